Context: an optimization exercise on an open-source flow, tuned for small area. The choices shown serve that exercise and are no tape-out recipe. Where RTL was checked, it was by simulation tests only, not by an equivalence proof against the original. The runs stand in the order in which they began. Some may have run side by side, so a run need not build on the results above it, and the first need not be the original design. The series may have gaps, and a smaller design here may also do less where the tests do not look. Only the layout flow was run in runs 2, 3, 7, 10, 14, 15, 17 and 21; the RTL was not checked for function there. In runs 9 to 16 and 18 to 21 the design's own scripts or RTL, not TritonCTS, make the clock network. The clock input has no modelled driver; a real chip could not lean on it and would need a root buffer or a full tree.

==> design/flow/design.v <==
`default_nettype none
module top (
  input  logic hz100, reset,
  input  logic [19:0] pb,
  output logic [6:0] ss7, ss6, ss5, ss4, ss3, ss2, ss1, ss0
);
  logic [4:0] keycode;
  logic strobe;
  logic strobe_rise;
  scankey sk1 (.clk(hz100), .rst(reset), .in(pb[19:0]), .strobe(strobe), .rise(strobe_rise), .out(keycode));
  logic [31:0] data;
  digits d1 (.in(keycode), .out(data), .clk(hz100), .en(strobe_rise), .reset(reset));
  ssdec s0(.in(data[3:0]),   .out(ss0[6:0]), .enable(1'b1));
  ssdec s1(.in(data[7:4]),   .out(ss1[6:0]), .enable(|data[31:4]));
  ssdec s2(.in(data[11:8]),  .out(ss2[6:0]), .enable(|data[31:8]));
  ssdec s3(.in(data[15:12]), .out(ss3[6:0]), .enable(|data[31:12]));
  ssdec s4(.in(data[19:16]), .out(ss4[6:0]), .enable(|data[31:16]));
  ssdec s5(.in(data[23:20]), .out(ss5[6:0]), .enable(|data[31:20]));
  ssdec s6(.in(data[27:24]), .out(ss6[6:0]), .enable(|data[31:24]));
  ssdec s7(.in(data[31:28]), .out(ss7[6:0]), .enable(|data[31:28]));
endmodule
module digits(input logic [4:0]in, output logic [31:0]out, input logic clk, input logic en, input logic reset);
  logic show;
  logic [31:0] current;
  logic [31:0] save;
  logic [3:0] op;
  logic [31:0] result;
  logic [7:0]full;
 math m(.op(op), .a(save), .b(current), .r(result)); 
always_ff @(posedge clk, posedge reset) begin
if (reset) begin
  current<= 32'b0;
  save <= 0;
  op <= 0;
  show<= 1'b0;
  full <= 0;
 end
 else if (en) begin
  if(in[4]==1'b0)begin
  if(show==1 && full != 8'b11111111) begin
  current <= {28'b0, in[3:0]};
  show<=1'b0;
  if (in != 0) begin 
  full <= 8'b00000001;
  end 
  end
  else if (full != 8'b11111111) begin
  if (full[0] == 1 || in != 0)
    full <= full<<1 | 8'b00000001;
  current<= current<<4;
  current[3:0]<=in[3:0];
  end
  end
else if(in==5'b10000) begin
save<=result;
show<=1;
full <= 0;
end
else if(in==5'b10001) begin  
  if(full[7:0] != 8'b0) begin
   current <=current>>4;
    full <= full>>1;
  end
end
  else if(in==5'b10010) begin
    op<= 0;
     if(show==0)
      save<= current;
    else
        current<=32'b0;
        show<=1;
        full <= 0;
    end
  else if(in==5'b10011) begin
     op<= 1;
     if(show==0)
      save<= current;
    else
        current<=32'b0;
        show<=1;
        full <= 0; 
    end
  end
  end
  always_comb begin
    if (show==0)
     out = current;
    else
     out = save;
  end
endmodule
module math(input logic [3:0] op,
                      input logic [31:0] a,b,
                      output logic [31:0] r);
            always_comb
              case (op)
                0: r = a + b;
                1: r = a - b;
                default: r = 0;
              endcase
    endmodule
module ssdec(input logic [3:0] in,
            input logic enable,
            output logic [6:0]out);
    logic [6:0] seg7[15:0];
    assign seg7[4'hf] = (enable==1)? 7'b1110001:7'b0000000;
    assign seg7[4'he] = (enable==1)? 7'b1111001:7'b0000000;
    assign seg7[4'hd] = (enable==1)?7'b1011110:7'b0000000;
    assign seg7[4'hc] = (enable==1)?7'b0111001:7'b0000000;
    assign seg7[4'hb] = (enable==1)?7'b1111100:7'b0000000;
    assign seg7[4'ha] = (enable==1)?7'b1110111:7'b0000000;
    assign seg7[4'h9] = (enable==1)?7'b1100111:7'b0000000;
    assign seg7[4'h8] = (enable==1)?7'b1111111:7'b0000000;
    assign seg7[4'h7] = (enable==1)?7'b0000111:7'b0000000;
    assign seg7[4'h6] = (enable==1)?7'b1111101:7'b0000000;
    assign seg7[4'h5] = (enable==1)?7'b1101101:7'b0000000;
    assign seg7[4'h4] = (enable==1)?7'b1100110:7'b0000000;
    assign seg7[4'h3] = (enable==1)?7'b1001111:7'b0000000;
    assign seg7[4'h2] = (enable==1)?7'b1011011:7'b0000000;
    assign seg7[4'h1] = (enable==1)?7'b0000110:7'b0000000;
    assign seg7[4'h0] =(enable==1)?7'b0111111:7'b0000000;
    assign out = seg7[in];
endmodule
module scankey(input logic clk, input logic [19:0]in, input logic rst, output logic strobe, output logic rise, output logic[4:0]out);
logic [1:0]delay;
assign strobe = delay[1];
assign rise = delay[0] & ~delay[1];
always_ff@(posedge clk, posedge rst) begin
if(rst)
  delay<=2'b00;
else begin
  delay[0]<=|in;
  delay[1]<= delay[0];
end
end
always_comb begin
out[0]=in[19]|in[17]|in[15]|in[13]|in[11]|in[9]|in[7]|in[5]|in[3]|in[1];
out[1]=in[19]|in[18]|in[15]|in[14]|in[11]|in[10]|in[7]|in[6]|in[3]|in[2];
out[2]=in[15]|in[14]|in[13]|in[12]|in[7]|in[6]|in[5]|in[4];
out[3]=in[15]|in[14]|in[13]|in[12]|in[11]|in[10]|in[9]|in[8];
out[4]=in[19]|in[18]|in[17]|in[16];
end
endmodule
==> design/flow/run.sh <==
#!/bin/bash
# synth_recipe.tcl (not shown) runs the flow's synth.tcl, then flattens the netlist and writes it again
# the make line also repeats each setting of config.mk as NAME=value (left out here)
make -C /OpenROAD-flow-scripts/flow DESIGN_CONFIG=/design/flow/config.mk WORK_HOME=/design/flow/orfs CLKGATE_MAP_FILE= SYNTH_SCRIPT=/design/flow/synth_recipe.tcl finish
==> design/flow/config.mk <==
export PLATFORM = sky130hd
export DESIGN_NAME = top
export DESIGN_NICKNAME = top
export VERILOG_FILES = /design/flow/design.v
export SDC_FILE = /design/flow/constraint.sdc
export NUM_CORES = 4
export LEC_CHECK = 0
export CAP_MARGIN = 20
export CORE_MARGIN = 2
export CORE_UTILIZATION = 40
export PLACE_DENSITY = 0.6
export SLEW_MARGIN = 20
==> design/flow/constraint.sdc <==
create_clock -name core_clock -period 15.0 [get_ports {hz100}]
set_input_delay 3.0000 -clock core_clock [delete_from_list [all_inputs] [get_ports {hz100}]]
set_output_delay 3.0000 -clock core_clock [all_outputs]
set_load 0.01 [all_outputs]
==> impl_metrics.tcl, run 1 <==
set metrics [dict create \
    r2r_end "d1.save[31]" \
    hold_viol_final 0 \
    maxCapViolations 0 \
    worstHoldStart "sk1.delay[0]" \
    routabilityCongestion 0.863 \
    ios 78 \
    synth_area_sq_um 8140 \
    dp.final_hpwl_um 16500 \
    route.detailed.drc 0 \
    setup_viol 0 \
    hold_end "sk1.delay[1]" \
    clockBufferDepth 2 \
    rr_worst_depth 16 \
    synth_cells 1101 \
    synth_area_leader_cell "dfrtp_1" \
    cp_max_fo 23 \
    max_freq_mhz 136 \
    finalSetupTns_ns 0 \
    min_path_cells 0 \
    synthTopCellsByCount "a21oi_1 (155), nor2_1 (136), nand2_1 (102), o21ai_0 (83), dfrtp_1 (76)" \
    avgRoutedWirePerCell_um 16.5 \
    holdBufCountCts 0 \
    slew_violations 0 \
    dieArea_sq_um 21500 \
    layout_min_cycle_time_ns 7.36 \
    area_growth_pct 14.4 \
    placementRows 52 \
    hold_class "flip-flop to flip-flop" \
    worst_ep_required_time_ns 12.00 \
    rsz0062_at_grt "no" \
    critical_path_class "flip-flop to output port" \
    period_share_pct 49.1 \
    vias 8138 \
    reg2reg_from "d1.current[2]" \
    yosys_warnings 5 \
    dp_cells 1383 \
    fin_cells 1398 \
    clock-root-buffer "clkbuf_16" \
    cts_num_sinks 76 \
    antennaDiodeCount 0 \
    routed_wl_um 23100 \
    synth_top_area_share_pct 23.4 \
    first_pass_iters 5 \
    endpoint_kind "output port" \
    r2r_setup_slack_ns 10.46 \
    cts_tree "done" \
    cts_buffers 9 \
    synth.most_common_cell "a21oi_1" \
    fillCellCount 2028 \
    htreeDepth 3 \
    avgSynthCellArea_sq_um 7.39 \
    synth-main-ff-cell "dfrtp_1" \
    cts_resized 0 \
    cts_setup_buffers 0 \
    worstSkewPairLatency_ns 0.35 \
    skew_ns 0.00890 \
    seq_area_frac_synth_pct 23.4 \
    synth-edff-count 0 \
    arrival_ns 4.36 \
    ant_nets 0 \
    startpoint "d1.show" \
    antenna_found_initial 0 \
    die_h_um 147 \
    first_iter_violations 634 \
    fp.dieW_um 147 \
    start_util_pct 40.5 \
    ys_types 78 \
    synth-seq-cells 76 \
    drive_gt1_share_pct 7.00 \
    core_sq_um 20100 \
    io_buffers 77 \
    start_kind "flip-flop" \
    slew_headroom_pct 31.8 \
    grt_pass1_vias 7615 \
    postSynth.asyncResetShare_pct 100 \
    gr-total-overflow 0 \
    status "complete, no violations" \
    grt_first_pass_wirelength_um 38400 \
    grt_usage_pct 21.5 \
    clkSlewWorstSetupHoldPaths_ns 0.06 \
    syn_nets 1156 \
    worst_slew_pin_slew_ns 0.994 \
    synthTopCellsByArea "dfrtp_1 (23%), a21oi_1 (9.5%), nor2_1 (6.3%), o21ai_0 (5.1%), ha_1 (4.9%)" \
    grt_max_degree 77 \
    vias_per_cell 5.82 \
    fin_nets 1179 \
]
per-layer routing:
metal / GRT usage (%) / vias up / routed length [um] / share of wire [%]
li1: - / 4077 / - / -
met1: 28.9 / 3862 / 10900 / 47
met2: 36.7 / 174 / 11000 / 48
met3: 3.41 / 25 / 850 / 3.7
met4: 4.42 / 0 / 335 / 1.5
met5: 0 / - / 0 / 0
registers in the layout, summed over array words and instances, names as in the netlist:
register    cells
d1.current     32
d1.save        32
d1.full         8
sk1.delay       2
d1.op           1
d1.show         1
worst max-delay path, stage by stage, from the launching register on:
cell and delay [ns]:
dfrtp_2 0.70, mux2i_1 0.89, nand2_1 0.31, a21oi_1 0.86, nand2_1 0.28, nand3_1 0.16
o21ai_0 0.08, o22ai_1 0.15, a32oi_1 0.07, clkdlybuf4s50_1 0.52
cells by family after synthesis:
logic type / after synthesis / share of synthesized area [%]
AOI/OAI and AO/OA: 395 / 29.7
xor gates and xnor gates: 61 / 6.57
adders and majority gates: 33 / 5.17
buffers and inverters: 98 / 5.12
DFF: 76 / 23.4
muxes: 53 / 7.23
and+or+nand+nor: 385 / 22.8
worst max path at each step:
stage	slack [ns]	to
3_3_place_gp	8.12	ss4[0]
3_5_place_dp	8.02	ss4[0]
5_1_grt	7.31	ss4[0]
2_1_floorplan	9.82	ss6[0]
6_report	7.64	ss4[0]
4_1_cts	7.65	ss4[0]
cells in the final DEF, fill, tap and decap left out, drive strengths merged, types with 8 or more instances in the layout:
master           n
a21oi          156
nor2           137
nand2          102
o21ai           90
clkdlybuf4s50   77
dfrtp           76
nor3            46
xnor2           45
ha              32
a22oi           31
mux2i           31
nand3           23
mux2            22
inv             21
nor4            20
xor2            16
nand2b          15
o21a            14
a21o            12
a31oi           11
buf             11
clkbuf          11
a211oi          10
o211ai           9
and3             9
o31ai            8
o22ai            8
stage by stage:
step	setup slack (ns)	hold WS (ns)	utilization (%)	cell area (sq um)
6_report	7.64	0.381	46.3	9310
5_1_grt	7.31	0.410	46.3	9310
4_1_cts	7.65	0.386	46.2	9300
3_5_place_dp	8.02	0.371	44.8	9000
3_3_place_gp	8.12	0.367	44.8	9000
2_1_floorplan	9.82	0.355	-	8140
final cells by class:
cell class	instances	area (sq um)	share of cell area, %
repair buffers	88	857	9.21
flip-flops and latches	76	1900	20.4
well taps	270	338	3.63
clock buffers	11	243	2.61
inverters	22	83.8	0.901
multi-input cells	927	5830	62.7
clock inverters	4	50.0	0.538
Power of run 1 is not shown: the default activity estimate is doubtful for this run.
==> run 2: changes to the inputs <==
==> design/flow/design.v (replaced) <==
`default_nettype none
module top (
  input  logic hz100, reset,
  input  logic [19:0] pb,
  output logic [6:0] ss7, ss6, ss5, ss4, ss3, ss2, ss1, ss0
);
  logic [1:0] delay;
  logic [4:0] key;
  logic act;
  assign act = delay[0] & ~delay[1];
  assign key[0] = pb[19]|pb[17]|pb[15]|pb[13]|pb[11]|pb[9]|pb[7]|pb[5]|pb[3]|pb[1];
  assign key[1] = pb[19]|pb[18]|pb[15]|pb[14]|pb[11]|pb[10]|pb[7]|pb[6]|pb[3]|pb[2];
  assign key[2] = pb[15]|pb[14]|pb[13]|pb[12]|pb[7]|pb[6]|pb[5]|pb[4];
  assign key[3] = pb[15]|pb[14]|pb[13]|pb[12]|pb[11]|pb[10]|pb[9]|pb[8];
  assign key[4] = pb[19]|pb[18]|pb[17]|pb[16];
  logic k_digit, k_eq, k_back, k_op;
  assign k_digit = act & ~key[4];
  assign k_eq    = act & key[4] & (key[3:0] == 4'd0);
  assign k_back  = act & key[4] & (key[3:0] == 4'd1);
  assign k_op    = act & key[4] & (key[3:1] == 3'd1);
  logic [31:0] current, save, data;
  logic sub, show;
  logic [31:0] a, b, result;
  logic [32:0] c;
  logic s;
  assign s = sub & ~k_op;
  assign a = save & {32{~k_op}};
  assign b = current ^ {32{s}};
  assign c[0] = s;
  genvar i;
  for (i = 0; i < 32; i = i + 1) begin : g_add
    assign result[i] = a[i] ^ b[i] ^ c[i];
    assign c[i+1] = (a[i] & b[i]) | (a[i] & c[i]) | (b[i] & c[i]);
  end
  always_ff @(posedge hz100, posedge reset) begin
    if (reset)
      delay <= 2'b00;
    else
      delay <= {delay[0], |pb};
  end
  always_ff @(posedge hz100, posedge reset) begin
    if (reset) begin
      current <= 32'b0;
      save <= 32'b0;
      sub <= 1'b0;
      show <= 1'b0;
    end else begin
      if (k_digit) begin
        if (show)
          current <= {28'b0, key[3:0]};
        else if (current[31:28] == 4'b0)
          current <= {current[27:0], key[3:0]};
      end else if (k_back & ~show) begin
        current <= {4'b0, current[31:4]};
      end else if (k_op & show) begin
        current <= 32'b0;
      end
      if (k_eq | (k_op & ~show))
        save <= result;
      if (k_op)
        sub <= key[0];
      if (k_digit)
        show <= 1'b0;
      else if (k_eq | k_op)
        show <= 1'b1;
    end
  end
  assign data = show ? save : current;
  logic [7:0] nz;    
  logic [7:0] lit;   
  for (i = 0; i < 8; i = i + 1) begin : g_nz
    assign nz[i] = |data[4*i+3:4*i];
  end
  assign lit[7] = nz[7];
  for (i = 1; i < 7; i = i + 1) begin : g_lit
    assign lit[i] = lit[i+1] | nz[i];
  end
  assign lit[0] = 1'b1;
  ssdec s0(.in(data[3:0]),   .out(ss0), .enable(lit[0]));
  ssdec s1(.in(data[7:4]),   .out(ss1), .enable(lit[1]));
  ssdec s2(.in(data[11:8]),  .out(ss2), .enable(lit[2]));
  ssdec s3(.in(data[15:12]), .out(ss3), .enable(lit[3]));
  ssdec s4(.in(data[19:16]), .out(ss4), .enable(lit[4]));
  ssdec s5(.in(data[23:20]), .out(ss5), .enable(lit[5]));
  ssdec s6(.in(data[27:24]), .out(ss6), .enable(lit[6]));
  ssdec s7(.in(data[31:28]), .out(ss7), .enable(lit[7]));
endmodule
module ssdec(input logic [3:0] in,
             input logic enable,
             output logic [6:0] out);
  logic [6:0] seg;
  always_comb begin
    case (in)
      4'h0: seg = 7'h3F;
      4'h1: seg = 7'h06;
      4'h2: seg = 7'h5B;
      4'h3: seg = 7'h4F;
      4'h4: seg = 7'h66;
      4'h5: seg = 7'h6D;
      4'h6: seg = 7'h7D;
      4'h7: seg = 7'h07;
      4'h8: seg = 7'h7F;
      4'h9: seg = 7'h67;
      4'hA: seg = 7'h77;
      4'hB: seg = 7'h7C;
      4'hC: seg = 7'h39;
      4'hD: seg = 7'h5E;
      4'hE: seg = 7'h79;
      default: seg = 7'h71;
    endcase
  end
  assign out = enable ? seg : 7'b0;
endmodule
==> design/flow/flow/run.sh (new file) <==
#!/bin/bash
# Own layout flow: the standard flow, with an area-oriented synthesis
# mapping (ABC script in flow/abc_area.script, full adders only, no half
# adders) and the smallest buffer on the ports.
set -euo pipefail
work=$(pwd)
{
  echo "proc abc {args} {"
  echo "  set i [lsearch -exact \$args -script]"
  echo "  if {\$i >= 0} { lset args [expr {\$i + 1}] $work/flow/abc_area.script }"
  echo "  yosys abc {*}\$args"
  echo "}"
  echo "proc extract_fa {args} { yosys extract_fa -fa }"
  cat synth_recipe.tcl
} > own_synth.tcl
bash standard.sh SYNTH_SCRIPT=$work/own_synth.tcl \
  "BUFFER_PORTS_ARGS=-buffer_cell sky130_fd_sc_hd__buf_1" \
  finish > flow_make.log 2>&1
==> design/flow/flow/abc_area.script (new file) <==
strash
 balance -l
 resub -K 6 -l
 rewrite -l
 resub -K 6 -N 2 -l
 refactor -l
 resub -K 8 -l
 balance -l
 resub -K 8 -N 2 -l
 rewrite -l
 resub -K 10 -l
 rewrite -z -l
 resub -K 10 -N 2 -l
 balance -l
 resub -K 12 -l
 refactor -z -l
 resub -K 12 -N 2 -l
 rewrite -z -l
 balance -l
 balance -l
 resub -K 6 -l
 rewrite -l
 resub -K 6 -N 2 -l
 refactor -l
 resub -K 8 -l
 balance -l
 resub -K 8 -N 2 -l
 rewrite -l
 resub -K 10 -l
 rewrite -z -l
 resub -K 10 -N 2 -l
 balance -l
 resub -K 12 -l
 refactor -z -l
 resub -K 12 -N 2 -l
 rewrite -z -l
 balance -l
 dch -f
 amap
 topo
==> design/flow/standard.sh (new file) <==
#!/bin/bash
# synth_recipe.tcl (not shown) runs the flow's synth.tcl, then flattens the netlist and writes it again
# the make line also repeats each setting of config.mk as NAME=value (left out here)
make -C /OpenROAD-flow-scripts/flow DESIGN_CONFIG=/design/flow/config.mk WORK_HOME=/design/flow/orfs CLKGATE_MAP_FILE= SYNTH_SCRIPT=/design/flow/synth_recipe.tcl "${@:-finish}"
removed: design/flow/run.sh
==> run 2 against run 1 <==
The layout now fails its checks (negative setup slack). Critical path depth grew 38. Hold slack lost 0.0098 ns. Non-clock buffer count grew 16. Area after synthesis shrank 37%. Final cell count shrank 34%. Final area shrank 32%. Critical path type is now primary input to flip-flop. Die area shrank 36%. Highest routed layer unchanged.
==> impl_metrics.tcl, run 2 <==
set metrics [dict create \
    worst_slack_ns -0.806 \
    reg2reg_from "delay[1]" \
    slew_violations 0 \
    multi_input_area_sq_um 3190 \
    die_h_um 117 \
    worstHoldStart "delay[0]" \
    period_share_pct 105 \
    core_sq_um 12600 \
    cts_buffers 9 \
    synth_top_area_share_pct 33.3 \
    yosys_warnings 2 \
    synth_area_sq_um 5110 \
    status "finished with violations" \
    start_util_pct 40.7 \
    synthTopCellsByCount "clkinv_1 (108), o22ai_1 (105), nor2_1 (99), dfrtp_1 (68), nand2_1 (53)" \
    final_cell_area_sq_um 6300 \
    cts_num_sinks 68 \
    dieArea_sq_um 13700 \
    clkSlewWorstSetupHoldPaths_ns 0.06 \
    htreeDepth 3 \
    layout_min_cycle_time_ns 15.81 \
    setup_viol 3 \
    synth-seq-cells 68 \
    synth-main-ff-cell "dfrtp_1" \
    gr-total-overflow 0 \
    worst_slew_pin_slew_ns 0.999 \
    endpoint_kind "flip-flop" \
    avgSynthCellArea_sq_um 8.01 \
    fp.dieW_um 117 \
    area_growth_pct 23.4 \
    synthTopCellsByArea "dfrtp_1 (33%), o22ai_1 (13%), fa_1 (12%), clkinv_1 (7.9%), nor2_1 (7.3%)" \
    final_common_cell "clkinv_1" \
    crit_path_max_incr_delay_ns 0.45 \
    hold_viol_final 0 \
    synth-edff-count 0 \
    synth_cells 638 \
    first_pass_iters 5 \
    routabilityCongestion 0.887 \
    maxCapViolations 0 \
    rsz0062_at_grt "yes" \
    arrival_ns 16.06 \
    grt_usage_pct 22.3 \
    place_area_sq_um 5940 \
    vias 5416 \
    fin_nets 805 \
    critPathSlowestCell "or4_4" \
    slew_headroom_pct 32.8 \
    dp.final_hpwl_um 10400 \
    first_iter_violations 381 \
    routed_wl_um 14800 \
    io_buffers 77 \
    placementRows 41 \
    route.detailed.drc 0 \
    ys_types 33 \
    seq_area_frac_synth_pct 33.3 \
    syn_nets 690 \
    worstSkewPairLatency_ns 0.33 \
    synth.most_common_cell "clkinv_1" \
    critical_path_class "primary input to flip-flop" \
    cpMostUsedCell "fa_2" \
    largest_registers "current (32), save (32), delay (2)" \
    grt_max_degree 69 \
    regArea_sq_um 1700 \
    ant_nets 0 \
    final_cell_mix "clkinv_1 (103), o22ai_1 (102), nor2_1 (97)" \
    ios 78 \
    postSynth.asyncResetShare_pct 100 \
    fillCellCount 1258 \
    avgRoutedWirePerCell_um 15.9 \
    start_kind "primary input" \
    antenna_found_initial 0 \
    vias_per_cell 5.83 \
    grt_pass1_vias 5108 \
    max_freq_mhz 63.3 \
    startpoint "pb[15]" \
    cts_tree "done" \
    so.violations "negative setup slack" \
    worst_ep_required_time_ns 15.25 \
    clock-root-buffer "clkbuf_16" \
    grt_first_pass_wirelength_um 24300 \
    cp_max_fo 2 \
    finalSetupTns_ns -1.48 \
    synth_area_leader_cell "dfrtp_1" \
    skew_ns 0.00865 \
    drive_gt1_share_pct 12.0 \
    antennaDiodeCount 0 \
    clockBufferDepth 2 \
    hold_class "flip-flop to flip-flop" \
]
run 2: critical path, delay by kind of cell:
| family | cells | cell delay, ns |
|---|---|---|
| buffers and inverters | 5 | 0.40 |
| adder cells (fa/ha/maj) | 30 | 10.33 |
| AND/OR/NAND/NOR | 8 | 1.73 |
| AO/OA/AOI/OAI | 4 | 0.59 |
run 2: per-stage QoR:
step	setup slack [ns]	cells	utilization, %	hold slack [ns]
detailed placement	-1.37	908	47.3	0.363
global route	-1.12	929	50.2	0.396
CTS	-0.865	924	49.6	0.375
global placement	-1.15	908	47.3	0.361
floorplan	-1.20	638	-	0.355
finish	-0.806	929	50.2	0.371
run 2: cells by family (layout without fill, tap and decap cells):
kind of cell | count (synthesis) | count (layout) | synth area share [%]
simple gates | 198 | 198 | 16.6
compound gates | 234 | 234 | 30.5
flops | 68 | 68 | 33.3
fa+ha+maj | 30 | 30 | 11.8
buf+inv | 108 | 227 | 7.93
run 2: area by class of cell:
type	count	area share [%]
tap	172	3.41
multi-input combinational	462	50.6
timing repair buffer	104	7.98
sequential	68	27.0
clock inverter	2	0.159
clock buffer	13	4.13
inverter	108	6.75
run 2: path summary, 6_finish.rpt:
kind | to | slack, ns | cells past startpoint
max in group asynchronous | current[9] | 11.48 | 3
min in group asynchronous | show | 2.91 | 3
min | delay[1] | 0.37 | 0
min reg2reg | delay[1] | 0.37 | 0
max | save[31] | -0.81 | 47
max reg2reg | save[31] | 2.39 | 43
run 2: metal layers:
metal  vias up  global-route usage [%]  part of all wire, %
met4         0                    6.12                  1.0
met1      2654                    29.5                   44
li1       2603                       -                    -
met5         -                       0                    0
met2       146                    39.1                   51
met3        13                    2.27                  3.9
run 2: what timing repair did:
item                       in CTS  in global routing
setup endpoints to repair       4                  4
gates resized for setup         4                  5
hold buffers                    0                  0
pin swaps                       2                  4
setup buffers                   1                  4
Power of run 2 is not shown: the default activity estimate is doubtful for this run.
==> run 3: changes to the inputs <==
--- a/design/flow/design.v
+++ b/design/flow/design.v
@@ -23,8 +23,8 @@
   logic [31:0] a, b, result;
   logic [32:0] c;
   logic s;
-  assign s = sub & ~k_op;
-  assign a = save & {32{~k_op}};
+  assign s = sub & ~key[1];
+  assign a = save & {32{~key[1]}};
   assign b = current ^ {32{s}};
   assign c[0] = s;
   genvar i;
==> run 3 against run 2 <==
Still fails the layout checks on negative setup slack. Die area barely moved. Core utilization fell by 0.094 points. Synthesized cell count rose by 0.63%. Hold slack improved by 0.012 ns. Sequential share of layout area rose by 0.16 points. Final cell count rose by 0.22%. Count of clock-buffer cells in the layout rose by 2. Register-to-register slack improved by 0.43 ns. Maximum frequency rose by 5.2%. Via count fell by 0.94%. Routed wire length fell by 1.6%. First-iteration DRC count fell by 5.2%.
==> impl_metrics.tcl, run 3 <==
set metrics [dict create \
    placementRows 41 \
    antenna_found_initial 0 \
    regArea_sq_um 1700 \
    yosys_warnings 2 \
    syn_nets 694 \
    worstSkewPairLatency_ns 0.33 \
    wl_met3_um 590 \
    dp.final_hpwl_um 10200 \
    synth-seq-cells 68 \
    area_growth_pct 22.7 \
    grt_first_pass_wirelength_um 23900 \
    route.detailed.drc 0 \
    io_buffers 77 \
    critPathSlowestCell "fa_2" \
    maxCapViolations 0 \
    drive_gt1_share_pct 10.9 \
    avgRoutedWirePerCell_um 15.6 \
    synth_top_area_share_pct 33.3 \
    clockBufferDepth 2 \
    slew_violations 0 \
    layout_min_cycle_time_ns 15.02 \
    timing.hold.ws_ns 0.384 \
    slew_headroom_pct 30.5 \
    hold_viol_final 0 \
    skew_ns 0.00815 \
    multi_input_area_sq_um 3160 \
    endpoint_kind "flip-flop" \
    first_pass_iters 5 \
    worst_slack_ns -0.0223 \
    fillCellCount 1240 \
    cp_max_fo 4 \
    grt_usage_pct 21.7 \
    top_layer "met4" \
    htreeDepth 3 \
    status "finished with violations" \
    largest_registers "current (32), save (32), delay (2)" \
    setup_viol 1 \
    hold_class "flip-flop to flip-flop" \
    vias 5365 \
    routed_wl_um 14500 \
    arrival_ns 15.28 \
    grt_pass1_vias 4976 \
    synthTopCellsByArea "dfrtp_1 (33%), o22ai_1 (14%), fa_1 (12%), clkinv_1 (7.8%), nor2_1 (7.6%)" \
    ys_types 30 \
    max_freq_mhz 66.6 \
    synth_cells 642 \
    antennaDiodeCount 0 \
    cpMostUsedCell "fa_2" \
    synth_area_sq_um 5110 \
    worst_slew_pin_slew_ns 1.04 \
    ios 78 \
    clkSlewWorstSetupHoldPaths_ns 0.05 \
    post-route-util_pct 50.1 \
    synth_area_leader_cell "dfrtp_1" \
    final_common_cell "o22ai_1" \
    cts_num_sinks 68 \
    critical_path_class "primary input to flip-flop" \
    gr-total-overflow 0 \
    rsz0062_at_grt "yes" \
    period_share_pct 100 \
    fp.dieW_um 117 \
    crit_path_max_incr_delay_ns 0.36 \
    so.violations "negative setup slack" \
    clock-root-buffer "clkbuf_16" \
    wl_met2_um 7190 \
    dieArea_sq_um 13700 \
    synth-edff-count 0 \
    wl_met1_um 6610 \
    first_iter_violations 361 \
    synthTopCellsByCount "o22ai_1 (112), clkinv_1 (106), nor2_1 (104), dfrtp_1 (68), nand2_1 (55)" \
    core_sq_um 12500 \
    avgSynthCellArea_sq_um 7.95 \
    die_h_um 117 \
    grt_max_degree 69 \
    finalSetupTns_ns -0.0223 \
    start_util_pct 40.8 \
    start_kind "primary input" \
    final_cell_mix "o22ai_1 (111), clkinv_1 (102), nor2_1 (102)" \
    seq_area_frac_synth_pct 33.3 \
    worst_ep_required_time_ns 15.25 \
    synth-main-ff-cell "dfrtp_1" \
    fin_nets 806 \
    synth.most_common_cell "o22ai_1" \
    postSynth.asyncResetShare_pct 100 \
    cts_buffers 9 \
    ant_nets 0 \
    cts_tree "done" \
    routabilityCongestion 0.857 \
    vias_per_cell 5.76 \
]
## run 3: changes by cell type after synthesis, moves of 2 or more
cell | previous run | this run
a21oi_1 | 24 | 29
clkinv_1 | 108 | 106
o22ai_1 | 105 | 112
or4_1 | 2 | 0
a22oi_1 | 8 | 6
a221oi_1 | 6 | 3
nor2_1 | 99 | 104
nor3_1 | 12 | 14
nand2_1 | 53 | 55
o21ai_0 | 25 | 21
or3_1 | 8 | 6
## run 3: area by class of cell
type | instances | share of cell area, %
clock buffer | 15 | 4.43
tap | 172 | 3.43
inverter | 106 | 6.65
multi-input combinational | 468 | 50.4
timing repair buffer | 101 | 7.81
sequential | 68 | 27.2
clock inverter | 1 | 0.0799
## run 3: logic make-up after synthesis
kind of cell	share of synthesized area [%]
compound gates	30.5
simple gates	16.6
buf+inv	7.79
fa+ha+maj	11.8
flops	33.3
## run 3: worst max-delay path, delay by kind of cell
family / cells / cell delay (ns)
adders and majority gates: 30 / 10.30
AOI/OAI and AO/OA: 6 / 0.73
and+or+nand+nor: 8 / 1.00
buffers and inverters: 3 / 0.23
## run 3: final timing paths
check	startpoint	to	slack, ns	cells past startpoint
max	pb[3]	save[31]	-0.02	47
max reg2reg	sub	save[31]	2.82	41
max in group asynchronous	reset	current[20]	11.49	3
min reg2reg	delay[0]	delay[1]	0.38	0
min in group asynchronous	reset	delay[0]	2.92	3
min	delay[0]	delay[1]	0.38	0
## run 3: stage by stage
step | area [sq um] | setup WS (ns) | cells
after detailed placement | 5910 | -0.523 | 910
after CTS | 6200 | -0.102 | 927
after global placement | 5910 | -0.412 | 910
final | 6270 | -0.0223 | 931
after global routing | 6270 | -0.505 | 931
after floorplan | 5240 | -0.422 | 642
## run 3: per-layer routing
layer  up-vias  GRT usage, %
li1       2605             -
met1      2599          29.6
met2       149          36.9
met3        12          3.09
met4         0          5.25
met5         -             0
## run 3: repair_timing
item | CTS | global route
resized for setup | 1 | 4
pin swaps | 3 | 2
endpoints found under the setup margin | 1 | 2
hold buffers | 0 | 0
buffers inserted | 1 | 3
Power of run 3 is not shown: the default activity estimate is doubtful for this run.
==> run 4: changes to the inputs <==
--- a/design/flow/design.v
+++ b/design/flow/design.v
@@ -20,18 +20,26 @@
   assign k_op    = act & key[4] & (key[3:1] == 3'd1);
   logic [31:0] current, save, data;
   logic sub, show;
-  logic [31:0] a, b, result;
+  localparam int LOW = 6;
+  logic [31:0] a, b, sum, result;
   logic [32:0] c;
   logic s;
   assign s = sub & ~key[1];
-  assign a = save & {32{~key[1]}};
-  assign b = current ^ {32{s}};
-  assign c[0] = s;
+  assign a = {save[31:LOW] & {(32-LOW){~key[1]}}, save[LOW-1:0]};
+  assign b = current ^ {{(32-LOW){s}}, {LOW{sub}}};
   genvar i;
   for (i = 0; i < 32; i = i + 1) begin : g_add
-    assign result[i] = a[i] ^ b[i] ^ c[i];
-    assign c[i+1] = (a[i] & b[i]) | (a[i] & c[i]) | (b[i] & c[i]);
+    logic cin;
+    if (i == 0)
+      assign cin = sub;
+    else if (i == LOW)
+      assign cin = c[i] & ~key[1];
+    else
+      assign cin = c[i];
+    assign sum[i] = a[i] ^ b[i] ^ cin;
+    assign c[i+1] = (a[i] & b[i]) | (a[i] & cin) | (b[i] & cin);
   end
+  assign result = {sum[31:LOW], key[1] ? current[LOW-1:0] : sum[LOW-1:0]};
   always_ff @(posedge hz100, posedge reset) begin
     if (reset)
       delay <= 2'b00;
--- a/design/flow/flow/run.sh
+++ b/design/flow/flow/run.sh
@@ -1,7 +1,7 @@
 #!/bin/bash
 # Own layout flow: the standard flow, with an area-oriented synthesis
 # mapping (ABC script in flow/abc_area.script, full adders only, no half
-# adders) and the smallest buffer on the ports.
+# adders), the smallest buffer on the ports and a smaller clock tree.
 set -euo pipefail
 work=$(pwd)
 {
@@ -15,4 +15,5 @@
 } > own_synth.tcl
 bash standard.sh SYNTH_SCRIPT=$work/own_synth.tcl \
   "BUFFER_PORTS_ARGS=-buffer_cell sky130_fd_sc_hd__buf_1" \
+  "CTS_ARGS=-sink_clustering_enable -repair_clock_nets -dont_use_dummy_load -buf_list sky130_fd_sc_hd__clkbuf_8 -root_buf sky130_fd_sc_hd__clkbuf_8 -sink_clustering_size 30 -sink_clustering_max_diameter 200" \
   finish > flow_make.log 2>&1
==> run 4 against run 3 <==
The run now finishes clean. Global-route usage shrank 1.3 points. Die area grew 0.92%. Synthesized cell count grew 1.4%. Count of clock-buffer cells in the layout shrank 6. Via count shrank 1.2%. Critical endpoint unchanged. Clock skew grew 0.018 ns. Non-clock buffer count shrank 14. Routed wire length shrank 1.5%.
==> impl_metrics.tcl, run 4 <==
set metrics [dict create \
    endpoint_kind "flip-flop" \
    fin_nets 801 \
    cp_top_family "adder cells" \
    crit_path_max_incr_delay_ns 0.42 \
    die_h_um 118 \
    final_common_cell "clkinv_1" \
    routabilityCongestion 0.885 \
    setup_viol 0 \
    htreeDepth 3 \
    yosys.area_share.xor_xnor_pct 0 \
    synth_area_leader_cell "dfrtp_1" \
    antennaDiodeCount 0 \
    placementRows 41 \
    clkSlewWorstSetupHoldPaths_ns 0.05 \
    synth_compound_area_share_pct 27.0 \
    synthTopCellsByArea "dfrtp_1 (33%), fa_1 (12%), o22ai_1 (11%), clkinv_1 (8.3%), nor2_1 (6.5%)" \
    ys_types 31 \
    start_util_pct 40.8 \
    cts_num_sinks 68 \
    synth_cells 651 \
    hold_viol_final 0 \
    synth_area_sq_um 5150 \
    synth_fa_ha_area_share_pct 11.7 \
    clockBufferDepth 2 \
    slew_headroom_pct 30.2 \
    slew_violations 0 \
    synth_top_area_share_pct 33.0 \
    core_sq_um 12600 \
    cts_tree "done" \
    maxCapViolations 0 \
    status "complete, no violations" \
    cts_setup_buffers 0 \
    fillCellCount 1257 \
    syn_nets 703 \
    start_kind "primary input" \
    gr-total-overflow 0 \
    grt_usage_pct 20.4 \
    skew_ns 0.0265 \
    cts_resized 0 \
    ant_nets 0 \
    dieArea_sq_um 13800 \
    critPathSlowestCell "fa_2" \
    synth_simple_gate_area_share_pct 20.0 \
    postSynth.asyncResetShare_pct 100 \
    grt_pass1_vias 5012 \
    holdBufCountCts 0 \
    synth-main-ff-cell "dfrtp_1" \
    worst_ep_required_time_ns 15.25 \
    cts_buffers 9 \
    synthTopCellsByCount "clkinv_1 (114), o22ai_1 (92), nor2_1 (89), dfrtp_1 (68), nand2_1 (61)" \
    final_cell_mix "clkinv_1 (112), o22ai_1 (91), nor2_1 (88)" \
    avgRoutedWirePerCell_um 15.6 \
    io_buffers 77 \
    synth_mux_area_share_pct 0 \
    synth-edff-count 0 \
    vias 5303 \
    rsz0062_at_grt "no" \
    worstSkewPairLatency_ns 0.35 \
    largest_registers "current (32), save (32), delay (2)" \
    crit_buf_inv 3 \
    fp.dieW_um 118 \
    finalSetupTns_ns 0 \
    antenna_found_initial 0 \
    area_growth_pct 16.1 \
    arrival_ns 14.66 \
    layout_min_cycle_time_ns 14.41 \
    yosys_warnings 2 \
    vias_per_cell 5.77 \
    max_freq_mhz 69.4 \
    grt_max_degree 69 \
    dp.final_hpwl_um 10300 \
    period_share_pct 96.1 \
    drive_gt1_share_pct 7.10 \
    routed_wl_um 14300 \
    cp_max_fo 2 \
    grt_first_pass_wirelength_um 23600 \
    synth-seq-cells 68 \
    first_iter_violations 292 \
    avgSynthCellArea_sq_um 7.92 \
    first_pass_iters 7 \
    worst_slew_pin_slew_ns 1.05 \
    critical_path_class "primary input to flip-flop" \
    synth_top_family_by_area "compound AO/OA/AOI/OAI gates" \
    synth.most_common_cell "clkinv_1" \
    ios 78 \
    hold_class "flip-flop to flip-flop" \
    seq_area_frac_synth_pct 33.0 \
    clock-root-buffer "clkbuf_8" \
    cpMostUsedCell "fa_2" \
    route.detailed.drc 0 \
]
## run 4: changes by cell type after synthesis, moves of 3 or more
cell / delta
a211oi_1: -3
a21oi_1: -7
a32oi_1: -27
clkinv_1: +8
nand2_1: +6
nor2_1: -15
nor3_1: +8
o21ai_0: +3
o221ai_1: +28
o22ai_1: -20
or3_1: +26
## run 4: worst register-to-register path: cells and delay by family, from the launching register on
kind	cells	cell delay, ns
adders and majority gates	30	11.40
AOI/OAI and AO/OA	4	0.84
buffers and inverters	3	0.49
DFF	1	0.47
and+or+nand+nor	3	0.31
## run 4: cell families (layout without fill, tap and decap cells)
| group | Yosys count | count (layout) |
|---|---|---|
| buffers and inverters | 114 | 210 |
| AOI/OAI and AO/OA | 209 | 209 |
| DFF | 68 | 68 |
| and+or+nand+nor | 230 | 230 |
| adders and majority gates | 30 | 30 |
## run 4: worst paths after layout
| check | slack (ns) | cells after the start | endpoint | start |
|---|---|---|---|---|
| min reg2reg | 0.38 | 0 | delay[1] | delay[0] |
| max reg2reg | 1.38 | 40 | save[31] | sub |
| min in group asynchronous | 2.89 | 3 | save[3] | reset |
| max | 0.59 | 38 | save[31] | pb[19] |
| min | 0.38 | 0 | delay[1] | delay[0] |
| max in group asynchronous | 11.50 | 3 | save[31] | reset |
## run 4: metal layers
| metal | track usage, % | share of wire (%) | vias up |
|---|---|---|---|
| met1 | 27.4 | 44 | 2540 |
| li1 | - | - | 2583 |
| met2 | 35.2 | 49 | 162 |
| met3 | 2.13 | 4.9 | 18 |
| met4 | 5.80 | 1.2 | 0 |
| met5 | 0 | 0 | - |
## run 4: metrics by stage
step           util (%)  worst slack, ns  hold WS (ns)  instances  instance area [sq um]
2_1_floorplan         -           0.0600         0.355        651                   5260
3_3_place_gp       46.4            0.297         0.361        909                   5850
3_5_place_dp       46.4            0.188         0.375        909                   5850
4_1_cts            47.4            0.497         0.388        918                   5980
5_1_grt            47.4            0.118         0.408        919                   5980
6_report           47.4            0.587         0.383        919                   5980
## run 4: layout make-up
type | instances | area [sq um] | share of cell area, %
inverter | 114 | 433 | 7.24
sequential | 68 | 1700 | 28.4
clock buffer | 9 | 124 | 2.07
timing repair buffer | 87 | 364 | 6.09
multi-input combinational | 469 | 3150 | 52.6
tap | 172 | 215 | 3.60
Power of run 4 is not shown: the default activity estimate is doubtful for this run.
==> run 5: changes to the inputs <==
--- a/design/flow/config.mk
+++ b/design/flow/config.mk
@@ -7,6 +7,6 @@
 export LEC_CHECK = 0
 export CAP_MARGIN = 20
 export CORE_MARGIN = 2
-export CORE_UTILIZATION = 40
-export PLACE_DENSITY = 0.6
+export CORE_UTILIZATION = 60
+export PLACE_DENSITY = 0.75
 export SLEW_MARGIN = 20
==> run 5 against run 4 <==
Core utilization increased by 24 points. Critical path depth down 1. Maximum frequency hardly changed. Worst setup slack gained 0.013 ns. Count of clock-buffer cells in the layout unchanged. Synthesized cell count is the same. Still clean on timing, DRC and antenna. Final cell count down 7.3%. Die area is 32% lower. Sequential share of layout area up 0.46 points. Non-clock buffer count unchanged. Hold slack worse by 0.018 ns.
==> impl_metrics.tcl, run 5 <==
set metrics [dict create \
    status "complete, no violations" \
    hold_viol_final 0 \
    synth-main-ff-cell "dfrtp_1" \
    ios 78 \
    worst_slew_pin_slew_ns 1.03 \
    hold_end "delay[1]" \
    slew_violations 0 \
    rr_worst_depth 40 \
    fin_nets 801 \
    top_layer "met4" \
    cts_resized 0 \
    grt_usage_pct 30.2 \
    cts_setup_buffers 0 \
    cts_num_sinks 68 \
    synthTopCellsByArea "dfrtp_1 (33%), fa_1 (12%), o22ai_1 (11%), clkinv_1 (8.3%), nor2_1 (6.5%)" \
    finalSetupTns_ns 0 \
    seq_area_frac_synth_pct 33.0 \
    yosys_warnings 2 \
    clkSlewWorstSetupHoldPaths_ns 0.08 \
    antennaDiodeCount 0 \
    holdBufCountCts 0 \
    htreeDepth 3 \
    ys_types 31 \
    synth_cells 651 \
    arrival_ns 14.66 \
    vias_per_cell 6.26 \
    grt_max_degree 69 \
    endpoint_kind "flip-flop" \
    placementRows 33 \
    final_cell_mix "clkinv_1 (112), o22ai_1 (91), nor2_1 (88)" \
    drive_gt1_share_pct 7.10 \
    clockBufferDepth 2 \
    r2r_end "save[31]" \
    rsz0062_at_grt "no" \
    grt_first_pass_wirelength_um 24000 \
    cts_buffers 9 \
    period_share_pct 96.0 \
    synthTopCellsByCount "clkinv_1 (114), o22ai_1 (92), nor2_1 (89), dfrtp_1 (68), nand2_1 (61)" \
    worst_ep_required_time_ns 15.26 \
    avgRoutedWirePerCell_um 16.1 \
    fp.dieW_um 96.7 \
    cp_max_fo 10 \
    dieArea_sq_um 9350 \
    synth_area_sq_um 5150 \
    final_common_cell "clkinv_1" \
    worstSkewPairLatency_ns 0.34 \
    setup_viol 0 \
    wl_met2_um 6800 \
    layout_min_cycle_time_ns 14.40 \
    wl_met1_um 5960 \
    min_path_cells 0 \
    synth-seq-cells 68 \
    die_h_um 96.7 \
    start_kind "primary input" \
    first_pass_iters 5 \
    synth_top_area_share_pct 33.0 \
    vias 5333 \
    critPathSlowestCell "fa_2" \
    maxCapViolations 0 \
    ant_nets 0 \
    area_growth_pct 14.2 \
    io_buffers 77 \
    cts_tree "done" \
    critical_path_class "primary input to flip-flop" \
    cpMostUsedCell "fa_2" \
    worstHoldStart "delay[0]" \
    clock-root-buffer "clkbuf_8" \
    start_util_pct 62.4 \
    gr-total-overflow 0 \
    route.detailed.drc 0 \
    max_freq_mhz 69.4 \
    routed_wl_um 13800 \
    skew_ns 0.0152 \
    postSynth.asyncResetShare_pct 100 \
    synth_area_leader_cell "dfrtp_1" \
    slew_headroom_pct 31.1 \
    routabilityCongestion 0.938 \
    r2r_setup_slack_ns 1.39 \
    antenna_found_initial 0 \
    hold_class "flip-flop to flip-flop" \
    syn_nets 703 \
    core_sq_um 8260 \
    avgSynthCellArea_sq_um 7.92 \
    synth.most_common_cell "clkinv_1" \
    reg2reg_from "sub" \
    grt_pass1_vias 5285 \
    synth-edff-count 0 \
    wl_met3_um 805 \
    largest_registers "current (32), save (32), delay (2)" \
    crit_path_max_incr_delay_ns 0.42 \
    dp.final_hpwl_um 9730 \
    first_iter_violations 491 \
]
## run 5: cell count changes in the layout (fill, tap and decap cells not counted)
cell      change
buf_4         +1
clkbuf_4      -1
o32ai_2       +1
o32ai_4       -1
## run 5: worst max path at each step
stage | start | to
5_1_grt | pb[19] | save[31]
6_report | pb[19] | save[31]
4_1_cts | pb[19] | save[31]
3_5_place_dp | pb[19] | save[31]
2_1_floorplan | pb[19] | save[31]
3_3_place_gp | pb[19] | save[31]
## run 5: metrics by stage
step / hold slack (ns) / cell area (sq um) / worst slack (ns) / std cells / utilization, %
2_1_floorplan: 0.355 / 5260 / 0.0600 / 651 / -
3_3_place_gp: 0.358 / 5760 / 0.386 / 843 / 69.8
3_5_place_dp: 0.365 / 5760 / 0.255 / 843 / 69.8
4_1_cts: 0.365 / 5890 / 0.562 / 852 / 71.3
5_1_grt: 0.381 / 5890 / 0.126 / 852 / 71.3
6_report: 0.364 / 5890 / 0.600 / 852 / 71.3
## run 5: final cells by class
class / count / area [sq um]
Multi-Input combinational cell: 469 / 3130
Fill cell: 674 / 2370
Sequential cell: 68 / 1700
Inverter: 114 / 433
Timing Repair Buffer: 87 / 364
Tap cell: 105 / 131
Clock buffer: 9 / 124
## run 5: cells by family after synthesis
| family | Yosys count | share of synthesized area [%] |
|---|---|---|
| flops | 68 | 33.0 |
| buf+inv | 114 | 8.30 |
| fa+ha+maj | 30 | 11.7 |
| compound gates | 209 | 27.0 |
| simple gates | 230 | 20.0 |
## run 5: critical path, delay by kind of cell
family	cells	cell delay, ns
and+or+nand+nor	6	1.05
AOI/OAI and AO/OA	3	0.50
adders and majority gates	25	9.75
buffers and inverters	3	0.39
## run 5: metal layers
layer	up-vias	global-route usage, %
met1	2547	40.8
li1	2561	-
met2	203	51.4
met3	22	2.96
met4	0	9.75
met5	-	0
Power of run 5 is not shown: the default activity estimate is doubtful for this run.
==> run 6: changes to the inputs <==
--- a/design/flow/flow/run.sh
+++ b/design/flow/flow/run.sh
@@ -15,5 +15,6 @@
 } > own_synth.tcl
 bash standard.sh SYNTH_SCRIPT=$work/own_synth.tcl \
   "BUFFER_PORTS_ARGS=-buffer_cell sky130_fd_sc_hd__buf_1" \
-  "CTS_ARGS=-sink_clustering_enable -repair_clock_nets -dont_use_dummy_load -buf_list sky130_fd_sc_hd__clkbuf_8 -root_buf sky130_fd_sc_hd__clkbuf_8 -sink_clustering_size 30 -sink_clustering_max_diameter 200" \
+  "CTS_ARGS=-sink_clustering_enable -repair_clock_nets -dont_use_dummy_load -buf_list sky130_fd_sc_hd__clkbuf_8 -root_buf sky130_fd_sc_hd__clkbuf_8 -sink_clustering_size 35 -sink_clustering_max_diameter 500" \
+  REMOVE_ABC_BUFFERS=1 \
   finish > flow_make.log 2>&1
==> run 6 against run 5 <==
Count of clock-buffer cells in the layout did not move. Final area rose by 1.2%. Sequential share of layout area fell by 0.33 points. Register-to-register slack improved by 0.18 ns. Flip-flop and latch count did not move. Area after synthesis did not move. Highest routed layer unchanged. First-iteration DRC count fell by 0.61%. Clock skew rose by 0.0086 ns. Hold slack improved by 0.017 ns. Non-clock buffer count rose by 8. Critical path depth rose by 1.
==> impl_metrics.tcl, run 6 <==
set metrics [dict create \
    synth_area_sq_um 5150 \
    die_h_um 96.7 \
    cp_top_family "adder cells" \
    first_iter_violations 488 \
    grt_usage_pct 31.7 \
    synth_area_leader_cell "dfrtp_1" \
    fp.dieW_um 96.7 \
    slew_headroom_pct 30.4 \
    final_cell_area_sq_um 5960 \
    worst_slew_pin_slew_ns 1.04 \
    grt_max_degree 69 \
    clock-root-buffer "clkbuf_8" \
    start_kind "primary input" \
    status "complete, no violations" \
    r2r_end "save[31]" \
    vias_per_cell 6.45 \
    synth_top_area_share_pct 33.0 \
    drive_gt1_share_pct 8.34 \
    htreeDepth 3 \
    crit_path_max_incr_delay_ns 0.42 \
    clkSlewWorstSetupHoldPaths_ns 0.06 \
    worstSkewPairLatency_ns 0.35 \
    postSynth.asyncResetShare_pct 100 \
    min_path_cells 0 \
    gr-total-overflow 0 \
    endpoint_kind "flip-flop" \
    rsz0062_at_grt "no" \
    final_cell_mix "clkinv_1 (112), o22ai_1 (91), nor2_1 (86)" \
    antennaDiodeCount 0 \
    yosys_warnings 2 \
    cts_num_sinks 68 \
    cts_setup_buffers 0 \
    ant_nets 0 \
    core_sq_um 8260 \
    multi_input_area_sq_um 3130 \
    ys_types 31 \
    placementRows 33 \
    critical_path_class "primary input to flip-flop" \
    dp.final_hpwl_um 10200 \
    routabilityCongestion 0.912 \
    reg2reg_from "sub" \
    setup_viol 0 \
    skew_ns 0.0238 \
    io_buffers 77 \
    ios 78 \
    grt_pass1_vias 5304 \
    avgSynthCellArea_sq_um 7.92 \
    worstHoldStart "delay[0]" \
    synth-seq-cells 68 \
    synth_cells 651 \
    arrival_ns 14.74 \
    crit_buf_inv 3 \
    cts_buffers 9 \
    timing.hold.ws_ns 0.381 \
    period_share_pct 96.5 \
    r2r_setup_slack_ns 1.57 \
    regArea_sq_um 1700 \
    slew_violations 0 \
    hold_end "delay[1]" \
    largest_registers "current (32), save (32), delay (2)" \
    avgRoutedWirePerCell_um 16.9 \
    hold_viol_final 0 \
    vias 5550 \
    synth-edff-count 0 \
    max_freq_mhz 69.1 \
    seq_area_frac_synth_pct 33.0 \
    synth.most_common_cell "clkinv_1" \
    grt_first_pass_wirelength_um 25000 \
    start_util_pct 62.4 \
    holdBufCountCts 0 \
    dieArea_sq_um 9350 \
    rr_worst_depth 40 \
    synthTopCellsByArea "dfrtp_1 (33%), fa_1 (12%), o22ai_1 (11%), clkinv_1 (8.3%), nor2_1 (6.5%)" \
    area_growth_pct 15.6 \
    hold_class "flip-flop to flip-flop" \
    first_pass_iters 7 \
    route.detailed.drc 0 \
    cts_tree "done" \
    layout_min_cycle_time_ns 14.47 \
    fin_nets 809 \
    place_area_sq_um 5740 \
    cpMostUsedCell "fa_2" \
    synthTopCellsByCount "clkinv_1 (114), o22ai_1 (92), nor2_1 (89), dfrtp_1 (68), nand2_1 (61)" \
    antenna_found_initial 0 \
    critPathSlowestCell "fa_2" \
    cp_max_fo 2 \
    clockBufferDepth 2 \
    final_common_cell "clkinv_1" \
    worst_ep_required_time_ns 15.27 \
    synth-main-ff-cell "dfrtp_1" \
    maxCapViolations 0 \
    fillCellCount 684 \
    routed_wl_um 14600 \
]
==> run 6: cell counts after synthesis <==
Identical to the previous run, type by type.
==> run 6: worst max-delay path by stage <==
stage,to,cells after the start,from
detailed placement,save[31],38,pb[19]
floorplan,save[31],37,pb[19]
global placement,save[31],38,pb[19]
global route,save[31],38,pb[19]
CTS,save[31],38,pb[19]
finish,save[31],38,pb[19]
==> run 6: kinds of logic (layout without fill, tap and decap cells) <==
logic type / after synthesis / in the layout / share of synthesized area, %
simple gates: 230 / 230 / 20.0
fa+ha+maj: 30 / 30 / 11.7
compound gates: 209 / 209 / 27.0
flops: 68 / 68 / 33.0
buf+inv: 114 / 218 / 8.30
==> run 6: stage by stage <==
| step | cells | worst slack, ns | setup TNS (ns) | util, % |
|---|---|---|---|---|
| after floorplan | 651 | -2.66 | -9.42 | - |
| after global placement | 850 | -1.35 | -2.68 | 69.2 |
| after detailed placement | 851 | -1.45 | -2.96 | 69.5 |
| after CTS | 860 | 0.0111 | 0 | 71.8 |
| after global routing | 860 | 0.0322 | 0 | 72.1 |
| final | 860 | 0.529 | 0 | 72.1 |
==> run 6: cell type report <==
class,instances,share of cell area [%]
multi-input cells,469,52.5
flip-flops and latches,68,28.6
repair buffers,95,7.46
well taps,105,2.21
clock buffers,9,2.08
inverters,114,7.18
==> run 6: layer usage <==
metal | wire length [um] | GRT usage, %
met5 | 0 | 0
met4 | 177 | 7.80
met3 | 959 | 5.56
met2 | 7320 | 53.1
met1 | 6100 | 43.2
==> run 6: what timing repair did <==
action,in CTS,in global routing
gates resized for setup,24,9
pin swaps,4,8
cloned,0,0
endpoints found under the setup margin,3,1
Power of run 6 is not shown: the default activity estimate is doubtful for this run.
==> run 7: changes to the inputs <==
--- a/design/flow/design.v
+++ b/design/flow/design.v
@@ -20,7 +20,7 @@
   assign k_op    = act & key[4] & (key[3:1] == 3'd1);
   logic [31:0] current, save, data;
   logic sub, show;
-  localparam int LOW = 6;
+  localparam int LOW = 10;
   logic [31:0] a, b, sum, result;
   logic [32:0] c;
   logic s;
--- a/design/flow/flow/run.sh
+++ b/design/flow/flow/run.sh
@@ -15,6 +15,5 @@
 } > own_synth.tcl
 bash standard.sh SYNTH_SCRIPT=$work/own_synth.tcl \
   "BUFFER_PORTS_ARGS=-buffer_cell sky130_fd_sc_hd__buf_1" \
-  "CTS_ARGS=-sink_clustering_enable -repair_clock_nets -dont_use_dummy_load -buf_list sky130_fd_sc_hd__clkbuf_8 -root_buf sky130_fd_sc_hd__clkbuf_8 -sink_clustering_size 35 -sink_clustering_max_diameter 500" \
-  REMOVE_ABC_BUFFERS=1 \
+  "CTS_ARGS=-sink_clustering_enable -repair_clock_nets -dont_use_dummy_load -buf_list sky130_fd_sc_hd__clkbuf_8 -root_buf sky130_fd_sc_hd__clkbuf_8 -sink_clustering_size 30 -sink_clustering_max_diameter 200" \
   finish > flow_make.log 2>&1
==> run 7 against run 6 <==
Worst setup slack improved by 0.058 ns. Routed wire length fell by 6.8%. Die area rose by 0.28%. Core utilization fell by 1.5 points. Critical path type is now flip-flop to flip-flop. Largest cell class unchanged.
==> impl_metrics.tcl, run 7 <==
set metrics [dict create \
    rr_worst_depth 40 \
    syn_nets 706 \
    gr-total-overflow 0 \
    vias_per_cell 6.35 \
    cp_top_family "adder cells" \
    cp_max_fo 3 \
    vias 5441 \
    synth_area_leader_cell "dfrtp_1" \
    avgRoutedWirePerCell_um 15.8 \
    ios 78 \
    ant_nets 0 \
    holdBufCountCts 0 \
    largest_registers "current (32), save (32), delay (2)" \
    cpMostUsedCell "fa_1" \
    skew_ns 0.0221 \
    start_util_pct 62.3 \
    crit_buf_inv 3 \
    synth_area_sq_um 5170 \
    final_cell_mix "clkinv_1 (106), o22ai_1 (94), nor2_1 (90)" \
    start_kind "flip-flop" \
    die_h_um 96.8 \
    worstSkewPairLatency_ns 0.36 \
    fin_nets 806 \
    critical_path_class "flip-flop to flip-flop" \
    avgSynthCellArea_sq_um 7.91 \
    ys_types 31 \
    setup_viol 0 \
    grt_usage_pct 29.8 \
    dieArea_sq_um 9380 \
    reg2reg_from "sub" \
    clkSlewWorstSetupHoldPaths_ns 0.07 \
    synthTopCellsByCount "clkinv_1 (111), o22ai_1 (96), nor2_1 (92), dfrtp_1 (68), nand2_1 (56)" \
    antenna_found_initial 0 \
    crit_path_max_incr_delay_ns 0.48 \
    worstSetupPathDepth 40 \
    io_buffers 77 \
    worst_ep_required_time_ns 15.26 \
    grt_first_pass_wirelength_um 23400 \
    crit_end "save[31]" \
    maxCapViolations 0 \
    status "complete, no violations" \
    period_share_pct 96.1 \
    grt_max_degree 69 \
    clock-root-buffer "clkbuf_8" \
    yosys_warnings 2 \
    synthTopCellsByArea "dfrtp_1 (33%), fa_1 (12%), o22ai_1 (12%), clkinv_1 (8.1%), nor2_1 (6.7%)" \
    routabilityCongestion 0.940 \
    slew_violations 0 \
    synth_cells 654 \
    r2r_end "save[31]" \
    layout_min_cycle_time_ns 14.41 \
    cts_setup_buffers 0 \
    endpoint_kind "flip-flop" \
    timing.hold.ws_ns 0.381 \
    postSynth.asyncResetShare_pct 100 \
    r2r_setup_slack_ns 0.59 \
    hold_viol_final 0 \
    hold_class "flip-flop to flip-flop" \
    antennaDiodeCount 0 \
    dp.final_hpwl_um 9740 \
    first_pass_iters 5 \
    max_freq_mhz 69.4 \
    synth_top_area_share_pct 32.9 \
    htreeDepth 3 \
    startpoint "sub" \
    critPathSlowestCell "fa_1" \
    routed_wl_um 13600 \
    slew_headroom_pct 33.2 \
    core_sq_um 8300 \
    finalSetupTns_ns 0 \
    arrival_ns 14.68 \
    fp.dieW_um 96.8 \
    drive_gt1_share_pct 5.19 \
    clockBufferDepth 2 \
    placementRows 33 \
    synth-seq-cells 68 \
    seq_area_frac_synth_pct 32.9 \
    cts_buffers 9 \
    synth-edff-count 0 \
    first_iter_violations 344 \
    synth-main-ff-cell "dfrtp_1" \
    worst_slew_pin_slew_ns 1.00 \
    synth.most_common_cell "clkinv_1" \
    cts_tree "done" \
    grt_pass1_vias 5108 \
    area_growth_pct 13.4 \
    final_common_cell "clkinv_1" \
    route.detailed.drc 0 \
    cts_num_sinks 68 \
]
==> run 7: repair_timing <==
action	4_1_cts	5_1_grt
endpoints found under the setup margin	0	1
resized for setup	0	14
endpoints found under the hold margin	0	0
==> run 7: metrics by stage <==
step | std cells | instance area [sq um] | setup slack (ns) | utilization [%]
after floorplan | 654 | 5180 | 0.112 | -
after global placement | 848 | 5700 | 0.310 | 68.7
after detailed placement | 848 | 5700 | 0.148 | 68.7
after CTS | 857 | 5820 | 0.0610 | 70.2
after global routing | 857 | 5860 | -0.000544 | 70.6
final | 857 | 5860 | 0.587 | 70.6
==> run 7: final cells by class <==
type	count	area [sq um]
clock buffer	9	124
fill	705	2440
inverter	111	418
multi-input combinational	475	3110
sequential	68	1700
tap	105	131
timing repair buffer	89	379
==> run 7: how the worst min path moves through the flow <==
stage | from | endpoint | slack, ns | depth (start not counted)
global route | delay[0] | delay[1] | 0.41 | 0
floorplan | delay[0] | delay[1] | 0.35 | 0
detailed placement | delay[0] | delay[1] | 0.37 | 0
CTS | delay[0] | delay[1] | 0.39 | 0
finish | delay[0] | delay[1] | 0.38 | 0
global placement | delay[0] | delay[1] | 0.37 | 0
==> run 7: logic make-up (layout without fill, tap and decap cells) <==
family / after synthesis / count (layout) / synth area share [%]
AOI/OAI and AO/OA: 214 / 214 / 27.3
adders and majority gates: 30 / 30 / 11.6
buffers and inverters: 111 / 209 / 8.06
DFF: 68 / 68 / 32.9
and+or+nand+nor: 231 / 231 / 20.1
==> run 7: layer usage <==
metal | global-route usage [%] | vias up | routed length, um
met5 | 0 | - | 0
met4 | 11.8 | 0 | 364
met3 | 3.61 | 35 | 837
met2 | 49.7 | 237 | 6570
met1 | 39.9 | 2564 | 5790
li1 | - | 2605 | -
Power of run 7 is not shown: the default activity estimate is doubtful for this run.
==> run 8: changes to the inputs <==
--- a/design/flow/design.v
+++ b/design/flow/design.v
@@ -19,27 +19,34 @@
   assign k_back  = act & key[4] & (key[3:0] == 4'd1);
   assign k_op    = act & key[4] & (key[3:1] == 3'd1);
   logic [31:0] current, save, data;
-  logic sub, show;
-  localparam int LOW = 10;
-  logic [31:0] a, b, sum, result;
+  logic sub, show, saved;
+  localparam int LOW = 6;
+  logic w_eq, w_cp;
+  assign w_eq = k_eq;
+  assign w_cp = k_op & ~show;
+  logic [31:0] a, b, sum, save_next;
   logic [32:0] c;
   logic s;
-  assign s = sub & ~key[1];
-  assign a = {save[31:LOW] & {(32-LOW){~key[1]}}, save[LOW-1:0]};
-  assign b = current ^ {{(32-LOW){s}}, {LOW{sub}}};
+  assign s = sub & w_eq;
+  assign a = {save[31:LOW] & {(32-LOW){saved & ~w_cp}}, save[LOW-1:0] & {LOW{saved}}};
+  assign b = {(current[31:LOW] ^ {(32-LOW){s}}) & {(32-LOW){w_eq | w_cp}},
+              current[LOW-1:0] ^ {LOW{sub}}};
   genvar i;
   for (i = 0; i < 32; i = i + 1) begin : g_add
     logic cin;
     if (i == 0)
       assign cin = sub;
     else if (i == LOW)
-      assign cin = c[i] & ~key[1];
+      assign cin = c[i] & w_eq;
     else
       assign cin = c[i];
     assign sum[i] = a[i] ^ b[i] ^ cin;
     assign c[i+1] = (a[i] & b[i]) | (a[i] & cin) | (b[i] & cin);
   end
-  assign result = {sum[31:LOW], key[1] ? current[LOW-1:0] : sum[LOW-1:0]};
+  assign save_next = {sum[31:LOW],
+                      w_eq ? sum[LOW-1:0] : w_cp ? current[LOW-1:0] : save[LOW-1:0]};
+  always_ff @(posedge hz100)
+    save <= save_next;
   always_ff @(posedge hz100, posedge reset) begin
     if (reset)
       delay <= 2'b00;
@@ -49,7 +56,7 @@
   always_ff @(posedge hz100, posedge reset) begin
     if (reset) begin
       current <= 32'b0;
-      save <= 32'b0;
+      saved <= 1'b0;
       sub <= 1'b0;
       show <= 1'b0;
     end else begin
@@ -64,7 +71,7 @@
         current <= 32'b0;
       end
       if (k_eq | (k_op & ~show))
-        save <= result;
+        saved <= 1'b1;
       if (k_op)
         sub <= key[0];
       if (k_digit)
==> run 8 against run 7 <==
Core utilization increased by 2.2 points. Global-route usage decreased by 0.33 points. Non-clock buffer count grew 1. First-iteration DRC count is 10% lower.
==> impl_metrics.tcl, run 8 <==
set metrics [dict create \
    start_util_pct 62.4 \
    route.detailed.drc 0 \
    avgSynthCellArea_sq_um 8.07 \
    grt_first_pass_wirelength_um 20900 \
    critical_path_class "primary input to flip-flop" \
    critPathSlowestCell "or4_4" \
    max_freq_mhz 67.9 \
    dp.final_hpwl_um 9020 \
    synth.most_common_cell "nor2_1" \
    yosys_warnings 2 \
    area_growth_pct 16.6 \
    crit_buf_inv 1 \
    placementRows 32 \
    drive_gt1_share_pct 8.68 \
    fillCellCount 630 \
    synth-edff-count 6 \
    r2r_end "save[31]" \
    clock-root-buffer "clkbuf_8" \
    fp.dieW_um 94.1 \
    postSynth.asyncResetShare_pct 53.6 \
    seq_area_frac_synth_pct 33.4 \
    core_sq_um 7810 \
    rr_worst_depth 37 \
    slew_headroom_pct 37.0 \
    antennaDiodeCount 0 \
    dieArea_sq_um 8860 \
    synth_area_leader_cell "dfrtp_1" \
    die_h_um 94.1 \
    timing.hold.ws_ns 0.383 \
    grt_max_degree 52 \
    vias_per_cell 6.18 \
    maxCapViolations 0 \
    ant_nets 0 \
    grt_usage_pct 29.5 \
    grt_pass1_vias 4642 \
    endpoint_kind "flip-flop" \
    regArea_sq_um 1630 \
    htreeDepth 3 \
    arrival_ns 14.94 \
    start_kind "primary input" \
    gr-total-overflow 0 \
    skew_ns 0.0163 \
    synth_cells 604 \
    crit_path_max_incr_delay_ns 0.55 \
    fin_nets 757 \
    r2r_setup_slack_ns 2.70 \
    ios 78 \
    synthTopCellsByCount "nor2_1 (101), clkinv_1 (100), o22ai_1 (59), dfrtp_1 (37), nand2_1 (34)" \
    min_path_cells 0 \
    hold_class "flip-flop to flip-flop" \
    layout_min_cycle_time_ns 14.74 \
    fin_cells 805 \
    vias 4977 \
    multi_input_area_sq_um 3040 \
    synth-seq-cells 69 \
    syn_nets 656 \
    worst_ep_required_time_ns 15.20 \
    cpMostUsedCell "fa_2" \
    first_iter_violations 309 \
    worst_slew_pin_slew_ns 0.945 \
    hold_end "delay[1]" \
    antenna_found_initial 0 \
    synth_area_sq_um 4870 \
    setup_viol 0 \
    first_pass_iters 5 \
    worstSkewPairLatency_ns 0.34 \
    hold_viol_final 0 \
    clockBufferDepth 2 \
    io_buffers 77 \
    status "complete, no violations" \
    synth-main-ff-cell "dfrtp_1" \
    cts_tree "done" \
    avgRoutedWirePerCell_um 15.6 \
    synthTopCellsByArea "dfrtp_1 (19%), fa_1 (12%), dfxtp_1 (11%), nor2_1 (7.8%), clkinv_1 (7.7%)" \
    ys_types 36 \
    dp_cells 795 \
    clkSlewWorstSetupHoldPaths_ns 0.07 \
    routabilityCongestion 0.859 \
    slew_violations 0 \
    cp_top_family "adder cells" \
    final_cell_mix "clkinv_1 (100), nor2_1 (100), buf_1 (77)" \
    cts_num_sinks 69 \
    period_share_pct 98.3 \
    largest_registers "current (32), save (32), delay (2)" \
    routed_wl_um 12600 \
    cts_buffers 9 \
    cp_max_fo 3 \
    finalSetupTns_ns 0 \
    synth_top_area_share_pct 19.0 \
    worstHoldStart "delay[0]" \
    reg2reg_from "sub" \
]
-- run 8: changes by cell type in the layout (fill, tap and decap cells not counted), sizes merged, moves of 4 or more --
cell and delta:
nor3 -7, a311oi -4, nand2 -22, nor2 +9, a22oi +16, dfxtp +26
dfrtp -31, clkinv -7, edfxtp +6, a21oi -12, nor2b +5, inv -4
o22ai -37
-- run 8: kinds of logic (layout without fill, tap and decap cells) --
group / count (synthesis) / after routing / share of synthesized area, %
compound gates: 179 / 179 / 25.0
xor+xnor: 1 / 1 / 0.180
fa+ha+maj: 30 / 30 / 12.3
buf+inv: 100 / 199 / 7.70
flops: 69 / 69 / 33.4
simple gates: 225 / 225 / 21.5
-- run 8: cell type report --
type | instances | area share [%]
clock buffers | 9 | 2.18
multi-input cells | 435 | 53.6
flip-flops and latches | 69 | 28.6
repair buffers | 90 | 6.80
inverters | 100 | 6.60
well taps | 102 | 2.25
-- run 8: metrics by stage --
| step | setup WS, ns | utilization [%] | area (sq um) |
|---|---|---|---|
| 2_1_floorplan | 0.0282 | - | 4990 |
| 3_3_place_gp | 0.117 | 70.5 | 5510 |
| 3_5_place_dp | -0.0736 | 70.5 | 5510 |
| 4_1_cts | 0.253 | 72.1 | 5630 |
| 5_1_grt | -0.0132 | 72.8 | 5680 |
| 6_report | 0.262 | 72.8 | 5680 |
-- run 8: worst max-delay path by stage --
stage,slack (ns),cells after the start,to,from
after floorplan,0.03,36,save[31],pb[15]
after global placement,0.12,35,save[31],pb[15]
after detailed placement,-0.07,35,save[31],pb[15]
after CTS,0.25,35,save[31],pb[15]
after global routing,-0.01,37,save[31],pb[15]
final,0.26,37,save[31],pb[15]
-- run 8: repair_timing --
action | CTS | global route
resized for setup | 0 | 9
setup buffers | 0 | 1
endpoints found under the setup margin | 0 | 1
hold buffers | 0 | 0
-- run 8: worst register-to-register path: cells and delay by family (launching register included) --
kind / cells / cell delay (ns)
DFF: 1 / 0.49
buffers and inverters: 2 / 0.27
xor gates and xnor gates: 1 / 0.16
AOI/OAI and AO/OA: 3 / 0.32
adders and majority gates: 30 / 10.88
and+or+nand+nor: 1 / 0.07
-- run 8: routing by layer --
layer,vias to the layer above,global-route usage [%],routed length (um)
met5,-,0,0
met4,0,10.1,112
met3,13,4.90,744
met2,177,48.5,6210
met1,2392,39.8,5530
li1,2395,-,-
Power of run 8 is not shown: the default activity estimate is doubtful for this run.
==> run 9: changes to the inputs <==
--- a/design/flow/flow/run.sh
+++ b/design/flow/flow/run.sh
@@ -1,7 +1,8 @@
 #!/bin/bash
 # Own layout flow: the standard flow, with an area-oriented synthesis
 # mapping (ABC script in flow/abc_area.script, full adders only, no half
-# adders), the smallest buffer on the ports and a smaller clock tree.
+# adders), the smallest buffer on the ports, and in place of the clock
+# tree 4 clock buffers that each drive a group of registers (clk_post.tcl).
 set -euo pipefail
 work=$(pwd)
 {
@@ -13,6 +14,7 @@
   echo "proc extract_fa {args} { yosys extract_fa -fa }"
   cat synth_recipe.tcl
 } > own_synth.tcl
+export POST_CTS_TCL=$work/flow/clk_post.tcl
 bash standard.sh SYNTH_SCRIPT=$work/own_synth.tcl \
   "BUFFER_PORTS_ARGS=-buffer_cell sky130_fd_sc_hd__buf_1" \
   "CTS_ARGS=-sink_clustering_enable -repair_clock_nets -dont_use_dummy_load -buf_list sky130_fd_sc_hd__clkbuf_8 -root_buf sky130_fd_sc_hd__clkbuf_8 -sink_clustering_size 30 -sink_clustering_max_diameter 200" \
==> design/flow/flow/clk_post.tcl (new file) <==
# POST_CTS hook: replace the clock tree that CTS built with 4 clkbuf_8
# clock buffers, each next to the centre of a group of nearby registers and
# driving their clock pins. The clock port drives those 4 buffers only.
set block [ord::get_db_block]
set clknet [$block findNet hz100]
# the clock tree's buffers and nets, found from the clock port down
set tree_insts {}
set tree_nets {}
set sinks {}
set todo [list $clknet]
while {[llength $todo]} {
  set net [lindex $todo 0]; set todo [lrange $todo 1 end]
  foreach it [$net getITerms] {
    if {![$it isInputSignal]} { continue }
    set inst [$it getInst]
    set m [[$inst getMaster] getName]
    if {[string match "sky130_fd_sc_hd__clkbuf_*" $m]} {
      lappend tree_insts $inst
      set out [[$inst findITerm X] getNet]
      if {$out ne "NULL"} { lappend tree_nets $out; lappend todo $out }
    } else {
      lappend sinks $it
    }
  }
}
puts "clock tree: [llength $tree_insts] buffers, [llength $sinks] sinks"
set master [[ord::get_db] findMaster sky130_fd_sc_hd__clkbuf_8]
foreach inst $tree_insts { odb::dbInst_destroy $inst }
foreach net $tree_nets { odb::dbNet_destroy $net }
# split the sinks into OWN_CLK_GROUPS groups of nearby registers: into
# columns by x, each column into equal parts by y
proc by_x {a b} { expr {[lindex $a 1] - [lindex $b 1]} }
proc by_y {a b} { expr {[lindex $a 2] - [lindex $b 2]} }
set pts {}
foreach it $sinks {
  set loc [[$it getInst] getLocation]
  lappend pts [list $it [lindex $loc 0] [lindex $loc 1]]
}
set k 4
set cols [expr {$k >= 4 ? 2 : 1}]
set rows [expr {$k / $cols}]
set pts [lsort -command by_x $pts]
set n [llength $pts]
set groups {}
for {set c 0} {$c < $cols} {incr c} {
  set col [lrange $pts [expr {$c * $n / $cols}] [expr {($c + 1) * $n / $cols - 1}]]
  set col [lsort -command by_y $col]
  set m [llength $col]
  for {set r 0} {$r < $rows} {incr r} {
    lappend groups [lrange $col [expr {$r * $m / $rows}] [expr {($r + 1) * $m / $rows - 1}]]
  }
}
set g 0
foreach grp $groups {
  set buf [odb::dbInst_create $block $master clkroot_$g]
  set newnet [odb::dbNet_create $block clkroot_net_$g]
  $newnet setSigType CLOCK
  set sx 0; set sy 0
  foreach p $grp {
    set it [lindex $p 0]
    set sx [expr {$sx + [lindex $p 1]}]; set sy [expr {$sy + [lindex $p 2]}]
    $it disconnect
    $it connect $newnet
  }
  [$buf findITerm A] connect $clknet
  [$buf findITerm X] connect $newnet
  set m [llength $grp]
  $buf setLocation [expr {$sx / $m}] [expr {$sy / $m}]
  $buf setPlacementStatus PLACED
  incr g
}
detailed_placement
estimate_parasitics -placement
repair_timing -hold -hold_margin 0
detailed_placement
check_placement -verbose
report_clock_skew
report_check_types -max_slew -max_capacitance
report_worst_slack -max
report_worst_slack -min
==> run 9 against run 8 <==
Routed wire length shrank 0.82%. Die area is the same. Core utilization fell by 0.88 points. Critical endpoint unchanged. Largest cell class unchanged.
==> impl_metrics.tcl, run 9 <==
set metrics [dict create \
    post-route-util_pct 71.9 \
    worst_ep_required_time_ns 15.05 \
    maxCapViolations 0 \
    max_freq_mhz 67.8 \
    worstSkewPairLatency_ns 0.17 \
    gr-total-overflow 0 \
    largest_registers "current (32), save (32), delay (2)" \
    critical_path_class "primary input to flip-flop" \
    dp_cells 795 \
    regArea_sq_um 1630 \
    area_growth_pct 15.2 \
    synth_top_area_share_pct 19.0 \
    synthTopCellsByCount "nor2_1 (101), clkinv_1 (100), o22ai_1 (59), dfrtp_1 (37), nand2_1 (34)" \
    hold_viol_final 0 \
    syn_nets 656 \
    routabilityCongestion 0.859 \
    start_util_pct 62.4 \
    fillCellCount 640 \
    crit_buf_inv 1 \
    slew_violations 0 \
    drive_gt1_share_pct 8.02 \
    start_kind "primary input" \
    min_path_cells 0 \
    synth.most_common_cell "nor2_1" \
    die_h_um 94.1 \
    grt_first_pass_wirelength_um 20800 \
    cp_top_family "adder cells" \
    antenna_found_initial 0 \
    vias_per_cell 6.18 \
    endpoint_kind "flip-flop" \
    first_iter_violations 305 \
    avgRoutedWirePerCell_um 15.6 \
    synth_area_leader_cell "dfrtp_1" \
    place_area_sq_um 5510 \
    multi_input_area_sq_um 3040 \
    rr_worst_depth 37 \
    dieArea_sq_um 8860 \
    placementRows 32 \
    grt_max_degree 52 \
    route.detailed.drc 0 \
    ys_types 36 \
    cp_max_fo 3 \
    worst_slew_pin_slew_ns 0.911 \
    critPathSlowestCell "or4_4" \
    ios 78 \
    final_cell_mix "clkinv_1 (100), nor2_1 (100), buf_1 (77)" \
    fp.dieW_um 94.1 \
    cpMostUsedCell "fa_2" \
    routed_wl_um 12500 \
    grt_usage_pct 28.9 \
    setup_viol 0 \
    slew_headroom_pct 39.0 \
    fin_nets 752 \
    synth-seq-cells 69 \
    seq_area_frac_synth_pct 33.4 \
    synth-edff-count 6 \
    worstSetupPathDepth 37 \
    vias 4943 \
    status "complete, no violations" \
    cts_num_sinks 69 \
    period_share_pct 98.3 \
    fin_cells 800 \
    avgSynthCellArea_sq_um 8.07 \
    ant_nets 0 \
    skew_ns 0.0101 \
    arrival_ns 14.80 \
    core_sq_um 7810 \
    synth_cells 604 \
    crit_path_max_incr_delay_ns 0.55 \
    synth_area_sq_um 4870 \
    synthTopCellsByArea "dfrtp_1 (19%), fa_1 (12%), dfxtp_1 (11%), nor2_1 (7.8%), clkinv_1 (7.7%)" \
    layout_min_cycle_time_ns 14.75 \
    final_cell_area_sq_um 5620 \
    antennaDiodeCount 0 \
    postSynth.asyncResetShare_pct 53.6 \
    dp.final_hpwl_um 9020 \
    first_pass_iters 5 \
    yosys_warnings 2 \
    grt_pass1_vias 4603 \
    hold_class "flip-flop to flip-flop" \
    io_buffers 77 \
    clkSlewWorstSetupHoldPaths_ns 0.11 \
    synth-main-ff-cell "dfrtp_1" \
]
[run 9: cell counts after synthesis]
No cell type changed its count.
[run 9: layout make-up]
class                   count  share of cell area (%)
multi-input cells         435                    54.2
flip-flops and latches     69                    29.0
repair buffers             90                    6.89
inverters                 100                    6.68
well taps                 102                    2.27
plain buffers               4                   0.980
[run 9: final timing paths]
check	start	end	slack, ns
max	pb[15]	save[31]	0.25
max in group asynchronous	reset	current[24]	11.77
min	delay[0]	delay[1]	0.39
min reg2reg	delay[0]	delay[1]	0.39
min in group asynchronous	reset	current[10]	2.90
max reg2reg	sub	save[31]	2.85
[run 9: logic make-up (layout without fill, tap and decap cells)]
| logic type | Yosys count | count (layout) | synth area share (%) |
|---|---|---|---|
| AO/OA/AOI/OAI | 179 | 179 | 25.0 |
| buffers and inverters | 100 | 194 | 7.70 |
| XOR/XNOR | 1 | 1 | 0.180 |
| AND/OR/NAND/NOR | 225 | 225 | 21.5 |
| flip-flops | 69 | 69 | 33.4 |
| adder cells (fa/ha/maj) | 30 | 30 | 12.3 |
[run 9: per-stage QoR]
stage                     worst slack (ns)  hold WS (ns)  setup TNS (ns)
final                                0.253         0.392               0
after global routing               -0.0196         0.406         -0.0196
after detailed placement           -0.0736         0.370         -0.0736
after global placement               0.117         0.367               0
after floorplan                     0.0282         0.361               0
[run 9: routing by layer]
layer | track usage, % | wire [um] | vias up
met1 | 39.2 | 5400 | 2370
li1 | - | - | 2381
met2 | 49.2 | 6150 | 177
met3 | 4.90 | 809 | 15
met5 | 0 | 0 | -
met4 | 5.92 | 130 | 0
Power of run 9 is not shown: the default activity estimate is doubtful for this run.
==> run 10: changes to the inputs <==
--- a/design/flow/design.v
+++ b/design/flow/design.v
@@ -47,6 +47,16 @@
                       w_eq ? sum[LOW-1:0] : w_cp ? current[LOW-1:0] : save[LOW-1:0]};
   always_ff @(posedge hz100)
     save <= save_next;
+  logic sel_l, sel_r, sel_n, sel_h;
+  logic [31:0] cur_next;
+  assign sel_l = k_digit & ~show & (current[31:28] == 4'b0);
+  assign sel_r = k_back & ~show;
+  assign sel_n = (k_digit | k_op) & show;
+  assign sel_h = ~(sel_l | sel_r | sel_n);
+  assign cur_next = ({32{sel_h}} & current)
+                  | ({32{sel_l}} & {current[27:0], key[3:0]})
+                  | ({32{sel_r}} & {4'b0, current[31:4]})
+                  | ({32{sel_n & k_digit}} & {28'b0, key[3:0]});
   always_ff @(posedge hz100, posedge reset) begin
     if (reset)
       delay <= 2'b00;
@@ -60,16 +70,7 @@
       sub <= 1'b0;
       show <= 1'b0;
     end else begin
-      if (k_digit) begin
-        if (show)
-          current <= {28'b0, key[3:0]};
-        else if (current[31:28] == 4'b0)
-          current <= {current[27:0], key[3:0]};
-      end else if (k_back & ~show) begin
-        current <= {4'b0, current[31:4]};
-      end else if (k_op & show) begin
-        current <= 32'b0;
-      end
+      current <= cur_next;
       if (k_eq | (k_op & ~show))
         saved <= 1'b1;
       if (k_op)
==> run 10 against run 9 <==
Via count decreased by 2.0%. Critical path depth increased by 2. First-iteration DRC count unchanged. Flip-flop and latch count unchanged. Global-route usage increased by 0.64 points. Final area decreased by 1.0%. Area after synthesis decreased by 1.4%. Synthesized cell count decreased by 0.33%. Core utilization about the same. Register-to-register slack about the same. Critical endpoint unchanged. Highest routed layer unchanged. Maximum frequency increased by 0.58%.
==> impl_metrics.tcl, run 10 <==
set metrics [dict create \
    layout_min_cycle_time_ns 14.66 \
    gr-total-overflow 0 \
    synth_cells 602 \
    first_iter_violations 305 \
    top_layer "met4" \
    start_util_pct 62.2 \
    postSynth.asyncResetShare_pct 53.6 \
    reg2reg_from "sub" \
    synth_simple_gate_area_share_pct 19.4 \
    synth-seq-cells 69 \
    wl_met2_um 5980 \
    start_kind "primary input" \
    yosys_warnings 2 \
    worst_ep_required_time_ns 15.10 \
    synth-main-ff-cell "dfrtp_1" \
    synth_compound_area_share_pct 26.5 \
    grt_usage_pct 29.6 \
    setup_viol 0 \
    endpoint_kind "flip-flop" \
    period_share_pct 97.7 \
    routed_wl_um 12300 \
    worstHoldStart "delay[0]" \
    critical_path_class "primary input to flip-flop" \
    cpMostUsedCell "fa_2" \
    largest_registers "current (32), save (32), delay (2)" \
    synth_fa_ha_area_share_pct 12.5 \
    hold_viol_final 0 \
    first_pass_iters 5 \
    ys_types 37 \
    grt_max_degree 38 \
    final_common_cell "nor2_1" \
    wl_met3_um 611 \
    arrival_ns 14.76 \
    vias 4843 \
    antennaDiodeCount 0 \
    hold_end "delay[1]" \
    synth-edff-count 6 \
    maxCapViolations 0 \
    dp.final_hpwl_um 9060 \
    crit_path_max_incr_delay_ns 0.41 \
    seq_area_frac_synth_pct 33.8 \
    core_sq_um 7730 \
    ios 78 \
    route.detailed.drc 0 \
    final_cell_mix "nor2_1 (97), clkinv_1 (94), buf_1 (77)" \
    clkSlewWorstSetupHoldPaths_ns 0.10 \
    status "complete, no violations" \
    synth_top_family_by_area "compound AO/OA/AOI/OAI gates" \
    antenna_found_initial 0 \
    synth.most_common_cell "nor2_1" \
    cts_num_sinks 69 \
    avgSynthCellArea_sq_um 7.99 \
    r2r_setup_slack_ns 2.86 \
    cp_max_fo 3 \
    io_buffers 77 \
    synthTopCellsByCount "nor2_1 (99), clkinv_1 (97), o22ai_1 (69), nand2_1 (50), dfrtp_1 (37)" \
    synth_mux_area_share_pct 0 \
    syn_nets 654 \
    grt_pass1_vias 4568 \
    synth_area_leader_cell "dfrtp_1" \
    fillCellCount 644 \
    grt_first_pass_wirelength_um 21100 \
    wl_met1_um 5480 \
    max_freq_mhz 68.2 \
    ant_nets 0 \
    vias_per_cell 6.05 \
    r2r_end "save[31]" \
    worst_slew_pin_slew_ns 0.910 \
    synth_top_area_share_pct 19.3 \
    synthTopCellsByArea "dfrtp_1 (19%), fa_1 (12%), dfxtp_1 (11%), o22ai_1 (9.0%), nor2_1 (7.7%)" \
    yosys.area_share.xor_xnor_pct 0.182 \
    dieArea_sq_um 8740 \
    routabilityCongestion 0.992 \
    slew_violations 0 \
    fin_nets 753 \
    avgRoutedWirePerCell_um 15.3 \
    skew_ns 0.00954 \
    hold_class "flip-flop to flip-flop" \
    drive_gt1_share_pct 8.44 \
    synth_area_sq_um 4810 \
    area_growth_pct 15.6 \
    rr_worst_depth 36 \
    placementRows 32 \
    die_h_um 93.5 \
    worstSkewPairLatency_ns 0.17 \
    min_path_cells 0 \
    critPathSlowestCell "fa_2" \
    post-route-util_pct 71.9 \
    fp.dieW_um 93.5 \
    slew_headroom_pct 39.1 \
]
run 10: cell types whose count changed after synthesis, sizes merged, moves of 4 or more:
cell / previous run / this run
a211oi: 5 / 1
o221ai: 28 / 21
or2: 11 / 7
nor3: 17 / 22
nand2: 34 / 50
o22ai: 59 / 69
a31oi: 10 / 2
o21ai: 23 / 32
or3: 33 / 6
a22oi: 21 / 7
a222oi: 0 / 4
a21oi: 13 / 23
run 10: layout make-up:
type | count | area, sq um | share of cell area (%)
flip-flops and latches | 69 | 1630 | 29.3
well taps | 102 | 128 | 2.30
repair buffers | 93 | 417 | 7.50
multi-input cells | 436 | 2960 | 53.2
plain buffers | 4 | 55.1 | 0.991
inverters | 97 | 374 | 6.73
run 10: per-stage QoR:
stage               hold WS, ns  instances  setup TNS (ns)  setup slack [ns]  cell area (sq um)
global route              0.402        801         -0.0184           -0.0184               5560
detailed placement        0.372        795          -0.124            -0.124               5460
finish                    0.394        801               0             0.338               5560
global placement          0.368        795               0            0.0913               5460
floorplan                 0.355        602               0            0.0171               4940
run 10: layer usage:
| metal | vias to the layer above | global-route usage [%] |
|---|---|---|
| li1 | 2368 | - |
| met1 | 2293 | 41.5 |
| met2 | 165 | 48.3 |
| met3 | 17 | 3.63 |
| met4 | 0 | 8.95 |
| met5 | - | 0 |
run 10: worst max-delay path, delay by kind of cell:
kind	cells	cell delay, ns
xor gates and xnor gates	1	0.15
adders and majority gates	25	9.36
and+or+nand+nor	8	1.62
buffers and inverters	3	0.25
AOI/OAI and AO/OA	2	0.35
run 10: cells by family after synthesis:
group | Yosys count
adder cells (fa/ha/maj) | 30
flip-flops | 69
AO/OA/AOI/OAI | 191
XOR/XNOR | 1
buffers and inverters | 97
AND/OR/NAND/NOR | 214
run 10: how the worst max path moves through the flow:
| stage | start | slack [ns] | cells past startpoint | to |
|---|---|---|---|---|
| 3_5_place_dp | pb[15] | -0.12 | 39 | save[31] |
| 2_1_floorplan | pb[15] | 0.02 | 39 | save[31] |
| 5_1_grt | pb[15] | -0.02 | 39 | save[31] |
| 3_3_place_gp | pb[15] | 0.09 | 40 | save[31] |
| 6_report | pb[15] | 0.34 | 39 | save[31] |
Power of run 10 is not shown: the default activity estimate is doubtful for this run.
==> run 11: changes to the inputs <==
--- a/design/flow/design.v
+++ b/design/flow/design.v
@@ -82,48 +82,53 @@
     end
   end
   assign data = show ? save : current;
-  logic [7:0] nz;    
-  logic [7:0] lit;   
+  logic [7:0] nz;
+  logic [7:0] blank;
   for (i = 0; i < 8; i = i + 1) begin : g_nz
     assign nz[i] = |data[4*i+3:4*i];
   end
-  assign lit[7] = nz[7];
-  for (i = 1; i < 7; i = i + 1) begin : g_lit
-    assign lit[i] = lit[i+1] | nz[i];
+  assign blank[7] = 1'b1;
+  for (i = 0; i < 7; i = i + 1) begin : g_blank
+    assign blank[i] = (i == 0) ? 1'b0 : blank[i+1] & ~nz[i+1];
   end
-  assign lit[0] = 1'b1;
-  ssdec s0(.in(data[3:0]),   .out(ss0), .enable(lit[0]));
-  ssdec s1(.in(data[7:4]),   .out(ss1), .enable(lit[1]));
-  ssdec s2(.in(data[11:8]),  .out(ss2), .enable(lit[2]));
-  ssdec s3(.in(data[15:12]), .out(ss3), .enable(lit[3]));
-  ssdec s4(.in(data[19:16]), .out(ss4), .enable(lit[4]));
-  ssdec s5(.in(data[23:20]), .out(ss5), .enable(lit[5]));
-  ssdec s6(.in(data[27:24]), .out(ss6), .enable(lit[6]));
-  ssdec s7(.in(data[31:28]), .out(ss7), .enable(lit[7]));
+  ssdec s0(.in(data[3:0]),   .out(ss0), .blank(blank[0]));
+  ssdec s1(.in(data[7:4]),   .out(ss1), .blank(blank[1]));
+  ssdec s2(.in(data[11:8]),  .out(ss2), .blank(blank[2]));
+  ssdec s3(.in(data[15:12]), .out(ss3), .blank(blank[3]));
+  ssdec s4(.in(data[19:16]), .out(ss4), .blank(blank[4]));
+  ssdec s5(.in(data[23:20]), .out(ss5), .blank(blank[5]));
+  ssdec s6(.in(data[27:24]), .out(ss6), .blank(blank[6]));
+  ssdec s7(.in(data[31:28]), .out(ss7), .blank(blank[7]));
 endmodule
 module ssdec(input logic [3:0] in,
-             input logic enable,
+             input logic blank,
              output logic [6:0] out);
-  logic [6:0] seg;
-  always_comb begin
-    case (in)
-      4'h0: seg = 7'h3F;
-      4'h1: seg = 7'h06;
-      4'h2: seg = 7'h5B;
-      4'h3: seg = 7'h4F;
-      4'h4: seg = 7'h66;
-      4'h5: seg = 7'h6D;
-      4'h6: seg = 7'h7D;
-      4'h7: seg = 7'h07;
-      4'h8: seg = 7'h7F;
-      4'h9: seg = 7'h67;
-      4'hA: seg = 7'h77;
-      4'hB: seg = 7'h7C;
-      4'hC: seg = 7'h39;
-      4'hD: seg = 7'h5E;
-      4'hE: seg = 7'h79;
-      default: seg = 7'h71;
-    endcase
-  end
-  assign out = enable ? seg : 7'b0;
+  logic n00, n01, n02, n03, n04, n05, n06, n07, n08, n09;
+  logic n10, n11, n12, n13, n14, n15, n16, n17, n18;
+  assign n00 = ~(in[2] | blank);
+  assign n01 = ~(in[1] | in[3] | n00);
+  assign n02 = ~in[1];
+  assign n03 = ~(n02 | in[2]);
+  assign n04 = ~(in[0] | n01 | n03);
+  assign n05 = ~in[3];
+  assign n06 = ~((n05 | in[2]) & in[1]);
+  assign n07 = ~in[2];
+  assign n08 = ~(in[1] | n07);
+  assign n09 = ~((n03 | n08) & in[0]);
+  assign n10 = ~((in[0] | n06) & n09);
+  assign out[3] = n04 | n10;
+  assign n11 = ~(n05 | n07);
+  assign n12 = ~(n05 & n08);
+  assign n13 = ~((n05 | n08) & n12);
+  assign n14 = ~(n04 | n13);
+  assign n15 = ~((n02 | n05) & in[0]);
+  assign out[2] = ~((n11 | n14) & n15);
+  assign n16 = ~((in[0] | n01) & n15);
+  assign out[5] = ~n14;
+  assign n17 = ~(out[5] & n16);
+  assign out[1] = (n08 | n16) & (n07 | n17);
+  assign out[0] = ~(n06 & n17);
+  assign out[6] = n10 | n13;
+  assign n18 = ~n15;
+  assign out[4] = ~((n05 | n07) & (n01 | n18));
 endmodule
==> run 11 against run 10 <==
Via count shrank 8.1%. Global-route usage shrank 1.8 points. Synthesized cell count shrank 8.0%. Core utilization shrank 1.3 points. Critical path depth shrank 2. Critical path type unchanged. Hold slack lost 0.0047 ns. Sequential share of layout area grew 0.85 points. Final area shrank 2.8%. Still clean on timing, DRC and antenna.
==> impl_metrics.tcl, run 11 <==
set metrics [dict create \
    status "complete, no violations" \
    synth_area_leader_cell "dfrtp_1" \
    worstSkewPairLatency_ns 0.17 \
    layout_min_cycle_time_ns 14.64 \
    postSynth.asyncResetShare_pct 53.6 \
    synthTopCellsByArea "dfrtp_1 (20%), fa_1 (13%), o22ai_1 (11%), dfxtp_1 (11%), clkinv_1 (8.1%)" \
    critPathSlowestCell "fa_1" \
    clkSlewWorstSetupHoldPaths_ns 0.11 \
    max_freq_mhz 68.3 \
    place_area_sq_um 5330 \
    worst_slew_pin_slew_ns 0.696 \
    vias_per_cell 5.93 \
    synth-main-ff-cell "dfrtp_1" \
    grt_first_pass_wirelength_um 19400 \
    synth-seq-cells 69 \
    drive_gt1_share_pct 7.56 \
    largest_registers "current (32), save (32), delay (2)" \
    synth_area_sq_um 4680 \
    dieArea_sq_um 8520 \
    antenna_found_initial 0 \
    synth-edff-count 6 \
    critical_path_class "primary input to flip-flop" \
    cp_max_fo 4 \
    skew_ns 0.00937 \
    ios 78 \
    post-place-ws_ns -0.153 \
    io_buffers 77 \
    hold_viol_final 0 \
    syn_nets 606 \
    vias 4449 \
    start_util_pct 61.2 \
    avgRoutedWirePerCell_um 15.3 \
    hold_class "flip-flop to flip-flop" \
    die_h_um 92.3 \
    period_share_pct 97.6 \
    slew_violations 0 \
    dp_cells 746 \
    final_cell_mix "clkinv_1 (100), o22ai_1 (84), nor2_1 (78)" \
    area_growth_pct 15.4 \
    timing.hold.ws_ns 0.390 \
    synth_cells 554 \
    maxCapViolations 0 \
    placementRows 32 \
    core_sq_um 7650 \
    rsz0062_at_grt "no" \
    route.detailed.drc 0 \
    routabilityCongestion 0.817 \
    slew_headroom_pct 53.3 \
    avgSynthCellArea_sq_um 8.44 \
    grt_usage_pct 27.7 \
    dp.final_hpwl_um 8390 \
    setup_viol 0 \
    gr-total-overflow 0 \
    yosys_warnings 1 \
    synthTopCellsByCount "clkinv_1 (101), o22ai_1 (84), nor2_1 (80), dfrtp_1 (37), nor2b_1 (32)" \
    crit_path_max_incr_delay_ns 0.44 \
    grt_pass1_vias 4246 \
    arrival_ns 14.70 \
    antennaDiodeCount 0 \
    first_iter_violations 379 \
    grt_max_degree 38 \
    fin_nets 702 \
    ant_nets 0 \
    final_common_cell "clkinv_1" \
    synth.most_common_cell "clkinv_1" \
    fin_cells 750 \
    worst_ep_required_time_ns 15.05 \
    endpoint_kind "flip-flop" \
    cpMostUsedCell "fa_2" \
    start_kind "primary input" \
    first_pass_iters 7 \
    final_cell_area_sq_um 5400 \
    synth_top_area_share_pct 19.8 \
    seq_area_frac_synth_pct 34.8 \
    routed_wl_um 11400 \
    ys_types 32 \
    worst_slack_ns 0.355 \
    fp.dieW_um 92.3 \
    cts_num_sinks 69 \
]
run 11: changes by cell type after synthesis, moves of 10 or more:
cell / delta
nand2_1: -28
a222oi_1: +20
nor2_1: -19
nor2b_1: +19
or2_0: +19
nor3_1: -18
o221ai_1: -18
a21oi_1: -17
o22ai_1: +15
o21ai_0: -10
run 11: cell type report:
class,instances,area (sq um)
multi-input combinational,384,2820
fill,656,2250
sequential,69,1630
timing repair buffer,90,387
inverter,101,382
tap,102,128
buffer,4,55.1
run 11: kinds of logic (layout without fill, tap and decap cells):
kind of cell	count (synthesis)	after routing	synth area share [%]
DFF	69	69	34.8
adders and majority gates	30	30	12.8
and+or+nand+nor	184	184	19.1
xor gates and xnor gates	2	2	0.375
buffers and inverters	101	195	8.10
AOI/OAI and AO/OA	168	168	24.8
run 11: critical path: cells and delay by family:
kind | cells | cell delay, ns
AOI/OAI and AO/OA | 1 | 0.15
xor gates and xnor gates | 2 | 0.36
adders and majority gates | 25 | 9.55
buffers and inverters | 2 | 0.14
and+or+nand+nor | 7 | 1.51
run 11: path summary, 6_finish.rpt:
check / startpoint / end / slack, ns / cells after the start
setup / recovery: pb[15] / save[31] / 0.36 / 37
hold / removal: delay[0] / delay[1] / 0.39 / 0
setup reg to reg: sub / save[31] / 2.85 / 36
hold reg to reg: delay[0] / delay[1] / 0.39 / 0
max in group asynchronous: reset / current[26] / 11.78 / 3
min in group asynchronous: reset / delay[1] / 2.89 / 3
run 11: layer usage:
layer  vias to the layer above  GRT usage, %  share of wire, %
met5                         -             0                 0
met4                         0          4.98               1.1
met3                        10          3.82               4.3
met2                       114          47.1                49
met1                      2130          38.7                45
li1                       2195             -                 -
run 11: stage by stage:
stage	utilization (%)	setup TNS, ns
final	70.6	0
after global routing	70.6	0
after detailed placement	69.7	-0.153
after global placement	69.7	0
after floorplan	-	0
Power of run 11 is not shown: the default activity estimate is doubtful for this run.
==> run 12: changes to the inputs <==
--- a/design/flow/config.mk
+++ b/design/flow/config.mk
@@ -8,5 +8,6 @@
 export CAP_MARGIN = 20
 export CORE_MARGIN = 2
 export CORE_UTILIZATION = 60
+export GPL_TIMING_DRIVEN = 0
 export PLACE_DENSITY = 0.75
 export SLEW_MARGIN = 20
==> run 12 against run 11 <==
First-iteration DRC count increased by 14%. Routed wire length is 1.9% higher. Global-route usage shrank 0.35 points. Clock skew increased by 0.00074 ns. Final area is 1.8% higher. Sequential share of layout area shrank 0.50 points. Flip-flop and latch count unchanged. Final cell count is 0.67% higher. Via count rose by 3.5%.
==> impl_metrics.tcl, run 12 <==
set metrics [dict create \
    status "complete, no violations" \
    vias_per_cell 6.10 \
    core_sq_um 7650 \
    fillCellCount 616 \
    ios 78 \
    synth_cells 554 \
    startpoint "pb[15]" \
    routed_wl_um 11700 \
    gr-total-overflow 0 \
    dp.final_hpwl_um 8130 \
    worst_slew_pin_slew_ns 0.784 \
    routabilityCongestion 0.866 \
    cp_max_fo 3 \
    synth_area_sq_um 4680 \
    worst_ep_required_time_ns 15.05 \
    slew_headroom_pct 47.4 \
    start_kind "primary input" \
    avgRoutedWirePerCell_um 15.5 \
    critical_path_class "primary input to flip-flop" \
    antennaDiodeCount 0 \
    worstHoldStart "delay[0]" \
    synth_top_area_share_pct 19.8 \
    fin_nets 707 \
    drive_gt1_share_pct 9.34 \
    grt_usage_pct 27.4 \
    crit_path_max_incr_delay_ns 0.42 \
    seq_area_frac_synth_pct 34.8 \
    synth-edff-count 6 \
    layout_min_cycle_time_ns 14.75 \
    synth-seq-cells 69 \
    yosys_warnings 1 \
    vias 4605 \
    worstSkewPairLatency_ns 0.17 \
    route.detailed.drc 0 \
    hold_viol_final 0 \
    io_buffers 77 \
    critPathSlowestCell "fa_2" \
    final_cell_mix "clkinv_1 (99), o22ai_1 (84), nor2_1 (78)" \
    placementRows 32 \
    cts_num_sinks 69 \
    cpMostUsedCell "fa_2" \
    die_h_um 92.3 \
    arrival_ns 14.80 \
    skew_ns 0.0101 \
    max_freq_mhz 67.8 \
    area_growth_pct 17.4 \
    largest_registers "current (32), save (32), delay (2)" \
    postSynth.asyncResetShare_pct 53.6 \
    hold_class "flip-flop to flip-flop" \
    period_share_pct 98.3 \
    setup_viol 0 \
    synth-main-ff-cell "dfrtp_1" \
    fin_cells 755 \
    dp_cells 737 \
    dieArea_sq_um 8520 \
    syn_nets 606 \
    synthTopCellsByCount "clkinv_1 (101), o22ai_1 (84), nor2_1 (80), dfrtp_1 (37), nor2b_1 (32)" \
    ant_nets 0 \
    first_pass_iters 5 \
    synth.most_common_cell "clkinv_1" \
    clkSlewWorstSetupHoldPaths_ns 0.11 \
    synth_area_leader_cell "dfrtp_1" \
    synthTopCellsByArea "dfrtp_1 (20%), fa_1 (13%), o22ai_1 (11%), dfxtp_1 (11%), clkinv_1 (8.1%)" \
    grt_max_degree 39 \
    grt_first_pass_wirelength_um 19300 \
    fp.dieW_um 92.3 \
    reg2reg_from "sub" \
    final_common_cell "clkinv_1" \
    slew_violations 0 \
    avgSynthCellArea_sq_um 8.44 \
    post-route-util_pct 71.8 \
    first_iter_violations 432 \
    ys_types 32 \
    timing.hold.ws_ns 0.389 \
    endpoint_kind "flip-flop" \
    antenna_found_initial 0 \
    start_util_pct 61.2 \
    maxCapViolations 0 \
    grt_pass1_vias 4103 \
]
==> run 12: cell counts after synthesis <==
No cell type changed its count.
==> run 12: metal layers <==
metal	share of wire (%)	track usage (%)	wire length [um]
met1	45	39.6	5250
met2	49	46.2	5700
met3	5.7	2.93	666
met4	0.45	3.73	53
met5	0	0	0
==> run 12: cells by family (layout without fill, tap and decap cells) <==
| logic type | Yosys count | after routing | share of synthesized area (%) |
|---|---|---|---|
| adders and majority gates | 30 | 30 | 12.8 |
| xor gates and xnor gates | 2 | 2 | 0.375 |
| AOI/OAI and AO/OA | 168 | 169 | 24.8 |
| buffers and inverters | 101 | 197 | 8.10 |
| and+or+nand+nor | 184 | 186 | 19.1 |
| DFF | 69 | 69 | 34.8 |
==> run 12: worst paths after layout <==
kind | slack, ns | cells after the start | endpoint
worst max-delay path | 0.25 | 37 | save[31]
worst min-delay path | 0.39 | 0 | delay[1]
worst max register to register | 2.94 | 36 | save[31]
worst min register to register | 0.39 | 0 | delay[1]
max in group asynchronous | 11.71 | 2 | show
min in group asynchronous | 2.86 | 2 | delay[1]
==> run 12: final cells by class <==
class	count	area (sq um)	share of cell area [%]
multi-input combinational	387	2880	52.4
sequential	69	1630	29.6
timing repair buffer	92	420	7.65
inverter	101	383	6.97
tap	102	128	2.32
buffer	4	55.1	1.00
==> run 12: worst max-delay path: cells and delay by family <==
family | cells | cell delay (ns)
simple gates | 8 | 1.92
xor+xnor | 2 | 0.34
buf+inv | 1 | 0.08
compound gates | 1 | 0.11
fa+ha+maj | 25 | 9.34
==> run 12: metrics by stage <==
step | cell area, sq um | setup TNS [ns] | worst slack [ns]
5_1_grt | 5490 | -0.0919 | -0.0919
3_3_place_gp | 5230 | -0.944 | -0.618
2_1_floorplan | 4810 | 0 | 0.0276
6_report | 5490 | 0 | 0.251
3_5_place_dp | 5270 | -1.20 | -0.731
Power of run 12 is not shown: the default activity estimate is doubtful for this run.
==> run 13: changes to the inputs <==
--- a/design/flow/flow/run.sh
+++ b/design/flow/flow/run.sh
@@ -15,7 +15,10 @@
   cat synth_recipe.tcl
 } > own_synth.tcl
 export POST_CTS_TCL=$work/flow/clk_post.tcl
-bash standard.sh SYNTH_SCRIPT=$work/own_synth.tcl \
-  "BUFFER_PORTS_ARGS=-buffer_cell sky130_fd_sc_hd__buf_1" \
-  "CTS_ARGS=-sink_clustering_enable -repair_clock_nets -dont_use_dummy_load -buf_list sky130_fd_sc_hd__clkbuf_8 -root_buf sky130_fd_sc_hd__clkbuf_8 -sink_clustering_size 30 -sink_clustering_max_diameter 200" \
-  finish > flow_make.log 2>&1
+args=(SYNTH_SCRIPT=$work/own_synth.tcl
+  "BUFFER_PORTS_ARGS=-buffer_cell sky130_fd_sc_hd__buf_1"
+  "CTS_ARGS=-sink_clustering_enable -repair_clock_nets -dont_use_dummy_load -buf_list sky130_fd_sc_hd__clkbuf_8 -root_buf sky130_fd_sc_hd__clkbuf_8 -sink_clustering_size 30 -sink_clustering_max_diameter 200")
+# The floorplan's timing repair only has wire-load estimates, which are far
+# too pessimistic here; leave the repair to the later steps.
+bash standard.sh "${args[@]}" SETUP_SLACK_MARGIN=-3 floorplan > flow_make_floorplan.log 2>&1
+bash standard.sh "${args[@]}" finish > flow_make.log 2>&1
--- a/design/flow/config.mk
+++ b/design/flow/config.mk
@@ -8,6 +8,5 @@
 export CAP_MARGIN = 20
 export CORE_MARGIN = 2
 export CORE_UTILIZATION = 60
-export GPL_TIMING_DRIVEN = 0
 export PLACE_DENSITY = 0.75
 export SLEW_MARGIN = 20
==> run 13 against run 12 <==
Still clean. Sequential share of layout area down 0.60 points. Register-to-register slack worse by 0.08 ns. Maximum frequency up 0.58%. Global-route usage up 3.1 points. Area after synthesis unchanged. Final cell count up 3.8%. Final area up 2.0%. Clock skew down 0.0038 ns. Worst setup slack better by 0.085 ns.
==> impl_metrics.tcl, run 13 <==
set metrics [dict create \
    grt_pass1_vias 4517 \
    rr_worst_depth 36 \
    startpoint "pb[15]" \
    timing.hold.ws_ns 0.402 \
    synthTopCellsByCount "clkinv_1 (101), o22ai_1 (84), nor2_1 (80), dfrtp_1 (37), nor2b_1 (32)" \
    drive_gt1_share_pct 11.4 \
    core_sq_um 7650 \
    grt_first_pass_wirelength_um 21100 \
    synth.most_common_cell "clkinv_1" \
    hold_viol_final 0 \
    synth_cells 554 \
    synth_area_leader_cell "dfrtp_1" \
    gr-total-overflow 0 \
    synth-main-ff-cell "dfrtp_1" \
    skew_ns 0.00629 \
    globalRoute.busiestLayer "met2" \
    crit_end "save[31]" \
    synth-edff-count 6 \
    worst_slack_ns 0.336 \
    start_util_pct 61.2 \
    placementRows 32 \
    start_kind "primary input" \
    reg2reg_from "sub" \
    hold_class "flip-flop to flip-flop" \
    ios 78 \
    clkSlewWorstSetupHoldPaths_ns 0.11 \
    ant_nets 0 \
    syn_nets 606 \
    status "complete, no violations" \
    seq_area_frac_synth_pct 34.8 \
    period_share_pct 97.8 \
    final_cell_mix "clkinv_1 (100), o22ai_1 (84), nor2_1 (78)" \
    ys_types 32 \
    first_pass_iters 7 \
    fp.dieW_um 92.3 \
    worst_slew_pin_slew_ns 0.700 \
    first_iter_violations 514 \
    cts_num_sinks 69 \
    synth_area_sq_um 4680 \
    synthTopCellsByArea "dfrtp_1 (20%), fa_1 (13%), o22ai_1 (11%), dfxtp_1 (11%), clkinv_1 (8.1%)" \
    crit_path_max_incr_delay_ns 0.44 \
    largest_registers "current (32), save (32), delay (2)" \
    cp_max_fo 3 \
    critical_path_class "primary input to flip-flop" \
    grt_max_degree 38 \
    regArea_sq_um 1630 \
    slew_violations 0 \
    max_freq_mhz 68.2 \
    setup_viol 0 \
    maxCapViolations 0 \
    endpoint_kind "flip-flop" \
    routabilityCongestion 0.899 \
    slew_headroom_pct 53.1 \
    met3_usage_pct 2.85 \
    die_h_um 92.3 \
    multi_input_area_sq_um 2770 \
    dieArea_sq_um 8520 \
    yosys_warnings 1 \
    area_growth_pct 19.8 \
    cpMostUsedCell "fa_2" \
    antennaDiodeCount 0 \
    antenna_found_initial 0 \
    vias_per_cell 6.14 \
    use_met2_pct 52.4 \
    fillCellCount 612 \
    avgRoutedWirePerCell_um 16.2 \
    worstSkewPairLatency_ns 0.16 \
    fin_nets 736 \
    avgSynthCellArea_sq_um 8.44 \
    worst_ep_required_time_ns 15.05 \
    io_buffers 77 \
    routed_wl_um 12700 \
    grt_usage_pct 30.5 \
    rsz0062_at_grt "no" \
    route.detailed.drc 0 \
    vias 4815 \
    critPathSlowestCell "fa_2" \
    r2r_setup_slack_ns 2.86 \
    synth_top_area_share_pct 19.8 \
    final_common_cell "clkinv_1" \
    grtUsageMet1_pct 40.7 \
    r2r_end "save[31]" \
    dp.final_hpwl_um 8580 \
    postSynth.asyncResetShare_pct 53.6 \
    arrival_ns 14.72 \
    post-place-ws_ns -1.13 \
    layout_min_cycle_time_ns 14.66 \
    synth-seq-cells 69 \
]
## run 13: cell count changes in the layout (fill, tap and decap cells not counted), sizes merged
cell,before,now
o21ai,23,22
buf,92,124
nand2,24,22
## run 13: metrics by stage
stage | instance area (sq um) | utilization (%) | TNS, ns | instances
3_5_place_dp | 5260 | 68.8 | -2.42 | 754
6_report | 5600 | 73.3 | 0 | 784
3_3_place_gp | 5260 | 68.8 | -1.44 | 754
5_1_grt | 5600 | 73.3 | 0 | 784
2_1_floorplan | 4680 | - | -5.88 | 554
## run 13: critical path, delay by kind of cell
kind | cells | cell delay [ns]
adders and majority gates | 25 | 9.60
and+or+nand+nor | 8 | 1.60
xor gates and xnor gates | 2 | 0.35
AOI/OAI and AO/OA | 1 | 0.11
buffers and inverters | 1 | 0.08
## run 13: how the worst min path moves through the flow
stage	startpoint	to	slack, ns	depth (start not counted)
5_1_grt	delay[0]	delay[1]	0.41	0
3_3_place_gp	delay[0]	delay[1]	0.37	0
3_5_place_dp	delay[0]	delay[1]	0.37	0
6_report	delay[0]	delay[1]	0.40	0
2_1_floorplan	delay[0]	delay[1]	0.35	0
## run 13: cell type report
class	count	share of cell area, %
multi-input cells	384	49.5
well taps	102	2.28
inverters	101	6.77
repair buffers	124	11.5
flip-flops and latches	69	29.0
plain buffers	4	0.983
## run 13: logic make-up after synthesis
family | count (synthesis) | share of synthesized area [%]
AOI/OAI and AO/OA | 168 | 24.8
and+or+nand+nor | 184 | 19.1
DFF | 69 | 34.8
xor gates and xnor gates | 2 | 0.375
buffers and inverters | 101 | 8.10
adders and majority gates | 30 | 12.8
## run 13: metal layers
metal / vias up / part of all wire [%] / wire (um)
met5: - / 0 / 0
met4: 0 / 2.3 / 297
met3: 21 / 4.9 / 630
met2: 188 / 51 / 6460
met1: 2337 / 42 / 5340
li1: 2269 / - / -
Power of run 13 is not shown: the default activity estimate is doubtful for this run.
==> run 14: changes to the inputs <==
--- a/design/flow/design.v
+++ b/design/flow/design.v
@@ -19,7 +19,7 @@
   assign k_back  = act & key[4] & (key[3:0] == 4'd1);
   assign k_op    = act & key[4] & (key[3:1] == 3'd1);
   logic [31:0] current, save, data;
-  logic sub, show, saved;
+  logic sub, show, init;
   localparam int LOW = 6;
   logic w_eq, w_cp;
   assign w_eq = k_eq;
@@ -28,7 +28,7 @@
   logic [32:0] c;
   logic s;
   assign s = sub & w_eq;
-  assign a = {save[31:LOW] & {(32-LOW){saved & ~w_cp}}, save[LOW-1:0] & {LOW{saved}}};
+  assign a = {save[31:LOW] & {(32-LOW){init & ~w_cp}}, save[LOW-1:0] & {LOW{init}}};
   assign b = {(current[31:LOW] ^ {(32-LOW){s}}) & {(32-LOW){w_eq | w_cp}},
               current[LOW-1:0] ^ {LOW{sub}}};
   genvar i;
@@ -44,7 +44,7 @@
     assign c[i+1] = (a[i] & b[i]) | (a[i] & cin) | (b[i] & cin);
   end
   assign save_next = {sum[31:LOW],
-                      w_eq ? sum[LOW-1:0] : w_cp ? current[LOW-1:0] : save[LOW-1:0]};
+                      w_eq ? sum[LOW-1:0] : w_cp ? current[LOW-1:0] : a[LOW-1:0]};
   always_ff @(posedge hz100)
     save <= save_next;
   logic sel_l, sel_r, sel_n, sel_h;
@@ -52,7 +52,7 @@
   assign sel_l = k_digit & ~show & (current[31:28] == 4'b0);
   assign sel_r = k_back & ~show;
   assign sel_n = (k_digit | k_op) & show;
-  assign sel_h = ~(sel_l | sel_r | sel_n);
+  assign sel_h = init & ~(sel_l | sel_r | sel_n);
   assign cur_next = ({32{sel_h}} & current)
                   | ({32{sel_l}} & {current[27:0], key[3:0]})
                   | ({32{sel_r}} & {4'b0, current[31:4]})
@@ -63,16 +63,15 @@
     else
       delay <= {delay[0], |pb};
   end
+  always_ff @(posedge hz100)
+    current <= cur_next;
   always_ff @(posedge hz100, posedge reset) begin
     if (reset) begin
-      current <= 32'b0;
-      saved <= 1'b0;
+      init <= 1'b0;
       sub <= 1'b0;
       show <= 1'b0;
     end else begin
-      current <= cur_next;
-      if (k_eq | (k_op & ~show))
-        saved <= 1'b1;
+      init <= 1'b1;
       if (k_op)
         sub <= key[0];
       if (k_digit)
@@ -81,7 +80,7 @@
         show <= 1'b1;
     end
   end
-  assign data = show ? save : current;
+  assign data = show ? save : (init ? current : 32'b0);
   logic [7:0] nz;
   logic [7:0] blank;
   for (i = 0; i < 8; i = i + 1) begin : g_nz
==> design/flow/flow/run.sh (replaced) <==
#!/bin/bash
# Own layout flow: the standard flow, with an area-oriented synthesis
# mapping (ABC script in flow/abc_area.script, full adders only, no half
# adders), the smallest buffer on the ports, and in place of the clock
# tree 4 clock buffers that each drive a group of registers (clk_post.tcl).
set -euo pipefail
work=$(pwd)
{
  echo "proc abc {args} {"
  echo "  set i [lsearch -exact \$args -script]"
  echo "  if {\$i >= 0} { lset args [expr {\$i + 1}] $work/flow/abc_area.script }"
  echo "  yosys abc {*}\$args"
  echo "}"
  echo "proc extract_fa {args} { yosys extract_fa -fa }"
  cat synth_recipe.tcl
} > own_synth.tcl
export POST_CTS_TCL=$work/flow/clk_post.tcl
bash standard.sh SYNTH_SCRIPT=$work/own_synth.tcl \
  "BUFFER_PORTS_ARGS=-buffer_cell sky130_fd_sc_hd__buf_1" \
  "CTS_ARGS=-sink_clustering_enable -repair_clock_nets -dont_use_dummy_load -buf_list sky130_fd_sc_hd__clkbuf_8 -root_buf sky130_fd_sc_hd__clkbuf_8 -sink_clustering_size 30 -sink_clustering_max_diameter 200" \
  finish > flow_make.log 2>&1
==> run 14 against run 13 <==
Die area is 1.9% lower. Synthesized cell count increased by 8.1%. Clock skew increased by 0.0015 ns. Critical path type unchanged. Register-to-register slack worse by 0.09 ns. Flip-flop and latch count unchanged. Hold slack got worse by 0.0081 ns. Core utilization about the same. Still clean on timing, DRC and antenna. Final cell count up 1.7%. Global-route usage down 3.1 points. Highest routed layer unchanged. Critical path depth is 2 higher. First-iteration DRC count fell by 9.1%. Sequential share of layout area is 2.9 points lower.
==> impl_metrics.tcl, run 14 <==
set metrics [dict create \
    synth-edff-count 0 \
    drive_gt1_share_pct 8.60 \
    placementRows 31 \
    worst_slack_ns 0.276 \
    synth_compound_area_share_pct 25.9 \
    synth_simple_gate_area_share_pct 18.3 \
    period_share_pct 98.2 \
    antenna_found_initial 0 \
    routed_wl_um 11200 \
    syn_nets 651 \
    first_pass_iters 7 \
    start_kind "primary input" \
    hold_class "flip-flop to flip-flop" \
    crit_path_max_incr_delay_ns 0.44 \
    ant_nets 0 \
    rsz0062_at_grt "no" \
    max_freq_mhz 67.9 \
    largest_registers "current (32), save (32), delay (2)" \
    avgSynthCellArea_sq_um 7.65 \
    worstHoldStart "delay[0]" \
    fp.dieW_um 91.4 \
    skew_ns 0.00778 \
    r2r_end "save[31]" \
    dp.final_hpwl_um 8640 \
    critPathSlowestCell "fa_1" \
    synth_fa_ha_area_share_pct 13.1 \
    routabilityCongestion 0.934 \
    synth_top_family_by_area "compound AO/OA/AOI/OAI gates" \
    synth_cells 599 \
    yosys_warnings 1 \
    ios 78 \
    setup_viol 0 \
    critical_path_class "primary input to flip-flop" \
    final_cell_mix "clkinv_1 (141), nor2_1 (94), buf_1 (77)" \
    grt_pass1_vias 4273 \
    first_iter_violations 467 \
    regArea_sq_um 1410 \
    endpoint_kind "flip-flop" \
    synth-seq-cells 69 \
    vias_per_cell 5.81 \
    synth-main-ff-cell "dfxtp_1" \
    area_growth_pct 17.2 \
    post-place-ws_ns -0.247 \
    crit_buf_inv 3 \
    die_h_um 91.4 \
    multi_input_area_sq_um 2820 \
    route.detailed.drc 0 \
    fillCellCount 593 \
    synth_top_area_share_pct 28.0 \
    hold_end "delay[1]" \
    arrival_ns 14.82 \
    core_sq_um 7330 \
    seq_area_frac_synth_pct 30.7 \
    fin_nets 752 \
    slew_headroom_pct 54.6 \
    grt_max_degree 30 \
    yosys.area_share.xor_xnor_pct 0.191 \
    synth.most_common_cell "clkinv_1" \
    timing.hold.ws_ns 0.394 \
    cts_num_sinks 69 \
    clkSlewWorstSetupHoldPaths_ns 0.10 \
    final_common_cell "clkinv_1" \
    reg2reg_from "sub" \
    start_util_pct 62.5 \
    synth_mux_area_share_pct 0 \
    layout_min_cycle_time_ns 14.72 \
    gr-total-overflow 0 \
    cp_top_family "adder cells" \
    status "complete, no violations" \
    synthTopCellsByArea "dfxtp_1 (28%), fa_1 (13%), clkinv_1 (12%), o22ai_1 (10%), nor2_1 (7.9%)" \
    io_buffers 77 \
    vias 4634 \
    worstSkewPairLatency_ns 0.16 \
    avgRoutedWirePerCell_um 14.1 \
    postSynth.asyncResetShare_pct 7.25 \
    synth_area_sq_um 4580 \
    r2r_setup_slack_ns 2.77 \
    min_path_cells 0 \
    maxCapViolations 0 \
    synthTopCellsByCount "clkinv_1 (143), nor2_1 (97), o22ai_1 (74), dfxtp_1 (64), fa_1 (30)" \
    cpMostUsedCell "fa_2" \
    dieArea_sq_um 8350 \
    cp_max_fo 2 \
    worst_ep_required_time_ns 15.10 \
    worst_slew_pin_slew_ns 0.676 \
    hold_viol_final 0 \
    grt_first_pass_wirelength_um 19200 \
    antennaDiodeCount 0 \
    rr_worst_depth 36 \
    grt_usage_pct 27.4 \
    slew_violations 0 \
    ys_types 34 \
    synth_area_leader_cell "dfxtp_1" \
]
run 14: cell count changes after synthesis, moves of 6 or more:
cell and change:
a21oi_1 +9, a22oi_1 -6, clkinv_1 +42, dfrtp_1 -32
dfxtp_1 +38, edfxtp_1 -6, nor2_1 +17, nor2b_1 -23
o22ai_1 -10
run 14: final cells by class:
type / count / area share (%)
multi-input combinational: 387 / 52.5
sequential: 69 / 26.2
tap: 99 / 2.31
inverter: 143 / 10.1
buffer: 4 / 1.02
timing repair buffer: 95 / 7.89
run 14: per-layer routing:
layer  vias to the layer above  GRT usage, %  share of wire [%]
met5                         -             0                  0
met4                         0          7.20                1.3
met3                        14          3.49                5.4
met2                       161          46.6                 48
met1                      2157          36.9                 45
li1                       2302             -                  -
run 14: per-stage QoR:
step | std cells | util, % | cell area, sq um | TNS (ns)
global placement | 791 | 72.1 | 5290 | -0.0451
finish | 797 | 73.3 | 5370 | 0
detailed placement | 791 | 72.1 | 5290 | -0.247
floorplan | 599 | - | 4750 | 0
global route | 797 | 73.3 | 5370 | 0
run 14: how the worst max path moves through the flow:
stage | to | cells past startpoint | start | slack (ns)
after floorplan | save[31] | 39 | pb[15] | 0.04
after global placement | save[31] | 40 | pb[15] | -0.05
after detailed placement | save[31] | 40 | pb[15] | -0.25
after global routing | save[31] | 39 | pb[15] | 0.0006
final | save[31] | 39 | pb[15] | 0.28
run 14: cells by family (layout without fill, tap and decap cells):
| group | count (synthesis) | in the layout |
|---|---|---|
| adder cells (fa/ha/maj) | 30 | 30 |
| AO/OA/AOI/OAI | 172 | 172 |
| AND/OR/NAND/NOR | 183 | 183 |
| other | 1 | 1 |
| buffers and inverters | 143 | 242 |
| XOR/XNOR | 1 | 1 |
| flip-flops | 69 | 69 |
Power of run 14 is not shown: the default activity estimate is doubtful for this run.
==> run 15: changes to the inputs <==
--- a/design/flow/design.v
+++ b/design/flow/design.v
@@ -102,32 +102,28 @@
 module ssdec(input logic [3:0] in,
              input logic blank,
              output logic [6:0] out);
-  logic n00, n01, n02, n03, n04, n05, n06, n07, n08, n09;
-  logic n10, n11, n12, n13, n14, n15, n16, n17, n18;
-  assign n00 = ~(in[2] | blank);
-  assign n01 = ~(in[1] | in[3] | n00);
-  assign n02 = ~in[1];
-  assign n03 = ~(n02 | in[2]);
-  assign n04 = ~(in[0] | n01 | n03);
-  assign n05 = ~in[3];
-  assign n06 = ~((n05 | in[2]) & in[1]);
-  assign n07 = ~in[2];
-  assign n08 = ~(in[1] | n07);
-  assign n09 = ~((n03 | n08) & in[0]);
-  assign n10 = ~((in[0] | n06) & n09);
-  assign out[3] = n04 | n10;
-  assign n11 = ~(n05 | n07);
-  assign n12 = ~(n05 & n08);
-  assign n13 = ~((n05 | n08) & n12);
-  assign n14 = ~(n04 | n13);
-  assign n15 = ~((n02 | n05) & in[0]);
-  assign out[2] = ~((n11 | n14) & n15);
-  assign n16 = ~((in[0] | n01) & n15);
-  assign out[5] = ~n14;
-  assign n17 = ~(out[5] & n16);
-  assign out[1] = (n08 | n16) & (n07 | n17);
-  assign out[0] = ~(n06 & n17);
-  assign out[6] = n10 | n13;
-  assign n18 = ~n15;
-  assign out[4] = ~((n05 | n07) & (n01 | n18));
+  logic n00, n01, n02, n03, n04, n05, n06, n07, n08, n09, n10, n11, n12, n13, n14, n15;
+  assign n00 = ~(in[1] | in[2]);
+  assign n01 = ~((in[1] & in[2]) | n00);
+  assign n02 = ~((in[1] | in[3]) & in[0]);
+  assign n03 = ~in[1];
+  assign n04 = ~in[3];
+  assign n05 = ~((n03 & in[0] & in[2]) | n04);
+  assign n06 = ~((in[2] & n02) | n05);
+  assign out[5] = ~((in[1] | in[0] | blank) & n06);
+  assign n07 = ~(in[0] | ~out[5]);
+  assign n08 = ~(n01 | n07);
+  assign n09 = ~n01;
+  assign n10 = in[2] & n05;
+  assign n11 = ~(n09 | n10 | ~n07);
+  assign out[3] = ~(n08 | n11);
+  assign n12 = ~(in[0] | out[5]);
+  assign out[2] = ~(n10 | n12);
+  assign n13 = ~(n00 | n06 | n11);
+  assign out[1] = ~((n09 & n12) | n13);
+  assign n14 = ~(n04 | ~in[0]);
+  assign n15 = ~(in[1] | out[3]);
+  assign out[0] = ~((n01 | n06) & (n14 | n15));
+  assign out[6] = ~((n09 | n10) & (n01 | n06));
+  assign out[4] = ~((in[0] & n04) | n15);
 endmodule
==> run 15 against run 14 <==
Highest routed layer unchanged. Worst setup slack better by 0.034 ns. Core utilization is 0.23 points lower. Final area decreased by 0.84%. Clock skew up 0.0014 ns. Via count is essentially flat. Still clean on timing, DRC and antenna. Critical path depth is the same. Synthesized cell count down 2.0%. Register-to-register slack gained 0.14 ns. Flip-flop and latch count unchanged.
==> impl_metrics.tcl, run 15 <==
set metrics [dict create \
    synth_area_sq_um 4520 \
    ios 78 \
    cpMostUsedCell "fa_2" \
    hold_class "flip-flop to flip-flop" \
    fin_nets 740 \
    grt_max_degree 31 \
    postSynth.asyncResetShare_pct 7.25 \
    first_pass_iters 9 \
    post-route-util_pct 73.1 \
    grt_usage_pct 27.6 \
    synth_cells 587 \
    io_buffers 77 \
    synth-main-ff-cell "dfxtp_1" \
    status "complete, no violations" \
    antennaDiodeCount 0 \
    vias 4633 \
    endpoint_kind "flip-flop" \
    antenna_found_initial 0 \
    route.detailed.drc 0 \
    placementRows 31 \
    synthTopCellsByCount "clkinv_1 (134), nor2_1 (73), o22ai_1 (66), dfxtp_1 (64), o21ai_0 (41)" \
    dieArea_sq_um 8250 \
    synthTopCellsByArea "dfxtp_1 (28%), fa_1 (13%), clkinv_1 (11%), o22ai_1 (9.1%), nor2_1 (6.1%)" \
    worst_ep_required_time_ns 15.10 \
    setup_viol 0 \
    arrival_ns 14.79 \
    crit_path_max_incr_delay_ns 0.43 \
    core_sq_um 7290 \
    start_kind "primary input" \
    dp.final_hpwl_um 8610 \
    timing.hold.ws_ns 0.394 \
    syn_nets 639 \
    grt_first_pass_wirelength_um 19200 \
    die_h_um 90.8 \
    avgRoutedWirePerCell_um 14.5 \
    vias_per_cell 5.90 \
    max_freq_mhz 68.1 \
    period_share_pct 97.9 \
    start_util_pct 62.0 \
    gr-total-overflow 0 \
    hold_viol_final 0 \
    worstSkewPairLatency_ns 0.17 \
    ys_types 31 \
    grt_pass1_vias 4280 \
    slew_headroom_pct 54.5 \
    yosys_warnings 1 \
    fp.dieW_um 90.8 \
    drive_gt1_share_pct 8.75 \
    cts_num_sinks 69 \
    synth-edff-count 0 \
    layout_min_cycle_time_ns 14.69 \
    seq_area_frac_synth_pct 31.1 \
    fillCellCount 612 \
    largest_registers "current (32), save (32), delay (2)" \
    final_cell_mix "clkinv_1 (132), buf_1 (77), nor2_1 (70)" \
    clkSlewWorstSetupHoldPaths_ns 0.10 \
    synth-seq-cells 69 \
    routed_wl_um 11400 \
    avgSynthCellArea_sq_um 7.70 \
    cp_max_fo 2 \
    ant_nets 0 \
    first_iter_violations 364 \
    skew_ns 0.00922 \
    worst_slew_pin_slew_ns 0.678 \
    synth.most_common_cell "clkinv_1" \
    critical_path_class "primary input to flip-flop" \
    synth_top_area_share_pct 28.3 \
    slew_violations 0 \
    area_growth_pct 17.8 \
    routabilityCongestion 0.862 \
    maxCapViolations 0 \
    final_common_cell "clkinv_1" \
    critPathSlowestCell "or3_4" \
    synth_area_leader_cell "dfxtp_1" \
]
==> run 15: cell types whose count changed in the layout (fill, tap and decap cells not counted), sizes merged, moves of 3 or more <==
cell    delta
or2        -8
or3        -4
a21oi      -6
nor2      -24
o21ai     +14
clkinv     -9
o21a      +11
a21o       +5
o32a       -6
a31oi      +3
o31ai      +3
nand2     +22
o22ai      -8
==> run 15: stage by stage <==
stage               setup slack, ns  setup TNS [ns]  std cells  area (sq um)
floorplan                   0.00126               0        587          4680
global placement             -0.134          -0.134        779          5210
global route                -0.0289         -0.0289        785          5330
finish                        0.310               0        785          5330
detailed placement           -0.341          -0.397        779          5210
==> run 15: layout make-up <==
type                    instances  area [sq um]  area share (%)
flip-flops and latches         69          1410            26.4
well taps                      99           124            2.33
multi-input cells             384          2800            52.6
inverters                     134           509            9.56
repair buffers                 95           432            8.10
plain buffers                   4          55.1            1.03
==> run 15: cells by family (layout without fill, tap and decap cells) <==
family / count (synthesis) / after routing / synth area share (%)
and+or+nand+nor: 167 / 167 / 16.5
AOI/OAI and AO/OA: 185 / 185 / 27.8
other: 1 / 1 / 0.0829
xor gates and xnor gates: 1 / 1 / 0.194
DFF: 69 / 69 / 31.1
adders and majority gates: 30 / 30 / 13.3
buffers and inverters: 134 / 233 / 11.1
==> run 15: metal layers <==
| layer | routed length, um | track usage (%) | part of all wire [%] | up-vias |
|---|---|---|---|---|
| li1 | - | - | - | 2268 |
| met1 | 4940 | 36.1 | 43 | 2182 |
| met2 | 5670 | 48.4 | 50 | 163 |
| met3 | 611 | 3.17 | 5.4 | 20 |
| met4 | 183 | 7.83 | 1.6 | 0 |
| met5 | 0 | 0 | 0 | - |
==> run 15: final timing paths <==
| path | cells past startpoint | to | slack, ns | from |
|---|---|---|---|---|
| worst max-delay path | 39 | save[31] | 0.31 | pb[15] |
| worst min register to register | 0 | delay[1] | 0.39 | delay[0] |
| worst max register to register | 36 | save[31] | 2.91 | init |
| worst min-delay path | 0 | delay[1] | 0.39 | delay[0] |
| max in group asynchronous | 2 | show | 12.21 | reset |
| min in group asynchronous | 2 | init | 2.66 | reset |
==> run 15: worst max-delay path: cells and delay by family <==
kind,cells,cell delay [ns]
XOR/XNOR,1,0.15
buffers and inverters,3,0.25
AND/OR/NAND/NOR,9,1.84
AO/OA/AOI/OAI,1,0.25
adder cells (fa/ha/maj),25,9.28
Power of run 15 is not shown: the default activity estimate is doubtful for this run.
==> run 16: changes to the inputs <==
--- a/design/flow/design.v
+++ b/design/flow/design.v
@@ -20,7 +20,7 @@
   assign k_op    = act & key[4] & (key[3:1] == 3'd1);
   logic [31:0] current, save, data;
   logic sub, show, init;
-  localparam int LOW = 6;
+  localparam int LOW = 8;
   logic w_eq, w_cp;
   assign w_eq = k_eq;
   assign w_cp = k_op & ~show;
==> run 16 against run 15 <==
Still clean. Via count rose by 0.17%. Register-to-register slack got worse by 0.50 ns. First-iteration DRC count rose by 25%. Sequential share of layout area rose by 0.58 points. Final area fell by 2.2%. Worst setup slack improved by 0.058 ns. Final cell count did not move. Global-route usage rose by 0.24 points. Critical path depth fell by 1.
==> impl_metrics.tcl, run 16 <==
set metrics [dict create \
    clkSlewWorstSetupHoldPaths_ns 0.11 \
    period_share_pct 97.5 \
    seq_area_frac_synth_pct 30.9 \
    avgRoutedWirePerCell_um 14.4 \
    synth-seq-cells 69 \
    ys_types 34 \
    dp_cells 780 \
    hold_class "flip-flop to flip-flop" \
    synth_top_area_share_pct 28.2 \
    gr-total-overflow 0 \
    cp_top_family "adder cells" \
    final_cell_area_sq_um 5210 \
    postSynth.asyncResetShare_pct 7.25 \
    synthTopCellsByCount "clkinv_1 (131), nor2_1 (72), dfxtp_1 (64), o22ai_1 (63), nand2_1 (43)" \
    synth_area_sq_um 4550 \
    dp.final_hpwl_um 8520 \
    worstSkewPairLatency_ns 0.16 \
    vias_per_cell 5.91 \
    max_freq_mhz 68.3 \
    fp.dieW_um 91.1 \
    worst_ep_required_time_ns 15.05 \
    routabilityCongestion 0.873 \
    area_growth_pct 14.6 \
    place_area_sq_um 5090 \
    fin_cells 785 \
    syn_nets 642 \
    placementRows 31 \
    worst_slew_pin_slew_ns 0.712 \
    start_kind "primary input" \
    arrival_ns 14.68 \
    setup_viol 0 \
    final_common_cell "clkinv_1" \
    antenna_found_initial 0 \
    grt_first_pass_wirelength_um 19300 \
    final_cell_mix "clkinv_1 (130), buf_1 (77), nor2_1 (69)" \
    routed_wl_um 11300 \
    ios 78 \
    slew_violations 0 \
    synth_cells 590 \
    synth_area_leader_cell "dfxtp_1" \
    antennaDiodeCount 0 \
    layout_min_cycle_time_ns 14.63 \
    ant_nets 0 \
    synth-edff-count 0 \
    endpoint_kind "flip-flop" \
    cp_max_fo 2 \
    synthTopCellsByArea "dfxtp_1 (28%), fa_1 (13%), clkinv_1 (11%), o22ai_1 (8.7%), nor2_1 (5.9%)" \
    hold_viol_final 0 \
    avgSynthCellArea_sq_um 7.71 \
    largest_registers "current (32), save (32), delay (2)" \
    grt_pass1_vias 4249 \
    grt_usage_pct 27.8 \
    grt_max_degree 29 \
    vias 4641 \
    core_sq_um 7290 \
    drive_gt1_share_pct 5.54 \
    first_pass_iters 8 \
    crit_buf_inv 3 \
    die_h_um 91.1 \
    synth-main-ff-cell "dfxtp_1" \
    synth.most_common_cell "clkinv_1" \
    critPathSlowestCell "fa_1" \
    io_buffers 77 \
    cts_num_sinks 69 \
    finalSetupTns_ns 0 \
    maxCapViolations 0 \
    status "complete, no violations" \
    critical_path_class "primary input to flip-flop" \
    yosys_warnings 1 \
    fin_nets 740 \
    cpMostUsedCell "fa_1" \
    dieArea_sq_um 8290 \
    route.detailed.drc 0 \
    first_iter_violations 455 \
    crit_path_max_incr_delay_ns 0.47 \
    skew_ns 0.00321 \
    slew_headroom_pct 52.3 \
    start_util_pct 62.4 \
]
==> run 16: cell types whose count changed in the layout (fill, tap and decap cells not counted), sizes merged, moves of 2 or more <==
cell,change
buf,-3
clkinv,-4
nand2,+3
nand3,+3
o221ai,+2
o22ai,-3
==> run 16: final timing paths <==
check	end	startpoint	cells past startpoint	slack, ns
hold / removal	delay[1]	delay[0]	0	0.41
setup reg to reg	save[31]	sub	37	2.41
min in group asynchronous	delay[0]	reset	2	2.67
max in group asynchronous	sub	reset	2	12.19
hold reg to reg	delay[1]	delay[0]	0	0.41
setup / recovery	save[31]	pb[15]	38	0.37
==> run 16: cells by family after synthesis <==
logic type                 Yosys count  share of synthesized area, %
xor gates and xnor gates             1                         0.193
AOI/OAI and AO/OA                  186                          27.8
buffers and inverters              131                          10.8
and+or+nand+nor                    172                          16.9
adders and majority gates           30                          13.2
other                                1                        0.0825
DFF                                 69                          30.9
==> run 16: per-layer routing <==
layer  routed length [um]  GRT usage, %  vias up
li1                     -             -     2281
met3                  707          2.16       11
met5                    0             0        -
met4                  121          5.56        0
met1                 4970          38.8     2170
met2                 5480          48.0      179
==> run 16: per-stage QoR <==
stage / hold slack (ns) / utilization [%] / worst slack, ns
floorplan: 0.355 / - / 0.0119
global placement: 0.365 / 69.8 / -0.0653
detailed placement: 0.387 / 69.8 / -0.307
global route: 0.422 / 71.5 / -0.00102
finish: 0.407 / 71.5 / 0.368
==> run 16: layout make-up <==
class / count / area (sq um)
multi-input cells: 390 / 2730
fillers: 608 / 2080
flip-flops and latches: 69 / 1410
inverters: 131 / 492
repair buffers: 92 / 402
well taps: 99 / 124
plain buffers: 4 / 55.1
==> run 16: worst reg2reg max path, delay by kind of cell (launching register included) <==
family	cells	cell delay [ns]
simple gates	1	0.06
xor+xnor	1	0.16
fa+ha+maj	30	11.06
compound gates	3	0.37
flops	1	0.53
buf+inv	2	0.31
Power of run 16 is not shown: the default activity estimate is doubtful for this run.
==> run 17: changes to the inputs <==
--- a/design/flow/design.v
+++ b/design/flow/design.v
@@ -5,31 +5,24 @@
   output logic [6:0] ss7, ss6, ss5, ss4, ss3, ss2, ss1, ss0
 );
   logic [1:0] delay;
-  logic [4:0] key;
+  logic [3:0] key;
+  logic [31:0] current, save, data;
+  logic sub, show, init;
   logic act;
   assign act = delay[0] & ~delay[1];
-  assign key[0] = pb[19]|pb[17]|pb[15]|pb[13]|pb[11]|pb[9]|pb[7]|pb[5]|pb[3]|pb[1];
-  assign key[1] = pb[19]|pb[18]|pb[15]|pb[14]|pb[11]|pb[10]|pb[7]|pb[6]|pb[3]|pb[2];
-  assign key[2] = pb[15]|pb[14]|pb[13]|pb[12]|pb[7]|pb[6]|pb[5]|pb[4];
-  assign key[3] = pb[15]|pb[14]|pb[13]|pb[12]|pb[11]|pb[10]|pb[9]|pb[8];
-  assign key[4] = pb[19]|pb[18]|pb[17]|pb[16];
   logic k_digit, k_eq, k_back, k_op;
-  assign k_digit = act & ~key[4];
-  assign k_eq    = act & key[4] & (key[3:0] == 4'd0);
-  assign k_back  = act & key[4] & (key[3:0] == 4'd1);
-  assign k_op    = act & key[4] & (key[3:1] == 3'd1);
-  logic [31:0] current, save, data;
-  logic sub, show, init;
+  logic ga, gb, s;
+  keydec kd(.pb(pb), .act(act), .show(show), .sub(sub), .init(init),
+            .key(key), .k_digit(k_digit), .k_eq(k_eq), .k_back(k_back), .k_op(k_op),
+            .ga(ga), .gb(gb), .s(s));
   localparam int LOW = 8;
   logic w_eq, w_cp;
   assign w_eq = k_eq;
   assign w_cp = k_op & ~show;
   logic [31:0] a, b, sum, save_next;
   logic [32:0] c;
-  logic s;
-  assign s = sub & w_eq;
-  assign a = {save[31:LOW] & {(32-LOW){init & ~w_cp}}, save[LOW-1:0] & {LOW{init}}};
-  assign b = {(current[31:LOW] ^ {(32-LOW){s}}) & {(32-LOW){w_eq | w_cp}},
+  assign a = {save[31:LOW] & {(32-LOW){ga}}, save[LOW-1:0] & {LOW{init}}};
+  assign b = {(current[31:LOW] ^ {(32-LOW){s}}) & {(32-LOW){gb}},
               current[LOW-1:0] ^ {LOW{sub}}};
   genvar i;
   for (i = 0; i < 32; i = i + 1) begin : g_add
@@ -99,6 +92,25 @@
   ssdec s6(.in(data[27:24]), .out(ss6), .blank(blank[6]));
   ssdec s7(.in(data[31:28]), .out(ss7), .blank(blank[7]));
 endmodule
+module keydec(input logic [19:0] pb,
+              input logic act, show, sub, init,
+              output logic [3:0] key,
+              output logic k_digit, k_eq, k_back, k_op,
+              output logic ga, gb, s);
+  logic key4;
+  assign key[0] = pb[19]|pb[17]|pb[15]|pb[13]|pb[11]|pb[9]|pb[7]|pb[5]|pb[3]|pb[1];
+  assign key[1] = pb[19]|pb[18]|pb[15]|pb[14]|pb[11]|pb[10]|pb[7]|pb[6]|pb[3]|pb[2];
+  assign key[2] = pb[15]|pb[14]|pb[13]|pb[12]|pb[7]|pb[6]|pb[5]|pb[4];
+  assign key[3] = pb[15]|pb[14]|pb[13]|pb[12]|pb[11]|pb[10]|pb[9]|pb[8];
+  assign key4   = pb[19]|pb[18]|pb[17]|pb[16];
+  assign k_digit = act & ~key4;
+  assign k_eq    = act & key4 & (key == 4'd0);
+  assign k_back  = act & key4 & (key == 4'd1);
+  assign k_op    = act & key4 & (key[3:1] == 3'd1);
+  assign ga = init & ~(k_op & ~show);
+  assign gb = k_eq | (k_op & ~show);
+  assign s  = sub & k_eq;
+endmodule
 module ssdec(input logic [3:0] in,
              input logic blank,
              output logic [6:0] out);
==> design/flow/flow/run.sh (replaced) <==
#!/bin/bash
# Own layout flow: the standard flow, with an area-oriented synthesis
# mapping (ABC script in flow/abc_area.script, full adders only, no half
# adders) except for module keydec, which is kept apart and mapped for speed
# (flow/abc_fast.script, ORFS's speed script without its buffering), the smallest buffer on the ports, and in place of the clock
# tree 4 clock buffers that each drive a group of registers (clk_post.tcl).
set -euo pipefail
work=$(pwd)
{
  echo "proc abc {args} {"
  echo "  set i [lsearch -exact \$args -script]"
  echo "  set fast \$args"
  echo "  lset fast [expr {\$i + 1}] $work/flow/abc_fast.script"
  echo "  lset args [expr {\$i + 1}] $work/flow/abc_area.script"
  echo "  yosys abc {*}\$fast keydec"
  echo "  yosys abc {*}\$args top"
  echo "}"
  echo "proc extract_fa {args} { yosys extract_fa -fa }"
  cat synth_recipe.tcl
} > own_synth.tcl
export POST_CTS_TCL=$work/flow/clk_post.tcl
bash standard.sh SYNTH_SCRIPT=$work/own_synth.tcl SYNTH_KEEP_MODULES=keydec \
  "BUFFER_PORTS_ARGS=-buffer_cell sky130_fd_sc_hd__buf_1" \
  "CTS_ARGS=-sink_clustering_enable -repair_clock_nets -dont_use_dummy_load -buf_list sky130_fd_sc_hd__clkbuf_8 -root_buf sky130_fd_sc_hd__clkbuf_8 -sink_clustering_size 30 -sink_clustering_max_diameter 200" \
  finish > flow_make.log 2>&1
==> design/flow/flow/abc_fast.script (new file) <==
&get -n
&st
&dch
&nf
&st
&syn2
&if -g -K 6
&synch2
&nf
&st
&syn2
&if -g -K 6
&synch2
&nf
&st
&syn2
&if -g -K 6
&synch2
&nf
&st
&syn2
&if -g -K 6
&synch2
&nf
&st
&syn2
&if -g -K 6
&synch2
&nf
topo
==> run 17 against run 16 <==
The flow now stops in synthesis (1_2_yosys).
==> impl_metrics.tcl, run 17 <==
set metrics [dict create \
    status "aborted with a tool error" \
    lastStage "synthesis (1_2_yosys)" \
    stop_error "ERROR: Found 47 problems in 'check -assert'." \
    yosys_warnings 1 \
]
==> run 18: changes to the inputs <==
==> design/flow/design.v: back to that of run 16 <==
==> design/flow/flow/run.sh (replaced) <==
#!/bin/bash
# Own layout flow: the standard flow, with an area-oriented synthesis
# mapping (ABC script in flow/abc_area.script, full adders only, no half
# adders), the smallest buffer on the ports, and in place of the clock
# tree 4 clock buffers that each drive a group of registers (clk_post.tcl).
set -euo pipefail
work=$(pwd)
{
  echo "proc abc {args} {"
  echo "  set i [lsearch -exact \$args -script]"
  echo "  if {\$i >= 0} { lset args [expr {\$i + 1}] $work/flow/abc_area.script }"
  echo "  yosys abc {*}\$args"
  echo "}"
  echo "proc extract_fa {args} { yosys extract_fa -fa }"
  cat synth_recipe.tcl
} > own_synth.tcl
export POST_CTS_TCL=$work/flow/clk_post.tcl
bash standard.sh SYNTH_SCRIPT=$work/own_synth.tcl \
  "BUFFER_PORTS_ARGS=-buffer_cell sky130_fd_sc_hd__buf_1" \
  "CTS_ARGS=-sink_clustering_enable -repair_clock_nets -dont_use_dummy_load -buf_list sky130_fd_sc_hd__clkbuf_8 -root_buf sky130_fd_sc_hd__clkbuf_8 -sink_clustering_size 30 -sink_clustering_max_diameter 200" \
  finish > flow_make.log 2>&1
==> design/flow/config.mk (replaced) <==
export PLATFORM = sky130hd
export DESIGN_NAME = top
export DESIGN_NICKNAME = top
export VERILOG_FILES = /design/flow/design.v
export SDC_FILE = /design/flow/constraint.sdc
export NUM_CORES = 4
export LEC_CHECK = 0
export CAP_MARGIN = 5
export CORE_MARGIN = 2
export CORE_UTILIZATION = 75
export PLACE_DENSITY = 0.85
export SLEW_MARGIN = 5
removed: design/flow/flow/abc_fast.script
==> run 18 against run 17 <==
Now clean on timing, DRC and antenna.
==> impl_metrics.tcl, run 18 <==
set metrics [dict create \
    routed_wl_um 12700 \
    postSynth.asyncResetShare_pct 7.25 \
    synth-seq-cells 69 \
    arrival_ns 14.69 \
    final_cell_mix "clkinv_1 (130), buf_1 (77), nor2_1 (70)" \
    post-place-ws_ns -0.290 \
    synth_simple_gate_area_share_pct 16.9 \
    hold_viol_final 0 \
    fp.dieW_um 81.9 \
    antenna_found_initial 0 \
    placementRows 28 \
    critPathSlowestCell "fa_1" \
    synth_top_family_by_area "compound AO/OA/AOI/OAI gates" \
    io_buffers 77 \
    status "complete, no violations" \
    synth_compound_area_share_pct 27.8 \
    routabilityCongestion 0.915 \
    vias 4968 \
    grt_first_pass_wirelength_um 19000 \
    worst_ep_required_time_ns 15.06 \
    yosys_warnings 1 \
    final_common_cell "clkinv_1" \
    synth_cells 590 \
    synth_fa_ha_area_share_pct 13.2 \
    critical_path_class "primary input to flip-flop" \
    cts_num_sinks 69 \
    gr-total-overflow 0 \
    reg2reg_from "sub" \
    grt_pass1_vias 4232 \
    finalSetupTns_ns 0 \
    synth_mux_area_share_pct 0 \
    crit_path_max_incr_delay_ns 0.48 \
    worstSkewPairLatency_ns 0.16 \
    maxCapViolations 0 \
    layout_min_cycle_time_ns 14.64 \
    r2r_end "save[31]" \
    vias_per_cell 6.53 \
    synth_area_leader_cell "dfxtp_1" \
    startpoint "pb[15]" \
    drive_gt1_share_pct 5.69 \
    synth-edff-count 0 \
    dp.final_hpwl_um 8850 \
    hold_class "flip-flop to flip-flop" \
    synth-main-ff-cell "dfxtp_1" \
    final_cell_area_sq_um 5190 \
    skew_ns 0.0107 \
    period_share_pct 97.6 \
    core_sq_um 5890 \
    max_freq_mhz 68.3 \
    dieArea_sq_um 6700 \
    slew_violations 0 \
    ys_types 34 \
    cp_top_family "adder cells" \
    die_h_um 81.9 \
    seq_area_frac_synth_pct 30.9 \
    r2r_setup_slack_ns 2.52 \
    synth.most_common_cell "clkinv_1" \
    antennaDiodeCount 0 \
    synthTopCellsByCount "clkinv_1 (131), nor2_1 (72), dfxtp_1 (64), o22ai_1 (63), nand2_1 (43)" \
    first_iter_violations 687 \
    worstHoldStart "delay[0]" \
    setup_viol 0 \
    synth_top_area_share_pct 28.2 \
    timing.hold.ws_ns 0.405 \
    grt_usage_pct 36.6 \
    ant_nets 0 \
    cpMostUsedCell "fa_1" \
    yosys.area_share.xor_xnor_pct 0.193 \
    min_path_cells 0 \
    endpoint_kind "flip-flop" \
    ios 78 \
    largest_registers "current (32), save (32), delay (2)" \
    clkSlewWorstSetupHoldPaths_ns 0.11 \
    route.detailed.drc 0 \
    slew_headroom_pct 51.1 \
    synth_area_sq_um 4550 \
    crit_buf_inv 1 \
    worst_slew_pin_slew_ns 0.729 \
    hold_end "delay[1]" \
    first_pass_iters 9 \
    place_area_sq_um 5070 \
    grt_max_degree 33 \
    avgSynthCellArea_sq_um 7.71 \
    cp_max_fo 2 \
    start_util_pct 77.3 \
    start_kind "primary input" \
    worst_slack_ns 0.363 \
    avgRoutedWirePerCell_um 16.6 \
    syn_nets 642 \
    synthTopCellsByArea "dfxtp_1 (28%), fa_1 (13%), clkinv_1 (11%), o22ai_1 (8.7%), nor2_1 (5.9%)" \
    rr_worst_depth 37 \
    fin_nets 740 \
    area_growth_pct 14.2 \
]
==> run 18: routing by layer <==
layer | vias up | GRT usage [%] | part of all wire (%)
met5 | - | 0 | 0
li1 | 2284 | - | -
met1 | 2315 | 45.1 | 38
met2 | 323 | 64.6 | 51
met4 | 0 | 13.8 | 2.6
met3 | 46 | 5.38 | 8.7
==> run 18: worst max-delay path by stage <==
stage,to,slack (ns),depth (start not counted)
floorplan,save[31],0.01,37
global placement,save[31],-0.03,38
detailed placement,save[31],-0.29,37
global route,save[31],-0.09,36
finish,save[31],0.36,36
==> run 18: logic make-up after synthesis <==
kind of cell / after synthesis
compound gates: 186
xor+xnor: 1
fa+ha+maj: 30
buf+inv: 131
flops: 69
other cells: 1
simple gates: 172
==> run 18: cell type report <==
type / count / area [sq um]
Buffer: 4 / 55.1
Multi-Input combinational cell: 390 / 2750
Tap cell: 75 / 93.8
Inverter: 131 / 492
Fill cell: 312 / 691
Timing Repair Buffer: 92 / 402
Sequential cell: 69 / 1410
==> run 18: per-stage QoR <==
step / cells / utilization (%)
after floorplan: 590 / -
after global placement: 757 / 86.1
after detailed placement: 757 / 86.1
after global routing: 761 / 88.3
final: 761 / 88.3
Power of run 18 is not shown: the default activity estimate is doubtful for this run.
==> run 19: changes to the inputs <==
--- a/design/flow/flow/run.sh
+++ b/design/flow/flow/run.sh
@@ -3,6 +3,8 @@
 # mapping (ABC script in flow/abc_area.script, full adders only, no half
 # adders), the smallest buffer on the ports, and in place of the clock
 # tree 4 clock buffers that each drive a group of registers (clk_post.tcl).
+# Before the floorplan, the adder's carry chain is moved onto the full
+# adders' fastest input (fa_pins.tcl).
 set -euo pipefail
 work=$(pwd)
 {
@@ -14,6 +16,7 @@
   echo "proc extract_fa {args} { yosys extract_fa -fa }"
   cat synth_recipe.tcl
 } > own_synth.tcl
+export PRE_FLOORPLAN_TCL=$work/flow/fa_pins.tcl
 export POST_CTS_TCL=$work/flow/clk_post.tcl
 bash standard.sh SYNTH_SCRIPT=$work/own_synth.tcl \
   "BUFFER_PORTS_ARGS=-buffer_cell sky130_fd_sc_hd__buf_1" \
==> design/flow/flow/fa_pins.tcl (new file) <==
# PRE_FLOORPLAN hook: in a ripple carry chain of full adders, put the carry
# from the previous adder on the CIN pin, the fastest path to COUT. A full
# adder's outputs are symmetric in A, B and CIN, so this changes no logic.
set block [ord::get_db_block]
proc carry_in {net} {
  if {$net eq "NULL"} { return 0 }
  foreach it [$net getITerms] {
    if {[$it isOutputSignal] && [[$it getMTerm] getName] eq "COUT"} { return 1 }
  }
  return 0
}
set swapped 0
foreach inst [$block getInsts] {
  if {![string match "sky130_fd_sc_hd__fa_*" [[$inst getMaster] getName]]} { continue }
  set cin [$inst findITerm CIN]
  if {[carry_in [$cin getNet]]} { continue }
  foreach p {A B} {
    set it [$inst findITerm $p]
    set n [$it getNet]
    if {[carry_in $n]} {
      set m [$cin getNet]
      $it disconnect
      $cin disconnect
      $it connect $m
      $cin connect $n
      incr swapped
      break
    }
  }
}
puts "fa_pins: moved the carry to CIN on $swapped full adders"
==> design/flow/config.mk (replaced) <==
export PLATFORM = sky130hd
export DESIGN_NAME = top
export DESIGN_NICKNAME = top
export VERILOG_FILES = /design/flow/design.v
export SDC_FILE = /design/flow/constraint.sdc
export NUM_CORES = 4
export LEC_CHECK = 0
export CAP_MARGIN = 20
export CORE_MARGIN = 2
export CORE_UTILIZATION = 60
export PLACE_DENSITY = 0.75
export SLEW_MARGIN = 20
==> run 19 against run 18 <==
First-iteration DRC count down 31%. Core utilization down 18 points. Worst setup slack better by 0.092 ns. Register-to-register slack better by 0.12 ns.
==> impl_metrics.tcl, run 19 <==
set metrics [dict create \
    startpoint "pb[15]" \
    grt_first_pass_wirelength_um 18900 \
    setup_viol 0 \
    synth-edff-count 0 \
    synth_compound_area_share_pct 27.8 \
    drive_gt1_share_pct 2.36 \
    synth_fa_ha_area_share_pct 13.2 \
    first_iter_violations 474 \
    synth_top_family_by_area "compound AO/OA/AOI/OAI gates" \
    max_freq_mhz 68.8 \
    cp_max_fo 3 \
    maxCapViolations 0 \
    io_buffers 77 \
    synth_top_area_share_pct 28.2 \
    dieArea_sq_um 8290 \
    synth_area_leader_cell "dfxtp_1" \
    start_kind "primary input" \
    antenna_found_initial 0 \
    start_util_pct 62.4 \
    yosys.area_share.xor_xnor_pct 0.193 \
    fp.dieW_um 91.1 \
    synthTopCellsByCount "clkinv_1 (131), nor2_1 (72), dfxtp_1 (64), o22ai_1 (63), nand2_1 (43)" \
    clkSlewWorstSetupHoldPaths_ns 0.11 \
    ys_types 34 \
    status "complete, no violations" \
    r2r_end "save[31]" \
    placementRows 31 \
    hold_class "flip-flop to flip-flop" \
    rr_worst_depth 37 \
    worstSkewPairLatency_ns 0.16 \
    finalSetupTns_ns 0 \
    final_cell_mix "clkinv_1 (130), buf_1 (77), nor2_1 (71)" \
    first_pass_iters 6 \
    critPathSlowestCell "fa_1" \
    crit_path_max_incr_delay_ns 0.42 \
    die_h_um 91.1 \
    gr-total-overflow 0 \
    routabilityCongestion 0.873 \
    endpoint_kind "flip-flop" \
    r2r_setup_slack_ns 2.64 \
    antennaDiodeCount 0 \
    period_share_pct 97.0 \
    slew_violations 0 \
    synth_mux_area_share_pct 0 \
    vias 4566 \
    avgRoutedWirePerCell_um 14.4 \
    layout_min_cycle_time_ns 14.54 \
    reg2reg_from "sub" \
    route.detailed.drc 0 \
    synth.most_common_cell "clkinv_1" \
    area_growth_pct 12.0 \
    ios 78 \
    rsz0062_at_grt "no" \
    critical_path_class "primary input to flip-flop" \
    worst_slew_pin_slew_ns 0.714 \
    synth-main-ff-cell "dfxtp_1" \
    synth_area_sq_um 4550 \
    crit_end "save[31]" \
    cpMostUsedCell "fa_1" \
    synth_simple_gate_area_share_pct 16.9 \
    grt_usage_pct 27.3 \
    routed_wl_um 11200 \
    largest_registers "current (32), save (32), delay (2)" \
    hold_viol_final 0 \
    skew_ns 0.00480 \
    seq_area_frac_synth_pct 30.9 \
    slew_headroom_pct 52.1 \
    arrival_ns 14.60 \
    synth-seq-cells 69 \
    grt_pass1_vias 4171 \
    worst_ep_required_time_ns 15.05 \
    core_sq_um 7290 \
    ant_nets 0 \
    dp.final_hpwl_um 8400 \
    final_common_cell "clkinv_1" \
    syn_nets 642 \
    postSynth.asyncResetShare_pct 7.25 \
    grt_max_degree 29 \
    avgSynthCellArea_sq_um 7.71 \
    synth_cells 590 \
    cts_num_sinks 69 \
    yosys_warnings 1 \
    fin_nets 732 \
    synthTopCellsByArea "dfxtp_1 (28%), fa_1 (13%), clkinv_1 (11%), o22ai_1 (8.7%), nor2_1 (5.9%)" \
    vias_per_cell 5.88 \
]
==> run 19: changes by cell type in the layout (fill, tap and decap cells not counted), moves of 2 or more <==
cell     before  now
nor4_4        2    0
fa_2          9    0
nand2_4       3    0
nand2_1      40   43
buf_4        15    6
fa_1         21   30
nor4_2        0    2
==> run 19: worst min-delay path by stage <==
stage | from | to | cells past startpoint
3_3_place_gp | delay[0] | delay[1] | 0
5_1_grt | delay[0] | delay[1] | 0
2_1_floorplan | delay[0] | delay[1] | 0
6_report | delay[0] | delay[1] | 0
3_5_place_dp | delay[0] | delay[1] | 0
==> run 19: critical path, delay by kind of cell <==
| kind | cells | cell delay, ns |
|---|---|---|
| buffers and inverters | 3 | 0.26 |
| and+or+nand+nor | 9 | 1.82 |
| AOI/OAI and AO/OA | 2 | 0.22 |
| adders and majority gates | 23 | 9.14 |
| xor gates and xnor gates | 1 | 0.16 |
==> run 19: cell families (layout without fill, tap and decap cells) <==
family / Yosys count / in the layout
compound gates: 186 / 186
xor+xnor: 1 / 1
fa+ha+maj: 30 / 30
buf+inv: 131 / 219
flops: 69 / 69
other cells: 1 / 1
simple gates: 172 / 172
==> run 19: area by class of cell <==
| type | count | area, sq um |
|---|---|---|
| Sequential cell | 69 | 1410 |
| Buffer | 4 | 55.1 |
| Tap cell | 99 | 124 |
| Multi-Input combinational cell | 390 | 2670 |
| Fill cell | 627 | 2200 |
| Inverter | 131 | 492 |
| Timing Repair Buffer | 84 | 345 |
==> run 19: metrics by stage <==
step	hold slack, ns	util (%)	setup WS, ns	instance area (sq um)	instances
after global placement	0.366	68.8	0.525	5010	773
final	0.392	69.8	0.455	5090	777
after detailed placement	0.371	68.8	0.214	5010	773
after floorplan	0.355	-	0.187	4550	590
after global routing	0.421	69.8	0.00142	5090	777
==> run 19: layer usage <==
metal	track usage, %	part of all wire, %	up-vias
met4	4.80	0.66	0
li1	-	-	2278
met2	46.0	48	171
met3	4.56	6.0	9
met5	0	0	-
met1	37.7	45	2108
Power of run 19 is not shown: the default activity estimate is doubtful for this run.
==> run 20: changes to the inputs <==
--- a/design/flow/flow/abc_area.script
+++ b/design/flow/flow/abc_area.script
@@ -1,5 +1,5 @@
 strash
- balance -l
+  balance -l
  resub -K 6 -l
  rewrite -l
  resub -K 6 -N 2 -l
@@ -17,7 +17,7 @@
  resub -K 12 -N 2 -l
  rewrite -z -l
  balance -l
- balance -l
+  balance -l
  resub -K 6 -l
  rewrite -l
  resub -K 6 -N 2 -l
@@ -36,5 +36,5 @@
  rewrite -z -l
  balance -l
  dch -f
- amap
+ amap -F 8 -m
  topo
==> run 20 against run 19 <==
Still clean. Hold slack better by 0.0051 ns. Maximum frequency fell by 0.33%. Clock skew rose by 0.0071 ns. Register-to-register slack improved by 0.17 ns. Area after synthesis down 1.2%. Critical path type unchanged.
==> impl_metrics.tcl, run 20 <==
set metrics [dict create \
    status "complete, no violations" \
    io_buffers 77 \
    synth_top_area_share_pct 28.5 \
    finalSetupTns_ns 0 \
    maxCapViolations 0 \
    critical_path_class "primary input to flip-flop" \
    synth_mux_area_share_pct 1.11 \
    hold_class "flip-flop to flip-flop" \
    core_sq_um 7250 \
    largest_registers "current (32), save (32), delay (2)" \
    synth-edff-count 0 \
    postSynth.asyncResetShare_pct 7.25 \
    seq_area_frac_synth_pct 31.3 \
    yosys_warnings 1 \
    fp.dieW_um 90.5 \
    synth_area_leader_cell "dfxtp_1" \
    synth_area_sq_um 4490 \
    rsz0062_at_grt "no" \
    yosys.area_share.xor_xnor_pct 0.195 \
    crit_path_max_incr_delay_ns 0.54 \
    routed_wl_um 11700 \
    worstSkewPairLatency_ns 0.17 \
    ios 78 \
    grt_first_pass_wirelength_um 19800 \
    final_common_cell "clkinv_1" \
    start_util_pct 61.9 \
    max_freq_mhz 68.5 \
    routabilityCongestion 0.860 \
    hold_viol_final 0 \
    fin_nets 732 \
    skew_ns 0.0119 \
    grt_pass1_vias 4302 \
    synth_top_family_by_area "compound AO/OA/AOI/OAI gates" \
    area_growth_pct 12.7 \
    start_kind "primary input" \
    synth-main-ff-cell "dfxtp_1" \
    grt_usage_pct 28.7 \
    vias 4617 \
    critPathSlowestCell "or4_1" \
    antennaDiodeCount 0 \
    drive_gt1_share_pct 2.95 \
    period_share_pct 97.3 \
    vias_per_cell 5.94 \
    setup_viol 0 \
    dp.final_hpwl_um 8630 \
    min_path_cells 0 \
    synthTopCellsByArea "dfxtp_1 (29%), fa_1 (13%), clkinv_1 (11%), o22ai_1 (9.1%), nor2_1 (8.1%)" \
    slew_headroom_pct 55.0 \
    synth-seq-cells 69 \
    synth_simple_gate_area_share_pct 17.1 \
    synth_fa_ha_area_share_pct 13.4 \
    syn_nets 642 \
    ys_types 31 \
    cts_num_sinks 69 \
    ant_nets 0 \
    slew_violations 0 \
    synth.most_common_cell "clkinv_1" \
    die_h_um 90.5 \
    route.detailed.drc 0 \
    dieArea_sq_um 8200 \
    synth_cells 590 \
    antenna_found_initial 0 \
    worst_ep_required_time_ns 15.06 \
    rr_worst_depth 37 \
    placementRows 31 \
    synthTopCellsByCount "clkinv_1 (127), nor2_1 (97), o22ai_1 (65), dfxtp_1 (64), o21ai_0 (50)" \
    grt_max_degree 29 \
    cp_max_fo 4 \
    avgRoutedWirePerCell_um 15.0 \
    worst_slew_pin_slew_ns 0.671 \
    endpoint_kind "flip-flop" \
    arrival_ns 14.66 \
    synth_compound_area_share_pct 26.3 \
    gr-total-overflow 0 \
    first_iter_violations 398 \
    first_pass_iters 5 \
    cpMostUsedCell "fa_1" \
    final_cell_mix "clkinv_1 (127), nor2_1 (97), buf_1 (77)" \
    avgSynthCellArea_sq_um 7.62 \
    layout_min_cycle_time_ns 14.59 \
    clkSlewWorstSetupHoldPaths_ns 0.11 \
]
## run 20: changes by cell type after synthesis, moves of 5 or more
| cell | before | now |
|---|---|---|
| a21o_1 | 5 | 0 |
| mux2i_1 | 0 | 5 |
| nand3_1 | 10 | 2 |
| nor2_1 | 72 | 97 |
| o21a_1 | 11 | 3 |
| o21ai_0 | 41 | 50 |
| o31ai_1 | 6 | 1 |
| or2_0 | 20 | 1 |
## run 20: through the flow
stage	area [sq um]	std cells	setup slack (ns)	hold slack (ns)	util, %
floorplan	4500	590	0.120	0.355	-
global placement	4980	773	0.265	0.365	68.7
detailed placement	4980	773	0.0291	0.368	68.7
global route	5060	777	0.0359	0.417	69.8
finish	5060	777	0.408	0.398	69.8
## run 20: final cells by class
class	count	area, sq um
plain buffers	4	55.1
fillers	655	2190
inverters	127	477
multi-input cells	394	2660
flip-flops and latches	69	1410
well taps	99	124
repair buffers	84	345
## run 20: logic make-up after synthesis
| family | count (synthesis) |
|---|---|
| AOI/OAI and AO/OA | 177 |
| xor gates and xnor gates | 1 |
| DFF | 69 |
| muxes | 5 |
| and+or+nand+nor | 180 |
| adders and majority gates | 30 |
| buffers and inverters | 127 |
| other | 1 |
## run 20: worst paths after layout
kind                               start        to  slack (ns)
max in group asynchronous          reset      init       12.19
min in group asynchronous          reset  delay[0]        2.67
worst min register to register  delay[0]  delay[1]        0.40
worst max register to register       sub  save[31]        2.81
worst min-delay path            delay[0]  delay[1]        0.40
worst max-delay path              pb[15]  save[31]        0.41
## run 20: metal layers
metal  global-route usage (%)  share of wire, %  up-vias
met4                     5.38              0.82        0
met3                     3.59               5.3        7
met2                     48.6                48      152
met1                     40.0                45     2190
li1                         -                 -     2268
met5                        0                 0        -
## run 20: worst max-delay path: cells and delay by family
kind | cells | cell delay [ns]
compound gates | 3 | 0.38
xor+xnor | 1 | 0.16
simple gates | 6 | 1.85
buf+inv | 2 | 0.22
fa+ha+maj | 23 | 9.05
Power of run 20 is not shown: the default activity estimate is doubtful for this run.
==> run 21: changes to the inputs <==
--- a/design/flow/design.v
+++ b/design/flow/design.v
@@ -20,7 +20,7 @@
   assign k_op    = act & key[4] & (key[3:1] == 3'd1);
   logic [31:0] current, save, data;
   logic sub, show, init;
-  localparam int LOW = 8;
+  localparam int LOW = 7;
   logic w_eq, w_cp;
   assign w_eq = k_eq;
   assign w_cp = k_op & ~show;
==> run 21 against run 20 <==
Worst setup slack improved by 0.0035 ns. Die area barely moved. Sequential share of layout area fell by 0.41 points. First-iteration DRC count fell by 19%. Final cell count rose by 0.77%. Register-to-register slack improved by 0.21 ns. Synthesized cell count did not move.
==> impl_metrics.tcl, run 21 <==
set metrics [dict create \
    status "complete, no violations" \
    ios 78 \
    ys_types 31 \
    start_kind "primary input" \
    core_sq_um 7250 \
    placementRows 31 \
    synth-seq-cells 69 \
    cts_num_sinks 69 \
    arrival_ns 14.69 \
    final_cell_mix "clkinv_1 (128), nor2_1 (99), buf_1 (77)" \
    largest_registers "current (32), save (32), delay (2)" \
    period_share_pct 97.3 \
    cp_max_fo 3 \
    ant_nets 0 \
    timing.hold.ws_ns 0.396 \
    synthTopCellsByCount "clkinv_1 (129), nor2_1 (99), o22ai_1 (67), dfxtp_1 (64), o21ai_0 (48)" \
    grt_pass1_vias 4264 \
    endpoint_kind "flip-flop" \
    first_iter_violations 323 \
    hold_class "flip-flop to flip-flop" \
    cpMostUsedCell "fa_1" \
    synth_top_family_by_area "compound AO/OA/AOI/OAI gates" \
    synth_cells 590 \
    skew_ns 0.00282 \
    avgSynthCellArea_sq_um 7.61 \
    start_util_pct 61.9 \
    drive_gt1_share_pct 4.97 \
    routed_wl_um 11000 \
    first_pass_iters 5 \
    gr-total-overflow 0 \
    area_growth_pct 14.4 \
    synth_top_area_share_pct 28.5 \
    synth_compound_area_share_pct 26.0 \
    slew_violations 0 \
    grt_first_pass_wirelength_um 19100 \
    synth.most_common_cell "clkinv_1" \
    layout_min_cycle_time_ns 14.59 \
    synth-edff-count 0 \
    io_buffers 77 \
    vias 4529 \
    slew_headroom_pct 54.9 \
    antennaDiodeCount 0 \
    rsz0062_at_grt "no" \
    hold_viol_final 0 \
    synth_area_leader_cell "dfxtp_1" \
    fin_nets 738 \
    synth_simple_gate_area_share_pct 17.1 \
    syn_nets 642 \
    vias_per_cell 5.78 \
    die_h_um 90.5 \
    regArea_sq_um 1410 \
    crit_path_max_incr_delay_ns 0.55 \
    max_freq_mhz 68.5 \
    critPathSlowestCell "or4_1" \
    synth_area_sq_um 4490 \
    dieArea_sq_um 8190 \
    fillCellCount 608 \
    avgRoutedWirePerCell_um 14.0 \
    critical_path_class "primary input to flip-flop" \
    route.detailed.drc 0 \
    seq_area_frac_synth_pct 31.3 \
    routabilityCongestion 0.902 \
    antenna_found_initial 0 \
    worst_ep_required_time_ns 15.10 \
    dp.final_hpwl_um 8360 \
    setup_viol 0 \
    clkSlewWorstSetupHoldPaths_ns 0.11 \
    final_cell_area_sq_um 5140 \
    yosys.area_share.xor_xnor_pct 0.195 \
    fp.dieW_um 90.5 \
    grt_max_degree 32 \
    multi_input_area_sq_um 2680 \
    postSynth.asyncResetShare_pct 7.25 \
    final_common_cell "clkinv_1" \
    maxCapViolations 0 \
    synth_mux_area_share_pct 1.11 \
    grt_usage_pct 27.8 \
    synth-main-ff-cell "dfxtp_1" \
    synth_fa_ha_area_share_pct 13.4 \
    worst_slew_pin_slew_ns 0.673 \
    synthTopCellsByArea "dfxtp_1 (29%), fa_1 (13%), clkinv_1 (11%), o22ai_1 (9.3%), nor2_1 (8.3%)" \
    worstSkewPairLatency_ns 0.16 \
    yosys_warnings 1 \
    place_area_sq_um 5050 \
]
run 21: area by class of cell:
| type | instances | share of cell area (%) |
|---|---|---|
| Buffer | 4 | 1.07 |
| Inverter | 129 | 9.42 |
| Multi-Input combinational cell | 392 | 52.2 |
| Sequential cell | 69 | 27.4 |
| Tap cell | 99 | 2.41 |
| Timing Repair Buffer | 90 | 7.52 |
run 21: metal layers:
| layer | vias to the layer above | wire length (um) | track usage (%) |
|---|---|---|---|
| li1 | 2277 | - | - |
| met1 | 2106 | 5060 | 38.2 |
| met2 | 138 | 5250 | 47.7 |
| met3 | 8 | 570 | 3.17 |
| met4 | 0 | 104 | 5.90 |
| met5 | - | 0 | 0 |
run 21: path summary, 6_finish.rpt:
path,cells past startpoint,startpoint,slack [ns],endpoint
hold reg to reg,0,delay[0],0.40,delay[1]
min in group asynchronous,2,reset,2.67,init
setup reg to reg,36,sub,3.02,save[31]
hold / removal,0,delay[0],0.40,delay[1]
max in group asynchronous,2,reset,12.20,sub
setup / recovery,35,pb[15],0.41,save[31]
run 21: cell families after synthesis:
| logic type | count (synthesis) |
|---|---|
| mux | 5 |
| buf+inv | 129 |
| xor+xnor | 1 |
| compound gates | 176 |
| fa+ha+maj | 30 |
| simple gates | 179 |
| other cells | 1 |
| flops | 69 |
run 21: worst max-delay path, delay by kind of cell:
| kind | cells | cell delay [ns] |
|---|---|---|
| and+or+nand+nor | 7 | 1.99 |
| AOI/OAI and AO/OA | 2 | 0.31 |
| xor gates and xnor gates | 1 | 0.16 |
| buffers and inverters | 1 | 0.09 |
| adders and majority gates | 24 | 9.14 |
run 21: through the flow:
| stage | setup WS [ns] | setup TNS (ns) | instances | util, % |
|---|---|---|---|---|
| 5_1_grt | 0.0161 | 0 | 783 | 70.8 |
| 3_5_place_dp | -0.0752 | -0.0752 | 779 | 69.7 |
| 3_3_place_gp | 0.0431 | 0 | 779 | 69.7 |
| 2_1_floorplan | 0.0399 | 0 | 590 | - |
| 6_report | 0.411 | 0 | 783 | 70.8 |
Power of run 21 is not shown: the default activity estimate is doubtful for this run.

==> afterwards: timing with drivers on the ports <==
No port has a modelled driver above. Below, the same layouts with a new extraction and two added sets of constraints.
Step 1 sets driving cells, clkbuf_16 on the clock port and buf_2 on the other inputs (assumed; they add their load-dependent delay and slew).
Step 2 times the ports against the registers' clock, not the clock port: input delays grow and output delays shrink by t, the midpoint of the rising clock arrivals with the driver on.
a / b / c = ideal / step 1 / step 2; a / b = the first two.
| run | shift t [ns] | setup slack, ns | slew at the worst register clock pin (ns) | cell pins on the clock port's net |
|---|---|---|---|---|
| run 1 | 0.388 | 7.638 / 7.595 / 7.983 | 0.06 / 0.06 | 1 |
| run 2 | 0.358 | -0.806 / -0.791 / -1.149 | 0.06 / 0.06 | 1 |
| run 3 | 0.366 | -0.022 / -0.002 / -0.368 | 0.06 / 0.06 | 1 |
| run 4 | 0.368 | 0.587 / 0.598 / 0.230 | 0.08 / 0.08 | 1 |
| run 5 | 0.362 | 0.600 / 0.609 / 0.246 | 0.08 / 0.08 | 1 |
| run 6 | 0.376 | 0.529 / 0.544 / 0.168 | 0.08 / 0.08 | 1 |
| run 7 | 0.383 | 0.587 / 0.587 / 0.587 | 0.08 / 0.08 | 1 |
| run 8 | 0.365 | 0.262 / 0.280 / -0.085 | 0.08 / 0.08 | 1 |
| run 9 | 0.228 | 0.253 / 0.297 / 0.069 | 0.12 / 0.12 | 4 |
| run 10 | 0.220 | 0.338 / 0.364 / 0.144 | 0.11 / 0.11 | 4 |
| run 11 | 0.222 | 0.355 / 0.395 / 0.174 | 0.11 / 0.11 | 4 |
| run 12 | 0.219 | 0.251 / 0.288 / 0.069 | 0.11 / 0.11 | 4 |
| run 13 | 0.222 | 0.336 / 0.379 / 0.157 | 0.11 / 0.11 | 4 |
| run 14 | 0.221 | 0.276 / 0.316 / 0.095 | 0.11 / 0.11 | 4 |
| run 15 | 0.222 | 0.310 / 0.344 / 0.123 | 0.11 / 0.11 | 4 |
| run 16 | 0.221 | 0.368 / 0.410 / 0.189 | 0.11 / 0.11 | 4 |
| run 18 | 0.224 | 0.363 / 0.407 / 0.183 | 0.11 / 0.11 | 4 |
| run 19 | 0.223 | 0.455 / 0.499 / 0.276 | 0.11 / 0.11 | 4 |
| run 20 | 0.231 | 0.408 / 0.452 / 0.221 | 0.12 / 0.12 | 4 |
| run 21 | 0.221 | 0.411 / 0.452 / 0.231 | 0.11 / 0.11 | 4 |
Met with ideal ports but missed after step 2: setup timing in run 8. The setup slack of run 6, which loses most, moves by +0.015 ns with the drivers and by -0.361 ns with both steps.
